Source: an optimization exercise on an open RTL-to-GDS flow (aim: small area, a short achievable clock period and few clock cycles per item). Production flows keep margins and buffers that such runs may drop. At most, simulation tests tie the RTL to the original design; equivalence was not proved. Runs are listed by start time; runs that overlapped did not see each other's results, and the first one shown may already differ from the original design. Some runs may be left out. An edit can pass the tests and still lose a function that they never use. Function not checked in runs 2 to 4, 7 and 8: the RTL went through the layout flow alone.

<file path="flow/config.mk">
export PLATFORM = sky130hd
export DESIGN_NAME = fm_lpr_fir
export DESIGN_NICKNAME = fm_lpr_fir
export VERILOG_FILES = /design/flow/design.v
export SDC_FILE = /design/flow/constraint.sdc
export NUM_CORES = 4
export LEC_CHECK = 0
export CAP_MARGIN = 20
export CORE_MARGIN = 2
export CORE_UTILIZATION = 40
export SLEW_MARGIN = 20
</file>
<file path="flow/constraint.sdc">
create_clock -name core_clock -period 12.0 [get_ports {clock}]
set_input_delay 2.4000 -clock core_clock [delete_from_list [all_inputs] [get_ports {clock}]]
set_output_delay 2.4000 -clock core_clock [all_outputs]
set_load 0.01 [all_outputs]
</file>
<file path="flow/design.v">
module fir #(
    parameter TAPS = 32,
    parameter DECIMATION = 8,
    parameter DATA_SIZE = 32,
    parameter [TAPS*DATA_SIZE-1:0] GLOBAL_COEFF = '0,
    parameter UNROLL = 16
) (
    input   logic clock,
    input   logic reset,
    input   logic [DATA_SIZE-1:0] x_in,   
    output   logic x_rd_en,
    input  logic x_empty,
    output  logic y_wr_en,
    input   logic y_out_full,
    output  logic [DATA_SIZE-1:0] y_out 
);
typedef enum logic[2:0] {
    INIT, 
    COMPUTE, 
    WRITE
} state_t;
state_t state, next_state;
logic [0:TAPS-1] [DATA_SIZE-1:0] shift_reg;
logic [0:TAPS-1][DATA_SIZE-1:0] shift_reg_c;
logic [$clog2(DECIMATION)-1:0] decimation_counter, decimation_counter_c;
logic [$clog2(TAPS)-1:0] taps_counter, taps_counter_c;
logic [0:UNROLL-1][DATA_SIZE-1:0] tap_value, tap_value_c;
logic signed [0:UNROLL-1][DATA_SIZE-1:0] product, product_c;
logic [0:UNROLL-1][DATA_SIZE-1:0] y_sum, y_sum_c; 
logic last_cycle, last_cycle_c;
logic [$clog2(TAPS)-1:0] coefficient_counter, coefficient_counter_c;
logic [DATA_SIZE-1:0] total_sum;
logic [0:TAPS-1][DATA_SIZE-1:0] coeff;
assign coeff = GLOBAL_COEFF;
function logic signed [DATA_SIZE-1:0] DEQUANTIZE(logic signed [DATA_SIZE-1:0] val);
    if (val < 0) begin
        DEQUANTIZE = DATA_SIZE'(-(-val >>> 10));
    end else begin
        DEQUANTIZE = DATA_SIZE'(val >>> 10);
    end
endfunction
always_ff @(posedge clock or posedge reset) begin
    if (reset == 1'b1) begin
        state <= INIT;       
        product <= '0;
        last_cycle <= '0;
        coefficient_counter <= '0;
        taps_counter <= '0;        
        decimation_counter <= '0;       
        y_sum <= '0;
        tap_value <= '0;
        shift_reg <= '0;
    end else begin
        taps_counter <= taps_counter_c;
        coefficient_counter <= coefficient_counter_c;
        shift_reg <= shift_reg_c;
        state <= next_state;  
        y_sum <= y_sum_c;
        tap_value <= tap_value_c;
        product <= product_c;
        last_cycle <= last_cycle_c;        
        decimation_counter <= decimation_counter_c;
    end
end
always_comb begin
    next_state = state;
    x_rd_en = 1'b0;
    y_wr_en = 1'b0;
    decimation_counter_c = decimation_counter;
    shift_reg_c = shift_reg;
    taps_counter_c = taps_counter;
    y_sum_c = y_sum;
    tap_value_c = tap_value;
    product_c = product;
    last_cycle_c = last_cycle;
    coefficient_counter_c = coefficient_counter;
    total_sum = '0;
    y_out = '0;
    case(state)
        INIT: begin
            if (x_empty == 1'b0) begin
                x_rd_en = 1'b1;
                shift_reg_c[1:TAPS-1] = shift_reg[0:TAPS-2];
                shift_reg_c[0] = x_in;
                decimation_counter_c = decimation_counter + 1'b1;
                if (decimation_counter == DECIMATION - 1) begin
                    next_state = COMPUTE;
                    for (int i = 0; i < UNROLL; i++) begin
                        tap_value_c[i] = shift_reg_c[i];
                    end  
                    taps_counter_c = taps_counter + UNROLL;
                end else begin
                    next_state = INIT;
                end
            end
        end
        COMPUTE: begin
            if (last_cycle == 1'b0) begin
                for (int i = 0; i < UNROLL; i++) begin 
                    product_c[i] = $signed(tap_value[i]) * $signed(coeff[TAPS-coefficient_counter-i-1]);
                end
                if (taps_counter != UNROLL) begin
                    for (int i = 0; i < UNROLL; i++) begin
                        y_sum_c[i] = $signed(y_sum[i]) + DEQUANTIZE(product[i]);
                    end
                end
                taps_counter_c = taps_counter + UNROLL;
                coefficient_counter_c = coefficient_counter + UNROLL;
                for (int i = 0; i < UNROLL; i++)
                    tap_value_c[i] = shift_reg[taps_counter+i];
                if (taps_counter == 0) begin
                    last_cycle_c = 1'b1;
                end
            end else begin
                for (int i = 0; i < UNROLL; i++) begin
                    y_sum_c[i] = $signed(y_sum[i]) + DEQUANTIZE(product[i]);
                end  
                last_cycle_c = 1'b0;
                next_state = WRITE;
            end            
        end
        WRITE: begin
            if (y_out_full == 1'b0) begin
                y_wr_en = 1'b1;
                total_sum = '0;
                for (int i = 0; i < UNROLL; i++) begin
                    total_sum = $signed(total_sum) + $signed(y_sum[i]);
                end
                y_out = total_sum;
                taps_counter_c = '0;
                coefficient_counter_c = '0;
                decimation_counter_c = '0;
                y_sum_c = '0;
                next_state = INIT;
            end
        end
        default: begin
            next_state = INIT;
            x_rd_en = 1'bx;
            y_wr_en = 1'bx;
            y_out = 'x;
            decimation_counter_c = 'x;
            taps_counter_c = 'x;
            y_sum_c = 'x;
            shift_reg_c = 'x;
            product_c = 'x;
            last_cycle_c = 'x;
            coefficient_counter_c = 'x;
            tap_value_c = 'x;
        end
    endcase
end
endmodule
module fm_lpr_fir (
    input  logic        clock,
    input  logic        reset,
    input  logic [31:0] x_in,
    output logic        x_rd_en,
    input  logic        x_empty,
    output logic [31:0] y_out,
    input  logic        y_out_full,
    output logic        y_wr_en
);
localparam AUDIO_LPR_COEFF_TAPS = 32;
localparam [AUDIO_LPR_COEFF_TAPS*32-1:0] AUDIO_LPR_COEFFS = {
    32'hfffffffd, 32'hfffffffa, 32'hfffffff4, 32'hffffffed, 32'hffffffe5, 32'hffffffdf, 32'hffffffe2, 32'hfffffff3,
    32'h00000015, 32'h0000004e, 32'h0000009b, 32'h000000f9, 32'h0000015d, 32'h000001be, 32'h0000020e, 32'h00000243,
    32'h00000243, 32'h0000020e, 32'h000001be, 32'h0000015d, 32'h000000f9, 32'h0000009b, 32'h0000004e, 32'h00000015,
    32'hfffffff3, 32'hffffffe2, 32'hffffffdf, 32'hffffffe5, 32'hffffffed, 32'hfffffff4, 32'hfffffffa, 32'hfffffffd
};
fir #(
    .TAPS(AUDIO_LPR_COEFF_TAPS),
    .DECIMATION(8),
    .DATA_SIZE(32),
    .GLOBAL_COEFF(AUDIO_LPR_COEFFS),
    .UNROLL(4)
) fir_lpr_inst (
    .clock(clock),
    .reset(reset),
    .x_in(x_in),
    .x_rd_en(x_rd_en),
    .x_empty(x_empty),
    .y_out(y_out),
    .y_out_full(y_out_full),
    .y_wr_en(y_wr_en)
);
endmodule
</file>
<file path="flow/run.sh">
#!/bin/bash
# synth_recipe.tcl (not shown) runs the flow's synth.tcl, then flattens the netlist and writes it again
# the make line also repeats each setting of config.mk as NAME=value (left out here)
make -C /OpenROAD-flow-scripts/flow DESIGN_CONFIG=/design/flow/config.mk WORK_HOME=/design/flow/orfs CLKGATE_MAP_FILE= SYNTH_SCRIPT=/design/flow/synth_recipe.tcl finish
</file>
==> results.sh, run 1 <==
export IMPL_synth_ff_latch_count=1420
export IMPL_max_clock_path_buffers=4
export IMPL_synth_main_ff_cell="sky130_fd_sc_hd__dfrtp_1"
export IMPL_pin_count=70
export IMPL_synth_yosys_warnings=1
export IMPL_floorplan_die_area_um2=323000
export IMPL_worst_clock_skew_ps=69.3
export IMPL_post_synth_cell_area_avg_um2=8.99
export IMPL_run_status="no timing/DRC/antenna violations"
export IMPL_post_cts_clock_slew_at_the_launch_and_capture_registers_of_the_worst_setup_and_hold_paths_ps=60
export IMPL_route_detailed_wl_per_inst_um=18.5
export IMPL_crit_required_ps=12740
export IMPL_syn_cell_area_um2=127000
export IMPL_place_ws_ps=824
export IMPL_maxClockFrequency_mhz=88.5
export IMPL_grt_start_max_net_pins=207
export IMPL_min_delay_worst_type="reg -> reg"
export IMPL_post_cts_hold_buffer_count=0
export IMPL_cts_buffers_inserted=167
export IMPL_final_util_pct=43.4
export IMPL_yosys_top_cells_area="sky130_fd_sc_hd__dfrtp_1, sky130_fd_sc_hd__fa_1, sky130_fd_sc_hd__nand2_1, sky130_fd_sc_hd__ha_1, sky130_fd_sc_hd__inv_1"
export IMPL_synth_enable_flop_cells=0
export IMPL_grt_antenna_before_repair=21
export IMPL_number_of_instances_resized_during_post_cts_repair=0
export IMPL_dieHeight_um=568
export IMPL_timing_worst_setup_path_type="reg -> reg"
export IMPL_asyncSetResetFlopFracSynth_pct=100
export IMPL_gp_routability_congestion=0.939
export IMPL_cap_violations=0
export IMPL_finalSetupViolations=0
export IMPL_post_synth_top_area_cell="sky130_fd_sc_hd__dfrtp_1"
export IMPL_route_final_wire_length_um=337000
export IMPL_tritoncts="done"
export IMPL_finalHoldWorstSlack_ps=457
export IMPL_synth_most_common_cell="sky130_fd_sc_hd__nand2_1"
export IMPL_insertion_delay_ps=860
export IMPL_grt_use_total_pct=21.1
export IMPL_core_area_um2=317000
export IMPL_detail_route_antenna_nets=0
export IMPL_fin_setup_tns_ps=0
export IMPL_hold_viol=0
export IMPL_critical_path_max_stage_delay_ps=830
export IMPL_first_pass_grt_wire_length_um=542000
export IMPL_area_growth_pct=8.16
export IMPL_cts_sinks=1420
export IMPL_fin_crit_sh_pct=94.2
export IMPL_critical_path_max_fanout=21
export IMPL_fin_ws_ps=696
export IMPL_synth_cells=14200
export IMPL_largest_register_ff_count=1024
export IMPL_critical_path_startpoint_type="register"
export IMPL_end_kind="register"
export IMPL_critical_path_most_common_cell="sky130_fd_sc_hd__fa_1"
export IMPL_die_w_um=568
export IMPL_rows=207
export IMPL_worst_ep_arrival_time_ps=12040
export IMPL_synth_sequential_area_ratio_pct=27.9
export IMPL_yosys_area_top_type_share_pct=27.9
export IMPL_place_hpwl_um=257000
export IMPL_grt_setup_unrepaired="false"
export IMPL_cts_repair_timing_setup_buffer_count=0
export IMPL_clock_root_buffer="sky130_fd_sc_hd__clkbuf_16"
export IMPL_synth_lib_cells_used_distinct=88
export IMPL_synth_common_cells="sky130_fd_sc_hd__nand2_1, sky130_fd_sc_hd__inv_1, sky130_fd_sc_hd__fa_1, sky130_fd_sc_hd__dfrtp_1, sky130_fd_sc_hd__ha_1"
export IMPL_detail_route_drc_violations=0
export IMPL_io_buffers=69
export IMPL_h_tree_levels=4
export IMPL_route_detailed_vias_per_inst=5.09
export IMPL_final_layout_size_suffix_gt1_share_pct=5.30
export IMPL_finalWorstPathRequiredPeriod_ps=11300
export IMPL_first_global_vias=93700
export IMPL_number_of_nets_in_the_synthesized_netlist=16400
export IMPL_relSlewSlack_pct=19.0
export IMPL_routed_via_count=92400
export IMPL_initial_core_util_pct=40.1
export IMPL_drt_pass1_iter_count=6
export IMPL_final_count_of_pins_violating_max_slew=0
export IMPL_fin_nets=16100
export IMPL_drt_iter0_markers=6771
export IMPL_global_route_overflow_total=0
export IMPL_worst_slew_pin_transition_ps=1220
export IMPL_worst_path_max_delay_cell="sky130_fd_sc_hd__nor3_1"
final timing paths:
check	start	to	slack, ps	depth (start not counted)
worst max register to register	fir_lpr_inst.coefficient_counter[2]	fir_lpr_inst.product[126]	700	33
worst max-delay path	fir_lpr_inst.coefficient_counter[2]	fir_lpr_inst.product[126]	700	33
min in group asynchronous	reset	fir_lpr_inst.shift_reg[869]	1980	2
worst min-delay path	fir_lpr_inst.shift_reg[275]	fir_lpr_inst.shift_reg[243]	460	2
max in group asynchronous	reset	fir_lpr_inst.tap_value[93]	7460	5
worst min register to register	fir_lpr_inst.shift_reg[275]	fir_lpr_inst.shift_reg[243]	460	2
layout by cell type (no fill, tap or decap), types with 19 or more instances in the layout:
cell	instances
sky130_fd_sc_hd__and3_1	101
sky130_fd_sc_hd__and2_1	429
sky130_fd_sc_hd__nand3_1	69
sky130_fd_sc_hd__o21ai_0	465
sky130_fd_sc_hd__xor2_1	161
sky130_fd_sc_hd__o31ai_1	43
sky130_fd_sc_hd__nor2_1	239
sky130_fd_sc_hd__nor2b_1	98
sky130_fd_sc_hd__a21oi_1	466
sky130_fd_sc_hd__mux2i_1	24
sky130_fd_sc_hd__clkbuf_1	30
sky130_fd_sc_hd__nand4_1	29
sky130_fd_sc_hd__o21bai_1	36
sky130_fd_sc_hd__a21o_1	101
sky130_fd_sc_hd__a211oi_1	27
sky130_fd_sc_hd__nand2b_1	41
sky130_fd_sc_hd__dfrtp_1	1417
sky130_fd_sc_hd__diode_2	19
sky130_fd_sc_hd__clkinv_2	31
sky130_fd_sc_hd__clkdlybuf4s50_1	69
sky130_fd_sc_hd__clkbuf_8	38
sky130_fd_sc_hd__fa_1	1489
sky130_fd_sc_hd__nor4_1	24
sky130_fd_sc_hd__buf_4	115
sky130_fd_sc_hd__nor3_1	62
sky130_fd_sc_hd__o21a_1	45
sky130_fd_sc_hd__nand2_1	4539
sky130_fd_sc_hd__mux4_2	256
sky130_fd_sc_hd__a31oi_1	43
sky130_fd_sc_hd__buf_12	20
sky130_fd_sc_hd__or3_1	34
sky130_fd_sc_hd__ha_1	749
sky130_fd_sc_hd__xnor2_1	351
sky130_fd_sc_hd__clkbuf_16	168
sky130_fd_sc_hd__inv_1	1845
routing by layer:
layer	wire, µm	track usage, %	up-vias
met1	155000	30.2	46400
met5	68	0	-
li1	-	-	43500
met4	10500	6.10	10
met3	16700	2.57	428
met2	154000	33.5	1985
worst max-delay path: cells and delay by family, from the launching register on:
kind                     cells  cell delay (ps)
AO/OA/AOI/OAI                6             1870
adder cells (fa/ha/maj)     11             5490
buffers and inverters        8             1230
flip-flops                   1              350
AND/OR/NAND/NOR              8             2280
kinds of logic (layout without fill, tap and decap cells):
logic type | after synthesis | count (layout) | share of synthesized area, %
DFF | 1420 | 1420 | 27.9
xor gates and xnor gates | 517 | 517 | 3.61
adders and majority gates | 2239 | 2239 | 30.8
muxes | 288 | 288 | 4.79
buffers and inverters | 2552 | 2353 | 7.55
and+or+nand+nor | 5750 | 5750 | 18.8
other | 0 | 19 | 0
AOI/OAI and AO/OA | 1392 | 1392 | 6.51
stage by stage:
step / instance area [µm²] / std cells
5_1_grt: 138000 / 18200
3_3_place_gp: 132000 / 17800
2_1_floorplan: 127000 / 14200
6_report: 138000 / 18200
4_1_cts: 138000 / 18100
3_5_place_dp: 132000 / 17800
cell type report:
cell class	instances	area, µm²
antenna	19	47.5
clock buffer	236	4840
clock inverter	63	776
fill	30800	180000
inverter	1850	6960
multi-input combinational	10200	82300
sequential	1420	35500
tap	4180	5230
timing repair buffer	204	1950
Testbench counts, summed over its fixed seeds: cycles 73,728, items 4,096.
Power of run 1 is not shown: default switching activity piles up to over one toggle a cycle in this logic, so the estimate is an artifact.
==> run 2: changes to the inputs <==
==> flow/design.v (replaced) <==
module fir_lane_add #(parameter bit NEGC = 1'b0) (
    input  logic [27:0] a,
    input  logic [31:0] sa,
    input  logic [31:0] sb,
    input  logic        nz,
    input  logic        sp,
    output logic [27:0] n
);
    logic [31:0] t;
    logic c31, c10, v31, hx, rnd;
    logic [27:0] u1, u2, pp, gg;
    logic [28:0] s;
    always_comb begin
        t = {1'b0, sa[30:0]} + {1'b0, sb[30:0]};
        c31 = t[31];
        c10 = t[10] ^ sa[10] ^ sb[10];
        hx = sa[31] ^ sb[31];
        v31 = hx ^ c31;
        rnd = v31 & nz;
        if (NEGC) begin
            u1 = {6'b111111, hx, ~sa[30:10]};
            u2 = {5'b00000, c31 & ~hx, 1'b0, ~sb[30:10]};
            gg[0] = ~c10;
        end else begin
            u1 = {{6{hx & ~sp}}, hx, sa[30:10]};
            u2 = {{6{c31 & ~hx & ~sp}}, 1'b0, sb[30:10]};
            gg[0] = c10;
        end
        pp = a ^ u1 ^ u2;
        gg[27:1] = (a[26:0] & u1[26:0]) | (a[26:0] & u2[26:0]) | (u1[26:0] & u2[26:0]);
        s = {pp, 1'b1} + {gg, NEGC ? ~rnd : rnd};
        n = s[28:1];
    end
endmodule
module fir (
    input  logic        clock,
    input  logic        reset,
    input  logic [31:0] x_in,
    output logic        x_rd_en,
    input  logic        x_empty,
    output logic [31:0] y_out,
    input  logic        y_out_full,
    output logic        y_wr_en
);
logic [31:0] x;           
logic [31:0] y;           
logic        xv;          
logic [2:0]  cnt;         
logic [7:0]  ph;          
logic        sh;          
logic        ov;          
logic [27:0] yreg;
logic [27:0] acc0;
logic [26:0] acc1, acc2;
logic [25:0] acc3;
logic        rd;
assign rd = x_rd_en & ~x_empty;
assign x_rd_en = ~(ov & (cnt == 3'd7));
assign y_wr_en = ov & ~y_out_full;
assign y_out = {{4{yreg[27]}}, yreg};
logic nz0, nz1, nz2, sp0, sp1;
assign nz0 = |x[9:0];
assign nz1 = |x[8:0];
assign nz2 = |x[7:0];
assign sp0 = x[31] & ~|x[30:0];
assign sp1 = x[30] & ~|x[29:0];
logic [31:0] sa0, sb0, sa1, sb1, sa2, sb2, sa3, sb3;
logic nz0l, nz1l, nz2l, nz3l;
logic sp0l, sp1l, sp2l, sp3l;
logic [31:0] s0_0;
logic [31:0] s0_1;
assign s0_0 = ({32{ph[0] | ph[2]}} & (x << 0))
    | ({32{ph[1] | ph[6]}} & (y << 1))
    | ({32{ph[3] | ph[4] | ph[7]}} & (y << 0))
    | ({32{ph[5]}} & (y << 2));
assign s0_1 = ({32{ph[0]}} & (y << 2))
    | ({32{ph[1] | ph[3]}} & (y << 3))
    | ({32{ph[2]}} & (x << 5))
    | ({32{ph[4]}} & (x << 4));
assign sa0 = s0_0;
assign sb0 = s0_1;
assign nz0l = ((ph[0] | ph[2] | ph[3] | ph[4] | ph[7]) & nz0) | ((ph[1] | ph[6]) & nz1) | ((ph[5]) & nz2);
logic [31:0] s1_0;
logic [31:0] s1_1;
logic [31:0] s1_2;
assign s1_0 = ({32{ph[0]}} & (x << 9))
    | ({32{ph[1]}} & ((x << 9) | 32'd2))
    | ({32{ph[2]}} & ((x << 9) | 32'd66))
    | ({32{ph[3]}} & ((x << 8) | 32'd1))
    | ({32{ph[4]}} & ((x << 8) | 32'd8))
    | ({32{ph[5]}} & (x << 7))
    | ({32{ph[6]}} & (x << 6))
    | ({32{ph[7]}} & (y << 3));
assign s1_1 = ({32{ph[0]}} & (x << 6))
    | ({32{ph[1]}} & (x << 4))
    | ({32{ph[2]}} & (~x << 6))
    | ({32{ph[3]}} & (y << 5))
    | ({32{ph[4]}} & (~x << 3))
    | ({32{ph[5]}} & (y << 3))
    | ({32{ph[6]}} & (y << 2))
    | ({32{ph[7]}} & 32'd1);
assign s1_2 = ({32{ph[0] | ph[5]}} & (y << 0))
    | ({32{ph[1] | ph[2]}} & (~x << 1))
    | ({32{ph[3] | ph[7]}} & (~y << 0))
    | ({32{ph[4]}} & (x << 0))
    | ({32{ph[6]}} & (x << 1));
assign sa1 = s1_0 ^ s1_1 ^ s1_2;
assign sb1 = {(s1_0[30:0] & s1_1[30:0]) | (s1_0[30:0] & s1_2[30:0]) | (s1_1[30:0] & s1_2[30:0]), 1'b0};
assign nz1l = ((ph[0] | ph[3] | ph[4] | ph[5] | ph[7]) & nz0) | ((ph[1] | ph[2] | ph[6]) & nz1);
assign sp1l = ((ph[0] | ph[3] | ph[4] | ph[5] | ph[7]) & sp0) | ((ph[1] | ph[2] | ph[6]) & sp1);
logic [31:0] s2_0;
logic [31:0] s2_1;
logic [31:0] s2_2;
assign s2_0 = ({32{ph[0]}} & (y << 3))
    | ({32{ph[1]}} & (x << 6))
    | ({32{ph[2]}} & (x << 7))
    | ({32{ph[3]}} & ((x << 8) | 32'd8))
    | ({32{ph[4]}} & ((x << 8) | 32'd1))
    | ({32{ph[5]}} & ((x << 9) | 32'd66))
    | ({32{ph[6]}} & ((x << 9) | 32'd2))
    | ({32{ph[7]}} & (x << 9));
assign s2_1 = ({32{ph[0]}} & 32'd1)
    | ({32{ph[1]}} & (y << 2))
    | ({32{ph[2]}} & (y << 3))
    | ({32{ph[3]}} & (~x << 3))
    | ({32{ph[4]}} & (y << 5))
    | ({32{ph[5]}} & (~x << 6))
    | ({32{ph[6]}} & (x << 4))
    | ({32{ph[7]}} & (x << 6));
assign s2_2 = ({32{ph[0] | ph[4]}} & (~y << 0))
    | ({32{ph[1]}} & (x << 1))
    | ({32{ph[2] | ph[7]}} & (y << 0))
    | ({32{ph[3]}} & (x << 0))
    | ({32{ph[5] | ph[6]}} & (~x << 1));
assign sa2 = s2_0 ^ s2_1 ^ s2_2;
assign sb2 = {(s2_0[30:0] & s2_1[30:0]) | (s2_0[30:0] & s2_2[30:0]) | (s2_1[30:0] & s2_2[30:0]), 1'b0};
assign nz2l = ((ph[0] | ph[2] | ph[3] | ph[4] | ph[7]) & nz0) | ((ph[1] | ph[5] | ph[6]) & nz1);
assign sp2l = ((ph[0] | ph[2] | ph[3] | ph[4] | ph[7]) & sp0) | ((ph[1] | ph[5] | ph[6]) & sp1);
logic [31:0] s3_0;
logic [31:0] s3_1;
assign s3_0 = ({32{ph[0] | ph[3] | ph[4]}} & (y << 0))
    | ({32{ph[1] | ph[6]}} & (y << 1))
    | ({32{ph[2]}} & (y << 2))
    | ({32{ph[5] | ph[7]}} & (x << 0));
assign s3_1 = ({32{ph[3]}} & (x << 4))
    | ({32{ph[4] | ph[6]}} & (y << 3))
    | ({32{ph[5]}} & (x << 5))
    | ({32{ph[7]}} & (y << 2));
assign sa3 = s3_0;
assign sb3 = s3_1;
assign nz3l = ((ph[0] | ph[3] | ph[4] | ph[5] | ph[7]) & nz0) | ((ph[1] | ph[6]) & nz1) | ((ph[2]) & nz2);
logic [27:0] a0, n0;
logic [26:0] a1, a2, n1, n2;
logic [25:0] a3, n3;
logic [27:0] n0w, n1w, n2w, n3w;
assign a0 = sh ? {acc1[26], acc1} : acc0;
assign a1 = sh ? {acc2[25], acc2} : acc1;
assign a2 = sh ? {acc3[25], acc3} : acc2;
assign a3 = sh ? '0 : acc3;
fir_lane_add #(1'b1) l0 (.a(a0), .sa(sa0), .sb(sb0), .nz(nz0l), .sp(1'b0), .n(n0w));
fir_lane_add #(1'b0) l1 (.a({{1{a1[26]}}, a1}), .sa(sa1), .sb(sb1), .nz(nz1l), .sp(sp1l), .n(n1w));
fir_lane_add #(1'b0) l2 (.a({{1{a2[26]}}, a2}), .sa(sa2), .sb(sb2), .nz(nz2l), .sp(sp2l), .n(n2w));
fir_lane_add #(1'b1) l3 (.a({{2{a3[25]}}, a3}), .sa(sa3), .sb(sb3), .nz(nz3l), .sp(1'b0), .n(n3w));
assign n0 = n0w;
assign n1 = n1w[26:0];
assign n2 = n2w[26:0];
assign n3 = n3w[25:0];
always_ff @(posedge clock or posedge reset) begin
    if (reset) begin
        x <= '0;
        y <= '0;
        xv <= 1'b0;
        cnt <= '0;
        ph <= 8'd1;
        sh <= 1'b0;
        ov <= 1'b0;
        acc0 <= '0;
        acc1 <= '0;
        acc2 <= '0;
        acc3 <= '0;
    end else begin
        x <= rd ? x_in : 32'd0;
        y <= rd ? x_in + {x_in[30:0], 1'b0} : 32'd0;
        xv <= rd;
        if (rd) begin
            cnt <= cnt + 3'd1;
            ph <= 8'd1 << cnt;
        end
        sh <= xv & ph[7];
        ov <= sh | (ov & y_out_full);
        acc0 <= n0;
        acc1 <= n1;
        acc2 <= n2;
        acc3 <= n3;
    end
end
always_ff @(posedge clock) begin
    if (sh) yreg <= acc0;
end
endmodule
module fm_lpr_fir (
    input  logic        clock,
    input  logic        reset,
    input  logic [31:0] x_in,
    output logic        x_rd_en,
    input  logic        x_empty,
    output logic [31:0] y_out,
    input  logic        y_out_full,
    output logic        y_wr_en
);
fir fir_lpr_inst (
    .clock(clock),
    .reset(reset),
    .x_in(x_in),
    .x_rd_en(x_rd_en),
    .x_empty(x_empty),
    .y_out(y_out),
    .y_out_full(y_out_full),
    .y_wr_en(y_wr_en)
);
endmodule
==> run 2 against run 1 <==
  * Clock skew is 38 ps lower
  * Non-clock buffer count is 94 lower
  * Sequential cell count is 1207 lower
  * Synthesized area is 77% lower
  * Sequential share of layout area is 8.1 points lower
  * Via count is 70% lower
  * First-iteration DRC count is 39% lower
  * Critical path type unchanged
==> results.sh, run 2 <==
export IMPL_cts_repair_timing_setup_buffer_count=0
export IMPL_tritoncts="done"
export IMPL_core_area_um2=71400
export IMPL_maxClockFrequency_mhz=116
export IMPL_routed_via_count=27600
export IMPL_rr_worst_depth=30
export IMPL_critical_path_reg2reg_endpoint="fir_lpr_inst.acc2[25]"
export IMPL_hold_path_startpoint="fir_lpr_inst.acc0[24]"
export IMPL_largest_registers="fir_lpr_inst.x x32, fir_lpr_inst.y x31"
export IMPL_route_top_layer_used="met4"
export IMPL_grt_setup_unrepaired="false"
export IMPL_crit_required_ps=12470
export IMPL_area_growth_pct=7.26
export IMPL_route_final_wire_length_um=109000
export IMPL_place_hpwl_um=80400
export IMPL_die_w_um=272
export IMPL_final_layout_size_suffix_gt1_share_pct=4.85
export IMPL_end_kind="register"
export IMPL_worst_clock_skew_ps=30.9
export IMPL_synth_sequential_area_ratio_pct=19.0
export IMPL_run_status="no timing/DRC/antenna violations"
export IMPL_wl_met3_um=13600
export IMPL_grt_use_total_pct=28.9
export IMPL_critPathTopFamily="compound AO/OA/AOI/OAI gates"
export IMPL_setup_reg_to_reg_worst_slack_ps=3410
export IMPL_dr_wl_met2_um=45400
export IMPL_critical_path_startpoint_type="register"
export IMPL_insertion_delay_ps=610
export IMPL_detail_route_antenna_nets=0
export IMPL_synth_most_common_cell="sky130_fd_sc_hd__nand2_1"
export IMPL_h_tree_levels=1
export IMPL_fin_setup_tns_ps=0
export IMPL_fill_cells=7244
export IMPL_timing_worst_setup_path_type="reg -> reg"
export IMPL_initial_core_util_pct=40.3
export IMPL_gp_routability_congestion=1.01
export IMPL_synth_lib_cells_used_distinct=97
export IMPL_max_clock_path_buffers=3
export IMPL_grt_antenna_before_repair=1
export IMPL_dieHeight_um=272
export IMPL_first_global_vias=26700
export IMPL_critical_path_startpoint="fir_lpr_inst.ph[0]"
export IMPL_syn_cell_area_um2=28800
export IMPL_number_of_instances_resized_during_post_cts_repair=0
export IMPL_critical_path_n_buffers_inverters=4
export IMPL_antenna_cells=0
export IMPL_synth_enable_flop_cells=28
export IMPL_timing_rr_start="fir_lpr_inst.ph[0]"
export IMPL_cap_violations=0
export IMPL_asyncSetResetFlopFracSynth_pct=86.9
export IMPL_yosys_top_cells_area="sky130_fd_sc_hd__dfrtp_1, sky130_fd_sc_hd__ha_1, sky130_fd_sc_hd__fa_1, sky130_fd_sc_hd__nand2_1, sky130_fd_sc_hd__mux2i_1"
export IMPL_route_detailed_vias_per_inst=6.26
export IMPL_worst_ep_arrival_time_ps=9060
export IMPL_route_detailed_wl_per_inst_um=24.7
export IMPL_detail_route_drc_violations=0
export IMPL_drt_iter0_markers=4135
export IMPL_fin_ws_ps=3410
export IMPL_drt_pass1_iter_count=11
export IMPL_fin_nets=3898
export IMPL_final_count_of_pins_violating_max_slew=0
export IMPL_final_util_pct=43.3
export IMPL_rows=98
export IMPL_cts_sinks=213
export IMPL_hold_viol=0
export IMPL_worst_slew_pin_transition_ps=1210
export IMPL_synth_common_cells="sky130_fd_sc_hd__nand2_1, sky130_fd_sc_hd__inv_1, sky130_fd_sc_hd__ha_1, sky130_fd_sc_hd__clkbuf_1, sky130_fd_sc_hd__dfrtp_1"
export IMPL_grt_start_max_net_pins=110
export IMPL_number_of_nets_in_the_synthesized_netlist=4037
export IMPL_critical_path_max_fanout=45
export IMPL_worstHoldEndpoint="fir_lpr_inst.yreg[24]"
export IMPL_floorplan_die_area_um2=74100
export IMPL_post_synth_top_area_cell="sky130_fd_sc_hd__dfrtp_1"
export IMPL_min_delay_worst_type="reg -> reg"
export IMPL_pin_count=70
export IMPL_layout_cells_most_common_list="sky130_fd_sc_hd__nand2_1, sky130_fd_sc_hd__inv_1, sky130_fd_sc_hd__ha_1"
export IMPL_wl_met1_um=44800
export IMPL_largest_register_ff_count=32
export IMPL_post_synth_cell_area_avg_um2=8.04
export IMPL_worst_path_max_delay_cell="sky130_fd_sc_hd__dfstp_2"
export IMPL_io_buffers=69
export IMPL_critical_path_max_stage_delay_ps=1180
export IMPL_synth_ff_latch_count=213
export IMPL_yosys_area_top_type_share_pct=16.0
export IMPL_layout_cells_most_common="sky130_fd_sc_hd__nand2_1"
export IMPL_finalWorstPathRequiredPeriod_ps=8590
export IMPL_cts_buffers_inserted=28
export IMPL_holdPathStages=0
export IMPL_critical_path_most_common_cell="sky130_fd_sc_hd__a21o_1"
export IMPL_synth_main_ff_cell="sky130_fd_sc_hd__dfrtp_1"
export IMPL_place_ws_ps=3530
export IMPL_post_cts_hold_buffer_count=0
export IMPL_post_cts_clock_slew_at_the_launch_and_capture_registers_of_the_worst_setup_and_hold_paths_ps=60
export IMPL_global_route_overflow_total=0
export IMPL_finalHoldWorstSlack_ps=448
export IMPL_synth_cells=3580
export IMPL_first_pass_grt_wire_length_um=165000
export IMPL_clock_root_buffer="sky130_fd_sc_hd__clkbuf_16"
export IMPL_synth_yosys_warnings=3
export IMPL_finalSetupViolations=0
export IMPL_relSlewSlack_pct=18.5
export IMPL_fin_crit_sh_pct=71.6
-- run 2: kinds of logic after synthesis --
kind of cell	synth area share, %
buffers and inverters	8.10
AOI/OAI and AO/OA	20.6
DFF	19.0
xor gates and xnor gates	4.06
and+or+nand+nor	20.3
muxes	5.55
adders and majority gates	22.4
-- run 2: layer usage --
metal,global-route usage (%),vias up
met5,0,-
met4,11.0,0
met3,9.39,342
met2,43.1,1623
met1,38.7,13200
li1,-,12500
-- run 2: cell type report --
type	count	area, µm²	share of cell area, %
Sequential cell	213	5490	17.8
Tap cell	950	1190	3.85
Clock buffer	41	800	2.59
Timing Repair Buffer	110	998	3.23
Inverter	327	1230	4.00
Multi-Input combinational cell	2761	21000	68.0
Clock inverter	11	180	0.583
-- run 2: worst max-delay path by stage --
| stage | end | slack (ps) | depth (start not counted) |
|---|---|---|---|
| floorplan | fir_lpr_inst.acc0[0] | 4570 | 1 |
| detailed placement | fir_lpr_inst.acc2[25] | 3530 | 30 |
| global route | fir_lpr_inst.acc2[25] | 3120 | 30 |
| CTS | fir_lpr_inst.acc2[25] | 3550 | 30 |
| finish | fir_lpr_inst.acc2[25] | 3410 | 30 |
| global placement | fir_lpr_inst.acc2[25] | 3680 | 30 |
-- run 2: metrics by stage --
step / cells / cell area (µm²)
6_report: 4413 / 30900
5_1_grt: 4413 / 30900
4_1_cts: 4413 / 30900
3_5_place_dp: 4361 / 29900
3_3_place_gp: 4361 / 29900
2_1_floorplan: 3580 / 28800
Power of run 2 is left out for the same reason.
==> run 3: changes to the inputs <==
==> flow/design.v (replaced) <==
module fir_lane_add #(parameter bit NEGC = 1'b0) (
    input  logic [27:0] a,
    input  logic [6:1] acs,
    input  logic        ac10,
    input  logic        arnd,
    input  logic        acor,
    input  logic [31:0] sa,
    input  logic [31:0] sb,
    input  logic        nz,
    input  logic        sp,
    output logic [27:0] n,
    output logic [6:1] ncs,
    output logic        nc10,
    output logic        nrnd,
    output logic        ncor
);
    logic [31:0] cy;
    logic c31, c10, v31, hx, rnd;
    logic [27:0] u1, u2, pp, gg;
    logic [28:0] rc;
    always_comb begin
        cy = {1'b0, sa[30:0]} + {1'b0, sb[30:0]};
        c31 = cy[31];
        c10 = cy[10] ^ sa[10] ^ sb[10];
        hx = sa[31] ^ sb[31];
        v31 = hx ^ c31;
        rnd = v31 & nz;
        if (NEGC) begin
            u1 = {6'b111111, hx, ~sa[30:10]};
            u2 = {5'b00000, acor, 1'b0, ~sb[30:10]};
            nc10 = ~c10;
            nrnd = ~rnd;
            ncor = c31 & ~hx;
        end else begin
            u1 = {{6{~sp}}, hx, sa[30:10]};
            u2 = {5'b00000, acor, 1'b0, sb[30:10]};
            nc10 = c10;
            nrnd = rnd;
            ncor = ~c31 & ~hx;
        end
        pp = a ^ u1 ^ u2;
        gg = {(a[26:0] & u1[26:0]) | (a[26:0] & u2[26:0]) | (u1[26:0] & u2[26:0]), ac10};
        rc[0] = arnd;
        n[0] = pp[0] ^ gg[0] ^ rc[0];
        rc[1] = (pp[0] & gg[0]) | (pp[0] & rc[0]) | (gg[0] & rc[0]);
        n[1] = pp[1] ^ gg[1] ^ rc[1];
        rc[2] = (pp[1] & gg[1]) | (pp[1] & rc[1]) | (gg[1] & rc[1]);
        n[2] = pp[2] ^ gg[2] ^ rc[2];
        rc[3] = (pp[2] & gg[2]) | (pp[2] & rc[2]) | (gg[2] & rc[2]);
        n[3] = pp[3] ^ gg[3] ^ rc[3];
        ncs[1] = (pp[3] & gg[3]) | (pp[3] & rc[3]) | (gg[3] & rc[3]);
        rc[4] = acs[1];
        n[4] = pp[4] ^ gg[4] ^ rc[4];
        rc[5] = (pp[4] & gg[4]) | (pp[4] & rc[4]) | (gg[4] & rc[4]);
        n[5] = pp[5] ^ gg[5] ^ rc[5];
        rc[6] = (pp[5] & gg[5]) | (pp[5] & rc[5]) | (gg[5] & rc[5]);
        n[6] = pp[6] ^ gg[6] ^ rc[6];
        rc[7] = (pp[6] & gg[6]) | (pp[6] & rc[6]) | (gg[6] & rc[6]);
        n[7] = pp[7] ^ gg[7] ^ rc[7];
        ncs[2] = (pp[7] & gg[7]) | (pp[7] & rc[7]) | (gg[7] & rc[7]);
        rc[8] = acs[2];
        n[8] = pp[8] ^ gg[8] ^ rc[8];
        rc[9] = (pp[8] & gg[8]) | (pp[8] & rc[8]) | (gg[8] & rc[8]);
        n[9] = pp[9] ^ gg[9] ^ rc[9];
        rc[10] = (pp[9] & gg[9]) | (pp[9] & rc[9]) | (gg[9] & rc[9]);
        n[10] = pp[10] ^ gg[10] ^ rc[10];
        rc[11] = (pp[10] & gg[10]) | (pp[10] & rc[10]) | (gg[10] & rc[10]);
        n[11] = pp[11] ^ gg[11] ^ rc[11];
        ncs[3] = (pp[11] & gg[11]) | (pp[11] & rc[11]) | (gg[11] & rc[11]);
        rc[12] = acs[3];
        n[12] = pp[12] ^ gg[12] ^ rc[12];
        rc[13] = (pp[12] & gg[12]) | (pp[12] & rc[12]) | (gg[12] & rc[12]);
        n[13] = pp[13] ^ gg[13] ^ rc[13];
        rc[14] = (pp[13] & gg[13]) | (pp[13] & rc[13]) | (gg[13] & rc[13]);
        n[14] = pp[14] ^ gg[14] ^ rc[14];
        rc[15] = (pp[14] & gg[14]) | (pp[14] & rc[14]) | (gg[14] & rc[14]);
        n[15] = pp[15] ^ gg[15] ^ rc[15];
        ncs[4] = (pp[15] & gg[15]) | (pp[15] & rc[15]) | (gg[15] & rc[15]);
        rc[16] = acs[4];
        n[16] = pp[16] ^ gg[16] ^ rc[16];
        rc[17] = (pp[16] & gg[16]) | (pp[16] & rc[16]) | (gg[16] & rc[16]);
        n[17] = pp[17] ^ gg[17] ^ rc[17];
        rc[18] = (pp[17] & gg[17]) | (pp[17] & rc[17]) | (gg[17] & rc[17]);
        n[18] = pp[18] ^ gg[18] ^ rc[18];
        rc[19] = (pp[18] & gg[18]) | (pp[18] & rc[18]) | (gg[18] & rc[18]);
        n[19] = pp[19] ^ gg[19] ^ rc[19];
        ncs[5] = (pp[19] & gg[19]) | (pp[19] & rc[19]) | (gg[19] & rc[19]);
        rc[20] = acs[5];
        n[20] = pp[20] ^ gg[20] ^ rc[20];
        rc[21] = (pp[20] & gg[20]) | (pp[20] & rc[20]) | (gg[20] & rc[20]);
        n[21] = pp[21] ^ gg[21] ^ rc[21];
        rc[22] = (pp[21] & gg[21]) | (pp[21] & rc[21]) | (gg[21] & rc[21]);
        n[22] = pp[22] ^ gg[22] ^ rc[22];
        rc[23] = (pp[22] & gg[22]) | (pp[22] & rc[22]) | (gg[22] & rc[22]);
        n[23] = pp[23] ^ gg[23] ^ rc[23];
        ncs[6] = (pp[23] & gg[23]) | (pp[23] & rc[23]) | (gg[23] & rc[23]);
        rc[24] = acs[6];
        n[24] = pp[24] ^ gg[24] ^ rc[24];
        rc[25] = (pp[24] & gg[24]) | (pp[24] & rc[24]) | (gg[24] & rc[24]);
        n[25] = pp[25] ^ gg[25] ^ rc[25];
        rc[26] = (pp[25] & gg[25]) | (pp[25] & rc[25]) | (gg[25] & rc[25]);
        n[26] = pp[26] ^ gg[26] ^ rc[26];
        rc[27] = (pp[26] & gg[26]) | (pp[26] & rc[26]) | (gg[26] & rc[26]);
        n[27] = pp[27] ^ gg[27] ^ rc[27];
    end
endmodule
module fir (
    input  logic        clock,
    input  logic        reset,
    input  logic [31:0] x_in,
    output logic        x_rd_en,
    input  logic        x_empty,
    output logic [31:0] y_out,
    input  logic        y_out_full,
    output logic        y_wr_en
);
logic [31:0] x;           
logic [31:0] y;           
logic        xv;          
logic [2:0]  cnt;         
logic [7:0]  ph;          
logic        sh;          
logic        ov;          
logic [27:0] yreg;
logic        rd;
assign rd = x_rd_en & ~x_empty;
assign x_rd_en = ~(ov & (cnt == 3'd7));
assign y_wr_en = ov & ~y_out_full;
assign y_out = {{4{yreg[27]}}, yreg};
logic nz0, nz1, nz2, sp0, sp1;
assign nz0 = |x[9:0];
assign nz1 = |x[8:0];
assign nz2 = |x[7:0];
assign sp0 = x[31] & ~|x[30:0];
assign sp1 = x[30] & ~|x[29:0];
logic [31:0] sa0, sb0, sa1, sb1, sa2, sb2, sa3, sb3;
logic nz0l, nz1l, nz2l, nz3l;
logic sp0l, sp1l, sp2l, sp3l;
logic [31:0] s0_0;
logic [31:0] s0_1;
assign s0_0 = ({32{ph[0] | ph[2]}} & (x << 0))
    | ({32{ph[1] | ph[6]}} & (y << 1))
    | ({32{ph[3] | ph[4] | ph[7]}} & (y << 0));
assign s0_1 = ({32{ph[0] | ph[5]}} & (y << 2))
    | ({32{ph[1] | ph[3]}} & (y << 3))
    | ({32{ph[2]}} & (x << 5))
    | ({32{ph[4]}} & (x << 4));
assign sa0 = s0_0;
assign sb0 = s0_1;
assign nz0l = ((ph[0] | ph[2] | ph[3] | ph[4] | ph[7]) & nz0) | ((ph[1] | ph[6]) & nz1) | ((ph[5]) & nz2);
logic [31:0] s1_0;
logic [31:0] s1_1;
logic [31:0] s1_2;
assign s1_0 = ({32{ph[0] | ph[5]}} & (y << 0))
    | ({32{ph[1] | ph[2] | ph[6]}} & (~x << 1))
    | ({32{ph[3] | ph[4] | ph[7]}} & (~y << 0));
assign s1_1 = ({32{ph[0] | ph[2]}} & (x << 6))
    | ({32{ph[1]}} & ((x << 9) | 32'd2))
    | ({32{ph[3]}} & ((x << 8) | 32'd1))
    | ({32{ph[4]}} & ((x << 8) | 32'd5))
    | ({32{ph[5]}} & (x << 7))
    | ({32{ph[6]}} & ((x << 6) | 32'd2))
    | ({32{ph[7]}} & 32'd1);
assign s1_2 = ({32{ph[0]}} & (x << 9))
    | ({32{ph[1] | ph[6]}} & (x << 4))
    | ({32{ph[2]}} & ((y << 7) | 32'd2))
    | ({32{ph[3]}} & (y << 5))
    | ({32{ph[4]}} & (~x << 2))
    | ({32{ph[5] | ph[7]}} & (y << 3));
assign sa1 = s1_0 ^ s1_1 ^ s1_2;
assign sb1 = {(s1_0[30:0] & s1_1[30:0]) | (s1_0[30:0] & s1_2[30:0]) | (s1_1[30:0] & s1_2[30:0]), 1'b0};
assign nz1l = ((ph[0] | ph[3] | ph[4] | ph[5] | ph[7]) & nz0) | ((ph[1] | ph[2] | ph[6]) & nz1);
assign sp1l = ((ph[0] | ph[3] | ph[4] | ph[5] | ph[7]) & sp0) | ((ph[1] | ph[2] | ph[6]) & sp1);
logic [31:0] s2_0;
logic [31:0] s2_1;
logic [31:0] s2_2;
assign s2_0 = ({32{ph[0] | ph[3] | ph[4]}} & (~y << 0))
    | ({32{ph[1] | ph[5] | ph[6]}} & (~x << 1))
    | ({32{ph[2] | ph[7]}} & (y << 0));
assign s2_1 = ({32{ph[0]}} & 32'd1)
    | ({32{ph[1]}} & ((x << 6) | 32'd2))
    | ({32{ph[2]}} & (x << 7))
    | ({32{ph[3]}} & ((x << 8) | 32'd5))
    | ({32{ph[4]}} & ((x << 8) | 32'd1))
    | ({32{ph[5] | ph[7]}} & (x << 6))
    | ({32{ph[6]}} & ((x << 9) | 32'd2));
assign s2_2 = ({32{ph[0] | ph[2]}} & (y << 3))
    | ({32{ph[1] | ph[6]}} & (x << 4))
    | ({32{ph[3]}} & (~x << 2))
    | ({32{ph[4]}} & (y << 5))
    | ({32{ph[5]}} & ((y << 7) | 32'd2))
    | ({32{ph[7]}} & (x << 9));
assign sa2 = s2_0 ^ s2_1 ^ s2_2;
assign sb2 = {(s2_0[30:0] & s2_1[30:0]) | (s2_0[30:0] & s2_2[30:0]) | (s2_1[30:0] & s2_2[30:0]), 1'b0};
assign nz2l = ((ph[0] | ph[2] | ph[3] | ph[4] | ph[7]) & nz0) | ((ph[1] | ph[5] | ph[6]) & nz1);
assign sp2l = ((ph[0] | ph[2] | ph[3] | ph[4] | ph[7]) & sp0) | ((ph[1] | ph[5] | ph[6]) & sp1);
logic [31:0] s3_0;
logic [31:0] s3_1;
assign s3_0 = ({32{ph[0] | ph[3] | ph[4]}} & (y << 0))
    | ({32{ph[1] | ph[6]}} & (y << 1))
    | ({32{ph[5] | ph[7]}} & (x << 0));
assign s3_1 = ({32{ph[2] | ph[7]}} & (y << 2))
    | ({32{ph[3]}} & (x << 4))
    | ({32{ph[4] | ph[6]}} & (y << 3))
    | ({32{ph[5]}} & (x << 5));
assign sa3 = s3_0;
assign sb3 = s3_1;
assign nz3l = ((ph[0] | ph[3] | ph[4] | ph[5] | ph[7]) & nz0) | ((ph[1] | ph[6]) & nz1) | ((ph[2]) & nz2);
logic [27:0] acc  [4];
logic [6:1]  accs [4];
logic [3:0]  ac10, arnd, acor;
logic [27:0] ina  [4];
logic [6:1]  incs [4];
logic [3:0]  inc10, inrnd, incor;
logic [27:0] nxa  [4];
logic [6:1]  nxcs [4];
logic [3:0]  nxc10, nxrnd, nxcor;
always_comb begin
    for (int m = 0; m < 3; m++) begin
        ina[m]   = sh ? acc[m+1]  : acc[m];
        incs[m]  = sh ? accs[m+1] : accs[m];
        inc10[m] = sh ? ac10[m+1] : ac10[m];
        inrnd[m] = sh ? arnd[m+1] : arnd[m];
        incor[m] = sh ? acor[m+1] : acor[m];
    end
    ina[3]   = sh ? '0 : acc[3];
    incs[3]  = sh ? '0 : accs[3];
    inc10[3] = sh ? 1'b0 : ac10[3];
    inrnd[3] = sh ? 1'b0 : arnd[3];
    incor[3] = sh ? 1'b0 : acor[3];
end
fir_lane_add #(1'b1) l0 (.a(ina[0]), .acs(incs[0]), .ac10(inc10[0]), .arnd(inrnd[0]), .acor(incor[0]),
    .sa(sa0), .sb(sb0), .nz(nz0l), .sp(1'b0),
    .n(nxa[0]), .ncs(nxcs[0]), .nc10(nxc10[0]), .nrnd(nxrnd[0]), .ncor(nxcor[0]));
fir_lane_add #(1'b0) l1 (.a(ina[1]), .acs(incs[1]), .ac10(inc10[1]), .arnd(inrnd[1]), .acor(incor[1]),
    .sa(sa1), .sb(sb1), .nz(nz1l), .sp(sp1l),
    .n(nxa[1]), .ncs(nxcs[1]), .nc10(nxc10[1]), .nrnd(nxrnd[1]), .ncor(nxcor[1]));
fir_lane_add #(1'b0) l2 (.a(ina[2]), .acs(incs[2]), .ac10(inc10[2]), .arnd(inrnd[2]), .acor(incor[2]),
    .sa(sa2), .sb(sb2), .nz(nz2l), .sp(sp2l),
    .n(nxa[2]), .ncs(nxcs[2]), .nc10(nxc10[2]), .nrnd(nxrnd[2]), .ncor(nxcor[2]));
fir_lane_add #(1'b1) l3 (.a(ina[3]), .acs(incs[3]), .ac10(inc10[3]), .arnd(inrnd[3]), .acor(incor[3]),
    .sa(sa3), .sb(sb3), .nz(nz3l), .sp(1'b0),
    .n(nxa[3]), .ncs(nxcs[3]), .nc10(nxc10[3]), .nrnd(nxrnd[3]), .ncor(nxcor[3]));
logic [27:0] fin;
assign fin = acc[0] + ((28'(arnd[0]) << 0) | (28'(accs[0][1]) << 4) | (28'(accs[0][2]) << 8) | (28'(accs[0][3]) << 12) | (28'(accs[0][4]) << 16) | (28'(accs[0][5]) << 20) | (28'(acor[0]) << 22) | (28'(accs[0][6]) << 24)) + 28'(ac10[0]);
always_ff @(posedge clock or posedge reset) begin
    if (reset) begin
        x <= '0;
        y <= '0;
        xv <= 1'b0;
        cnt <= '0;
        ph <= 8'd1;
        sh <= 1'b0;
        ov <= 1'b0;
        for (int m = 0; m < 4; m++) begin
            acc[m] <= '0;
            accs[m] <= '0;
        end
        ac10 <= '0;
        arnd <= '0;
        acor <= '0;
    end else begin
        x <= rd ? x_in : 32'd0;
        y <= rd ? x_in + {x_in[30:0], 1'b0} : 32'd0;
        xv <= rd;
        if (rd) begin
            cnt <= cnt + 3'd1;
            ph <= 8'd1 << cnt;
        end
        sh <= xv & ph[7];
        ov <= sh | (ov & y_out_full);
        for (int m = 0; m < 4; m++) begin
            acc[m] <= nxa[m];
            accs[m] <= nxcs[m];
        end
        ac10 <= nxc10;
        arnd <= nxrnd;
        acor <= nxcor;
    end
end
always_ff @(posedge clock) begin
    if (sh) yreg <= fin;
end
endmodule
module fm_lpr_fir (
    input  logic        clock,
    input  logic        reset,
    input  logic [31:0] x_in,
    output logic        x_rd_en,
    input  logic        x_empty,
    output logic [31:0] y_out,
    input  logic        y_out_full,
    output logic        y_wr_en
);
fir fir_lpr_inst (
    .clock(clock),
    .reset(reset),
    .x_in(x_in),
    .x_rd_en(x_rd_en),
    .x_empty(x_empty),
    .y_out(y_out),
    .y_out_full(y_out_full),
    .y_wr_en(y_wr_en)
);
endmodule
--- a/flow/config.mk
+++ b/flow/config.mk
@@ -5,7 +5,9 @@
 export SDC_FILE = /design/flow/constraint.sdc
 export NUM_CORES = 4
 export LEC_CHECK = 0
+export ABC_CLOCK_PERIOD_IN_PS = 4000
 export CAP_MARGIN = 20
 export CORE_MARGIN = 2
 export CORE_UTILIZATION = 40
+export SETUP_SLACK_MARGIN = 5
 export SLEW_MARGIN = 20
==> run 3 against run 2 <==
  * Wire length shrank 19%
  * Hold slack improved by 16 ps
  * Sequential share of layout area grew 5.1 points
  * Die area decreased by 9.4%
  * Synthesized area down 9.5%
  * Clock-buffer cell count fell by 3
  * Setup slack gained 2700 ps
  * Global-route usage is 2.7 points lower
  * Largest cell class unchanged
==> results.sh, run 3 <==
export IMPL_run_status="no timing/DRC/antenna violations"
export IMPL_holdPathStages=1
export IMPL_fin_crit_sh_pct=49.0
export IMPL_drt_iter0_markers=2964
export IMPL_drt_pass1_iter_count=13
export IMPL_synth_enable_flop_cells=28
export IMPL_worst_ep_arrival_time_ps=3480
export IMPL_insertion_delay_ps=620
export IMPL_largest_register_ff_count=112
export IMPL_grt_use_met2_pct=39.4
export IMPL_yosys_top_cells_area="sky130_fd_sc_hd__dfrtp_1, sky130_fd_sc_hd__fa_1, sky130_fd_sc_hd__ha_1, sky130_fd_sc_hd__nand2_1, sky130_fd_sc_hd__inv_1"
export IMPL_route_final_wire_length_um=87700
export IMPL_detail_route_drc_violations=0
export IMPL_die_w_um=259
export IMPL_gp_routability_congestion=0.978
export IMPL_rows=93
export IMPL_detail_route_antenna_nets=0
export IMPL_hold_viol=0
export IMPL_place_ws_ps=6110
export IMPL_fin_nets=3141
export IMPL_tritoncts="done"
export IMPL_post_synthesis_share_of_cell_area_spent_on_and_or_nand_and_nor_gates_pct=12.0
export IMPL_grt_setup_unrepaired="false"
export IMPL_synth_common_cells="sky130_fd_sc_hd__nand2_1, sky130_fd_sc_hd__inv_1, sky130_fd_sc_hd__fa_1, sky130_fd_sc_hd__dfrtp_1, sky130_fd_sc_hd__clkbuf_1"
export IMPL_synth_cells=2773
export IMPL_clock_root_buffer="sky130_fd_sc_hd__clkbuf_16"
export IMPL_cts_repair_timing_setup_buffer_count=0
export IMPL_synth_most_common_cell="sky130_fd_sc_hd__nand2_1"
export IMPL_post_synth_top_area_cell="sky130_fd_sc_hd__dfrtp_1"
export IMPL_syn_cell_area_um2=26100
export IMPL_global_route_peak_usage_layer="met2"
export IMPL_largest_registers="fir_lpr_inst.acc x112, fir_lpr_inst.x x32, fir_lpr_inst.y x31"
export IMPL_synth_ff_latch_count=253
export IMPL_finalSetupViolations=0
export IMPL_area_growth_pct=8.81
export IMPL_initial_core_util_pct=40.4
export IMPL_asyncSetResetFlopFracSynth_pct=88.9
export IMPL_final_count_of_pins_violating_max_slew=0
export IMPL_post_cts_clock_slew_at_the_launch_and_capture_registers_of_the_worst_setup_and_hold_paths_ps=60
export IMPL_core_area_um2=64500
export IMPL_post_cts_hold_buffer_count=0
export IMPL_floorplan_die_area_um2=67200
export IMPL_main_combinational_cell_family_by_area_after_synthesis="adder cells"
export IMPL_finalWorstPathRequiredPeriod_ps=5880
export IMPL_synthXorXnorAreaFrac_pct=2.72
export IMPL_final_layout_size_suffix_gt1_share_pct=7.44
export IMPL_layout_cells_most_common_list="sky130_fd_sc_hd__nand2_1, sky130_fd_sc_hd__inv_1, sky130_fd_sc_hd__fa_1"
export IMPL_worst_slew_pin_transition_ps=971
export IMPL_synth_fa_ha_area_share_pct=27.7
export IMPL_post_synth_cell_area_avg_um2=9.40
export IMPL_fill_cells=6185
export IMPL_cts_buffers_inserted=31
export IMPL_number_of_nets_in_the_synthesized_netlist=3237
export IMPL_mux_cell_area_share_after_synthesis_pct=4.79
export IMPL_yosys_area_top_type_share_pct=21.5
export IMPL_synth_lib_cells_used_distinct=68
export IMPL_use_met1_pct=37.1
export IMPL_synth_compound_area_share_pct=19.9
export IMPL_relSlewSlack_pct=33.6
export IMPL_synth_main_ff_cell="sky130_fd_sc_hd__dfrtp_1"
export IMPL_fin_setup_tns_ps=0
export IMPL_route_detailed_vias_per_inst=6.23
export IMPL_critical_path_startpoint_type="input pin"
export IMPL_rr_worst_depth=12
export IMPL_layout_cells_most_common="sky130_fd_sc_hd__nand2_1"
export IMPL_grt_use_total_pct=26.2
export IMPL_pin_count=70
export IMPL_h_tree_levels=1
export IMPL_grt_start_max_net_pins=76
export IMPL_min_delay_worst_type="reg -> reg"
export IMPL_max_clock_path_buffers=3
export IMPL_cap_violations=0
export IMPL_maxClockFrequency_mhz=170
export IMPL_global_route_overflow_total=0
export IMPL_routed_via_count=22200
export IMPL_place_hpwl_um=61500
export IMPL_end_kind="output pin"
export IMPL_synth_yosys_warnings=13
export IMPL_dieHeight_um=259
export IMPL_crit_required_ps=9600
export IMPL_fin_ws_ps=6120
export IMPL_first_global_vias=22600
export IMPL_number_of_instances_resized_during_post_cts_repair=0
export IMPL_timing_worst_setup_path_type="in -> out"
export IMPL_first_pass_grt_wire_length_um=137000
export IMPL_gr_usage_met3_pct=5.27
export IMPL_grt_antenna_before_repair=1
export IMPL_io_buffers=69
export IMPL_cts_sinks=253
export IMPL_worst_clock_skew_ps=18.0
export IMPL_synth_sequential_area_ratio_pct=24.8
export IMPL_critical_path_max_fanout=2
export IMPL_route_detailed_wl_per_inst_um=24.7
## run 3: worst max-delay path, stage by stage
cell	delay, ps
sky130_fd_sc_hd__clkdlybuf4s50_1	420
sky130_fd_sc_hd__nor2b_1	120
sky130_fd_sc_hd__clkdlybuf4s50_1	540
## run 3: final cells by class
| type | count | area [µm²] | area share [%] |
|---|---|---|---|
| timing repair buffer | 123 | 1100 | 3.87 |
| clock inverter | 20 | 245 | 0.865 |
| multi-input combinational | 1970 | 17500 | 61.7 |
| inverter | 298 | 1120 | 3.96 |
| clock buffer | 38 | 842 | 2.97 |
| sequential | 253 | 6480 | 22.9 |
| antenna | 1 | 2.50 | 0.00883 |
| tap | 855 | 1070 | 3.77 |
## run 3: worst paths after layout
kind	endpoint	slack, ps	start
worst max-delay path	y_wr_en	6120	y_out_full
min in group asynchronous	fir_lpr_inst.acc[3][22]	2280	reset
max in group asynchronous	fir_lpr_inst.ph[2]	7640	reset
worst min register to register	fir_lpr_inst.sh	460	fir_lpr_inst.xv
worst min-delay path	fir_lpr_inst.sh	460	fir_lpr_inst.xv
worst max register to register	fir_lpr_inst.acc[1][3]	6220	fir_lpr_inst.ph[4]
## run 3: routing by layer
| layer | vias to the layer above | wire length [µm] |
|---|---|---|
| li1 | 9675 | - |
| met1 | 10900 | 36500 |
| met2 | 1393 | 38200 |
| met3 | 218 | 9690 |
| met4 | 2 | 3290 |
| met5 | - | 13 |
## run 3: cell families after synthesis
group / after synthesis
adder cells (fa/ha/maj): 430
XOR/XNOR: 81
flip-flops: 253
AND/OR/NAND/NOR: 660
AO/OA/AOI/OAI: 682
multiplexers: 117
buffers and inverters: 550
## run 3: stage by stage
step | utilization [%] | instance area [µm²] | hold slack (ps) | std cells
after detailed placement | 42.3 | 27300 | 451 | 3499
after CTS | 44.0 | 28300 | 471 | 3557
after global placement | 42.3 | 27300 | 438 | 3499
after floorplan | - | 26100 | 434 | 2773
final | 44.0 | 28400 | 464 | 3558
after global routing | 44.0 | 28300 | 499 | 3557
Power of run 3 is left out for the same reason.
==> run 4: changes to the inputs <==
==> flow/flow/run.sh (new file) <==
#!/bin/bash
# Standard layout, with faster port buffers and timing repair aimed below the clock period.
set -euo pipefail
bash standard.sh \
  BUFFER_PORTS_ARGS="-buffer_cell sky130_fd_sc_hd__buf_4" \
  SETUP_SLACK_MARGIN=6.6 \
  finish > flow_make.log 2>&1
==> flow/standard.sh (new file) <==
#!/bin/bash
# synth_recipe.tcl (not shown) runs the flow's synth.tcl, then flattens the netlist and writes it again
# the make line also repeats each setting of config.mk as NAME=value (left out here)
make -C /OpenROAD-flow-scripts/flow DESIGN_CONFIG=/design/flow/config.mk WORK_HOME=/design/flow/orfs CLKGATE_MAP_FILE= SYNTH_SCRIPT=/design/flow/synth_recipe.tcl "${@:-finish}"
--- a/flow/config.mk
+++ b/flow/config.mk
@@ -9,5 +9,4 @@
 export CAP_MARGIN = 20
 export CORE_MARGIN = 2
 export CORE_UTILIZATION = 40
-export SETUP_SLACK_MARGIN = 5
 export SLEW_MARGIN = 20
removed: flow/run.sh
==> run 4 against run 3 <==
  * Utilization is 0.48 points lower
  * Clock-buffer cell count is 9 higher
  * Maximum frequency is 9.3% higher
  * Final cell count is 0.53% lower
  * Critical path depth is 11 higher
  * Sequential share of layout area is 0.27 points higher
  * Non-clock buffer count is 14 lower
  * Critical path type is now reg -> reg
  * Highest routed layer is now met4
==> results.sh, run 4 <==
export IMPL_fin_setup_tns_ps=0
export IMPL_die_w_um=259
export IMPL_place_ws_ps=6530
export IMPL_synth_yosys_warnings=13
export IMPL_synth_ff_latch_count=253
export IMPL_timing_worst_setup_path_type="reg -> reg"
export IMPL_fin_nets=3126
export IMPL_cts_repair_timing_setup_buffer_count=0
export IMPL_syn_cell_area_um2=26100
export IMPL_finalWorstPathRequiredPeriod_ps=5380
export IMPL_dr_wl_met2_um=36400
export IMPL_grt_setup_unrepaired="true"
export IMPL_area_growth_pct=7.62
export IMPL_antenna_cells=0
export IMPL_relSlewSlack_pct=23.2
export IMPL_end_kind="register"
export IMPL_maxClockFrequency_mhz=186
export IMPL_critical_path_max_fanout=65
export IMPL_route_final_wire_length_um=86600
export IMPL_fin_ws_ps=6620
export IMPL_detail_route_drc_violations=0
export IMPL_grt_use_total_pct=25.8
export IMPL_number_of_nets_in_the_synthesized_netlist=3237
export IMPL_synth_lib_cells_used_distinct=68
export IMPL_wl_met1_um=37400
export IMPL_grt_start_max_net_pins=128
export IMPL_synth_cells=2773
export IMPL_post_cts_clock_slew_at_the_launch_and_capture_registers_of_the_worst_setup_and_hold_paths_ps=60
export IMPL_rows=93
export IMPL_synth_main_ff_cell="sky130_fd_sc_hd__dfrtp_1"
export IMPL_min_delay_worst_type="reg -> reg"
export IMPL_fill_cells=6276
export IMPL_yosys_top_cells_area="sky130_fd_sc_hd__dfrtp_1, sky130_fd_sc_hd__fa_1, sky130_fd_sc_hd__ha_1, sky130_fd_sc_hd__nand2_1, sky130_fd_sc_hd__inv_1"
export IMPL_grt_antenna_before_repair=0
export IMPL_drt_iter0_markers=3148
export IMPL_number_of_instances_resized_during_post_cts_repair=1
export IMPL_synth_common_cells="sky130_fd_sc_hd__nand2_1, sky130_fd_sc_hd__inv_1, sky130_fd_sc_hd__fa_1, sky130_fd_sc_hd__dfrtp_1, sky130_fd_sc_hd__clkbuf_1"
export IMPL_max_clock_path_buffers=3
export IMPL_global_route_overflow_total=0
export IMPL_synth_sequential_area_ratio_pct=24.8
export IMPL_largest_registers="fir_lpr_inst.acc x112, fir_lpr_inst.x x32, fir_lpr_inst.y x31"
export IMPL_route_top_layer_used="met4"
export IMPL_initial_core_util_pct=40.4
export IMPL_largest_register_ff_count=112
export IMPL_io_buffers=69
export IMPL_route_detailed_wl_per_inst_um=24.5
export IMPL_floorplan_die_area_um2=67200
export IMPL_synth_most_common_cell="sky130_fd_sc_hd__nand2_1"
export IMPL_post_synth_cell_area_avg_um2=9.40
export IMPL_finalHoldWorstSlack_ps=453
export IMPL_detail_route_antenna_nets=0
export IMPL_asyncSetResetFlopFracSynth_pct=88.9
export IMPL_fin_crit_sh_pct=44.8
export IMPL_cap_violations=0
export IMPL_post_cts_hold_buffer_count=0
export IMPL_place_hpwl_um=62200
export IMPL_worst_slew_pin_transition_ps=1150
export IMPL_insertion_delay_ps=610
export IMPL_final_count_of_pins_violating_max_slew=0
export IMPL_cts_sinks=253
export IMPL_h_tree_levels=1
export IMPL_synth_enable_flop_cells=28
export IMPL_routed_via_count=22000
export IMPL_pin_count=70
export IMPL_crit_required_ps=12490
export IMPL_yosys_area_top_type_share_pct=21.5
export IMPL_drt_pass1_iter_count=12
export IMPL_worst_clock_skew_ps=29.4
export IMPL_first_pass_grt_wire_length_um=135000
export IMPL_critical_path_startpoint_type="register"
export IMPL_dieHeight_um=259
export IMPL_clock_root_buffer="sky130_fd_sc_hd__clkbuf_16"
export IMPL_layout_cells_most_common="sky130_fd_sc_hd__nand2_1"
export IMPL_hold_viol=0
export IMPL_run_status="no timing/DRC/antenna violations"
export IMPL_route_detailed_vias_per_inst=6.21
export IMPL_worst_ep_arrival_time_ps=5870
export IMPL_wl_met3_um=9170
export IMPL_first_global_vias=22000
export IMPL_dpl_cell_area_um2=27000
export IMPL_cts_buffers_inserted=30
export IMPL_gp_routability_congestion=0.972
export IMPL_layout_cells_most_common_list="sky130_fd_sc_hd__nand2_1, sky130_fd_sc_hd__inv_1, sky130_fd_sc_hd__fa_1"
export IMPL_core_area_um2=64500
export IMPL_final_layout_size_suffix_gt1_share_pct=9.35
export IMPL_finalSetupViolations=0
export IMPL_post_route_cell_area_um2=28000
export IMPL_post_synth_top_area_cell="sky130_fd_sc_hd__dfrtp_1"
export IMPL_tritoncts="done"
==> run 4: cell counts after synthesis <==
Identical to the previous run, type by type.
==> run 4: critical path, stage by stage, from the launching register on <==
cell and delay [ps]:
sky130_fd_sc_hd__dfstp_2 1000, sky130_fd_sc_hd__or2_2 230, sky130_fd_sc_hd__buf_6 500, sky130_fd_sc_hd__a221oi_1 300, sky130_fd_sc_hd__fa_1 620, sky130_fd_sc_hd__inv_1 80
sky130_fd_sc_hd__ha_1 310, sky130_fd_sc_hd__a21oi_1 160, sky130_fd_sc_hd__o21ai_0 100, sky130_fd_sc_hd__a21oi_1 270, sky130_fd_sc_hd__o21ai_0 390, sky130_fd_sc_hd__a221o_1 450
sky130_fd_sc_hd__a211oi_1 350, sky130_fd_sc_hd__ha_1 310, sky130_fd_sc_hd__and2_1 140
==> run 4: worst paths after layout <==
path                                         start                      end  cells after the start  slack, ps
worst min-delay path               fir_lpr_inst.xv          fir_lpr_inst.sh                      1        450
min in group asynchronous                    reset  fir_lpr_inst.acc[3][16]                      2       1940
worst max-delay path            fir_lpr_inst.ph[0]     fir_lpr_inst.arnd[2]                     14       6620
worst min register to register     fir_lpr_inst.xv          fir_lpr_inst.sh                      1        450
max in group asynchronous                    reset       fir_lpr_inst.ph[3]                      3       8730
worst max register to register  fir_lpr_inst.ph[0]     fir_lpr_inst.arnd[2]                     14       6620
==> run 4: final cells by class <==
| type | count | area, µm² | share of cell area, % |
|---|---|---|---|
| Sequential cell | 253 | 6490 | 23.1 |
| Clock inverter | 7 | 108 | 0.384 |
| Clock buffer | 47 | 915 | 3.26 |
| Multi-Input combinational cell | 1970 | 17500 | 62.4 |
| Inverter | 298 | 1120 | 4.00 |
| Timing Repair Buffer | 109 | 846 | 3.02 |
| Tap cell | 855 | 1070 | 3.81 |
==> run 4: logic make-up after synthesis <==
group	Yosys count	synth area share (%)
xor gates and xnor gates	81	2.72
DFF	253	24.8
AOI/OAI and AO/OA	682	19.9
and+or+nand+nor	660	12.0
buffers and inverters	550	8.11
muxes	117	4.79
adders and majority gates	430	27.7
==> run 4: per-stage QoR <==
stage,cells,util [%]
after floorplan,2773,-
after global placement,3485,41.9
after detailed placement,3485,41.9
after CTS,3539,43.5
after global routing,3539,43.5
final,3539,43.5
==> run 4: metal layers <==
metal,vias up,GRT usage (%)
met3,235,5.35
met1,10800,37.7
li1,9643,-
met5,-,0
met2,1301,37.3
met4,0,9.83
Power of run 4 is left out for the same reason.
==> run 5: changes to the inputs <==
--- a/flow/design.v
+++ b/flow/design.v
@@ -118,7 +118,7 @@
 logic [31:0] y;           
 logic        xv;          
 logic [2:0]  cnt;         
-logic [7:0]  ph;          
+logic [20:0] sel;
 logic        sh;          
 logic        ov;          
 logic [27:0] yreg;
@@ -138,74 +138,74 @@
 logic sp0l, sp1l, sp2l, sp3l;
 logic [31:0] s0_0;
 logic [31:0] s0_1;
-assign s0_0 = ({32{ph[0] | ph[2]}} & (x << 0))
-    | ({32{ph[1] | ph[6]}} & (y << 1))
-    | ({32{ph[3] | ph[4] | ph[7]}} & (y << 0));
-assign s0_1 = ({32{ph[0] | ph[5]}} & (y << 2))
-    | ({32{ph[1] | ph[3]}} & (y << 3))
-    | ({32{ph[2]}} & (x << 5))
-    | ({32{ph[4]}} & (x << 4));
+assign s0_0 = ({32{sel[0]}} & (x << 0))
+    | ({32{sel[1]}} & (y << 1))
+    | ({32{sel[2]}} & (y << 0));
+assign s0_1 = ({32{sel[3]}} & (y << 2))
+    | ({32{sel[4]}} & (y << 3))
+    | ({32{sel[5]}} & (x << 5))
+    | ({32{sel[6]}} & (x << 4));
 assign sa0 = s0_0;
 assign sb0 = s0_1;
-assign nz0l = ((ph[0] | ph[2] | ph[3] | ph[4] | ph[7]) & nz0) | ((ph[1] | ph[6]) & nz1) | ((ph[5]) & nz2);
+assign nz0l = (sel[7] & nz0) | (sel[1] & nz1) | (sel[8] & nz2);
 logic [31:0] s1_0;
 logic [31:0] s1_1;
 logic [31:0] s1_2;
-assign s1_0 = ({32{ph[0] | ph[5]}} & (y << 0))
-    | ({32{ph[1] | ph[2] | ph[6]}} & (~x << 1))
-    | ({32{ph[3] | ph[4] | ph[7]}} & (~y << 0));
-assign s1_1 = ({32{ph[0] | ph[2]}} & (x << 6))
-    | ({32{ph[1]}} & ((x << 9) | 32'd2))
-    | ({32{ph[3]}} & ((x << 8) | 32'd1))
-    | ({32{ph[4]}} & ((x << 8) | 32'd5))
-    | ({32{ph[5]}} & (x << 7))
-    | ({32{ph[6]}} & ((x << 6) | 32'd2))
-    | ({32{ph[7]}} & 32'd1);
-assign s1_2 = ({32{ph[0]}} & (x << 9))
-    | ({32{ph[1] | ph[6]}} & (x << 4))
-    | ({32{ph[2]}} & ((y << 7) | 32'd2))
-    | ({32{ph[3]}} & (y << 5))
-    | ({32{ph[4]}} & (~x << 2))
-    | ({32{ph[5] | ph[7]}} & (y << 3));
+assign s1_0 = ({32{sel[3]}} & (y << 0))
+    | ({32{sel[9]}} & (~x << 1))
+    | ({32{sel[2]}} & (~y << 0));
+assign s1_1 = ({32{sel[0]}} & (x << 6))
+    | ({32{sel[10]}} & ((x << 9) | 32'd2))
+    | ({32{sel[11]}} & ((x << 8) | 32'd1))
+    | ({32{sel[6]}} & ((x << 8) | 32'd5))
+    | ({32{sel[8]}} & (x << 7))
+    | ({32{sel[12]}} & ((x << 6) | 32'd2))
+    | ({32{sel[13]}} & 32'd1);
+assign s1_2 = ({32{sel[14]}} & (x << 9))
+    | ({32{sel[1]}} & (x << 4))
+    | ({32{sel[5]}} & ((y << 7) | 32'd2))
+    | ({32{sel[11]}} & (y << 5))
+    | ({32{sel[6]}} & (~x << 2))
+    | ({32{sel[15]}} & (y << 3));
 assign sa1 = s1_0 ^ s1_1 ^ s1_2;
 assign sb1 = {(s1_0[30:0] & s1_1[30:0]) | (s1_0[30:0] & s1_2[30:0]) | (s1_1[30:0] & s1_2[30:0]), 1'b0};
-assign nz1l = ((ph[0] | ph[3] | ph[4] | ph[5] | ph[7]) & nz0) | ((ph[1] | ph[2] | ph[6]) & nz1);
-assign sp1l = ((ph[0] | ph[3] | ph[4] | ph[5] | ph[7]) & sp0) | ((ph[1] | ph[2] | ph[6]) & sp1);
+assign nz1l = (sel[16] & nz0) | (sel[9] & nz1);
+assign sp1l = (sel[16] & sp0) | (sel[9] & sp1);
 logic [31:0] s2_0;
 logic [31:0] s2_1;
 logic [31:0] s2_2;
-assign s2_0 = ({32{ph[0] | ph[3] | ph[4]}} & (~y << 0))
-    | ({32{ph[1] | ph[5] | ph[6]}} & (~x << 1))
-    | ({32{ph[2] | ph[7]}} & (y << 0));
-assign s2_1 = ({32{ph[0]}} & 32'd1)
-    | ({32{ph[1]}} & ((x << 6) | 32'd2))
-    | ({32{ph[2]}} & (x << 7))
-    | ({32{ph[3]}} & ((x << 8) | 32'd5))
-    | ({32{ph[4]}} & ((x << 8) | 32'd1))
-    | ({32{ph[5] | ph[7]}} & (x << 6))
-    | ({32{ph[6]}} & ((x << 9) | 32'd2));
-assign s2_2 = ({32{ph[0] | ph[2]}} & (y << 3))
-    | ({32{ph[1] | ph[6]}} & (x << 4))
-    | ({32{ph[3]}} & (~x << 2))
-    | ({32{ph[4]}} & (y << 5))
-    | ({32{ph[5]}} & ((y << 7) | 32'd2))
-    | ({32{ph[7]}} & (x << 9));
+assign s2_0 = ({32{sel[17]}} & (~y << 0))
+    | ({32{sel[18]}} & (~x << 1))
+    | ({32{sel[19]}} & (y << 0));
+assign s2_1 = ({32{sel[14]}} & 32'd1)
+    | ({32{sel[10]}} & ((x << 6) | 32'd2))
+    | ({32{sel[5]}} & (x << 7))
+    | ({32{sel[11]}} & ((x << 8) | 32'd5))
+    | ({32{sel[6]}} & ((x << 8) | 32'd1))
+    | ({32{sel[15]}} & (x << 6))
+    | ({32{sel[12]}} & ((x << 9) | 32'd2));
+assign s2_2 = ({32{sel[0]}} & (y << 3))
+    | ({32{sel[1]}} & (x << 4))
+    | ({32{sel[11]}} & (~x << 2))
+    | ({32{sel[6]}} & (y << 5))
+    | ({32{sel[8]}} & ((y << 7) | 32'd2))
+    | ({32{sel[13]}} & (x << 9));
 assign sa2 = s2_0 ^ s2_1 ^ s2_2;
 assign sb2 = {(s2_0[30:0] & s2_1[30:0]) | (s2_0[30:0] & s2_2[30:0]) | (s2_1[30:0] & s2_2[30:0]), 1'b0};
-assign nz2l = ((ph[0] | ph[2] | ph[3] | ph[4] | ph[7]) & nz0) | ((ph[1] | ph[5] | ph[6]) & nz1);
-assign sp2l = ((ph[0] | ph[2] | ph[3] | ph[4] | ph[7]) & sp0) | ((ph[1] | ph[5] | ph[6]) & sp1);
+assign nz2l = (sel[7] & nz0) | (sel[18] & nz1);
+assign sp2l = (sel[7] & sp0) | (sel[18] & sp1);
 logic [31:0] s3_0;
 logic [31:0] s3_1;
-assign s3_0 = ({32{ph[0] | ph[3] | ph[4]}} & (y << 0))
-    | ({32{ph[1] | ph[6]}} & (y << 1))
-    | ({32{ph[5] | ph[7]}} & (x << 0));
-assign s3_1 = ({32{ph[2] | ph[7]}} & (y << 2))
-    | ({32{ph[3]}} & (x << 4))
-    | ({32{ph[4] | ph[6]}} & (y << 3))
-    | ({32{ph[5]}} & (x << 5));
+assign s3_0 = ({32{sel[17]}} & (y << 0))
+    | ({32{sel[1]}} & (y << 1))
+    | ({32{sel[15]}} & (x << 0));
+assign s3_1 = ({32{sel[19]}} & (y << 2))
+    | ({32{sel[11]}} & (x << 4))
+    | ({32{sel[20]}} & (y << 3))
+    | ({32{sel[8]}} & (x << 5));
 assign sa3 = s3_0;
 assign sb3 = s3_1;
-assign nz3l = ((ph[0] | ph[3] | ph[4] | ph[5] | ph[7]) & nz0) | ((ph[1] | ph[6]) & nz1) | ((ph[2]) & nz2);
+assign nz3l = (sel[16] & nz0) | (sel[1] & nz1) | (sel[5] & nz2);
 logic [27:0] acc  [4];
 logic [6:1]  accs [4];
 logic [3:0]  ac10, arnd, acor;
@@ -249,7 +249,7 @@
         y <= '0;
         xv <= 1'b0;
         cnt <= '0;
-        ph <= 8'd1;
+        sel <= 21'b000110100000010001001;
         sh <= 1'b0;
         ov <= 1'b0;
         for (int m = 0; m < 4; m++) begin
@@ -265,9 +265,29 @@
         xv <= rd;
         if (rd) begin
             cnt <= cnt + 3'd1;
-            ph <= 8'd1 << cnt;
         end
-        sh <= xv & ph[7];
+        sel[0] <= (cnt == 3'd0) | (cnt == 3'd2);
+        sel[1] <= (cnt == 3'd1) | (cnt == 3'd6);
+        sel[2] <= (cnt == 3'd3) | (cnt == 3'd4) | (cnt == 3'd7);
+        sel[3] <= (cnt == 3'd0) | (cnt == 3'd5);
+        sel[4] <= (cnt == 3'd1) | (cnt == 3'd3);
+        sel[5] <= (cnt == 3'd2);
+        sel[6] <= (cnt == 3'd4);
+        sel[7] <= (cnt == 3'd0) | (cnt == 3'd2) | (cnt == 3'd3) | (cnt == 3'd4) | (cnt == 3'd7);
+        sel[8] <= (cnt == 3'd5);
+        sel[9] <= (cnt == 3'd1) | (cnt == 3'd2) | (cnt == 3'd6);
+        sel[10] <= (cnt == 3'd1);
+        sel[11] <= (cnt == 3'd3);
+        sel[12] <= (cnt == 3'd6);
+        sel[13] <= (cnt == 3'd7);
+        sel[14] <= (cnt == 3'd0);
+        sel[15] <= (cnt == 3'd5) | (cnt == 3'd7);
+        sel[16] <= (cnt == 3'd0) | (cnt == 3'd3) | (cnt == 3'd4) | (cnt == 3'd5) | (cnt == 3'd7);
+        sel[17] <= (cnt == 3'd0) | (cnt == 3'd3) | (cnt == 3'd4);
+        sel[18] <= (cnt == 3'd1) | (cnt == 3'd5) | (cnt == 3'd6);
+        sel[19] <= (cnt == 3'd2) | (cnt == 3'd7);
+        sel[20] <= (cnt == 3'd4) | (cnt == 3'd6);
+        sh <= xv & sel[13];
         ov <= sh | (ov & y_out_full);
         for (int m = 0; m < 4; m++) begin
             acc[m] <= nxa[m];
--- a/flow/flow/run.sh
+++ b/flow/flow/run.sh
@@ -3,5 +3,5 @@
 set -euo pipefail
 bash standard.sh \
   BUFFER_PORTS_ARGS="-buffer_cell sky130_fd_sc_hd__buf_4" \
-  SETUP_SLACK_MARGIN=6.6 \
+  SETUP_SLACK_MARGIN=6.9 \
   finish > flow_make.log 2>&1
==> run 5 against run 4 <==
  * Critical path type is now in -> out
  * Sequential share of layout area up 1.1 points
  * Setup slack improved by 260 ps
  * Wire length increased by 0.23%
  * Die area grew 0.42%
  * Non-clock buffer count fell by 9
  * Largest cell class unchanged
  * Still clean
  * Synthesized cell count is 2.0% higher
==> results.sh, run 5 <==
export IMPL_finalWorstPathRequiredPeriod_ps=5120
export IMPL_cap_violations=0
export IMPL_worst_ep_arrival_time_ps=2720
export IMPL_hold_viol=0
export IMPL_insertion_delay_ps=600
export IMPL_critical_path_depth=3
export IMPL_end_kind="output pin"
export IMPL_wl_met3_um=8960
export IMPL_min_delay_worst_type="reg -> reg"
export IMPL_drt_iter0_markers=2705
export IMPL_fin_setup_tns_ps=0
export IMPL_global_route_overflow_total=0
export IMPL_first_global_vias=22100
export IMPL_synth_cells=2828
export IMPL_dr_wl_met2_um=37100
export IMPL_dieHeight_um=260
export IMPL_worst_path_max_delay_cell="sky130_fd_sc_hd__buf_4"
export IMPL_syn_cell_area_um2=26200
export IMPL_drt_pass1_iter_count=10
export IMPL_layout_cells_most_common="sky130_fd_sc_hd__nand2_1"
export IMPL_synth_most_common_cell="sky130_fd_sc_hd__nand2_1"
export IMPL_h_tree_levels=1
export IMPL_run_status="no timing/DRC/antenna violations"
export IMPL_synth_yosys_warnings=13
export IMPL_routed_via_count=21700
export IMPL_synth_main_ff_cell="sky130_fd_sc_hd__dfrtp_1"
export IMPL_cts_repair_timing_setup_buffer_count=0
export IMPL_grt_use_total_pct=25.7
export IMPL_die_w_um=260
export IMPL_rr_worst_depth=12
export IMPL_critical_path_reg2reg_endpoint="fir_lpr_inst.acc[1][3]"
export IMPL_gp_routability_congestion=0.998
export IMPL_max_clock_path_buffers=3
export IMPL_area_growth_pct=7.54
export IMPL_finalSetupViolations=0
export IMPL_synth_common_cells="sky130_fd_sc_hd__nand2_1, sky130_fd_sc_hd__inv_1, sky130_fd_sc_hd__fa_1, sky130_fd_sc_hd__dfrtp_1, sky130_fd_sc_hd__a22oi_1"
export IMPL_timing_worst_setup_path_type="in -> out"
export IMPL_critical_path_startpoint_type="input pin"
export IMPL_detail_route_antenna_nets=0
export IMPL_clock_root_buffer="sky130_fd_sc_hd__clkbuf_16"
export IMPL_final_layout_size_suffix_gt1_share_pct=9.81
export IMPL_yosys_top_cells_area="sky130_fd_sc_hd__dfrtp_1, sky130_fd_sc_hd__fa_1, sky130_fd_sc_hd__ha_1, sky130_fd_sc_hd__nand2_1, sky130_fd_sc_hd__a22oi_1"
export IMPL_worst_clock_skew_ps=22.3
export IMPL_fill_cells=6192
export IMPL_fin_crit_sh_pct=42.6
export IMPL_grt_start_max_net_pins=152
export IMPL_crit_chain="buf_6, nor2b_1, buf_4"
export IMPL_largest_register_ff_count=112
export IMPL_route_detailed_wl_per_inst_um=24.1
export IMPL_yosys_area_top_type_share_pct=22.2
export IMPL_wl_met1_um=37000
export IMPL_synth_ff_latch_count=266
export IMPL_worst_slew_pin_transition_ps=1130
export IMPL_route_final_wire_length_um=86800
export IMPL_detail_route_drc_violations=0
export IMPL_rows=93
export IMPL_fin_nets=3182
export IMPL_asyncSetResetFlopFracSynth_pct=89.5
export IMPL_tritoncts="done"
export IMPL_hold_path_startpoint="fir_lpr_inst.xv"
export IMPL_io_buffers=69
export IMPL_number_of_nets_in_the_synthesized_netlist=3291
export IMPL_critical_path_max_stage_delay_ps=130
export IMPL_worstHoldEndpoint="fir_lpr_inst.sh"
export IMPL_post_synth_cell_area_avg_um2=9.25
export IMPL_largest_registers="fir_lpr_inst.acc x112, fir_lpr_inst.x x32, fir_lpr_inst.y x31"
export IMPL_initial_core_util_pct=40.5
export IMPL_core_area_um2=64600
export IMPL_place_hpwl_um=62700
export IMPL_cts_buffers_inserted=30
export IMPL_route_detailed_vias_per_inst=6.04
export IMPL_relSlewSlack_pct=23.6
export IMPL_critical_path_max_fanout=2
export IMPL_critical_path_n_buffers_inverters=2
export IMPL_cts_sinks=266
export IMPL_final_count_of_pins_violating_max_slew=0
export IMPL_crit_required_ps=9600
export IMPL_timing_rr_start="fir_lpr_inst.sel[6]"
export IMPL_maxClockFrequency_mhz=195
export IMPL_post_cts_clock_slew_at_the_launch_and_capture_registers_of_the_worst_setup_and_hold_paths_ps=60
export IMPL_synth_enable_flop_cells=28
export IMPL_first_pass_grt_wire_length_um=135000
export IMPL_synth_sequential_area_ratio_pct=26.0
export IMPL_route_top_layer_used="met4"
export IMPL_grt_setup_unrepaired="true"
export IMPL_grt_antenna_before_repair=0
export IMPL_pin_count=70
export IMPL_antenna_cells=0
export IMPL_post_cts_hold_buffer_count=0
export IMPL_post_synth_top_area_cell="sky130_fd_sc_hd__dfrtp_1"
export IMPL_critPathTopFamily="buffers and inverters"
export IMPL_floorplan_die_area_um2=67500
export IMPL_holdPathStages=1
export IMPL_setup_reg_to_reg_worst_slack_ps=7020
export IMPL_synth_lib_cells_used_distinct=71
export IMPL_layout_cells_most_common_list="sky130_fd_sc_hd__nand2_1, sky130_fd_sc_hd__inv_1, sky130_fd_sc_hd__fa_1"
-- run 5: cell count changes after synthesis, moves of 19 or more --
| cell | delta |
|---|---|
| sky130_fd_sc_hd__a222oi_1 | -31 |
| sky130_fd_sc_hd__o22ai_1 | -23 |
| sky130_fd_sc_hd__a22o_1 | -25 |
| sky130_fd_sc_hd__nand2_1 | +78 |
| sky130_fd_sc_hd__a22oi_1 | +102 |
| sky130_fd_sc_hd__a221o_1 | -66 |
| sky130_fd_sc_hd__nand3_1 | +29 |
| sky130_fd_sc_hd__nor2_1 | +19 |
-- run 5: timing repair --
action                                 4_1_cts  5_1_grt
setup endpoints to repair                    3       13
endpoints found under the hold margin        0        0
resized for setup                            4        7
-- run 5: through the flow --
stage	cells	utilization, %	hold WS, ps	setup WS (ps)	instance area [µm²]
2_1_floorplan	2828	-	428	6490	26200
3_3_place_gp	3542	41.9	433	6860	27100
3_5_place_dp	3542	41.9	453	6780	27100
4_1_cts	3598	43.5	466	6880	28100
5_1_grt	3598	43.6	474	6820	28100
6_report	3598	43.6	461	6880	28100
-- run 5: cell type report --
class                      count  area, µm²  area share, %
timing repair buffer         100        786           2.79
multi-input combinational   2018      17300           61.5
clock inverter                19        199          0.707
clock buffer                  37        817           2.90
inverter                     303       1140           4.07
tap                          855       1070           3.80
sequential                   266       6820           24.2
-- run 5: worst max path at each step --
stage | from | endpoint | slack [ps]
final | y_out_full | y_wr_en | 6880
after CTS | y_out_full | y_wr_en | 6880
after detailed placement | fir_lpr_inst.sel[6] | fir_lpr_inst.arnd[1] | 6780
after global placement | y_out_full | y_wr_en | 6860
after floorplan | reset | fir_lpr_inst.ac10[0] | 6490
after global routing | fir_lpr_inst.sel[6] | fir_lpr_inst.arnd[1] | 6820
-- run 5: per-layer routing --
| metal | vias up | GRT usage, % |
|---|---|---|
| li1 | 9665 | - |
| met1 | 10600 | 36.1 |
| met2 | 1221 | 38.3 |
| met3 | 219 | 6.16 |
| met4 | 0 | 10.2 |
| met5 | - | 0 |
-- run 5: kinds of logic (layout without fill, tap and decap cells) --
kind of cell | Yosys count | count (layout) | share of synthesized area, %
and+or+nand+nor | 766 | 766 | 13.4
AOI/OAI and AO/OA | 621 | 621 | 17.6
buffers and inverters | 544 | 459 | 7.91
adders and majority gates | 430 | 430 | 27.5
DFF | 266 | 266 | 26.0
muxes | 115 | 115 | 4.70
xor gates and xnor gates | 86 | 86 | 2.88
-- run 5: worst reg2reg max path, stage by stage (launching register included) --
cell and delay (ps):
sky130_fd_sc_hd__dfrtp_4 640, sky130_fd_sc_hd__buf_6 460, sky130_fd_sc_hd__clkinvlp_4 540, sky130_fd_sc_hd__o21ai_0 290
sky130_fd_sc_hd__nand4b_1 190, sky130_fd_sc_hd__fa_1 350, sky130_fd_sc_hd__inv_1 90, sky130_fd_sc_hd__fa_1 490
sky130_fd_sc_hd__inv_1 50, sky130_fd_sc_hd__fa_1 390, sky130_fd_sc_hd__fa_1 460, sky130_fd_sc_hd__fa_1 460
sky130_fd_sc_hd__fa_1 540
Testbench counts for the RTL of run 5, summed over its fixed seeds: cycles 32,792, items 4,096.
Power of run 5 is not shown: the default activity estimate is doubtful for this run.
==> run 6: changes to the inputs <==
--- a/flow/config.mk
+++ b/flow/config.mk
@@ -8,5 +8,5 @@
 export ABC_CLOCK_PERIOD_IN_PS = 4000
 export CAP_MARGIN = 20
 export CORE_MARGIN = 2
-export CORE_UTILIZATION = 40
+export CORE_UTILIZATION = 50
 export SLEW_MARGIN = 20
==> run 6 against run 5 <==
  * Utilization up 11 points
  * Largest cell class unchanged
  * First-iteration DRC count up 1.5%
  * Still clean on timing, DRC and antenna
  * Critical path depth unchanged
  * Final area down 0.30%
  * Die area down 20%
==> results.sh, run 6 <==
export IMPL_grt_start_max_net_pins=160
export IMPL_final_layout_size_suffix_gt1_share_pct=9.92
export IMPL_layout_cells_most_common_list="sky130_fd_sc_hd__nand2_1, sky130_fd_sc_hd__inv_1, sky130_fd_sc_hd__fa_1"
export IMPL_cts_sinks=266
export IMPL_fin_crit_sh_pct=42.5
export IMPL_place_hpwl_um=62700
export IMPL_initial_core_util_pct=50.8
export IMPL_pin_count=70
export IMPL_crit_required_ps=9600
export IMPL_run_status="no timing/DRC/antenna violations"
export IMPL_critical_path_startpoint_type="input pin"
export IMPL_fin_setup_tns_ps=0
export IMPL_grt_use_total_pct=32.8
export IMPL_post_synth_cell_area_avg_um2=9.25
export IMPL_clock_root_buffer="sky130_fd_sc_hd__clkbuf_16"
export IMPL_critical_path_n_buffers_inverters=2
export IMPL_grt_antenna_before_repair=2
export IMPL_route_final_wire_length_um=86700
export IMPL_maxClockFrequency_mhz=196
export IMPL_post_synth_top_area_cell="sky130_fd_sc_hd__dfrtp_1"
export IMPL_hold_path_startpoint="fir_lpr_inst.xv"
export IMPL_worst_slew_pin_transition_ps=1110
export IMPL_synth_enable_flop_cells=28
export IMPL_largest_registers="fir_lpr_inst.acc x112, fir_lpr_inst.x x32, fir_lpr_inst.y x31"
export IMPL_insertion_delay_ps=560
export IMPL_critPathTopFamily="buffers and inverters"
export IMPL_route_detailed_vias_per_inst=6.43
export IMPL_hold_viol=0
export IMPL_layout_cells_most_common="sky130_fd_sc_hd__nand2_1"
export IMPL_crit_chain="buf_6, nor2b_4, buf_6"
export IMPL_synth_fa_ha_area_share_pct=27.5
export IMPL_finalSetupViolations=0
export IMPL_synth_compound_area_share_pct=17.6
export IMPL_rows=83
export IMPL_post_synthesis_share_of_cell_area_spent_on_and_or_nand_and_nor_gates_pct=13.4
export IMPL_timing_worst_setup_path_type="in -> out"
export IMPL_end_kind="output pin"
export IMPL_asyncSetResetFlopFracSynth_pct=89.5
export IMPL_grt_setup_unrepaired="true"
export IMPL_cts_buffers_inserted=35
export IMPL_synth_sequential_area_ratio_pct=26.0
export IMPL_first_global_vias=22500
export IMPL_tritoncts="done"
export IMPL_number_of_nets_in_the_synthesized_netlist=3291
export IMPL_first_pass_grt_wire_length_um=135000
export IMPL_syn_cell_area_um2=26200
export IMPL_finalWorstPathRequiredPeriod_ps=5090
export IMPL_critical_path_max_stage_delay_ps=100
export IMPL_synth_lib_cells_used_distinct=71
export IMPL_worst_ep_arrival_time_ps=2690
export IMPL_synth_ff_latch_count=266
export IMPL_routed_via_count=22100
export IMPL_yosys_area_top_type_share_pct=22.2
export IMPL_synth_main_ff_cell="sky130_fd_sc_hd__dfrtp_1"
export IMPL_largest_register_ff_count=112
export IMPL_timing_rr_start="fir_lpr_inst.sel[11]"
export IMPL_cap_violations=0
export IMPL_fin_nets=3190
export IMPL_dieHeight_um=233
export IMPL_drt_pass1_iter_count=6
export IMPL_die_w_um=233
export IMPL_cts_repair_timing_setup_buffer_count=0
export IMPL_worst_path_max_delay_cell="sky130_fd_sc_hd__buf_6"
export IMPL_global_route_overflow_total=0
export IMPL_synth_cells=2828
export IMPL_worst_clock_skew_ps=19.8
export IMPL_post_cts_clock_slew_at_the_launch_and_capture_registers_of_the_worst_setup_and_hold_paths_ps=50
export IMPL_h_tree_levels=2
export IMPL_route_detailed_wl_per_inst_um=25.2
export IMPL_max_clock_path_buffers=3
export IMPL_core_area_um2=51500
export IMPL_critical_path_most_common_cell="sky130_fd_sc_hd__buf_6"
export IMPL_relSlewSlack_pct=25.1
export IMPL_synth_common_cells="sky130_fd_sc_hd__nand2_1, sky130_fd_sc_hd__inv_1, sky130_fd_sc_hd__fa_1, sky130_fd_sc_hd__dfrtp_1, sky130_fd_sc_hd__a22oi_1"
export IMPL_critical_path_max_fanout=2
export IMPL_post_cts_hold_buffer_count=0
export IMPL_synth_yosys_warnings=13
export IMPL_drt_iter0_markers=2746
export IMPL_io_buffers=69
export IMPL_min_delay_worst_type="reg -> reg"
export IMPL_synthXorXnorAreaFrac_pct=2.88
export IMPL_gp_routability_congestion=1.03
export IMPL_mux_cell_area_share_after_synthesis_pct=4.70
export IMPL_detail_route_antenna_nets=0
export IMPL_final_count_of_pins_violating_max_slew=0
export IMPL_yosys_top_cells_area="sky130_fd_sc_hd__dfrtp_1, sky130_fd_sc_hd__fa_1, sky130_fd_sc_hd__ha_1, sky130_fd_sc_hd__nand2_1, sky130_fd_sc_hd__a22oi_1"
export IMPL_critical_path_startpoint="y_out_full"
export IMPL_area_growth_pct=7.21
export IMPL_detail_route_drc_violations=0
export IMPL_floorplan_die_area_um2=54200
export IMPL_main_combinational_cell_family_by_area_after_synthesis="adder cells"
export IMPL_synth_most_common_cell="sky130_fd_sc_hd__nand2_1"
## run 6: cell count changes in the layout (fill, tap and decap cells not counted), sizes merged
| cell | change |
|---|---|
| diode | +1 |
| clkinv | -6 |
| bufinv | -2 |
| clkbuf | +15 |
| buf | +3 |
## run 6: area by class of cell
cell class	instances	area (µm²)
clock inverters	11	110
inverters	303	1140
fillers	4753	23500
well taps	680	851
repair buffers	103	816
multi-input cells	2018	17300
clock buffers	52	1000
diodes	1	2.50
flip-flops and latches	266	6820
## run 6: through the flow
stage          area [µm²]  hold WS, ps  worst slack [ps]  util [%]  cells
3_5_place_dp        26900          437              6800      52.2   3370
3_3_place_gp        26900          432              6860      52.2   3370
2_1_floorplan       26200          428              6490         -   2828
5_1_grt             28100          477              6890      54.5   3433
6_report            28100          447              6910      54.5   3434
4_1_cts             28000          449              6880      54.4   3433
## run 6: logic make-up (layout without fill, tap and decap cells)
logic type,after synthesis,in the layout
other cells,0,1
flops,266,266
mux,115,115
compound gates,621,621
fa+ha+maj,430,430
simple gates,766,766
xor+xnor,86,86
buf+inv,544,469
## run 6: routing by layer
layer | vias up | routed length, µm | GRT usage, %
met3 | 260 | 10300 | 9.51
met5 | - | 13 | 0
li1 | 9652 | - | -
met4 | 2 | 4260 | 14.0
met2 | 1360 | 36400 | 48.1
met1 | 10800 | 35700 | 45.2
## run 6: what timing repair did
| item | CTS | global route |
|---|---|---|
| gates resized for setup | 3 | 14 |
| cloned | 0 | 0 |
| endpoints found under the setup margin | 7 | 22 |
| pin swaps | 0 | 0 |
## run 6: path summary, 6_finish.rpt
| kind | to | slack, ps | depth (start not counted) |
|---|---|---|---|
| max | y_wr_en | 6910 | 3 |
| max reg2reg | fir_lpr_inst.acc[1][7] | 7050 | 14 |
| min in group asynchronous | fir_lpr_inst.ac10[0] | 1960 | 2 |
| max in group asynchronous | fir_lpr_inst.sh | 7980 | 4 |
| min reg2reg | fir_lpr_inst.sh | 450 | 1 |
| min | fir_lpr_inst.sh | 450 | 1 |
Power of run 6 is not shown: the default activity estimate is doubtful for this run.
==> run 7: changes to the inputs <==
--- a/flow/design.v
+++ b/flow/design.v
@@ -1,3 +1,21 @@
+function automatic logic [32:0] add32(input logic [31:0] a, input logic [31:0] b, input logic cin);
+    logic [31:0] g, p, t;
+    g = a & b;
+    p = a ^ b;
+    t = p;
+    g[0] = g[0] | (p[0] & cin);
+    for (int l = 0; l < 5; l++)
+        for (int i = (2 << l) - 1; i < 32; i += (2 << l)) begin
+            g[i] = g[i] | (t[i] & g[i - (1 << l)]);
+            t[i] = t[i] & t[i - (1 << l)];
+        end
+    for (int l = 3; l >= 0; l--)
+        for (int i = (3 << l) - 1; i < 32; i += (2 << l)) begin
+            g[i] = g[i] | (t[i] & g[i - (1 << l)]);
+            t[i] = t[i] & t[i - (1 << l)];
+        end
+    add32 = {g[31], p ^ {g[30:0], cin}};
+endfunction
 module fir_lane_add #(parameter bit NEGC = 1'b0) (
     input  logic [27:0] a,
     input  logic [6:1] acs,
@@ -123,6 +141,8 @@
 logic        ov;          
 logic [27:0] yreg;
 logic        rd;
+logic [32:0] y_in;
+assign y_in = add32(x_in, {x_in[30:0], 1'b0}, 1'b0);
 assign rd = x_rd_en & ~x_empty;
 assign x_rd_en = ~(ov & (cnt == 3'd7));
 assign y_wr_en = ov & ~y_out_full;
@@ -261,7 +281,7 @@
         acor <= '0;
     end else begin
         x <= rd ? x_in : 32'd0;
-        y <= rd ? x_in + {x_in[30:0], 1'b0} : 32'd0;
+        y <= rd ? y_in[31:0] : 32'd0;
         xv <= rd;
         if (rd) begin
             cnt <= cnt + 3'd1;
==> flow/flow/run.sh (replaced) <==
#!/bin/bash
# Standard layout, with faster port buffers and timing repair aimed below the clock period.
set -euo pipefail
bash standard.sh \
  BUFFER_PORTS_ARGS="-buffer_cell sky130_fd_sc_hd__buf_2" \
  SETUP_SLACK_MARGIN=6.9 \
  finish > flow_make.log 2>&1
--- a/flow/config.mk
+++ b/flow/config.mk
@@ -9,4 +9,6 @@
 export CAP_MARGIN = 20
 export CORE_MARGIN = 2
 export CORE_UTILIZATION = 50
+export CTS_BUF_LIST = sky130_fd_sc_hd__clkbuf_4 sky130_fd_sc_hd__clkbuf_8
+export CTS_CLUSTER_SIZE = 20
 export SLEW_MARGIN = 20
==> run 7 against run 6 <==
  * Highest routed layer is now met4
  * Global-route usage is 1.4 points lower
  * Final area decreased by 2.2%
  * Clock skew up 36 ps
  * Critical path type unchanged
==> results.sh, run 7 <==
export IMPL_synth_yosys_warnings=13
export IMPL_io_buffers=69
export IMPL_drt_iter0_markers=2663
export IMPL_final_count_of_pins_violating_max_slew=0
export IMPL_critical_path_startpoint_type="input pin"
export IMPL_dieHeight_um=231
export IMPL_number_of_nets_in_the_synthesized_netlist=3182
export IMPL_synth_lib_cells_used_distinct=66
export IMPL_timing_worst_setup_path_type="in -> out"
export IMPL_critical_path_max_fanout=2
export IMPL_cts_sinks=266
export IMPL_drt_pass1_iter_count=8
export IMPL_syn_cell_area_um2=25700
export IMPL_dpl_cell_area_um2=26300
export IMPL_cts_buffers_inserted=50
export IMPL_core_area_um2=51100
export IMPL_asyncSetResetFlopFracSynth_pct=89.5
export IMPL_end_kind="output pin"
export IMPL_worst_ep_arrival_time_ps=2730
export IMPL_h_tree_levels=2
export IMPL_gp_routability_congestion=0.956
export IMPL_floorplan_die_area_um2=53200
export IMPL_fin_setup_tns_ps=0
export IMPL_grt_start_max_net_pins=148
export IMPL_worst_slew_pin_transition_ps=1170
export IMPL_yosys_area_top_type_share_pct=22.6
export IMPL_route_final_wire_length_um=82100
export IMPL_final_util_pct=53.7
export IMPL_worst_clock_skew_ps=56.1
export IMPL_post_synth_cell_area_avg_um2=9.50
export IMPL_synth_most_common_cell="sky130_fd_sc_hd__nand2_1"
export IMPL_first_pass_grt_wire_length_um=128000
export IMPL_critical_path_n_buffers_inverters=2
export IMPL_fin_ws_ps=6870
export IMPL_post_route_cell_area_um2=27400
export IMPL_layout_cells_most_common="sky130_fd_sc_hd__nand2_1"
export IMPL_route_detailed_wl_per_inst_um=24.5
export IMPL_hold_viol=0
export IMPL_clock_root_buffer="sky130_fd_sc_hd__clkbuf_8"
export IMPL_area_growth_pct=6.78
export IMPL_maxClockFrequency_mhz=195
export IMPL_cap_violations=0
export IMPL_synth_common_cells="sky130_fd_sc_hd__nand2_1, sky130_fd_sc_hd__inv_1, sky130_fd_sc_hd__fa_1, sky130_fd_sc_hd__dfrtp_1"
export IMPL_tritoncts="done"
export IMPL_critical_path_max_stage_delay_ps=140
export IMPL_largest_registers="fir_lpr_inst.acc x112, fir_lpr_inst.x x32, fir_lpr_inst.y x31"
export IMPL_synth_main_ff_cell="sky130_fd_sc_hd__dfrtp_1"
export IMPL_synth_enable_flop_cells=28
export IMPL_pin_count=70
export IMPL_place_ws_ps=6200
export IMPL_synth_sequential_area_ratio_pct=26.5
export IMPL_routed_via_count=20800
export IMPL_fin_crit_sh_pct=42.8
export IMPL_global_route_overflow_total=0
export IMPL_detail_route_drc_violations=0
export IMPL_crit_required_ps=9600
export IMPL_yosys_top_cells_area="sky130_fd_sc_hd__dfrtp_1, sky130_fd_sc_hd__fa_1, sky130_fd_sc_hd__ha_1, sky130_fd_sc_hd__nand2_1, sky130_fd_sc_hd__a22oi_1"
export IMPL_run_status="no timing/DRC/antenna violations"
export IMPL_final_layout_size_suffix_gt1_share_pct=11.7
export IMPL_largest_register_ff_count=112
export IMPL_min_delay_worst_type="reg -> reg"
export IMPL_critPathTopFamily="buffers and inverters"
export IMPL_synth_cells=2706
export IMPL_grt_setup_unrepaired="true"
export IMPL_crit_chain="buf_6, nor2b_1, buf_2"
export IMPL_synth_ff_latch_count=266
export IMPL_max_clock_path_buffers=3
export IMPL_timing_rr_start="fir_lpr_inst.sel[9]"
export IMPL_fin_nets=3107
export IMPL_relSlewSlack_pct=21.9
export IMPL_place_hpwl_um=59000
export IMPL_grt_use_total_pct=31.4
export IMPL_first_global_vias=21200
export IMPL_finalSetupViolations=0
export IMPL_post_synth_top_area_cell="sky130_fd_sc_hd__dfrtp_1"
export IMPL_hold_path_startpoint="fir_lpr_inst.xv"
export IMPL_die_w_um=231
export IMPL_critical_path_startpoint="y_out_full"
export IMPL_post_cts_hold_buffer_count=0
export IMPL_detail_route_antenna_nets=0
export IMPL_insertion_delay_ps=670
export IMPL_post_cts_clock_slew_at_the_launch_and_capture_registers_of_the_worst_setup_and_hold_paths_ps=50
export IMPL_route_detailed_vias_per_inst=6.21
export IMPL_initial_core_util_pct=50.3
export IMPL_layout_cells_most_common_list="sky130_fd_sc_hd__nand2_1, sky130_fd_sc_hd__inv_1, sky130_fd_sc_hd__fa_1"
export IMPL_worst_path_max_delay_cell="sky130_fd_sc_hd__buf_2"
export IMPL_finalWorstPathRequiredPeriod_ps=5130
export IMPL_rows=83
export IMPL_grt_antenna_before_repair=0
==> run 7: changes by cell type after synthesis, moves of 9 or more <==
cell,delta
sky130_fd_sc_hd__clkbuf_1,-17
sky130_fd_sc_hd__o21ai_0,-23
sky130_fd_sc_hd__buf_2,+11
sky130_fd_sc_hd__nand3_1,-9
sky130_fd_sc_hd__a21oi_1,-24
sky130_fd_sc_hd__nor3_1,-12
sky130_fd_sc_hd__fa_1,+14
==> run 7: routing by layer <==
metal / vias up / part of all wire [%] / track usage, %
li1: 9214 / - / -
met1: 10200 / 43 / 45.1
met2: 1167 / 43 / 45.9
met3: 198 / 11 / 8.25
met4: 0 / 3.6 / 11.1
met5: - / 0 / 0.0919
==> run 7: path summary, 6_finish.rpt <==
| path | slack, ps | depth (start not counted) | to |
|---|---|---|---|
| max reg2reg | 7050 | 11 | fir_lpr_inst.acc[1][3] |
| min in group asynchronous | 1890 | 2 | fir_lpr_inst.acc[3][3] |
| min | 440 | 1 | fir_lpr_inst.sh |
| min reg2reg | 440 | 1 | fir_lpr_inst.sh |
| max | 6870 | 3 | y_wr_en |
| max in group asynchronous | 8600 | 3 | fir_lpr_inst.sel[11] |
==> run 7: logic make-up (layout without fill, tap and decap cells) <==
family / after synthesis / in the layout / synth area share (%)
buffers and inverters: 538 / 504 / 8.00
and+or+nand+nor: 708 / 708 / 12.5
muxes: 113 / 113 / 4.71
other: 0 / 1 / 0
AOI/OAI and AO/OA: 556 / 556 / 16.5
adders and majority gates: 441 / 441 / 29.0
xor gates and xnor gates: 84 / 84 / 2.86
DFF: 266 / 266 / 26.5
==> run 7: area by class of cell <==
class                      instances  area (µm²)
clock inverter                    22         256
multi-input combinational       1902       16800
fill                            4608       23700
timing repair buffer             105         651
clock buffer                      71         865
antenna                            1        2.50
tap                              680         851
sequential                       266        6820
inverter                         306        1160
==> run 7: timing repair <==
| item | 4_1_cts | 5_1_grt |
|---|---|---|
| endpoints found under the setup margin | 29 | 12 |
| setup buffers | 1 | 1 |
| resized for setup | 4 | 5 |
==> run 7: per-stage QoR <==
stage / cells / hold slack [ps]
final: 3353 / 445
after global routing: 3352 / 488
after CTS: 3351 / 447
after detailed placement: 3257 / 439
after global placement: 3257 / 439
after floorplan: 2706 / 428
Power of run 7 is not shown: the default activity estimate is doubtful for this run.
==> run 8: changes to the inputs <==
--- a/flow/design.v
+++ b/flow/design.v
@@ -134,7 +134,6 @@
 );
 logic [31:0] x;           
 logic [31:0] y;           
-logic        xv;          
 logic [2:0]  cnt;         
 logic [20:0] sel;
 logic        sh;          
@@ -171,45 +170,45 @@
 logic [31:0] s1_0;
 logic [31:0] s1_1;
 logic [31:0] s1_2;
-assign s1_0 = ({32{sel[3]}} & (y << 0))
-    | ({32{sel[9]}} & (~x << 1))
-    | ({32{sel[2]}} & (~y << 0));
-assign s1_1 = ({32{sel[0]}} & (x << 6))
-    | ({32{sel[10]}} & ((x << 9) | 32'd2))
-    | ({32{sel[11]}} & ((x << 8) | 32'd1))
-    | ({32{sel[6]}} & ((x << 8) | 32'd5))
+assign s1_0 = ({32{sel[0]}} & (x << 6))
+    | ({32{sel[9]}} & ((x << 9) | 32'd2))
+    | ({32{sel[10]}} & (y << 5))
+    | ({32{sel[6]}} & (~x << 2))
     | ({32{sel[8]}} & (x << 7))
-    | ({32{sel[12]}} & ((x << 6) | 32'd2))
-    | ({32{sel[13]}} & 32'd1);
-assign s1_2 = ({32{sel[14]}} & (x << 9))
+    | ({32{sel[11]}} & ((x << 6) | 32'd2))
+    | ({32{sel[12]}} & 32'd1);
+assign s1_1 = ({32{sel[13]}} & (x << 9))
     | ({32{sel[1]}} & (x << 4))
     | ({32{sel[5]}} & ((y << 7) | 32'd2))
-    | ({32{sel[11]}} & (y << 5))
-    | ({32{sel[6]}} & (~x << 2))
-    | ({32{sel[15]}} & (y << 3));
+    | ({32{sel[10]}} & ((x << 8) | 32'd1))
+    | ({32{sel[6]}} & ((x << 8) | 32'd5))
+    | ({32{sel[14]}} & (y << 3));
+assign s1_2 = ({32{sel[3]}} & (y << 0))
+    | ({32{sel[15]}} & (~x << 1))
+    | ({32{sel[2]}} & (~y << 0));
 assign sa1 = s1_0 ^ s1_1 ^ s1_2;
 assign sb1 = {(s1_0[30:0] & s1_1[30:0]) | (s1_0[30:0] & s1_2[30:0]) | (s1_1[30:0] & s1_2[30:0]), 1'b0};
-assign nz1l = (sel[16] & nz0) | (sel[9] & nz1);
-assign sp1l = (sel[16] & sp0) | (sel[9] & sp1);
+assign nz1l = (sel[16] & nz0) | (sel[15] & nz1);
+assign sp1l = (sel[16] & sp0) | (sel[15] & sp1);
 logic [31:0] s2_0;
 logic [31:0] s2_1;
 logic [31:0] s2_2;
-assign s2_0 = ({32{sel[17]}} & (~y << 0))
-    | ({32{sel[18]}} & (~x << 1))
-    | ({32{sel[19]}} & (y << 0));
-assign s2_1 = ({32{sel[14]}} & 32'd1)
-    | ({32{sel[10]}} & ((x << 6) | 32'd2))
+assign s2_0 = ({32{sel[13]}} & 32'd1)
+    | ({32{sel[9]}} & ((x << 6) | 32'd2))
     | ({32{sel[5]}} & (x << 7))
-    | ({32{sel[11]}} & ((x << 8) | 32'd5))
-    | ({32{sel[6]}} & ((x << 8) | 32'd1))
-    | ({32{sel[15]}} & (x << 6))
-    | ({32{sel[12]}} & ((x << 9) | 32'd2));
-assign s2_2 = ({32{sel[0]}} & (y << 3))
-    | ({32{sel[1]}} & (x << 4))
-    | ({32{sel[11]}} & (~x << 2))
+    | ({32{sel[10]}} & (~x << 2))
     | ({32{sel[6]}} & (y << 5))
+    | ({32{sel[14]}} & (x << 6))
+    | ({32{sel[11]}} & ((x << 9) | 32'd2));
+assign s2_1 = ({32{sel[0]}} & (y << 3))
+    | ({32{sel[1]}} & (x << 4))
+    | ({32{sel[10]}} & ((x << 8) | 32'd5))
+    | ({32{sel[6]}} & ((x << 8) | 32'd1))
     | ({32{sel[8]}} & ((y << 7) | 32'd2))
-    | ({32{sel[13]}} & (x << 9));
+    | ({32{sel[12]}} & (x << 9));
+assign s2_2 = ({32{sel[17]}} & (~y << 0))
+    | ({32{sel[18]}} & (~x << 1))
+    | ({32{sel[19]}} & (y << 0));
 assign sa2 = s2_0 ^ s2_1 ^ s2_2;
 assign sb2 = {(s2_0[30:0] & s2_1[30:0]) | (s2_0[30:0] & s2_2[30:0]) | (s2_1[30:0] & s2_2[30:0]), 1'b0};
 assign nz2l = (sel[7] & nz0) | (sel[18] & nz1);
@@ -218,9 +217,9 @@
 logic [31:0] s3_1;
 assign s3_0 = ({32{sel[17]}} & (y << 0))
     | ({32{sel[1]}} & (y << 1))
-    | ({32{sel[15]}} & (x << 0));
+    | ({32{sel[14]}} & (x << 0));
 assign s3_1 = ({32{sel[19]}} & (y << 2))
-    | ({32{sel[11]}} & (x << 4))
+    | ({32{sel[10]}} & (x << 4))
     | ({32{sel[20]}} & (y << 3))
     | ({32{sel[8]}} & (x << 5));
 assign sa3 = s3_0;
@@ -265,11 +264,8 @@
 assign fin = acc[0] + ((28'(arnd[0]) << 0) | (28'(accs[0][1]) << 4) | (28'(accs[0][2]) << 8) | (28'(accs[0][3]) << 12) | (28'(accs[0][4]) << 16) | (28'(accs[0][5]) << 20) | (28'(acor[0]) << 22) | (28'(accs[0][6]) << 24)) + 28'(ac10[0]);
 always_ff @(posedge clock or posedge reset) begin
     if (reset) begin
-        x <= '0;
-        y <= '0;
-        xv <= 1'b0;
         cnt <= '0;
-        sel <= 21'b000110100000010001001;
+        sel <= 21'b000000000000000000000;
         sh <= 1'b0;
         ov <= 1'b0;
         for (int m = 0; m < 4; m++) begin
@@ -280,34 +276,31 @@
         arnd <= '0;
         acor <= '0;
     end else begin
-        x <= rd ? x_in : 32'd0;
-        y <= rd ? y_in[31:0] : 32'd0;
-        xv <= rd;
         if (rd) begin
             cnt <= cnt + 3'd1;
         end
-        sel[0] <= (cnt == 3'd0) | (cnt == 3'd2);
-        sel[1] <= (cnt == 3'd1) | (cnt == 3'd6);
-        sel[2] <= (cnt == 3'd3) | (cnt == 3'd4) | (cnt == 3'd7);
-        sel[3] <= (cnt == 3'd0) | (cnt == 3'd5);
-        sel[4] <= (cnt == 3'd1) | (cnt == 3'd3);
-        sel[5] <= (cnt == 3'd2);
-        sel[6] <= (cnt == 3'd4);
-        sel[7] <= (cnt == 3'd0) | (cnt == 3'd2) | (cnt == 3'd3) | (cnt == 3'd4) | (cnt == 3'd7);
-        sel[8] <= (cnt == 3'd5);
-        sel[9] <= (cnt == 3'd1) | (cnt == 3'd2) | (cnt == 3'd6);
-        sel[10] <= (cnt == 3'd1);
-        sel[11] <= (cnt == 3'd3);
-        sel[12] <= (cnt == 3'd6);
-        sel[13] <= (cnt == 3'd7);
-        sel[14] <= (cnt == 3'd0);
-        sel[15] <= (cnt == 3'd5) | (cnt == 3'd7);
-        sel[16] <= (cnt == 3'd0) | (cnt == 3'd3) | (cnt == 3'd4) | (cnt == 3'd5) | (cnt == 3'd7);
-        sel[17] <= (cnt == 3'd0) | (cnt == 3'd3) | (cnt == 3'd4);
-        sel[18] <= (cnt == 3'd1) | (cnt == 3'd5) | (cnt == 3'd6);
-        sel[19] <= (cnt == 3'd2) | (cnt == 3'd7);
-        sel[20] <= (cnt == 3'd4) | (cnt == 3'd6);
-        sh <= xv & sel[13];
+        sel[0] <= rd & ((cnt == 3'd0) | (cnt == 3'd2));
+        sel[1] <= rd & ((cnt == 3'd1) | (cnt == 3'd6));
+        sel[2] <= rd & ((cnt == 3'd3) | (cnt == 3'd4) | (cnt == 3'd7));
+        sel[3] <= rd & ((cnt == 3'd0) | (cnt == 3'd5));
+        sel[4] <= rd & ((cnt == 3'd1) | (cnt == 3'd3));
+        sel[5] <= rd & ((cnt == 3'd2));
+        sel[6] <= rd & ((cnt == 3'd4));
+        sel[7] <= rd & ((cnt == 3'd0) | (cnt == 3'd2) | (cnt == 3'd3) | (cnt == 3'd4) | (cnt == 3'd7));
+        sel[8] <= rd & ((cnt == 3'd5));
+        sel[9] <= rd & ((cnt == 3'd1));
+        sel[10] <= rd & ((cnt == 3'd3));
+        sel[11] <= rd & ((cnt == 3'd6));
+        sel[12] <= rd & ((cnt == 3'd7));
+        sel[13] <= rd & ((cnt == 3'd0));
+        sel[14] <= rd & ((cnt == 3'd5) | (cnt == 3'd7));
+        sel[15] <= rd & ((cnt == 3'd1) | (cnt == 3'd2) | (cnt == 3'd6));
+        sel[16] <= rd & ((cnt == 3'd0) | (cnt == 3'd3) | (cnt == 3'd4) | (cnt == 3'd5) | (cnt == 3'd7));
+        sel[17] <= rd & ((cnt == 3'd0) | (cnt == 3'd3) | (cnt == 3'd4));
+        sel[18] <= rd & ((cnt == 3'd1) | (cnt == 3'd5) | (cnt == 3'd6));
+        sel[19] <= rd & ((cnt == 3'd2) | (cnt == 3'd7));
+        sel[20] <= rd & ((cnt == 3'd4) | (cnt == 3'd6));
+        sh <= sel[12];
         ov <= sh | (ov & y_out_full);
         for (int m = 0; m < 4; m++) begin
             acc[m] <= nxa[m];
@@ -319,6 +312,8 @@
     end
 end
 always_ff @(posedge clock) begin
+    x <= x_in;
+    y <= y_in[31:0];
     if (sh) yreg <= fin;
 end
 endmodule
==> run 8 against run 7 <==
  * Clock skew fell by 36 ps
  * Utilization rose by 0.63 points
  * Via count fell by 2.9%
  * Synthesized area fell by 3.5%
  * Still clean on timing, DRC and antenna
  * Maximum frequency rose by 0.20%
==> results.sh, run 8 <==
export IMPL_run_status="no timing/DRC/antenna violations"
export IMPL_layout_cells_most_common="sky130_fd_sc_hd__nand2_1"
export IMPL_largest_register_ff_count=112
export IMPL_io_buffers=69
export IMPL_cts_sinks=265
export IMPL_synth_ff_latch_count=265
export IMPL_post_synth_top_area_cell="sky130_fd_sc_hd__fa_1"
export IMPL_clock_root_buffer="sky130_fd_sc_hd__clkbuf_8"
export IMPL_fin_ws_ps=6880
export IMPL_grt_start_max_net_pins=68
export IMPL_yosys_top_cells_area="sky130_fd_sc_hd__fa_1, sky130_fd_sc_hd__dfrtp_1, sky130_fd_sc_hd__ha_1, sky130_fd_sc_hd__dfxtp_1, sky130_fd_sc_hd__nand2_1"
export IMPL_crit_required_ps=9600
export IMPL_route_detailed_vias_per_inst=6.38
export IMPL_drt_iter0_markers=3302
export IMPL_gp_routability_congestion=0.963
export IMPL_area_occupied_by_multi_input_gates_um2=16400
export IMPL_detail_route_drc_violations=0
export IMPL_crit_chain="buf_6, nor2b_1, buf_2"
export IMPL_critical_path_depth=3
export IMPL_final_layout_size_suffix_gt1_share_pct=12.5
export IMPL_initial_core_util_pct=50.7
export IMPL_critical_path_max_fanout=2
export IMPL_end_kind="output pin"
export IMPL_h_tree_levels=2
export IMPL_grt_use_total_pct=31.9
export IMPL_route_final_wire_length_um=79800
export IMPL_fill_cells=4413
export IMPL_core_area_um2=49000
export IMPL_place_ws_ps=6580
export IMPL_insertion_delay_ps=670
export IMPL_antenna_cells=0
export IMPL_die_w_um=227
export IMPL_synth_lib_cells_used_distinct=73
export IMPL_critPathTopFamily="buffers and inverters"
export IMPL_drt_pass1_iter_count=13
export IMPL_dieHeight_um=227
export IMPL_asyncSetResetFlopFracSynth_pct=65.7
export IMPL_pin_count=70
export IMPL_place_hpwl_um=57300
export IMPL_finalHoldWorstSlack_ps=527
export IMPL_worst_ep_arrival_time_ps=2720
export IMPL_rows=81
export IMPL_number_of_nets_in_the_synthesized_netlist=2989
export IMPL_critical_path_n_buffers_inverters=2
export IMPL_fin_nets=2940
export IMPL_final_count_of_pins_violating_max_slew=0
export IMPL_synth_most_common_cell="sky130_fd_sc_hd__nand2_1"
export IMPL_grt_setup_unrepaired="true"
export IMPL_post_route_cell_area_um2=26600
export IMPL_tritoncts="done"
export IMPL_synth_common_cells="sky130_fd_sc_hd__nand2_1, sky130_fd_sc_hd__inv_1, sky130_fd_sc_hd__fa_1, sky130_fd_sc_hd__ha_1, sky130_fd_sc_hd__dfrtp_1"
export IMPL_rr_worst_depth=13
export IMPL_hold_viol=0
export IMPL_min_delay_worst_type="reg -> reg"
export IMPL_holdPathStages=1
export IMPL_fin_setup_tns_ps=0
export IMPL_synth_cells=2514
export IMPL_synth_yosys_warnings=13
export IMPL_worst_slew_pin_transition_ps=1120
export IMPL_yosys_area_top_type_share_pct=21.3
export IMPL_register_cell_area_after_layout_um2=6470
export IMPL_floorplan_die_area_um2=51400
export IMPL_critical_path_max_stage_delay_ps=130
export IMPL_finalSetupViolations=0
export IMPL_finalWorstPathRequiredPeriod_ps=5120
export IMPL_first_pass_grt_wire_length_um=123000
export IMPL_worst_path_max_delay_cell="sky130_fd_sc_hd__buf_2"
export IMPL_maxClockFrequency_mhz=195
export IMPL_first_global_vias=20500
export IMPL_global_route_overflow_total=0
export IMPL_cts_buffers_inserted=48
export IMPL_cap_violations=0
export IMPL_max_clock_path_buffers=3
export IMPL_route_detailed_wl_per_inst_um=25.2
export IMPL_fin_crit_sh_pct=42.7
export IMPL_layout_cells_most_common_list="sky130_fd_sc_hd__nand2_1, sky130_fd_sc_hd__inv_1, sky130_fd_sc_hd__fa_1"
export IMPL_syn_cell_area_um2=24800
export IMPL_routed_via_count=20200
export IMPL_grt_antenna_before_repair=2
export IMPL_synth_main_ff_cell="sky130_fd_sc_hd__dfrtp_1"
export IMPL_synth_sequential_area_ratio_pct=26.0
export IMPL_timing_worst_setup_path_type="in -> out"
export IMPL_worst_clock_skew_ps=19.7
export IMPL_post_synth_cell_area_avg_um2=9.86
export IMPL_detail_route_antenna_nets=0
export IMPL_area_growth_pct=7.25
export IMPL_dpl_cell_area_um2=25500
export IMPL_relSlewSlack_pct=25.5
export IMPL_largest_registers="fir_lpr_inst.acc x112, fir_lpr_inst.x x32, fir_lpr_inst.y x31"
export IMPL_synth_enable_flop_cells=28
export IMPL_post_cts_clock_slew_at_the_launch_and_capture_registers_of_the_worst_setup_and_hold_paths_ps=60
export IMPL_critical_path_startpoint_type="input pin"
-- run 8: changes by cell type in the layout (fill, tap and decap cells not counted), moves of 58 or more --
cell,before,now
sky130_fd_sc_hd__a222oi_1,36,107
sky130_fd_sc_hd__dfrtp_1,226,168
sky130_fd_sc_hd__dfxtp_1,0,63
sky130_fd_sc_hd__a221oi_1,62,2
sky130_fd_sc_hd__nand2_1,391,298
sky130_fd_sc_hd__a22oi_1,183,102
-- run 8: area by class of cell --
| cell class | instances | share of cell area, % |
|---|---|---|
| Timing Repair Buffer | 109 | 2.51 |
| Clock buffer | 74 | 3.45 |
| Tap cell | 664 | 3.12 |
| Sequential cell | 265 | 24.3 |
| Inverter | 292 | 4.15 |
| Multi-Input combinational cell | 1749 | 61.8 |
| Clock inverter | 15 | 0.602 |
-- run 8: stage by stage --
| step | instances | util, % |
|---|---|---|
| CTS | 3168 | 54.3 |
| global route | 3168 | 54.3 |
| detailed placement | 3078 | 52.0 |
| floorplan | 2514 | - |
| global placement | 3078 | 52.0 |
| finish | 3168 | 54.3 |
-- run 8: what timing repair did --
action,CTS,global route
setup buffers,1,0
resized for setup,2,6
hold buffers,0,0
setup endpoints to repair,2,11
-- run 8: worst paths after layout --
kind                                     start                      end  slack [ps]
setup reg to reg           fir_lpr_inst.sel[6]   fir_lpr_inst.acc[1][3]        7050
hold / removal                 fir_lpr_inst.ov          fir_lpr_inst.ov         530
min in group asynchronous                reset  fir_lpr_inst.acc[0][27]        1920
max in group asynchronous                reset      fir_lpr_inst.sel[1]        8660
setup / recovery                    y_out_full                  y_wr_en        6880
hold reg to reg                fir_lpr_inst.ov          fir_lpr_inst.ov         530
-- run 8: cell families after synthesis --
family	Yosys count	synth area share, %
fa+ha+maj	446	30.4
compound gates	534	17.4
simple gates	574	10.6
flops	265	26.0
buf+inv	500	7.66
xor+xnor	80	2.83
mux	115	5.00
-- run 8: layer usage --
| layer | routed length [µm] | vias up | part of all wire (%) | global-route usage (%) |
|---|---|---|---|---|
| met5 | 13 | - | 0.016 | 0 |
| met4 | 3580 | 2 | 4.5 | 13.2 |
| met3 | 9720 | 264 | 12 | 9.37 |
| met2 | 33500 | 1316 | 42 | 46.1 |
| met1 | 33000 | 9848 | 41 | 44.6 |
| li1 | - | 8782 | - | - |
-- run 8: worst register-to-register path, stage by stage, from the launching register on --
cell,delay (ps)
sky130_fd_sc_hd__dfrtp_2,390
sky130_fd_sc_hd__buf_6,270
sky130_fd_sc_hd__or2_1,390
sky130_fd_sc_hd__buf_4,270
sky130_fd_sc_hd__a22oi_1,260
sky130_fd_sc_hd__nand2_1,160
sky130_fd_sc_hd__fa_1,620
sky130_fd_sc_hd__inv_1,80
sky130_fd_sc_hd__fa_1,500
sky130_fd_sc_hd__inv_1,50
sky130_fd_sc_hd__fa_1,380
sky130_fd_sc_hd__fa_1,480
sky130_fd_sc_hd__fa_1,470
sky130_fd_sc_hd__fa_1,480
Power of run 8 is not shown: the default activity estimate is doubtful for this run.
==> run 9: changes to the inputs <==
--- a/flow/design.v
+++ b/flow/design.v
@@ -177,38 +177,38 @@
     | ({32{sel[8]}} & (x << 7))
     | ({32{sel[11]}} & ((x << 6) | 32'd2))
     | ({32{sel[12]}} & 32'd1);
-assign s1_1 = ({32{sel[13]}} & (x << 9))
+assign s1_1 = ({32{sel[3]}} & (y << 0))
+    | ({32{sel[13]}} & (~x << 1))
+    | ({32{sel[2]}} & (~y << 0));
+assign s1_2 = ({32{sel[14]}} & (x << 9))
     | ({32{sel[1]}} & (x << 4))
     | ({32{sel[5]}} & ((y << 7) | 32'd2))
     | ({32{sel[10]}} & ((x << 8) | 32'd1))
     | ({32{sel[6]}} & ((x << 8) | 32'd5))
-    | ({32{sel[14]}} & (y << 3));
-assign s1_2 = ({32{sel[3]}} & (y << 0))
-    | ({32{sel[15]}} & (~x << 1))
-    | ({32{sel[2]}} & (~y << 0));
+    | ({32{sel[15]}} & (y << 3));
 assign sa1 = s1_0 ^ s1_1 ^ s1_2;
 assign sb1 = {(s1_0[30:0] & s1_1[30:0]) | (s1_0[30:0] & s1_2[30:0]) | (s1_1[30:0] & s1_2[30:0]), 1'b0};
-assign nz1l = (sel[16] & nz0) | (sel[15] & nz1);
-assign sp1l = (sel[16] & sp0) | (sel[15] & sp1);
+assign nz1l = (sel[16] & nz0) | (sel[13] & nz1);
+assign sp1l = (sel[16] & sp0) | (sel[13] & sp1);
 logic [31:0] s2_0;
 logic [31:0] s2_1;
 logic [31:0] s2_2;
-assign s2_0 = ({32{sel[13]}} & 32'd1)
+assign s2_0 = ({32{sel[14]}} & 32'd1)
     | ({32{sel[9]}} & ((x << 6) | 32'd2))
     | ({32{sel[5]}} & (x << 7))
     | ({32{sel[10]}} & (~x << 2))
     | ({32{sel[6]}} & (y << 5))
-    | ({32{sel[14]}} & (x << 6))
+    | ({32{sel[15]}} & (x << 6))
     | ({32{sel[11]}} & ((x << 9) | 32'd2));
-assign s2_1 = ({32{sel[0]}} & (y << 3))
+assign s2_1 = ({32{sel[17]}} & (~y << 0))
+    | ({32{sel[18]}} & (~x << 1))
+    | ({32{sel[19]}} & (y << 0));
+assign s2_2 = ({32{sel[0]}} & (y << 3))
     | ({32{sel[1]}} & (x << 4))
     | ({32{sel[10]}} & ((x << 8) | 32'd5))
     | ({32{sel[6]}} & ((x << 8) | 32'd1))
     | ({32{sel[8]}} & ((y << 7) | 32'd2))
     | ({32{sel[12]}} & (x << 9));
-assign s2_2 = ({32{sel[17]}} & (~y << 0))
-    | ({32{sel[18]}} & (~x << 1))
-    | ({32{sel[19]}} & (y << 0));
 assign sa2 = s2_0 ^ s2_1 ^ s2_2;
 assign sb2 = {(s2_0[30:0] & s2_1[30:0]) | (s2_0[30:0] & s2_2[30:0]) | (s2_1[30:0] & s2_2[30:0]), 1'b0};
 assign nz2l = (sel[7] & nz0) | (sel[18] & nz1);
@@ -217,7 +217,7 @@
 logic [31:0] s3_1;
 assign s3_0 = ({32{sel[17]}} & (y << 0))
     | ({32{sel[1]}} & (y << 1))
-    | ({32{sel[14]}} & (x << 0));
+    | ({32{sel[15]}} & (x << 0));
 assign s3_1 = ({32{sel[19]}} & (y << 2))
     | ({32{sel[10]}} & (x << 4))
     | ({32{sel[20]}} & (y << 3))
@@ -261,7 +261,29 @@
     .sa(sa3), .sb(sb3), .nz(nz3l), .sp(1'b0),
     .n(nxa[3]), .ncs(nxcs[3]), .nc10(nxc10[3]), .nrnd(nxrnd[3]), .ncor(nxcor[3]));
 logic [27:0] fin;
-assign fin = acc[0] + ((28'(arnd[0]) << 0) | (28'(accs[0][1]) << 4) | (28'(accs[0][2]) << 8) | (28'(accs[0][3]) << 12) | (28'(accs[0][4]) << 16) | (28'(accs[0][5]) << 20) | (28'(acor[0]) << 22) | (28'(accs[0][6]) << 24)) + 28'(ac10[0]);
+logic [27:0] finx, finp, fing;
+logic [7:0] finc;
+assign finx = (28'(arnd[0]) << 0) | (28'(accs[0][1]) << 4) | (28'(accs[0][2]) << 8) | (28'(accs[0][3]) << 12) | (28'(accs[0][4]) << 16) | (28'(accs[0][5]) << 20) | (28'(acor[0]) << 22) | (28'(accs[0][6]) << 24);
+assign finp = acc[0] ^ finx;
+assign fing = acc[0] & finx;
+assign finc[0] = ac10[0];
+assign finc[1] = (fing[3] | (finp[3] & (fing[2] | (finp[2] & (fing[1] | (finp[1] & fing[0])))))) | (finp[0] & finp[1] & finp[2] & finp[3] & finc[0]);
+assign finc[2] = (fing[7] | (finp[7] & (fing[6] | (finp[6] & (fing[5] | (finp[5] & fing[4])))))) | (finp[4] & finp[5] & finp[6] & finp[7] & finc[1]);
+assign finc[3] = (fing[11] | (finp[11] & (fing[10] | (finp[10] & (fing[9] | (finp[9] & fing[8])))))) | (finp[8] & finp[9] & finp[10] & finp[11] & finc[2]);
+assign finc[4] = (fing[15] | (finp[15] & (fing[14] | (finp[14] & (fing[13] | (finp[13] & fing[12])))))) | (finp[12] & finp[13] & finp[14] & finp[15] & finc[3]);
+assign finc[5] = (fing[19] | (finp[19] & (fing[18] | (finp[18] & (fing[17] | (finp[17] & fing[16])))))) | (finp[16] & finp[17] & finp[18] & finp[19] & finc[4]);
+assign finc[6] = (fing[23] | (finp[23] & (fing[22] | (finp[22] & (fing[21] | (finp[21] & fing[20])))))) | (finp[20] & finp[21] & finp[22] & finp[23] & finc[5]);
+assign finc[7] = (fing[27] | (finp[27] & (fing[26] | (finp[26] & (fing[25] | (finp[25] & fing[24])))))) | (finp[24] & finp[25] & finp[26] & finp[27] & finc[6]);
+always_comb begin
+    for (int k = 0; k < 7; k++) begin
+        logic cc;
+        cc = finc[k];
+        for (int i = 4 * k; i < 4 * k + 4; i++) begin
+            fin[i] = finp[i] ^ cc;
+            cc = fing[i] | (finp[i] & cc);
+        end
+    end
+end
 always_ff @(posedge clock or posedge reset) begin
     if (reset) begin
         cnt <= '0;
@@ -292,9 +314,9 @@
         sel[10] <= rd & ((cnt == 3'd3));
         sel[11] <= rd & ((cnt == 3'd6));
         sel[12] <= rd & ((cnt == 3'd7));
-        sel[13] <= rd & ((cnt == 3'd0));
-        sel[14] <= rd & ((cnt == 3'd5) | (cnt == 3'd7));
-        sel[15] <= rd & ((cnt == 3'd1) | (cnt == 3'd2) | (cnt == 3'd6));
+        sel[13] <= rd & ((cnt == 3'd1) | (cnt == 3'd2) | (cnt == 3'd6));
+        sel[14] <= rd & ((cnt == 3'd0));
+        sel[15] <= rd & ((cnt == 3'd5) | (cnt == 3'd7));
         sel[16] <= rd & ((cnt == 3'd0) | (cnt == 3'd3) | (cnt == 3'd4) | (cnt == 3'd5) | (cnt == 3'd7));
         sel[17] <= rd & ((cnt == 3'd0) | (cnt == 3'd3) | (cnt == 3'd4));
         sel[18] <= rd & ((cnt == 3'd1) | (cnt == 3'd5) | (cnt == 3'd6));
==> flow/flow/run.sh (replaced) <==
#!/bin/bash
# Standard layout with: small port buffers (strong ones on the y_out_full -> y_wr_en
# path, set after global placement by io_buffers.tcl) and timing repair aimed below
# the clock period. make's output goes to flow_make.log, each step's to orfs/logs.
set -euo pipefail
bash standard.sh \
  BUFFER_PORTS_ARGS="-buffer_cell sky130_fd_sc_hd__buf_1" \
  POST_GLOBAL_PLACE_TCL="$(pwd)/flow/io_buffers.tcl" \
  SETUP_SLACK_MARGIN=6.9 \
  finish > flow_make.log 2>&1
==> flow/flow/io_buffers.tcl (new file) <==
# Give the combinational path from y_out_full to y_wr_en strong port buffers.
set block [ord::get_db_block]
foreach pname {y_out_full y_wr_en} {
  set bterm [$block findBTerm $pname]
  if { $bterm == "NULL" } { continue }
  set net [$bterm getNet]
  foreach iterm [$net getITerms] {
    set inst [$iterm getInst]
    set mname [[$inst getMaster] getName]
    if { [string match "sky130_fd_sc_hd__buf_*" $mname] } {
      puts "io_buffers: [$inst getName] $mname -> sky130_fd_sc_hd__buf_8"
      replace_cell [get_cells [$inst getName]] sky130_fd_sc_hd__buf_8
    }
  }
}
--- a/flow/config.mk
+++ b/flow/config.mk
@@ -8,7 +8,8 @@
 export ABC_CLOCK_PERIOD_IN_PS = 4000
 export CAP_MARGIN = 20
 export CORE_MARGIN = 2
-export CORE_UTILIZATION = 50
-export CTS_BUF_LIST = sky130_fd_sc_hd__clkbuf_4 sky130_fd_sc_hd__clkbuf_8
-export CTS_CLUSTER_SIZE = 20
+export CORE_UTILIZATION = 55
+export CTS_BUF_LIST = sky130_fd_sc_hd__clkbuf_8
+export CTS_CLUSTER_DIAMETER = 60
+export CTS_CLUSTER_SIZE = 12
 export SLEW_MARGIN = 20
==> run 9 against run 8 <==
  * Critical path depth unchanged
  * Synthesized cell count grew 0.12%
  * Clock skew up 6.4 ps
  * Via count shrank 0.17%
  * Final cell count shrank 3.6%
  * Hold slack better by 29 ps
  * First-iteration DRC count is 8.7% higher
  * Largest cell class unchanged
  * Highest routed layer unchanged
==> results.sh, run 9 <==
export IMPL_worst_ep_arrival_time_ps=2710
export IMPL_critical_path_startpoint_type="input pin"
export IMPL_crit_required_ps=9600
export IMPL_post_synth_top_area_cell="sky130_fd_sc_hd__fa_1"
export IMPL_timing_worst_setup_path_type="in -> out"
export IMPL_clock_root_buffer="sky130_fd_sc_hd__clkbuf_8"
export IMPL_final_count_of_pins_violating_max_slew=0
export IMPL_synth_most_common_cell="sky130_fd_sc_hd__inv_1"
export IMPL_die_w_um=216
export IMPL_crit_chain="buf_8, nor2b_4, buf_8"
export IMPL_synth_sequential_area_ratio_pct=26.1
export IMPL_final_util_pct=58.4
export IMPL_synth_yosys_warnings=13
export IMPL_fin_ws_ps=6890
export IMPL_min_delay_worst_type="reg -> reg"
export IMPL_area_growth_pct=4.47
export IMPL_global_route_overflow_total=0
export IMPL_core_area_um2=44300
export IMPL_initial_core_util_pct=55.9
export IMPL_cap_violations=0
export IMPL_worst_path_max_delay_cell="sky130_fd_sc_hd__nor2b_4"
export IMPL_drt_iter0_markers=3590
export IMPL_yosys_top_cells_area="sky130_fd_sc_hd__fa_1, sky130_fd_sc_hd__dfrtp_1, sky130_fd_sc_hd__ha_1, sky130_fd_sc_hd__dfxtp_1, sky130_fd_sc_hd__inv_1"
export IMPL_end_kind="output pin"
export IMPL_hold_viol=0
export IMPL_synth_lib_cells_used_distinct=70
export IMPL_relSlewSlack_pct=27.3
export IMPL_dpl_cell_area_um2=25300
export IMPL_fin_setup_tns_ps=0
export IMPL_place_hpwl_um=57500
export IMPL_worst_slew_pin_transition_ps=1090
export IMPL_number_of_nets_in_the_synthesized_netlist=3010
export IMPL_maxClockFrequency_mhz=196
export IMPL_h_tree_levels=1
export IMPL_cts_sinks=265
export IMPL_asyncSetResetFlopFracSynth_pct=65.7
export IMPL_max_clock_path_buffers=3
export IMPL_synth_enable_flop_cells=28
export IMPL_route_detailed_vias_per_inst=6.60
export IMPL_syn_cell_area_um2=24800
export IMPL_worst_clock_skew_ps=26.1
export IMPL_synth_common_cells="sky130_fd_sc_hd__inv_1, sky130_fd_sc_hd__nand2_1, sky130_fd_sc_hd__fa_1, sky130_fd_sc_hd__ha_1, sky130_fd_sc_hd__dfrtp_1"
export IMPL_detail_route_antenna_nets=0
export IMPL_first_global_vias=20700
export IMPL_critical_path_max_fanout=2
export IMPL_rows=77
export IMPL_detail_route_drc_violations=0
export IMPL_grt_antenna_before_repair=3
export IMPL_layout_cells_most_common_list="sky130_fd_sc_hd__inv_1, sky130_fd_sc_hd__nand2_1, sky130_fd_sc_hd__fa_1"
export IMPL_run_status="no timing/DRC/antenna violations"
export IMPL_first_pass_grt_wire_length_um=126000
export IMPL_layout_cells_most_common="sky130_fd_sc_hd__inv_1"
export IMPL_tritoncts="done"
export IMPL_routed_via_count=20200
export IMPL_synth_ff_latch_count=265
export IMPL_synth_main_ff_cell="sky130_fd_sc_hd__dfrtp_1"
export IMPL_final_layout_size_suffix_gt1_share_pct=7.88
export IMPL_drt_pass1_iter_count=15
export IMPL_yosys_area_top_type_share_pct=21.8
export IMPL_cts_buffers_inserted=30
export IMPL_dieHeight_um=216
export IMPL_grt_start_max_net_pins=131
export IMPL_insertion_delay_ps=660
export IMPL_fin_crit_sh_pct=42.6
export IMPL_finalSetupViolations=0
export IMPL_largest_registers="fir_lpr_inst.acc x112, fir_lpr_inst.x x32, fir_lpr_inst.y x31"
export IMPL_fin_nets=2933
export IMPL_critical_path_most_common_cell="sky130_fd_sc_hd__buf_8"
export IMPL_grt_setup_unrepaired="true"
export IMPL_largest_register_ff_count=112
export IMPL_fill_cells=3911
export IMPL_io_buffers=69
export IMPL_critical_path_max_stage_delay_ps=110
export IMPL_post_route_cell_area_um2=25900
export IMPL_route_detailed_wl_per_inst_um=26.6
export IMPL_post_cts_clock_slew_at_the_launch_and_capture_registers_of_the_worst_setup_and_hold_paths_ps=90
export IMPL_finalWorstPathRequiredPeriod_ps=5110
export IMPL_route_final_wire_length_um=81400
export IMPL_pin_count=70
export IMPL_floorplan_die_area_um2=46800
export IMPL_place_ws_ps=6640
export IMPL_grt_use_total_pct=35.3
export IMPL_synth_cells=2517
export IMPL_post_synth_cell_area_avg_um2=9.85
## run 9: changes by cell type after synthesis, moves of 10 or more
cell | previous run | this run
sky130_fd_sc_hd__nor3_1 | 20 | 10
sky130_fd_sc_hd__xnor2_1 | 49 | 36
sky130_fd_sc_hd__ha_1 | 175 | 187
sky130_fd_sc_hd__o211a_1 | 17 | 5
sky130_fd_sc_hd__inv_1 | 290 | 310
sky130_fd_sc_hd__a21o_1 | 49 | 38
sky130_fd_sc_hd__nor2_1 | 39 | 51
## run 9: layout make-up
type	instances	area, µm²	share of cell area (%)
multi-input combinational	1725	16300	63.1
sequential	265	6470	25.0
inverter	311	1170	4.54
tap	592	741	2.86
timing repair buffer	106	583	2.25
clock buffer	31	427	1.65
clock inverter	23	150	0.580
timing repair inverter	1	5.00	0.0193
antenna	1	2.50	0.00967
## run 9: layer usage
layer	track usage [%]	wire (µm)	share of wire (%)
met5	0	38	0.047
met4	16.2	4340	5.3
met3	9.15	10000	12
met2	50.8	33900	42
met1	50.0	33100	41
## run 9: final timing paths
path | start | to | slack (ps) | cells past startpoint
max | y_out_full | y_wr_en | 6890 | 3
min | fir_lpr_inst.ov | fir_lpr_inst.ov | 560 | 1
max reg2reg | fir_lpr_inst.sel[6] | fir_lpr_inst.arnd[1] | 6970 | 15
min reg2reg | fir_lpr_inst.ov | fir_lpr_inst.ov | 560 | 1
max in group asynchronous | reset | fir_lpr_inst.sh | 8560 | 4
min in group asynchronous | reset | fir_lpr_inst.acc[1][25] | 2000 | 3
## run 9: logic make-up after synthesis
family	count (synthesis)	share of synthesized area, %
muxes	115	4.96
xor gates and xnor gates	66	2.33
and+or+nand+nor	573	10.5
AOI/OAI and AO/OA	510	16.6
DFF	265	26.1
buffers and inverters	527	8.07
adders and majority gates	461	31.4
## run 9: what timing repair did
item	CTS	global route
cloned	1	0
buffers inserted	0	0
resized for setup	6	4
endpoints found under the setup margin	13	12
pin swaps	0	0
hold buffers	0	0
hold endpoints to repair	0	0
## run 9: stage by stage
stage	hold WS, ps	cells
after detailed placement	523	2999
after global routing	570	3055
final	556	3055
after CTS	555	3054
after floorplan	453	2517
after global placement	507	2999
## run 9: critical path, delay by kind of cell
kind / cells / cell delay [ps]
buffers and inverters: 2 / 200
and+or+nand+nor: 1 / 110
Testbench counts for the RTL of run 9, summed over its fixed seeds: cycles 32,792, items 4,096.
Power of run 9 is not shown: the default activity estimate is doubtful for this run.
==> run 10: changes to the inputs <==
--- a/flow/config.mk
+++ b/flow/config.mk
@@ -9,7 +9,7 @@
 export CAP_MARGIN = 20
 export CORE_MARGIN = 2
 export CORE_UTILIZATION = 55
-export CTS_BUF_LIST = sky130_fd_sc_hd__clkbuf_8
-export CTS_CLUSTER_DIAMETER = 60
-export CTS_CLUSTER_SIZE = 12
+export CTS_BUF_LIST = sky130_fd_sc_hd__clkbuf_8 sky130_fd_sc_hd__clkbuf_16
+export CTS_CLUSTER_DIAMETER = 80
+export CTS_CLUSTER_SIZE = 16
 export SLEW_MARGIN = 20
==> run 10 against run 9 <==
  * Critical path depth stayed put
  * Final cell count is 0.36% lower
  * Maximum frequency hardly changed
  * Clock-buffer cell count is 7 lower
  * Die area stayed put
  * Utilization is 0.36 points higher
  * Wire length is 0.45% higher
  * Setup slack hardly changed
  * Synthesized area stayed put
  * Clock skew is 15 ps higher
  * Sequential cell count stayed put
==> results.sh, run 10 <==
export IMPL_synth_yosys_warnings=13
export IMPL_worst_clock_skew_ps=41.6
export IMPL_synth_common_cells="sky130_fd_sc_hd__inv_1, sky130_fd_sc_hd__nand2_1, sky130_fd_sc_hd__fa_1, sky130_fd_sc_hd__ha_1, sky130_fd_sc_hd__dfrtp_1"
export IMPL_die_w_um=216
export IMPL_maxClockFrequency_mhz=196
export IMPL_setup_reg_to_reg_worst_slack_ps=7030
export IMPL_worst_ep_arrival_time_ps=2710
export IMPL_io_buffers=69
export IMPL_final_layout_size_suffix_gt1_share_pct=7.67
export IMPL_floorplan_die_area_um2=46800
export IMPL_fin_crit_sh_pct=42.6
export IMPL_crit_required_ps=9600
export IMPL_drt_iter0_markers=3527
export IMPL_synth_cells=2517
export IMPL_post_synth_top_area_cell="sky130_fd_sc_hd__fa_1"
export IMPL_area_occupied_by_multi_input_gates_um2=16300
export IMPL_finalWorstPathRequiredPeriod_ps=5110
export IMPL_core_area_um2=44300
export IMPL_first_global_vias=20700
export IMPL_cap_violations=0
export IMPL_fin_nets=2929
export IMPL_finalSetupViolations=0
export IMPL_grt_antenna_before_repair=1
export IMPL_layout_cells_most_common_list="sky130_fd_sc_hd__inv_1, sky130_fd_sc_hd__nand2_1, sky130_fd_sc_hd__fa_1"
export IMPL_timing_worst_setup_path_type="in -> out"
export IMPL_pin_count=70
export IMPL_yosys_top_cells_area="sky130_fd_sc_hd__fa_1, sky130_fd_sc_hd__dfrtp_1, sky130_fd_sc_hd__ha_1, sky130_fd_sc_hd__dfxtp_1, sky130_fd_sc_hd__inv_1"
export IMPL_end_kind="output pin"
export IMPL_detail_route_drc_violations=0
export IMPL_register_cell_area_after_layout_um2=6470
export IMPL_tritoncts="done"
export IMPL_synth_ff_latch_count=265
export IMPL_asyncSetResetFlopFracSynth_pct=65.7
export IMPL_critical_path_n_buffers_inverters=2
export IMPL_drt_pass1_iter_count=13
export IMPL_critical_path_startpoint_type="input pin"
export IMPL_largest_registers="fir_lpr_inst.acc x112, fir_lpr_inst.x x32, fir_lpr_inst.y x31"
export IMPL_fin_setup_tns_ps=0
export IMPL_yosys_area_top_type_share_pct=21.8
export IMPL_synth_sequential_area_ratio_pct=26.1
export IMPL_hold_viol=0
export IMPL_clock_root_buffer="sky130_fd_sc_hd__clkbuf_16"
export IMPL_routed_via_count=20100
export IMPL_area_growth_pct=5.12
export IMPL_cts_buffers_inserted=23
export IMPL_grt_use_total_pct=35.3
export IMPL_route_final_wire_length_um=81800
export IMPL_largest_register_ff_count=112
export IMPL_place_hpwl_um=57500
export IMPL_relSlewSlack_pct=27.0
export IMPL_run_status="no timing/DRC/antenna violations"
export IMPL_rows=77
export IMPL_post_cts_hold_buffer_count=0
export IMPL_route_detailed_vias_per_inst=6.61
export IMPL_worst_path_max_delay_cell="sky130_fd_sc_hd__nor2b_4"
export IMPL_post_synth_cell_area_avg_um2=9.85
export IMPL_critical_path_most_common_cell="sky130_fd_sc_hd__buf_8"
export IMPL_synth_lib_cells_used_distinct=70
export IMPL_number_of_nets_in_the_synthesized_netlist=3010
export IMPL_critical_path_max_stage_delay_ps=110
export IMPL_insertion_delay_ps=590
export IMPL_route_detailed_wl_per_inst_um=26.9
export IMPL_critical_path_max_fanout=2
export IMPL_fill_cells=3858
export IMPL_synth_main_ff_cell="sky130_fd_sc_hd__dfrtp_1"
export IMPL_final_count_of_pins_violating_max_slew=0
export IMPL_global_route_overflow_total=0
export IMPL_synth_most_common_cell="sky130_fd_sc_hd__inv_1"
export IMPL_synth_enable_flop_cells=28
export IMPL_grt_start_max_net_pins=131
export IMPL_initial_core_util_pct=55.9
export IMPL_post_cts_clock_slew_at_the_launch_and_capture_registers_of_the_worst_setup_and_hold_paths_ps=70
export IMPL_detail_route_antenna_nets=0
export IMPL_antenna_cells=0
export IMPL_dieHeight_um=216
export IMPL_critPathTopFamily="buffers and inverters"
export IMPL_final_util_pct=58.8
export IMPL_cts_sinks=265
export IMPL_min_delay_worst_type="reg -> reg"
export IMPL_grt_setup_unrepaired="true"
export IMPL_crit_chain="buf_8, nor2b_4, buf_8"
export IMPL_worst_slew_pin_transition_ps=1090
export IMPL_max_clock_path_buffers=3
export IMPL_first_pass_grt_wire_length_um=126000
export IMPL_syn_cell_area_um2=24800
export IMPL_layout_cells_most_common="sky130_fd_sc_hd__inv_1"
export IMPL_h_tree_levels=1
==> run 10: changes by cell type in the layout (fill, tap and decap cells not counted), sizes merged <==
cell | previous run | this run
buf | 106 | 108
clkbuf | 31 | 24
clkinv | 2 | 3
bufinv | 1 | 0
or2 | 7 | 8
inv | 329 | 323
diode | 1 | 0
==> run 10: worst paths after layout <==
path / start / endpoint / cells after the start
setup / recovery: y_out_full / y_wr_en / 3
hold / removal: fir_lpr_inst.ov / fir_lpr_inst.ov / 1
setup reg to reg: fir_lpr_inst.sel[9] / fir_lpr_inst.arnd[2] / 17
hold reg to reg: fir_lpr_inst.ov / fir_lpr_inst.ov / 1
max in group asynchronous: reset / fir_lpr_inst.sh / 4
min in group asynchronous: reset / fir_lpr_inst.acc[1][25] / 3
==> run 10: worst register-to-register path, stage by stage (launching register included) <==
cell                       delay, ps
sky130_fd_sc_hd__dfrtp_1         320
sky130_fd_sc_hd__buf_4           340
sky130_fd_sc_hd__or2_2           760
sky130_fd_sc_hd__nand2_1         120
sky130_fd_sc_hd__o211ai_1        130
sky130_fd_sc_hd__a221oi_1         80
sky130_fd_sc_hd__fa_1            670
sky130_fd_sc_hd__inv_1            70
sky130_fd_sc_hd__ha_1            280
sky130_fd_sc_hd__nand3_1         210
sky130_fd_sc_hd__nor2_1          170
sky130_fd_sc_hd__nand2_1         170
sky130_fd_sc_hd__or3_1           530
sky130_fd_sc_hd__o221ai_1        240
sky130_fd_sc_hd__nor2_1           60
sky130_fd_sc_hd__o31a_1          130
sky130_fd_sc_hd__ha_1            270
sky130_fd_sc_hd__nor2b_1         290
==> run 10: area by class of cell <==
cell class              count  area share [%]
clock buffers              24            2.31
clock inverters            17           0.456
inverters                 311            4.51
multi-input cells        1726            62.7
flip-flops and latches    265            24.8
well taps                 592            2.84
repair buffers            108            2.30
repair inverters            1          0.0192
==> run 10: cells by family after synthesis <==
group           count (synthesis)  share of synthesized area, %
fa+ha+maj                     461                          31.4
buf+inv                       527                          8.07
compound gates                510                          16.6
mux                           115                          4.96
simple gates                  573                          10.5
flops                         265                          26.1
xor+xnor                       66                          2.33
==> run 10: repair_timing <==
| action | in CTS | in global routing |
|---|---|---|
| setup endpoints to repair | 11 | 11 |
| gates resized for setup | 7 | 3 |
| pin swaps | 0 | 2 |
| setup buffers | 0 | 2 |
| cloned | 1 | 1 |
==> run 10: metal layers <==
layer / GRT usage, % / part of all wire, %
met5: 0 / 0.013
met4: 15.5 / 5.2
met1: 49.6 / 40
met3: 9.73 / 13
met2: 51.3 / 42
==> run 10: metrics by stage <==
step / setup slack (ps) / std cells / instance area [µm²] / hold slack, ps
2_1_floorplan: 7020 / 2517 / 24800 / 453
3_3_place_gp: 6720 / 2999 / 25300 / 507
3_5_place_dp: 6640 / 2999 / 25300 / 523
4_1_cts: 6890 / 3041 / 26000 / 551
5_1_grt: 6880 / 3044 / 26100 / 566
6_report: 6890 / 3044 / 26100 / 546
Power of run 10 is not shown: the default activity estimate is doubtful for this run.
==> run 11: changes to the inputs <==
--- a/flow/config.mk
+++ b/flow/config.mk
@@ -9,7 +9,7 @@
 export CAP_MARGIN = 20
 export CORE_MARGIN = 2
 export CORE_UTILIZATION = 55
-export CTS_BUF_LIST = sky130_fd_sc_hd__clkbuf_8 sky130_fd_sc_hd__clkbuf_16
+export CTS_BUF_LIST = sky130_fd_sc_hd__clkbuf_8
 export CTS_CLUSTER_DIAMETER = 80
 export CTS_CLUSTER_SIZE = 16
 export SLEW_MARGIN = 20
==> run 11 against run 10 <==
  * Clock-buffer cell count down 1
  * Clock skew up 5.7 ps
  * Critical path depth unchanged
  * Sequential share of layout area up 0.27 points
  * Setup slack about the same
  * Utilization down 0.64 points
  * Highest routed layer unchanged
  * Synthesized cell count unchanged
  * Wire length down 1.0%
==> results.sh, run 11 <==
export IMPL_largest_registers="fir_lpr_inst.acc x112, fir_lpr_inst.x x32, fir_lpr_inst.y x31"
export IMPL_max_clock_path_buffers=3
export IMPL_cts_sinks=265
export IMPL_synth_ff_latch_count=265
export IMPL_finalSetupViolations=0
export IMPL_timing_worst_setup_path_type="in -> out"
export IMPL_route_detailed_wl_per_inst_um=26.6
export IMPL_synth_common_cells="sky130_fd_sc_hd__inv_1, sky130_fd_sc_hd__nand2_1, sky130_fd_sc_hd__fa_1, sky130_fd_sc_hd__ha_1, sky130_fd_sc_hd__dfrtp_1"
export IMPL_wl_met1_um=33000
export IMPL_worst_slew_pin_transition_ps=1060
export IMPL_grt_setup_unrepaired="true"
export IMPL_largest_register_ff_count=112
export IMPL_core_area_um2=44300
export IMPL_drt_pass1_iter_count=14
export IMPL_grt_antenna_before_repair=2
export IMPL_route_final_wire_length_um=80900
export IMPL_insertion_delay_ps=640
export IMPL_holdPathStages=1
export IMPL_main_combinational_cell_family_by_area_after_synthesis="adder cells"
export IMPL_cts_repair_timing_setup_buffer_count=0
export IMPL_detail_route_drc_violations=0
export IMPL_routed_via_count=20100
export IMPL_number_of_nets_in_the_synthesized_netlist=3010
export IMPL_yosys_area_top_type_share_pct=21.8
export IMPL_route_detailed_vias_per_inst=6.59
export IMPL_final_count_of_pins_violating_max_slew=0
export IMPL_grt_start_max_net_pins=131
export IMPL_syn_cell_area_um2=24800
export IMPL_area_growth_pct=3.98
export IMPL_dieHeight_um=216
export IMPL_finalWorstPathRequiredPeriod_ps=5110
export IMPL_synth_sequential_area_ratio_pct=26.1
export IMPL_rr_worst_depth=15
export IMPL_synth_lib_cells_used_distinct=70
export IMPL_clock_root_buffer="sky130_fd_sc_hd__clkbuf_8"
export IMPL_cts_buffers_inserted=23
export IMPL_critical_path_startpoint_type="input pin"
export IMPL_post_route_cell_area_um2=25800
export IMPL_floorplan_die_area_um2=46800
export IMPL_maxClockFrequency_mhz=196
export IMPL_tritoncts="done"
export IMPL_fin_crit_sh_pct=42.6
export IMPL_run_status="no timing/DRC/antenna violations"
export IMPL_dr_wl_met2_um=33800
export IMPL_hold_viol=0
export IMPL_post_synth_cell_area_avg_um2=9.85
export IMPL_asyncSetResetFlopFracSynth_pct=65.7
export IMPL_post_cts_hold_buffer_count=0
export IMPL_final_layout_size_suffix_gt1_share_pct=7.55
export IMPL_layout_cells_most_common="sky130_fd_sc_hd__inv_1"
export IMPL_synth_enable_flop_cells=28
export IMPL_finalHoldWorstSlack_ps=560
export IMPL_synth_yosys_warnings=13
export IMPL_synth_compound_area_share_pct=16.6
export IMPL_pin_count=70
export IMPL_cap_violations=0
export IMPL_min_delay_worst_type="reg -> reg"
export IMPL_end_kind="output pin"
export IMPL_io_buffers=69
export IMPL_die_w_um=216
export IMPL_post_synthesis_share_of_cell_area_spent_on_and_or_nand_and_nor_gates_pct=10.5
export IMPL_route_top_layer_used="met5"
export IMPL_worst_clock_skew_ps=47.3
export IMPL_fin_setup_tns_ps=0
export IMPL_synthXorXnorAreaFrac_pct=2.33
export IMPL_crit_required_ps=9600
export IMPL_synth_cells=2517
export IMPL_post_synth_top_area_cell="sky130_fd_sc_hd__fa_1"
export IMPL_worst_ep_arrival_time_ps=2710
export IMPL_wl_met3_um=9990
export IMPL_fin_ws_ps=6890
export IMPL_first_pass_grt_wire_length_um=126000
export IMPL_drt_iter0_markers=3449
export IMPL_h_tree_levels=1
export IMPL_initial_core_util_pct=55.9
export IMPL_grt_use_total_pct=35.3
export IMPL_first_global_vias=20700
export IMPL_place_hpwl_um=57500
export IMPL_post_cts_clock_slew_at_the_launch_and_capture_registers_of_the_worst_setup_and_hold_paths_ps=100
export IMPL_rows=77
export IMPL_global_route_overflow_total=0
export IMPL_synth_most_common_cell="sky130_fd_sc_hd__inv_1"
export IMPL_layout_cells_most_common_list="sky130_fd_sc_hd__inv_1, sky130_fd_sc_hd__nand2_1, sky130_fd_sc_hd__fa_1"
export IMPL_synth_fa_ha_area_share_pct=31.4
export IMPL_synth_main_ff_cell="sky130_fd_sc_hd__dfrtp_1"
export IMPL_yosys_top_cells_area="sky130_fd_sc_hd__fa_1, sky130_fd_sc_hd__dfrtp_1, sky130_fd_sc_hd__ha_1, sky130_fd_sc_hd__dfxtp_1, sky130_fd_sc_hd__inv_1"
export IMPL_detail_route_antenna_nets=0
export IMPL_mux_cell_area_share_after_synthesis_pct=4.96
export IMPL_critical_path_max_fanout=2
export IMPL_fin_nets=2926
export IMPL_dpl_cell_area_um2=25300
export IMPL_place_ws_ps=6640
export IMPL_relSlewSlack_pct=29.4
run 11: cell counts after synthesis:
No cell type changed its count.
run 11: cell type report:
class                   instances  area [µm²]
diodes                          1        2.50
clock buffers                  23         317
clock inverters                18         140
fillers                      3898       18500
inverters                     311        1170
multi-input cells            1725       16300
flip-flops and latches        265        6470
well taps                     592         741
repair buffers                106         583
repair inverters                1        5.00
run 11: cells by family (layout without fill, tap and decap cells):
| logic type | after synthesis | count (layout) |
|---|---|---|
| multiplexers | 115 | 115 |
| AO/OA/AOI/OAI | 510 | 510 |
| AND/OR/NAND/NOR | 573 | 573 |
| buffers and inverters | 527 | 459 |
| XOR/XNOR | 66 | 66 |
| flip-flops | 265 | 265 |
| other | 0 | 1 |
| adder cells (fa/ha/maj) | 461 | 461 |
run 11: worst max-delay path, stage by stage:
cell and delay (ps):
sky130_fd_sc_hd__buf_8 100, sky130_fd_sc_hd__nor2b_4 110, sky130_fd_sc_hd__buf_8 100
run 11: final timing paths:
| path | startpoint | endpoint | slack, ps |
|---|---|---|---|
| max reg2reg | fir_lpr_inst.sel[6] | fir_lpr_inst.arnd[1] | 6970 |
| max in group asynchronous | reset | fir_lpr_inst.sh | 8540 |
| min in group asynchronous | reset | fir_lpr_inst.acc[1][25] | 2010 |
| max | y_out_full | y_wr_en | 6890 |
| min reg2reg | fir_lpr_inst.ov | fir_lpr_inst.ov | 560 |
| min | fir_lpr_inst.ov | fir_lpr_inst.ov | 560 |
run 11: timing repair:
action,4_1_cts,5_1_grt
resized for setup,7,3
setup endpoints to repair,11,11
pin swaps,0,1
cloned,1,0
run 11: per-layer routing:
layer,GRT usage [%],vias up
li1,-,8641
met1,50.0,9690
met2,51.0,1418
met3,9.19,300
met4,15.5,2
met5,0,-
run 11: metrics by stage:
step | cells | utilization [%]
floorplan | 2517 | -
global placement | 2999 | 57.0
detailed placement | 2999 | 57.0
CTS | 3041 | 58.1
global route | 3042 | 58.1
finish | 3042 | 58.1
Power of run 11 is not shown: the default activity estimate is doubtful for this run.

[separate check: timing with driven ports]
No port has a modelled driver above. Below, the same layouts with a new extraction and two added sets of constraints. Step 1 (the two cells are an assumption about what drives the block):
set clk [get_ports {clock}]
set_driving_cell -lib_cell sky130_fd_sc_hd__clkbuf_16 $clk
set_driving_cell -lib_cell sky130_fd_sc_hd__buf_2 [delete_from_list [all_inputs] $clk]
Step 2 also shifts input and output timing later by t, the mid clock arrival at the registers, as if the neighbouring blocks saw the same clock. Three values: no drivers, after step 1, after step 2; two values: the first two.
run | t (ns) | slack for setup (ns) | slew at the worst register clock pin (ns)
run 1 | 0.924 | 0.696 / 0.696 / 0.696 | 0.07 / 0.07
run 2 | 0.653 | 3.405 / 3.405 / 3.405 | 0.06 / 0.06
run 3 | 0.673 | 6.123 / 6.093 / 6.093 | 0.07 / 0.07
run 4 | 0.653 | 6.622 / 6.622 / 6.622 | 0.08 / 0.08
run 5 | 0.653 | 6.883 / 6.849 / 6.849 | 0.08 / 0.08
run 6 | 0.607 | 6.906 / 6.873 / 6.873 | 0.07 / 0.07
run 7 | 0.703 | 6.869 / 6.838 / 6.838 | 0.07 / 0.07
run 8 | 0.712 | 6.879 / 6.848 / 6.585 | 0.07 / 0.07
run 9 | 0.698 | 6.890 / 6.850 / 6.672 | 0.09 / 0.09
run 10 | 0.623 | 6.889 / 6.850 / 6.684 | 0.08 / 0.08
run 11 | 0.659 | 6.889 / 6.850 / 6.684 | 0.11 / 0.11
After both steps every run listed still meets setup and hold. For run 8, which loses most, drivers alone change the setup slack by -0.031 ns; drivers and shift together by -0.294 ns.
